From an optimization exercise on the open Yosys and OpenROAD flow, aimed at small area; shortcuts taken in it are not production practice. Where RTL was checked, it was by simulation tests only, not by an equivalence proof against the original. The runs stand in the order in which they began. Some may have run side by side, so a run need not build on the results above it, and the first need not be the original design. Not every run is shown, and edits may drop behaviour that the tests do not exercise. The RTL of runs 5 and 7 was laid out without a check of its function. Power and IR drop assume default switching activity. The clock port is modelled as an ideal driver; clocking choices that lean on that would not hold on a real chip.

`flow/run.sh`:
```
#!/bin/bash
# synth_recipe.tcl (not shown) runs the flow's synth.tcl, then flattens the netlist and writes it again
# the make line also repeats each setting of config.mk as NAME=value (left out here)
make -C /OpenROAD-flow-scripts/flow DESIGN_CONFIG=/design/flow/config.mk WORK_HOME=/design/flow/orfs CLKGATE_MAP_FILE= SYNTH_SCRIPT=/design/flow/synth_recipe.tcl finish
```
`flow/config.mk`:
```
export PLATFORM = sky130hd
export DESIGN_NAME = CIC_Interpolator
export DESIGN_NICKNAME = CIC_Interpolator
export VERILOG_FILES = /design/flow/design.v
export SDC_FILE = /design/flow/constraint.sdc
export NUM_CORES = 4
export LEC_CHECK = 0
export CAP_MARGIN = 20
export CORE_MARGIN = 2
export CORE_UTILIZATION = 40
export SLEW_MARGIN = 20
```
`flow/constraint.sdc`:
```
create_clock -name core_clock -period 4.0 [get_ports {clk}]
set_input_delay 0.8000 -clock core_clock [delete_from_list [all_inputs] [get_ports {clk}]]
set_output_delay 0.8000 -clock core_clock [all_outputs]
set_load 0.01 [all_outputs]
```
`flow/design.v`:
```
`timescale 1ns / 1ps
module SRAM(
    clk,
	 rst,
	 i_write_EN,
    i_data,
    o_data
    );
 parameter ADDR_WIDTH = 12,
			  DATA_WIDTH = 8,
			  DEPTH      = 4096;
 input wire clk, rst, i_write_EN;
 input wire [DATA_WIDTH - 1:0] i_data;
 output reg  [DATA_WIDTH - 1:0] o_data;
 integer Index;
 reg signed [DATA_WIDTH-1:0] memory_array [0:DEPTH-2];
    always @ (posedge clk)
    begin
        if(rst) begin
            o_data   <= 0;
            for(Index = 0; Index < DEPTH - 1; Index = Index + 1) begin
                memory_array[Index] <= 0;
            end
        end else if(i_write_EN) begin
            o_data <= memory_array[DEPTH-2];									 
            for(Index = 1; Index < DEPTH - 1; Index = Index + 1) begin
                memory_array[Index] <= memory_array[Index - 1];
            end
            memory_array[0] <= i_data;
        end
    end
endmodule
`timescale 1ns/1ns
module Comb         (input wire 	   				clk,
							input wire 	   				ce,
							input wire 	   				rst,
							input wire signed [31:0] 	d_in,
							output reg signed [31:0] 	d_out);
parameter M = 2;
reg  [31:0] mem_write;
wire [31:0] mem_read;
SRAM #(.ADDR_WIDTH(8), .DATA_WIDTH(32), .DEPTH(M)) memory(clk, rst, ce, mem_write, mem_read);
	always @(posedge clk)
	begin
		if (rst)
		begin
			d_out     <= 32'd0;
			mem_write <= 32'd0;
		end else if (ce)
		begin
			mem_write <= d_in;
			d_out		<= d_in - mem_read;
		end
	end
endmodule
`timescale 1ns/1ns
module upsampler  (input wire 	   			clk,
						 input wire 	   			rst,
						 input wire signed [31:0] 	d_in,
						 output reg signed [31:0] 	d_out);
	parameter R = 2;
reg [7:0] zero_counter;
	always @(posedge clk)
	begin
		if (rst)
		begin
			d_out <= 32'd0;
			zero_counter <= 8'd0;
		end else
		begin
			if(zero_counter < R) begin
				d_out <= 32'd0;
				zero_counter <= zero_counter + 1'b1;
			end
			else begin
				d_out <= d_in;
				zero_counter <= 8'd0;
			end
		end
	end
endmodule
`timescale 1ns/1ns
module Intergrator		(input wire 	   			clk,
								 input wire 	   			rst,
								 input wire signed [31:0] 	d_in,
								 output reg signed [31:0] 	d_out);
	always @(posedge clk)
	begin
		if (rst)
		begin
			d_out <= 32'd0;
		end else
		begin
			d_out		<= d_out + d_in;
		end
	end
endmodule
`timescale 1ns / 1ps
module CIC_Interpolator 			(input wire 	   			clk,
								 			 input wire 	   			rst,
											 input wire signed [31:0] 	d_in,
											 output reg signed [31:0] 	d_out);
parameter M = 2,
			 R = 2;
reg sclk;								 
reg [7:0] clk_scaler_counter;
wire [31:0] comb_out1, comb_out2, comb_out3, comb_out;
wire [31:0] upsampler_out;
wire [31:0] integ_out1, integ_out2, integ_out3, integ_out;
always @(posedge clk)
begin
	if (rst) begin
		sclk               <= 1'b0;
		clk_scaler_counter <= 8'd0;
	end
	else begin
		clk_scaler_counter <= clk_scaler_counter + 1'b1;
		if(clk_scaler_counter >= R) begin
			sclk <= 1'b1;
			clk_scaler_counter <= 8'd0;
		end
		else begin
			sclk <= 1'b0;
		end
	end
end
Comb  #(.M(M)) comb1(clk,sclk,rst, d_in, 		comb_out1);
Comb  #(.M(M)) comb2(clk,sclk,rst, comb_out1, comb_out2);
Comb  #(.M(M)) comb3(clk,sclk,rst, comb_out2, comb_out3);
Comb  #(.M(M)) comb4(clk,sclk,rst, comb_out3, comb_out);
upsampler  #(.R(R)) Upsample(clk, rst, comb_out, upsampler_out);
Intergrator	integrator1	(clk,rst,upsampler_out,integ_out1);
Intergrator	integrator2	(clk,rst,integ_out1,integ_out2);
Intergrator	integrator3	(clk,rst,integ_out2,integ_out3);
Intergrator	integrator4	(clk,rst,integ_out3,integ_out);
always @(*) begin
	d_out = integ_out;
end
endmodule
```
==> results of run 1 <==
==> path summary, 6_finish.rpt <==
check | end
max | integrator2.d_out[28]
min | Upsample.zero_counter[0]
max reg2reg | integrator2.d_out[28]
min reg2reg | Upsample.zero_counter[0]
==> routing by layer <==
| metal | vias to the layer above | share of wire, % | wire length [um] |
|---|---|---|---|
| li1 | 13900 | - | - |
| met1 | 12400 | 48 | 37500 |
| met2 | 354 | 47 | 36200 |
| met3 | 116 | 3.0 | 2350 |
| met4 | 0 | 2.1 | 1640 |
| met5 | - | 0 | 0 |
==> area by class of cell <==
type,count,area (um2)
timing repair buffer,85,881
sequential,689,13800
inverter,179,672
fill,8710,48300
tap,1165,1460
multi-input combinational,2942,20300
clock inverter,32,587
clock buffer,107,2160
==> where the power goes <==
| part | internal [W] | switching (W) | total (W) |
|---|---|---|---|
| combinational | 0.00310 | 0.00399 | 0.00709 |
| sequential | 0.00774 | 0.000723 | 0.00847 |
| clock | 0.00471 | 0.00294 | 0.00765 |
| total | 0.0156 | 0.00765 | 0.0232 |
==> critical path: cells and delay by family, from the launching register on <==
kind / cells / cell delay, ns
flops: 1 / 0.32
compound gates: 7 / 1.92
fa+ha+maj: 2 / 0.64
xor+xnor: 1 / 0.13
simple gates: 1 / 0.05
==> kinds of logic (layout without fill, tap and decap cells) <==
logic type	Yosys count	in the layout
and+or+nand+nor	1204	1204
adders and majority gates	259	259
xor gates and xnor gates	216	216
muxes	430	430
buffers and inverters	379	403
other	1	10
DFF	689	689
AOI/OAI and AO/OA	823	823
==> synth_stat cells, types with 8 or more instances <==
cell / number
sky130_fd_sc_hd__nor2_1: 655
sky130_fd_sc_hd__nor3b_1: 9
sky130_fd_sc_hd__or3_1: 10
sky130_fd_sc_hd__a211oi_1: 29
sky130_fd_sc_hd__buf_1: 45
sky130_fd_sc_hd__inv_1: 179
sky130_fd_sc_hd__xnor2_1: 124
sky130_fd_sc_hd__o21ai_0: 163
sky130_fd_sc_hd__nor3_1: 43
sky130_fd_sc_hd__a21oi_1: 225
sky130_fd_sc_hd__xor2_1: 92
sky130_fd_sc_hd__dfxtp_1: 689
sky130_fd_sc_hd__fa_1: 8
sky130_fd_sc_hd__nand3_1: 59
sky130_fd_sc_hd__o31ai_1: 16
sky130_fd_sc_hd__o21a_1: 29
sky130_fd_sc_hd__clkbuf_1: 147
sky130_fd_sc_hd__ha_1: 251
sky130_fd_sc_hd__a31oi_1: 33
sky130_fd_sc_hd__o21bai_1: 28
sky130_fd_sc_hd__and3_1: 24
sky130_fd_sc_hd__o211ai_1: 17
sky130_fd_sc_hd__nand2b_1: 19
sky130_fd_sc_hd__mux2i_1: 427
sky130_fd_sc_hd__a221oi_1: 11
sky130_fd_sc_hd__nand4_1: 47
sky130_fd_sc_hd__o2111ai_1: 8
sky130_fd_sc_hd__o21ai_1: 17
sky130_fd_sc_hd__nand2_1: 214
sky130_fd_sc_hd__nor2b_1: 46
sky130_fd_sc_hd__a21o_1: 140
sky130_fd_sc_hd__and2_1: 45
==> layout by cell type (no fill, tap or decap), types with 17 or more instances in the layout <==
cell type                           n
sky130_fd_sc_hd__and3_1            24
sky130_fd_sc_hd__a21o_1           140
sky130_fd_sc_hd__nand2b_1          18
sky130_fd_sc_hd__mux2i_1          427
sky130_fd_sc_hd__nand3_1           59
sky130_fd_sc_hd__a21oi_1          225
sky130_fd_sc_hd__xnor2_1          124
sky130_fd_sc_hd__ha_1             251
sky130_fd_sc_hd__nor2b_1           45
sky130_fd_sc_hd__o21ai_0          163
sky130_fd_sc_hd__clkbuf_16         76
sky130_fd_sc_hd__nand2_1          214
sky130_fd_sc_hd__clkbuf_1          17
sky130_fd_sc_hd__o21a_1            29
sky130_fd_sc_hd__inv_1            179
sky130_fd_sc_hd__a211oi_1          29
sky130_fd_sc_hd__o21bai_1          28
sky130_fd_sc_hd__dfxtp_1          688
sky130_fd_sc_hd__and2_1            45
sky130_fd_sc_hd__o211ai_1          17
sky130_fd_sc_hd__clkdlybuf4s50_1   64
sky130_fd_sc_hd__o21ai_1           17
sky130_fd_sc_hd__xor2_1            92
sky130_fd_sc_hd__nand4_1           47
sky130_fd_sc_hd__nor2_1           654
sky130_fd_sc_hd__a31oi_1           33
sky130_fd_sc_hd__nor3_1            43
==> per-stage QoR <==
stage	total power, W	util [%]
5_1_grt	0.0246	45.2
3_5_place_dp	0.0157	42.1
4_1_cts	0.0234	45.2
3_3_place_gp	0.0157	42.1
6_report	0.0232	45.2
2_1_floorplan	0.0139	-
==> results.py, run 1 <==
metrics = {
    "outcome": {
        "outcome": "complete, no violations",
    },
    "route": {
        "drtIter0Drc": 1406,
        "num_vias": 26800,
        "postRouteAntennaNets": 0,
        "routed_via_density": 5.15,
        "drt_wl_total_um": 77600,
        "dr.pass1.iters": 5,
        "detail_route.wl_per_cell_um": 14.9,
        "drc_violation_count_after_routing": 0,
    },
    "logic_synthesis": {
        "biggest_area_consumer_among_synthesized_cells": "sky130_fd_sc_hd__dfxtp_1",
        "synth_cell_type_count": 92,
        "number_of_synthesized_register_bits": 689,
        "ys.warnings.count": 6,
        "netlist_top_cells_area": "sky130_fd_sc_hd__dfxtp_1, sky130_fd_sc_hd__mux2i_1, sky130_fd_sc_hd__ha_1, sky130_fd_sc_hd__nor2_1, sky130_fd_sc_hd__a21oi_1",
        "synth_xor_xnor_area_share_pct": 5.34,
        "mux_share_of_post_synthesis_cell_area_pct": 12.2,
        "synth_edf_count": 0,
        "synth_area_um2": 35400,
        "postSynth.topFlopCell": "sky130_fd_sc_hd__dfxtp_1",
        "yosys.area.top_type_share_pct": 38.9,
        "synth.avg_cell_area_um2": 8.86,
        "synth_sequential_area_ratio_pct": 38.9,
        "synth_top_family_by_area": "compound AO/OA/AOI/OAI gates",
        "fraction_of_the_mapped_netlist_area_in_adder_cells_pct": 9.31,
        "post_synth_and_or_nand_nor_area_fraction_pct": 14.9,
        "post_synth_inst_count": 4001,
        "synthArstFlopShare_pct": 0,
        "area_fraction_in_compound_gates_after_synthesis_pct": 15.3,
    },
    "sta": {
        "layout_worst_path_cycle_share_pct": 79.3,
        "setup_tns_ns": 0,
        "timing.final.max_slew_violations": 0,
        "fin_worst_skew_ns": 0.0309,
        "rsz_0062_raised_after_global_routing": "false",
        "timing.final.ws_setup_ns": 0.826,
        "holdWs_ns": 0.423,
        "max_clock_freq_mhz": 315,
        "tightest_slew_ns": 1.04,
        "layout_min_cycle_time_ns": 3.17,
        "max-slew-margin-rel_pct": 30.3,
        "final_hold_viols": 0,
        "final_setup_vio_count": 0,
    },
    "critical_path": {
        "slowest_stage": "sky130_fd_sc_hd__a2111oi_1",
        "reg2regPathDepth": 11,
        "max_stage_delay_ns": 0.53,
        "critical_path_class": "reg2reg",
        "critical_path_required_ns": 4.51,
        "end_kind": "register",
        "rr_startpoint": "integrator1.d_out[0]",
        "crit_path_max_fanout": 4,
        "cp_cell_sequence": "ha_1, fa_1, a21oi_1, o21ai_1, a2111oi_1, o41ai_1, a31oi_1, o211a_1, o21ai_2, xnor2_1, nor2_1",
        "arrival_ns": 3.68,
        "worst_r2r_setup_slack_ns": 0.83,
        "startpoint": "integrator1.d_out[0]",
        "crit_path_start_kind": "register",
    },
    "final_layout": {
        "post_layout_nonfiller_instances": 5199,
        "final_layout_size_suffix_gt1_share_pct": 4.66,
        "area_growth_syn_to_layout_pct": 12.3,
        "design.final.nets": 4266,
        "antennaDiodeCount": 0,
        "post-route-cell-area_um2": 39800,
    },
    "place": {
        "io_buffer_count": 65,
        "globalplace.congestion": 0.873,
        "dp_cells": 5060,
        "placement.setup.worst_slack_ns": 0.339,
        "detailed_place.area_um2": 37100,
        "place.detailed.hpwl_um": 56100,
    },
    "clocking": {
        "clock_pin_transition_on_the_worst_setup_and_hold_timing_paths_ns": 0.06,
        "cts_post_setup_buffers_inserted": 0,
        "cts_root_buffer": "sky130_fd_sc_hd__clkbuf_16",
        "worst_skew_pair.late_latency_ns": 0.64,
        "cts-htree-levels": 3,
        "cts_max_path_buffers": 3,
        "clock_sinks": 689,
        "cts_resized": 0,
        "cts_buffers": 76,
        "cts_tree": "done",
        "cts_hold_repair.buffers": 0,
    },
    "global_routing": {
        "globalRouteMet2Util_pct": 28.7,
        "gr-usage-all-layers_pct": 17.0,
        "grt_antenna_before_repair": 0,
        "gr-max-usage-layer": "met2",
        "largest_net_degree_at_the_start_of_global_routing": 156,
        "vias_in_the_first_global_route": 25400,
        "overall_overflow_remaining_after_global_route": 0,
        "grt.met3_usage_pct": 2.48,
        "globalRouteMet1Util_pct": 22.7,
        "grt_pass1_wl_um": 129000,
    },
    "floorplanning": {
        "top_level_ports": 66,
        "initial_core_util_pct": 40.2,
        "die_x_um": 302,
        "fp.dieArea_um2": 91000,
        "fp.coreArea_um2": 88100,
        "die_h_um": 302,
        "floorplan.rows": 109,
    },
    "power_and_ir_drop": {
        "cellLeakagePower_nw": 17.4,
        "cellPowerDensity_nw_per_um2": 583,
        "ir_drop_mv": 0.376,
    },
    "worst_hold_path": {
        "timing.hold.worst_path_depth": 1,
        "min_path_type": "reg2reg",
        "min_from": "Upsample.zero_counter[0]",
    },
    "job": {
        "cap_violations": 0,
    },
}
==> run 2, diff against run 1 <==
==> flow/design.v (replaced) <==
`timescale 1ns / 1ps
module SRAM #(parameter DATA_WIDTH = 32)
            (input  wire                    clk,
             input  wire                    i_flush,
             input  wire                    i_write_EN,
             input  wire [DATA_WIDTH-1:0]   i_data,
             output wire [DATA_WIDTH-1:0]   o_tap1,      
             output wire [DATA_WIDTH-1:0]   o_tap4);     
 reg [DATA_WIDTH-1:0] r0, r1, r2, r3;
    always @(posedge clk)
    begin
        r0 <= i_flush ? {DATA_WIDTH{1'b0}} : (i_write_EN ? i_data : r3);
        r1 <= r0;
        r2 <= r1;
        r3 <= r2;
    end
 assign o_tap1 = r2;
 assign o_tap4 = r3;
endmodule
`timescale 1ns/1ns
module Comb         (input  wire                clk,
                     input  wire                ce,
                     input  wire                flush,
                     input  wire        [31:0]  d_in,
                     output wire        [31:0]  d_out);
wire [31:0] tap1, tap4;
SRAM #(.DATA_WIDTH(32)) memory(.clk(clk), .i_flush(flush), .i_write_EN(ce),
                               .i_data(d_in), .o_tap1(tap1), .o_tap4(tap4));
assign d_out = tap1 - tap4;
endmodule
`timescale 1ns/1ns
module upsampler  (input  wire clk,
                   input  wire rst,
                   output wire sample,
                   output wire flush);
reg [1:0] phase;
reg       first;
	always @(posedge clk)
	begin
		if (rst)
		begin
			phase <= 2'd0;
			first <= 1'b1;
		end else
		begin
			phase <= (phase == 2'd2) ? 2'd0 : phase + 2'd1;
			if (phase == 2'd2)
				first <= 1'b0;
		end
	end
assign sample = (phase == 2'd0) & ~first;
assign flush  = rst | first;
endmodule
`timescale 1ns/1ns
module Intergrator		(input  wire 	   		clk,
						 input  wire 	   		rst,
						 input  wire [31:0] 	d_in,
						 output reg  [31:0] 	d_out);
	always @(posedge clk)
	begin
		if (rst)
			d_out <= 32'd0;
		else
			d_out <= d_out + d_in;
	end
endmodule
`timescale 1ns / 1ps
module CIC_Interpolator 			(input wire 	   			clk,
								 			 input wire 	   			rst,
											 input wire signed [31:0] 	d_in,
											 output wire signed [31:0] 	d_out);
wire sample, flush;
wire [31:0] comb_out1, comb_out2, comb_out3, comb_out;
reg  [31:0] integ_out1;
wire [31:0] integ_out2, integ_out3, integ_out;
upsampler  ctrl(.clk(clk), .rst(rst), .sample(sample), .flush(flush));
Comb comb1(clk, sample, flush, d_in,      comb_out1);
Comb comb2(clk, sample, flush, comb_out1, comb_out2);
Comb comb3(clk, sample, flush, comb_out2, comb_out3);
Comb comb4(clk, sample, flush, comb_out3, comb_out);
always @(posedge clk)
begin
	if (rst)
		integ_out1 <= 32'd0;
	else if (sample)
		integ_out1 <= integ_out1 + comb_out;
end
Intergrator	integrator2	(clk,rst,integ_out1,integ_out2);
Intergrator	integrator3	(clk,rst,integ_out2,integ_out3);
Intergrator	integrator4	(clk,rst,integ_out3,integ_out);
assign d_out = integ_out;
endmodule
==> run 2 against run 1 <==
Effect of this change:
- die area down 22%
- final cell count is 26% lower
- sequential power decreased by 16%
- fmax fell by 13%
- synthesized cell count decreased by 29%
- register-to-register slack got worse by 0.48 ns
- largest cell class unchanged
- highest routed layer unchanged
==> results.py, run 2 <==
metrics = {
    "clocking": {
        "cts_hold_repair.buffers": 0,
        "clock_pin_transition_on_the_worst_setup_and_hold_timing_paths_ns": 0.06,
        "cts_post_setup_buffers_inserted": 0,
        "worst_skew_pair.late_latency_ns": 0.61,
        "clock_sinks": 643,
        "cts_buffers": 69,
        "cts_max_path_buffers": 3,
        "cts_root_buffer": "sky130_fd_sc_hd__clkbuf_16",
        "cts_resized": 0,
        "cts_tree": "done",
        "cts-htree-levels": 3,
    },
    "power_and_ir_drop": {
        "cellLeakagePower_nw": 13.9,
        "clockPowerShare_pct": 32.1,
        "power.internal_w": 0.0137,
        "p_sw_share_pct": 31.9,
        "fin_total_pwr_w": 0.0201,
        "power.net_switching_w": 0.00641,
        "power.combinational.fraction_pct": 32.3,
        "share_seq_of_total_power_pct": 35.6,
        "cellPowerDensity_nw_per_um2": 640,
        "ir_drop_mv": 0.374,
    },
    "logic_synthesis": {
        "synth_edf_count": 0,
        "biggest_area_consumer_among_synthesized_cells": "sky130_fd_sc_hd__dfxtp_1",
        "synthArstFlopShare_pct": 0,
        "synth_top_family_by_area": "compound AO/OA/AOI/OAI gates",
        "postSynth.topFlopCell": "sky130_fd_sc_hd__dfxtp_1",
        "synth_xor_xnor_area_share_pct": 6.28,
        "synth_cell_type_count": 76,
        "area_fraction_in_compound_gates_after_synthesis_pct": 16.5,
        "post_synth_and_or_nand_nor_area_fraction_pct": 10.5,
        "post_synth_inst_count": 2827,
        "yosys.area.top_type_share_pct": 46.9,
        "ys.warnings.count": 4,
        "synth_sequential_area_ratio_pct": 46.9,
        "netlist_top_cells_area": "sky130_fd_sc_hd__dfxtp_1, sky130_fd_sc_hd__ha_1, sky130_fd_sc_hd__a21oi_1, sky130_fd_sc_hd__xnor2_1, sky130_fd_sc_hd__nor2_1",
        "yosys.cell_count.top_type": "sky130_fd_sc_hd__dfxtp_1",
        "synth.avg_cell_area_um2": 9.72,
        "fraction_of_the_mapped_netlist_area_in_adder_cells_pct": 12.7,
        "number_of_synthesized_register_bits": 643,
        "mux_share_of_post_synthesis_cell_area_pct": 2.62,
        "ys_top_cells_by_count": "sky130_fd_sc_hd__dfxtp_1, sky130_fd_sc_hd__nor2_1, sky130_fd_sc_hd__inv_1",
        "synth_area_um2": 27500,
    },
    "critical_path": {
        "crit_path_max_fanout": 5,
        "critical_path_class": "reg2reg",
        "startpoint": "integ_out1[6]",
        "reg_to_reg_endpoint": "integ_out1[31]",
        "slowest_stage": "sky130_fd_sc_hd__fa_1",
        "end_kind": "register",
        "crit_path_start_kind": "register",
        "rr_startpoint": "integ_out1[6]",
        "arrival_ns": 4.20,
        "cp_cell_sequence": "inv_1, fa_1, inv_1, ha_1, a21oi_1, o211ai_1, a21bo_2, a41oi_2, o31ai_4, a21oi_2, o21ai_1, xnor2_1, or3_1, a21oi_1",
        "worst_r2r_setup_slack_ns": 0.34,
        "critical_path_required_ns": 4.54,
        "reg2regPathDepth": 14,
        "max_stage_delay_ns": 0.53,
    },
    "place": {
        "globalplace.congestion": 0.867,
        "place.detailed.hpwl_um": 37000,
        "dp_cells": 3709,
        "io_buffer_count": 65,
    },
    "sta": {
        "fin_worst_skew_ns": 0.0241,
        "max-slew-margin-rel_pct": 41.4,
        "tightest_slew_ns": 0.857,
        "timing.final.max_slew_violations": 0,
        "rsz_0062_raised_after_global_routing": "false",
        "final_setup_vio_count": 0,
        "layout_worst_path_cycle_share_pct": 91.5,
        "setup_tns_ns": 0,
        "layout_min_cycle_time_ns": 3.66,
        "final_hold_viols": 0,
        "max_clock_freq_mhz": 273,
    },
    "floorplanning": {
        "floorplan.rows": 96,
        "fp.coreArea_um2": 68300,
        "initial_core_util_pct": 40.2,
        "top_level_ports": 66,
        "die_h_um": 266,
        "fp.dieArea_um2": 70800,
        "die_x_um": 266,
    },
    "worst_hold_path": {
        "min_path_type": "reg2reg",
        "timing.hold.worst_path_depth": 0,
        "worst_hold_path.endpoint": "comb1.memory.r1[0]",
        "min_from": "comb1.memory.r0[0]",
    },
    "route": {
        "routed_via_density": 4.90,
        "postRouteAntennaNets": 0,
        "num_vias": 18800,
        "drt_wl_total_um": 51500,
        "dr.pass1.iters": 4,
        "drc_violation_count_after_routing": 0,
        "drtIter0Drc": 758,
        "detail_route.wl_per_cell_um": 13.5,
    },
    "final_layout": {
        "final_layout_size_suffix_gt1_share_pct": 5.26,
        "area_growth_syn_to_layout_pct": 14.2,
        "commonest_cells_after_routing_fill_and_taps_aside": "sky130_fd_sc_hd__dfxtp_1, sky130_fd_sc_hd__nor2_1, sky130_fd_sc_hd__inv_1, sky130_fd_sc_hd__a21oi_1, sky130_fd_sc_hd__ha_1",
        "antennaDiodeCount": 0,
        "post_layout_nonfiller_instances": 3829,
        "design.final.nets": 3189,
        "count_of_fill_cells_added_during_filler_insertion": 6343,
        "layout.cells.most_common": "sky130_fd_sc_hd__dfxtp_1",
    },
    "global_routing": {
        "vias_in_the_first_global_route": 18400,
        "grt_pass1_wl_um": 86700,
        "gr-usage-all-layers_pct": 14.7,
        "largest_net_degree_at_the_start_of_global_routing": 88,
        "overall_overflow_remaining_after_global_route": 0,
        "grt_antenna_before_repair": 0,
    },
    "outcome": {
        "outcome": "complete, no violations",
    },
    "job": {
        "cap_violations": 0,
    },
}
run 2: changes by cell type in the layout (fill, tap and decap cells not counted), moves of 26 or more:
cell                      before  now
sky130_fd_sc_hd__nand2_1     214  153
sky130_fd_sc_hd__nor2_1      654  282
sky130_fd_sc_hd__and2_1       45    8
sky130_fd_sc_hd__ha_1        251  219
sky130_fd_sc_hd__inv_1       179  248
sky130_fd_sc_hd__fa_1          8   37
sky130_fd_sc_hd__nand3_1      59   31
sky130_fd_sc_hd__mux2i_1     427   72
sky130_fd_sc_hd__dfxtp_1     688  643
sky130_fd_sc_hd__o21ai_0     163  101
sky130_fd_sc_hd__nand4_1      47   21
run 2: how the worst max path moves through the flow:
| stage | end | slack, ns | cells after the start |
|---|---|---|---|
| floorplan | integ_out1[31] | 0.66 | 15 |
| global placement | integ_out1[31] | 0.29 | 14 |
| detailed placement | integ_out1[31] | 0.28 | 14 |
| CTS | integ_out1[31] | 0.26 | 14 |
| global route | integ_out1[31] | 0.02 | 14 |
| finish | integ_out1[31] | 0.34 | 14 |
run 2: worst max-delay path, delay by kind of cell, from the launching register on:
kind                     cells  cell delay (ns)
AO/OA/AOI/OAI                8             1.83
adder cells (fa/ha/maj)      2             0.87
flip-flops                   1             0.36
AND/OR/NAND/NOR              1             0.31
XOR/XNOR                     1             0.13
buffers and inverters        2             0.11
run 2: power by group through the flow:
stage	clock, W	combinational [W]	sequential [W]
after global placement	0	0.00632	0.00728
after global routing	0.00689	0.00723	0.00721
after CTS	0.00665	0.00646	0.00715
after floorplan	0	0.00511	0.00720
after detailed placement	0	0.00643	0.00729
final	0.00645	0.00648	0.00714
run 2: routing by layer:
layer	global-route usage (%)	share of wire, %	up-vias
li1	-	-	9874
met1	18.5	48	8437
met2	25.1	46	312
met3	2.57	3.0	128
met4	5.62	3.3	0
met5	0	0	-
run 2: final cells by class:
| class | instances | area [um2] | share of cell area, % |
|---|---|---|---|
| multi-input combinational | 1858 | 13400 | 42.7 |
| sequential | 643 | 12900 | 41.0 |
| clock buffer | 94 | 1960 | 6.25 |
| tap | 882 | 1100 | 3.52 |
| inverter | 249 | 935 | 2.98 |
| timing repair buffer | 77 | 738 | 2.35 |
| clock inverter | 26 | 369 | 1.18 |
run 2: metrics by stage:
step	area, um2	utilization (%)	hold slack, ns	setup slack, ns
3_3_place_gp	29000	42.5	0.309	0.294
4_1_cts	31400	45.9	0.319	0.260
5_1_grt	31400	45.9	0.322	0.0186
3_5_place_dp	29000	42.5	0.312	0.284
2_1_floorplan	27500	-	0.310	0.665
6_report	31400	45.9	0.319	0.342
run 2: kinds of logic (layout without fill, tap and decap cells):
group | count (synthesis) | count (layout)
mux | 72 | 72
fa+ha+maj | 257 | 257
compound gates | 687 | 687
xor+xnor | 197 | 197
buf+inv | 326 | 446
flops | 643 | 643
simple gates | 645 | 645
==> run 3, diff against run 2 <==
--- a/flow/config.mk
+++ b/flow/config.mk
@@ -8,4 +8,5 @@
 export CAP_MARGIN = 20
 export CORE_MARGIN = 2
 export CORE_UTILIZATION = 40
+export CTS_BUF_LIST = sky130_fd_sc_hd__clkbuf_4
 export SLEW_MARGIN = 20
==> run 3 against run 2 <==
Effect of this change:
- core utilization down 0.57 points
- clock-buffer cell count increased by 134
- largest power group unchanged
- fmax is 0.23% higher
- sequential share of layout area grew 0.52 points
- highest routed layer unchanged
- total power shrank 6.4%
- wire length rose by 1.2%
- first-iteration DRC count fell by 14%
- clock skew rose by 0.047 ns
- setup slack gained 0.0084 ns
- via count increased by 2.8%
==> results.py, run 3 <==
metrics = {
    "route": {
        "postRouteAntennaNets": 0,
        "drtIter0Drc": 650,
        "detail_route.wl_per_cell_um": 13.1,
        "routed_via_density": 4.84,
        "dr.pass1.iters": 7,
        "drt_wl_total_um": 52100,
        "drc_violation_count_after_routing": 0,
        "num_vias": 19300,
    },
    "clocking": {
        "cts_buffers": 165,
        "clock_sinks": 643,
        "cts_hold_repair.buffers": 0,
        "cts-htree-levels": 4,
        "clock_pin_transition_on_the_worst_setup_and_hold_timing_paths_ns": 0.07,
        "cts_post_setup_buffers_inserted": 0,
        "cts_tree": "done",
        "worst_skew_pair.late_latency_ns": 0.99,
        "cts_max_path_buffers": 3,
        "cts_root_buffer": "sky130_fd_sc_hd__clkbuf_4",
    },
    "critical_path": {
        "critical_path_required_ns": 4.86,
        "reg_to_reg_endpoint": "integ_out1[31]",
        "crit_path_start_kind": "register",
        "critical_path_class": "reg2reg",
        "end_kind": "register",
        "rr_startpoint": "integ_out1[11]",
        "worst_r2r_setup_slack_ns": 0.35,
        "crit_path_max_fanout": 7,
        "arrival_ns": 4.51,
        "reg2regPathDepth": 14,
    },
    "logic_synthesis": {
        "synthArstFlopShare_pct": 0,
        "number_of_synthesized_register_bits": 643,
        "yosys.cell_count.top_type": "sky130_fd_sc_hd__dfxtp_1",
        "postSynth.topFlopCell": "sky130_fd_sc_hd__dfxtp_1",
        "netlist_top_cells_area": "sky130_fd_sc_hd__dfxtp_1, sky130_fd_sc_hd__ha_1, sky130_fd_sc_hd__a21oi_1, sky130_fd_sc_hd__xnor2_1, sky130_fd_sc_hd__nor2_1",
        "biggest_area_consumer_among_synthesized_cells": "sky130_fd_sc_hd__dfxtp_1",
        "synth.avg_cell_area_um2": 9.72,
        "synth_sequential_area_ratio_pct": 46.9,
        "ys_top_cells_by_count": "sky130_fd_sc_hd__dfxtp_1, sky130_fd_sc_hd__nor2_1, sky130_fd_sc_hd__inv_1",
        "yosys.area.top_type_share_pct": 46.9,
        "synth_edf_count": 0,
        "synth_cell_type_count": 76,
        "post_synth_inst_count": 2827,
        "synth_area_um2": 27500,
        "ys.warnings.count": 4,
    },
    "global_routing": {
        "grt_antenna_before_repair": 2,
        "largest_net_degree_at_the_start_of_global_routing": 88,
        "gr-usage-all-layers_pct": 15.1,
        "overall_overflow_remaining_after_global_route": 0,
        "grt_pass1_wl_um": 88000,
        "vias_in_the_first_global_route": 19200,
    },
    "place": {
        "dp_cells": 3709,
        "place.detailed.hpwl_um": 37000,
        "globalplace.congestion": 0.867,
        "io_buffer_count": 65,
        "placement.setup.worst_slack_ns": 0.284,
    },
    "sta": {
        "final_hold_viols": 0,
        "max_clock_freq_mhz": 274,
        "rsz_0062_raised_after_global_routing": "false",
        "timing.final.ws_setup_ns": 0.350,
        "max-slew-margin-rel_pct": 37.8,
        "fin_worst_skew_ns": 0.0709,
        "tightest_slew_ns": 0.933,
        "setup_tns_ns": 0,
        "layout_min_cycle_time_ns": 3.65,
        "final_setup_vio_count": 0,
        "layout_worst_path_cycle_share_pct": 91.2,
        "timing.final.max_slew_violations": 0,
    },
    "final_layout": {
        "seq_area_um2": 12900,
        "final_layout_size_suffix_gt1_share_pct": 9.32,
        "post_layout_nonfiller_instances": 3985,
        "area_growth_syn_to_layout_pct": 12.8,
        "commonest_cells_after_routing_fill_and_taps_aside": "sky130_fd_sc_hd__dfxtp_1, sky130_fd_sc_hd__nor2_1, sky130_fd_sc_hd__inv_1, sky130_fd_sc_hd__clkbuf_4, sky130_fd_sc_hd__a21oi_1",
        "multi_input_comb_area_um2": 13400,
        "design.final.nets": 3285,
        "layout.cells.most_common": "sky130_fd_sc_hd__dfxtp_1",
        "post-route-util_pct": 45.3,
        "count_of_fill_cells_added_during_filler_insertion": 6494,
    },
    "floorplanning": {
        "fp.coreArea_um2": 68300,
        "fp.dieArea_um2": 70800,
        "floorplan.rows": 96,
        "top_level_ports": 66,
        "die_h_um": 266,
        "die_x_um": 266,
        "initial_core_util_pct": 40.2,
    },
    "outcome": {
        "outcome": "complete, no violations",
    },
    "worst_hold_path": {
        "timing.hold.worst_path_depth": 0,
        "worst_hold_path.endpoint": "comb3.memory.r1[10]",
        "min_path_type": "reg2reg",
        "min_from": "comb3.memory.r0[10]",
    },
    "power_and_ir_drop": {
        "cellLeakagePower_nw": 13.9,
        "fin_total_pwr_w": 0.0188,
        "ir_drop_mv": 0.299,
        "cellPowerDensity_nw_per_um2": 606,
    },
    "job": {
        "cap_violations": 0,
    },
}
[run 3: area by class of cell]
cell class | instances | area share [%]
Multi-Input combinational cell | 1858 | 43.2
Tap cell | 882 | 3.56
Inverter | 249 | 3.02
Sequential cell | 643 | 41.6
Timing Repair Buffer | 77 | 2.38
Antenna cell | 3 | 0.0242
Clock buffer | 228 | 5.53
Clock inverter | 45 | 0.711
[run 3: how the worst max path moves through the flow]
stage	slack (ns)	startpoint	end
after CTS	0.24	integ_out1[1]	integ_out1[31]
final	0.35	integ_out1[11]	integ_out1[31]
after floorplan	0.66	integ_out1[11]	integ_out1[31]
after global placement	0.29	integ_out1[1]	integ_out1[31]
after detailed placement	0.28	integ_out1[1]	integ_out1[31]
after global routing	0.003	integ_out1[9]	integ_out1[31]
[run 3: logic make-up after synthesis]
group | share of synthesized area, %
compound gates | 16.5
xor+xnor | 6.28
fa+ha+maj | 12.7
buf+inv | 4.48
flops | 46.9
mux | 2.62
simple gates | 10.5
[run 3: per-stage QoR]
step	hold slack [ns]	cell area [um2]
floorplan	0.310	27500
global placement	0.309	29000
detailed placement	0.312	29000
CTS	0.280	31000
global route	0.286	31000
finish	0.284	31000
[run 3: critical path, cell delays in order, from the launching register on]
cell and delay, ns:
sky130_fd_sc_hd__dfxtp_1 0.36, sky130_fd_sc_hd__inv_1 0.08, sky130_fd_sc_hd__fa_1 0.53, sky130_fd_sc_hd__inv_1 0.04, sky130_fd_sc_hd__ha_1 0.37, sky130_fd_sc_hd__and3_1 0.22
sky130_fd_sc_hd__a221oi_1 0.27, sky130_fd_sc_hd__a21bo_2 0.29, sky130_fd_sc_hd__a41oi_2 0.33, sky130_fd_sc_hd__o31ai_4 0.12, sky130_fd_sc_hd__a21oi_2 0.22, sky130_fd_sc_hd__o21ai_1 0.11
sky130_fd_sc_hd__xnor2_1 0.13, sky130_fd_sc_hd__or3_1 0.31, sky130_fd_sc_hd__a21oi_1 0.14
[run 3: power by group]
part,total [W],switching (W),internal [W],leakage (nW)
Sequential,0.00714,0.000287,0.00686,5.19
Combinational,0.00647,0.00352,0.00295,7.54
Clock,0.00516,0.00253,0.00263,1.15
[run 3: timing repair]
| item | 4_1_cts | 5_1_grt |
|---|---|---|
| gates resized for setup | 0 | 2 |
| setup endpoints to repair | 0 | 1 |
| endpoints found under the hold margin | 0 | 0 |
[run 3: metal layers]
layer  vias up  wire [um]  global-route usage (%)  part of all wire (%)
li1      10100          -                       -                     -
met1      8673      24600                    18.0                    47
met2       350      24100                    25.2                    46
met3       110       1990                    3.90                   3.8
met4         0       1440                    7.32                   2.8
met5         -          0                       0                     0
==> run 4, diff against run 3 <==
--- a/flow/config.mk
+++ b/flow/config.mk
@@ -8,5 +8,5 @@
 export CAP_MARGIN = 20
 export CORE_MARGIN = 2
 export CORE_UTILIZATION = 40
-export CTS_BUF_LIST = sky130_fd_sc_hd__clkbuf_4
+export CTS_BUF_LIST = sky130_fd_sc_hd__clkbuf_8
 export SLEW_MARGIN = 20
==> run 4 against run 3 <==
Effect of this change:
- area after synthesis stayed put
- non-clock buffer count stayed put
- design area is 0.57% higher
- critical path depth stayed put
- sequential share of layout area is 0.24 points lower
- critical path type unchanged
- highest routed layer unchanged
==> results.py, run 4 <==
metrics = {
    "outcome": {
        "outcome": "complete, no violations",
    },
    "clocking": {
        "cts_tree": "done",
        "worst_skew_pair.late_latency_ns": 0.71,
        "cts_post_setup_buffers_inserted": 0,
        "cts_buffers": 101,
        "cts-htree-levels": 3,
        "clock_sinks": 643,
        "cts_max_path_buffers": 3,
        "cts_root_buffer": "sky130_fd_sc_hd__clkbuf_8",
        "clock_pin_transition_on_the_worst_setup_and_hold_timing_paths_ns": 0.06,
    },
    "final_layout": {
        "final_layout_size_suffix_gt1_share_pct": 6.59,
        "post_layout_nonfiller_instances": 3888,
        "post-route-util_pct": 45.6,
        "area_growth_syn_to_layout_pct": 13.4,
        "post-route-cell-area_um2": 31200,
        "commonest_cells_after_routing_fill_and_taps_aside": "sky130_fd_sc_hd__dfxtp_1, sky130_fd_sc_hd__nor2_1, sky130_fd_sc_hd__inv_1, sky130_fd_sc_hd__a21oi_1, sky130_fd_sc_hd__ha_1",
        "layout.cells.most_common": "sky130_fd_sc_hd__dfxtp_1",
        "antennaDiodeCount": 0,
        "design.final.nets": 3221,
    },
    "logic_synthesis": {
        "synth_edf_count": 0,
        "synth_cell_type_count": 76,
        "postSynth.topFlopCell": "sky130_fd_sc_hd__dfxtp_1",
        "ys.warnings.count": 4,
        "post_synth_inst_count": 2827,
        "number_of_synthesized_register_bits": 643,
        "synthArstFlopShare_pct": 0,
        "ys_top_cells_by_count": "sky130_fd_sc_hd__dfxtp_1, sky130_fd_sc_hd__nor2_1, sky130_fd_sc_hd__inv_1",
        "synth_sequential_area_ratio_pct": 46.9,
        "synth.avg_cell_area_um2": 9.72,
        "yosys.area.top_type_share_pct": 46.9,
        "biggest_area_consumer_among_synthesized_cells": "sky130_fd_sc_hd__dfxtp_1",
        "synth_area_um2": 27500,
        "netlist_top_cells_area": "sky130_fd_sc_hd__dfxtp_1, sky130_fd_sc_hd__ha_1, sky130_fd_sc_hd__a21oi_1, sky130_fd_sc_hd__xnor2_1, sky130_fd_sc_hd__nor2_1",
        "yosys.cell_count.top_type": "sky130_fd_sc_hd__dfxtp_1",
    },
    "sta": {
        "layout_worst_path_cycle_share_pct": 90.4,
        "rsz_0062_raised_after_global_routing": "false",
        "layout_min_cycle_time_ns": 3.62,
        "final_setup_vio_count": 0,
        "max_clock_freq_mhz": 277,
        "setup_tns_ns": 0,
        "holdWs_ns": 0.312,
        "max-slew-margin-rel_pct": 38.3,
        "tightest_slew_ns": 0.925,
        "final_hold_viols": 0,
        "fin_worst_skew_ns": 0.0334,
        "timing.final.max_slew_violations": 0,
    },
    "place": {
        "io_buffer_count": 65,
        "globalplace.congestion": 0.867,
        "dp_cells": 3709,
        "place.detailed.hpwl_um": 37000,
        "detailed_place.area_um2": 29000,
    },
    "worst_hold_path": {
        "min_path_type": "reg2reg",
    },
    "power_and_ir_drop": {
        "cellLeakagePower_nw": 13.9,
        "cellPowerDensity_nw_per_um2": 618,
        "ir_drop_mv": 0.403,
    },
    "critical_path": {
        "cp_cell_sequence": "inv_1, fa_1, inv_1, ha_1, a21oi_1, o211ai_1, a21bo_2, a41oi_2, o31ai_4, a21oi_2, o21ai_1, xnor2_1, or3_1, a21oi_1",
        "slowest_stage": "sky130_fd_sc_hd__fa_1",
        "end_kind": "register",
        "critical_path_class": "reg2reg",
        "critical_path_required_ns": 4.63,
        "crit_path_max_fanout": 5,
        "crit_path_start_kind": "register",
        "max_stage_delay_ns": 0.53,
        "arrival_ns": 4.25,
    },
    "floorplanning": {
        "die_h_um": 266,
        "floorplan.rows": 96,
        "top_level_ports": 66,
        "die_x_um": 266,
        "fp.coreArea_um2": 68300,
        "fp.dieArea_um2": 70800,
        "initial_core_util_pct": 40.2,
    },
    "global_routing": {
        "overall_overflow_remaining_after_global_route": 0,
        "grt_antenna_before_repair": 0,
        "grt_pass1_wl_um": 87400,
        "vias_in_the_first_global_route": 18700,
        "gr-usage-all-layers_pct": 14.8,
        "largest_net_degree_at_the_start_of_global_routing": 88,
    },
    "job": {
        "cap_violations": 0,
    },
    "route": {
        "drt_wl_total_um": 51900,
        "num_vias": 18900,
        "dr.pass1.iters": 5,
        "drtIter0Drc": 743,
        "detail_route.wl_per_cell_um": 13.3,
        "routed_via_density": 4.86,
        "postRouteAntennaNets": 0,
        "drc_violation_count_after_routing": 0,
    },
}
-- run 4: changes by cell type in the layout (fill, tap and decap cells not counted), moves of 2 or more --
cell	before	now
sky130_fd_sc_hd__inv_6	6	0
sky130_fd_sc_hd__clkinv_1	30	0
sky130_fd_sc_hd__diode_2	3	0
sky130_fd_sc_hd__bufinv_16	0	2
sky130_fd_sc_hd__inv_12	0	3
sky130_fd_sc_hd__clkbuf_8	0	130
sky130_fd_sc_hd__clkbuf_4	228	0
sky130_fd_sc_hd__clkinv_2	3	14
sky130_fd_sc_hd__clkinv_4	2	0
sky130_fd_sc_hd__inv_1	248	275
sky130_fd_sc_hd__clkinvlp_4	2	0
sky130_fd_sc_hd__inv_2	3	1
-- run 4: logic make-up (layout without fill, tap and decap cells) --
| group | Yosys count | in the layout | synth area share, % |
|---|---|---|---|
| AO/OA/AOI/OAI | 687 | 687 | 16.5 |
| AND/OR/NAND/NOR | 645 | 645 | 10.5 |
| flip-flops | 643 | 643 | 46.9 |
| buffers and inverters | 326 | 505 | 4.48 |
| adder cells (fa/ha/maj) | 257 | 257 | 12.7 |
| XOR/XNOR | 197 | 197 | 6.28 |
| multiplexers | 72 | 72 | 2.62 |
-- run 4: final cells by class --
cell class                      count  area [um2]
Inverter                          249         935
Fill cell                        6415       37200
Clock buffer                      130        1790
Tap cell                          882        1100
Timing Repair Buffer               77         738
Sequential cell                   643       12900
Multi-Input combinational cell   1858       13400
Clock inverter                     49         328
-- run 4: power breakdown --
group / switching (W) / leakage (nW) / internal, W
combinational: 0.00353 / 7.54 / 0.00295
clock: 0.00256 / 1.21 / 0.00307
sequential: 0.000286 / 5.19 / 0.00686
-- run 4: repair_timing --
item                       in CTS  in global routing
setup endpoints to repair       0                  1
resized for setup               0                  2
hold buffers                    0                  0
-- run 4: critical path: cells and delay by family, from the launching register on --
kind                     cells  cell delay [ns]
AO/OA/AOI/OAI                8             1.78
adder cells (fa/ha/maj)      2             0.87
flip-flops                   1             0.36
AND/OR/NAND/NOR              1             0.31
XOR/XNOR                     1             0.13
buffers and inverters        2             0.11
-- run 4: final timing paths --
check             cells past startpoint                 from             endpoint  slack, ns
setup reg to reg                     14        integ_out1[6]       integ_out1[31]       0.38
hold reg to reg                       0  comb4.memory.r0[29]  comb4.memory.r1[29]       0.31
hold / removal                        0  comb4.memory.r0[29]  comb4.memory.r1[29]       0.31
setup / recovery                     14        integ_out1[6]       integ_out1[31]       0.38
-- run 4: metal layers --
layer | global-route usage, % | up-vias | share of wire [%]
li1 | - | 9944 | -
met1 | 18.5 | 8514 | 48
met2 | 25.2 | 301 | 46
met3 | 2.99 | 128 | 3.2
met4 | 5.85 | 0 | 3.1
met5 | 0 | - | 0
-- run 4: through the flow --
step                setup slack [ns]  power [W]
floorplan                      0.665     0.0123
global placement               0.294     0.0136
detailed placement             0.284     0.0137
CTS                            0.255     0.0195
global route                 0.00442     0.0206
finish                         0.385     0.0193
==> run 5, diff against run 4 <==
--- a/flow/design.v
+++ b/flow/design.v
@@ -26,7 +26,7 @@
 wire [31:0] tap1, tap4;
 SRAM #(.DATA_WIDTH(32)) memory(.clk(clk), .i_flush(flush), .i_write_EN(ce),
                                .i_data(d_in), .o_tap1(tap1), .o_tap4(tap4));
-assign d_out = tap1 - tap4;
+Adder32 sub(.a(tap1), .b(~tap4), .cin(1'b1), .s(d_out));
 endmodule
 `timescale 1ns/1ns
 module upsampler  (input  wire clk,
@@ -56,13 +56,38 @@
 						 input  wire 	   		rst,
 						 input  wire [31:0] 	d_in,
 						 output reg  [31:0] 	d_out);
+wire [31:0] sum;
+Adder32 add(.a(d_out), .b(d_in), .cin(1'b0), .s(sum));
 	always @(posedge clk)
 	begin
 		if (rst)
 			d_out <= 32'd0;
 		else
-			d_out <= d_out + d_in;
+			d_out <= sum;
 	end
+endmodule
+module Adder32 (input  wire [31:0] a,
+                input  wire [31:0] b,
+                input  wire        cin,
+                output wire [31:0] s);
+wire [31:0] p = a ^ b;
+wire [31:0] g = a & b;
+reg  [31:0] G, P, Gn, Pn;
+integer i, d;
+always @(*) begin
+	G = g; P = p;
+	G[0] = g[0] | (p[0] & cin);
+	for (d = 1; d < 32; d = d * 2) begin
+		Gn = G; Pn = P;
+		for (i = 0; i < 32; i = i + 1)
+			if ((i / d) % 2 == 1) begin
+				Gn[i] = G[i] | (P[i] & G[(i / d) * d - 1]);
+				Pn[i] = P[i] & P[(i / d) * d - 1];
+			end
+		G = Gn; P = Pn;
+	end
+end
+assign s = p ^ {G[30:0], cin};
 endmodule
 `timescale 1ns / 1ps
 module CIC_Interpolator 			(input wire 	   			clk,
@@ -70,20 +95,26 @@
 											 input wire signed [31:0] 	d_in,
 											 output wire signed [31:0] 	d_out);
 wire sample, flush;
-wire [31:0] comb_out1, comb_out2, comb_out3, comb_out;
+wire [31:0] comb_out1, comb_out2, comb_out3;
 reg  [31:0] integ_out1;
 wire [31:0] integ_out2, integ_out3, integ_out;
 upsampler  ctrl(.clk(clk), .rst(rst), .sample(sample), .flush(flush));
 Comb comb1(clk, sample, flush, d_in,      comb_out1);
 Comb comb2(clk, sample, flush, comb_out1, comb_out2);
 Comb comb3(clk, sample, flush, comb_out2, comb_out3);
-Comb comb4(clk, sample, flush, comb_out3, comb_out);
+wire [31:0] tap1, tap4;
+SRAM #(.DATA_WIDTH(32)) comb4_mem(.clk(clk), .i_flush(flush), .i_write_EN(sample),
+                                  .i_data(comb_out3), .o_tap1(tap1), .o_tap4(tap4));
+wire [31:0] integ_next1, cs_s, cs_c;
+assign cs_s = integ_out1 ^ tap1 ^ ~tap4;
+assign cs_c = (integ_out1 & tap1) | (integ_out1 & ~tap4) | (tap1 & ~tap4);
+Adder32 add1(.a(cs_s), .b({cs_c[30:0], 1'b1}), .cin(1'b0), .s(integ_next1));
 always @(posedge clk)
 begin
 	if (rst)
 		integ_out1 <= 32'd0;
 	else if (sample)
-		integ_out1 <= integ_out1 + comb_out;
+		integ_out1 <= integ_next1;
 end
 Intergrator	integrator2	(clk,rst,integ_out1,integ_out2);
 Intergrator	integrator3	(clk,rst,integ_out2,integ_out3);
--- a/flow/config.mk
+++ b/flow/config.mk
@@ -7,6 +7,6 @@
 export LEC_CHECK = 0
 export CAP_MARGIN = 20
 export CORE_MARGIN = 2
-export CORE_UTILIZATION = 40
-export CTS_BUF_LIST = sky130_fd_sc_hd__clkbuf_8
+export CORE_UTILIZATION = 60
+export CTS_BUF_LIST = sky130_fd_sc_hd__clkbuf_2 sky130_fd_sc_hd__clkbuf_4 sky130_fd_sc_hd__clkbuf_8
 export SLEW_MARGIN = 20
==> run 5 against run 4 <==
Effect of this change:
- still clean
- global-route usage increased by 4.8 points
- core utilization increased by 23 points
- area after synthesis decreased by 8.1%
- setup slack got worse by 0.16 ns
- critical endpoint unchanged
- largest cell class is now registers
==> results.py, run 5 <==
metrics = {
    "route": {
        "postRouteAntennaNets": 0,
        "drt_wl_total_um": 41500,
        "drc_violation_count_after_routing": 0,
        "routed_via_density": 5.05,
        "dr.pass1.iters": 5,
        "detail_route.wl_per_cell_um": 13.2,
        "drtIter0Drc": 656,
        "num_vias": 15900,
    },
    "final_layout": {
        "final_layout_size_suffix_gt1_share_pct": 9.02,
        "post-route-cell-area_um2": 28700,
        "area_growth_syn_to_layout_pct": 13.5,
        "design.final.nets": 2839,
        "post-route-util_pct": 68.6,
        "commonest_cells_after_routing_fill_and_taps_aside": "sky130_fd_sc_hd__dfxtp_1, sky130_fd_sc_hd__inv_1, sky130_fd_sc_hd__nor2_1, sky130_fd_sc_hd__ha_1, sky130_fd_sc_hd__a21oi_1",
        "antennaDiodeCount": 0,
        "post_layout_nonfiller_instances": 3145,
        "layout.cells.most_common": "sky130_fd_sc_hd__dfxtp_1",
    },
    "critical_path": {
        "critical_path_class": "reg2reg",
        "critical_path_required_ns": 4.54,
        "crit_path_max_fanout": 4,
        "end_kind": "register",
        "crit_path_start_kind": "register",
        "worst_r2r_setup_slack_ns": 0.22,
        "arrival_ns": 4.32,
    },
    "sta": {
        "rsz_0062_raised_after_global_routing": "false",
        "layout_min_cycle_time_ns": 3.78,
        "setup_tns_ns": 0,
        "final_setup_vio_count": 0,
        "tightest_slew_ns": 0.993,
        "layout_worst_path_cycle_share_pct": 94.4,
        "final_hold_viols": 0,
        "max_clock_freq_mhz": 265,
        "holdWs_ns": 0.313,
        "fin_worst_skew_ns": 0.0150,
        "max-slew-margin-rel_pct": 33.8,
        "timing.final.max_slew_violations": 0,
    },
    "logic_synthesis": {
        "netlist_top_cells_area": "sky130_fd_sc_hd__dfxtp_1, sky130_fd_sc_hd__ha_1, sky130_fd_sc_hd__fa_1, sky130_fd_sc_hd__inv_1, sky130_fd_sc_hd__nor2_1",
        "synthArstFlopShare_pct": 0,
        "synth.avg_cell_area_um2": 10.5,
        "ys.warnings.count": 5,
        "synth_area_um2": 25200,
        "synth_cell_type_count": 72,
        "post_synth_inst_count": 2398,
        "biggest_area_consumer_among_synthesized_cells": "sky130_fd_sc_hd__dfxtp_1",
        "synth_sequential_area_ratio_pct": 51.0,
        "ys_top_cells_by_count": "sky130_fd_sc_hd__dfxtp_1, sky130_fd_sc_hd__inv_1, sky130_fd_sc_hd__nor2_1",
        "yosys.cell_count.top_type": "sky130_fd_sc_hd__dfxtp_1",
        "synth_edf_count": 0,
        "number_of_synthesized_register_bits": 643,
        "yosys.area.top_type_share_pct": 51.0,
        "postSynth.topFlopCell": "sky130_fd_sc_hd__dfxtp_1",
    },
    "floorplanning": {
        "die_x_um": 209,
        "top_level_ports": 66,
        "die_h_um": 209,
        "fp.dieArea_um2": 43700,
        "floorplan.rows": 75,
        "fp.coreArea_um2": 41800,
        "initial_core_util_pct": 60.4,
    },
    "global_routing": {
        "globalRouteMet2Util_pct": 32.7,
        "grt.met3_usage_pct": 3.73,
        "grt_pass1_wl_um": 71300,
        "vias_in_the_first_global_route": 15700,
        "overall_overflow_remaining_after_global_route": 0,
        "grt_antenna_before_repair": 0,
        "gr-max-usage-layer": "met2",
        "largest_net_degree_at_the_start_of_global_routing": 97,
        "gr-usage-all-layers_pct": 19.6,
        "globalRouteMet1Util_pct": 25.1,
    },
    "clocking": {
        "cts_tree": "done",
        "cts_post_setup_buffers_inserted": 0,
        "worst_skew_pair.late_latency_ns": 0.66,
        "clock_sinks": 643,
        "clock_pin_transition_on_the_worst_setup_and_hold_timing_paths_ns": 0.07,
        "cts-htree-levels": 3,
        "cts_resized": 0,
        "cts_max_path_buffers": 3,
        "cts_hold_repair.buffers": 0,
        "cts_buffers": 101,
        "cts_root_buffer": "sky130_fd_sc_hd__clkbuf_8",
    },
    "outcome": {
        "outcome": "complete, no violations",
    },
    "place": {
        "dp_cells": 2964,
        "place.detailed.hpwl_um": 29100,
        "io_buffer_count": 65,
        "globalplace.congestion": 0.830,
        "detailed_place.area_um2": 26500,
    },
    "worst_hold_path": {
        "min_path_type": "reg2reg",
    },
    "job": {
        "cap_violations": 0,
    },
    "power_and_ir_drop": {
        "ir_drop_mv": 0.336,
        "cellPowerDensity_nw_per_um2": 637,
        "cellLeakagePower_nw": 12.5,
    },
}
-- run 5: changes by cell type after synthesis, sizes merged, moves of 10 or more --
cell,change
xnor2,-45
a21o,-65
nand2b,-12
a31oi,-12
nand2,-50
a22o,-22
inv,+13
fa,+29
a21oi,-76
o21ai,-37
clkbuf,-23
nor2,-47
o21a,-10
nand4,-11
-- run 5: kinds of logic (layout without fill, tap and decap cells) --
family | count (synthesis) | after routing | synth area share, %
flip-flops | 643 | 643 | 51.0
AO/OA/AOI/OAI | 425 | 425 | 11.1
adder cells (fa/ha/maj) | 277 | 277 | 15.7
XOR/XNOR | 160 | 160 | 5.55
multiplexers | 78 | 78 | 3.10
buffers and inverters | 314 | 522 | 4.67
AND/OR/NAND/NOR | 501 | 501 | 8.91
-- run 5: area by class of cell --
type | instances | area (um2)
tap | 539 | 674
clock inverter | 20 | 115
inverter | 263 | 987
multi-input combinational | 1441 | 11200
sequential | 643 | 12900
clock buffer | 161 | 2050
timing repair buffer | 78 | 746
fill | 3249 | 13100
-- run 5: worst paths after layout --
check | startpoint | end | depth (start not counted)
max | integ_out1[1] | integ_out1[31] | 14
min | comb3.memory.r1[8] | comb3.memory.r2[8] | 0
max reg2reg | integ_out1[1] | integ_out1[31] | 14
min reg2reg | comb3.memory.r1[8] | comb3.memory.r2[8] | 0
-- run 5: power by group --
part | total, W | leakage, nW | switching, W | internal, W
registers | 0.00717 | 5.19 | 0.000289 | 0.00689
clock network | 0.00565 | 1.16 | 0.00242 | 0.00324
logic | 0.00542 | 6.15 | 0.00288 | 0.00254
-- run 5: critical path, cell delays in order (launching register included) --
cell                       delay (ns)
sky130_fd_sc_hd__dfxtp_1         0.39
sky130_fd_sc_hd__inv_1           0.08
sky130_fd_sc_hd__fa_1            0.54
sky130_fd_sc_hd__inv_1           0.06
sky130_fd_sc_hd__fa_1            0.46
sky130_fd_sc_hd__a211oi_1        0.25
sky130_fd_sc_hd__o21bai_1        0.15
sky130_fd_sc_hd__o21a_1          0.26
sky130_fd_sc_hd__o211ai_1        0.31
sky130_fd_sc_hd__a21oi_1         0.19
sky130_fd_sc_hd__o21ai_0         0.21
sky130_fd_sc_hd__o21ai_0         0.19
sky130_fd_sc_hd__mux2i_1         0.24
sky130_fd_sc_hd__a211oi_1        0.10
sky130_fd_sc_hd__a31o_2          0.22
-- run 5: routing by layer --
| metal | routed length, um | vias to the layer above |
|---|---|---|
| met3 | 1390 | 90 |
| met4 | 1080 | 0 |
| met2 | 19100 | 228 |
| met5 | 0 | - |
| met1 | 19900 | 7270 |
| li1 | - | 8287 |
-- run 5: per-stage QoR --
stage	worst slack (ns)	total power [W]
global placement	0.347	0.0125
detailed placement	0.230	0.0127
floorplan	0.771	0.0116
finish	0.225	0.0183
CTS	0.210	0.0185
global route	0.0298	0.0195
==> run 6, diff against run 5 <==
==> flow/design.v (replaced) <==
`timescale 1ns / 1ps
module SRAM #(parameter DATA_WIDTH = 11,
              parameter TAP1 = 1,
              parameter TAP4 = 4)
            (input  wire                    clk,
             input  wire [DATA_WIDTH-1:0]   i_data,
             output wire [DATA_WIDTH-1:0]   o_tap1,
             output wire [DATA_WIDTH-1:0]   o_tap4);
 reg  [3*TAP4*DATA_WIDTH-1:0] memory_array;
 wire [(3*TAP4+1)*DATA_WIDTH-1:0] line = {memory_array, i_data};
    always @ (posedge clk)
        memory_array <= line[3*TAP4*DATA_WIDTH-1:0];
 assign o_tap1 = line[3*TAP1*DATA_WIDTH +: DATA_WIDTH];
 assign o_tap4 = line[3*TAP4*DATA_WIDTH +: DATA_WIDTH];
endmodule
`timescale 1ns/1ns
module Comb #(parameter D = 1)
                    (input  wire                clk,
                     input  wire                first,    
                     input  wire                va,
                     input  wire                vb,
                     input  wire        [10:0]  d_in,
                     output wire        [10:0]  d_out);
wire [10:0] tap1, tap4;
reg         carry;
wire        cin, cout;
SRAM #(.DATA_WIDTH(11), .TAP1(D), .TAP4(D + 3)) memory(.clk(clk), .i_data(d_in), .o_tap1(tap1), .o_tap4(tap4));
assign cin = first | carry;
Adder #(.W(11)) sub(.a(tap1 & {11{va}}), .b(~(tap4 & {11{vb}})), .cin(cin),
                    .s(d_out), .cout(cout));
always @(posedge clk)
	carry <= cout;
endmodule
`timescale 1ns/1ns
module upsampler  (input  wire        clk,
                   input  wire        rst,
                   input  wire [31:0] d_in,
                   output wire [10:0] d_out,      
                   output wire        first,      
                   output wire        load,       
                   output wire        v0,         
                   output wire        v3);        
reg [1:0]  phase;
reg [2:0]  nsmp;
reg [10:0] dig1;
reg [9:0]  dig2;
	always @(posedge clk)
	begin
		if (rst)
		begin
			phase <= 2'd0;
			nsmp  <= 3'd0;
		end else
		begin
			phase <= (phase == 2'd2) ? 2'd0 : phase + 2'd1;
			if (phase == 2'd2 && nsmp != 3'd4)
				nsmp <= nsmp + 3'd1;
		end
	end
	always @(posedge clk)
	begin
		dig1 <= (phase == 2'd0) ? d_in[21:11] : {1'b0, dig2};
		dig2 <= d_in[31:22];
	end
assign d_out = (phase == 2'd0) ? d_in[10:0] : dig1;
assign first = (phase == 2'd0);
assign load  = (phase == 2'd0);
assign v0    = (nsmp != 3'd0);
assign v3    = (nsmp == 3'd4);
endmodule
`timescale 1ns/1ns
module Intergrator		(input  wire 	   		clk,
						 input  wire 	   		rst,
						 input  wire [31:0] 	d_in,
						 output reg  [31:0] 	d_out);
wire [31:0] sum;
Adder #(.W(32)) add(.a(d_out), .b(d_in), .cin(1'b0), .s(sum), .cout());
	always @(posedge clk)
	begin
		if (rst)
			d_out <= 32'd0;
		else
			d_out <= sum;
	end
endmodule
module Adder #(parameter W = 32)
              (input  wire [W-1:0] a,
               input  wire [W-1:0] b,
               input  wire         cin,
               output wire [W-1:0] s,
               output wire         cout);
wire [W-1:0] p = a ^ b;
wire [W-1:0] g = a & b;
reg  [W-1:0] G, P, Gn, Pn;
integer i, d;
always @(*) begin
	G = g; P = p;
	G[0] = g[0] | (p[0] & cin);
	for (d = 1; d < W; d = d * 2) begin
		Gn = G; Pn = P;
		for (i = 0; i < W; i = i + 1)
			if ((i / d) % 2 == 1) begin
				Gn[i] = G[i] | (P[i] & G[(i / d) * d - 1]);
				Pn[i] = P[i] & P[(i / d) * d - 1];
			end
		G = Gn; P = Pn;
	end
end
assign s    = p ^ {G[W-2:0], cin};
assign cout = G[W-1];
endmodule
`timescale 1ns / 1ps
module CIC_Interpolator 			(input wire 	   			clk,
								 			 input wire 	   			rst,
											 input wire signed [31:0] 	d_in,
											 output wire signed [31:0] 	d_out);
wire        first, load, v0, v3;
wire [10:0] dig_in, comb_out1, comb_out2, comb_out3;
reg  [31:0] integ_out1;
wire [31:0] integ_out2, integ_out3, integ_out;
upsampler  ctrl(.clk(clk), .rst(rst), .d_in(d_in), .d_out(dig_in), .first(first),
                .load(load), .v0(v0), .v3(v3));
Comb #(.D(0)) comb1(clk, first, v0, v3, dig_in,    comb_out1);
Comb #(.D(1)) comb2(clk, first, v0, v3, comb_out1, comb_out2);
Comb #(.D(1)) comb3(clk, first, v0, v3, comb_out2, comb_out3);
wire [10:0] tap1, tap4;
SRAM #(.DATA_WIDTH(11), .TAP1(1), .TAP4(4)) comb4_mem(.clk(clk), .i_data(comb_out3), .o_tap1(tap1), .o_tap4(tap4));
reg  [10:0] acc_d0, acc_d1, acc_d2;
reg         cs_carry, add_carry;
wire [10:0] x = acc_d2 & {11{v0}};
wire [10:0] y = tap1 & {11{v0}};
wire [10:0] z = ~(tap4 & {11{v3}});
wire [10:0] cs_s = x ^ y ^ z;
wire [10:0] cs_c = (x & y) | (x & z) | (y & z);
wire [10:0] acc_next;
wire        add_cout;
Adder #(.W(11)) acc_add(.a(cs_s), .b({cs_c[9:0], first | cs_carry}),
                        .cin(~first & add_carry), .s(acc_next), .cout(add_cout));
always @(posedge clk)
begin
	acc_d0    <= acc_next;
	acc_d1    <= acc_d0;
	acc_d2    <= acc_d1;
	cs_carry  <= cs_c[10];
	add_carry <= add_cout;
end
always @(posedge clk)
begin
	if (rst)
		integ_out1 <= 32'd0;
	else if (load & v0)
		integ_out1 <= {acc_d0[9:0], acc_d1, acc_d2};
end
Intergrator	integrator2	(clk,rst,integ_out1,integ_out2);
Intergrator	integrator3	(clk,rst,integ_out2,integ_out3);
Intergrator	integrator4	(clk,rst,integ_out3,integ_out);
assign d_out = integ_out;
endmodule
--- a/flow/config.mk
+++ b/flow/config.mk
@@ -7,6 +7,5 @@
 export LEC_CHECK = 0
 export CAP_MARGIN = 20
 export CORE_MARGIN = 2
-export CORE_UTILIZATION = 60
-export CTS_BUF_LIST = sky130_fd_sc_hd__clkbuf_2 sky130_fd_sc_hd__clkbuf_4 sky130_fd_sc_hd__clkbuf_8
+export CORE_UTILIZATION = 40
 export SLEW_MARGIN = 20
==> run 6 against run 5 <==
Effect of this change:
- wire length is 21% lower
- sequential power is 36% higher
- design area is 13% lower
- die area is 25% higher
- hold slack worse by 0.0030 ns
- global-route usage is 7.0 points lower
- register-to-register slack better by 0.04 ns
- final cell count is 19% lower
- critical path type unchanged
==> results.py, run 6 <==
metrics = {
    "power_and_ir_drop": {
        "fin_total_pwr_w": 0.0184,
        "p_sw_share_pct": 23.7,
        "power.net_switching_w": 0.00436,
        "share_seq_of_total_power_pct": 52.9,
        "ir_drop_mv": 0.372,
        "clockPowerShare_pct": 35.5,
        "cellLeakagePower_nw": 10.8,
        "cellPowerDensity_nw_per_um2": 736,
        "power.combinational.fraction_pct": 11.6,
        "power.internal_w": 0.0141,
    },
    "worst_hold_path": {
        "worst_hold_path.endpoint": "comb2.memory.memory_array[108]",
        "timing.hold.worst_path_depth": 0,
        "min_from": "comb2.memory.memory_array[97]",
        "min_path_type": "reg2reg",
    },
    "logic_synthesis": {
        "synth_sequential_area_ratio_pct": 65.1,
        "ys.warnings.count": 9,
        "synthArstFlopShare_pct": 0,
        "synth_area_um2": 21100,
        "ys_top_cells_by_count": "sky130_fd_sc_hd__dfxtp_1, sky130_fd_sc_hd__nand2_1, sky130_fd_sc_hd__ha_1",
        "post_synth_inst_count": 1711,
        "synth_cell_type_count": 63,
        "number_of_synthesized_register_bits": 687,
        "postSynth.topFlopCell": "sky130_fd_sc_hd__dfxtp_1",
        "synth.avg_cell_area_um2": 12.4,
        "yosys.area.top_type_share_pct": 65.1,
        "yosys.cell_count.top_type": "sky130_fd_sc_hd__dfxtp_1",
        "synth_edf_count": 0,
        "biggest_area_consumer_among_synthesized_cells": "sky130_fd_sc_hd__dfxtp_1",
        "netlist_top_cells_area": "sky130_fd_sc_hd__dfxtp_1, sky130_fd_sc_hd__ha_1, sky130_fd_sc_hd__fa_1, sky130_fd_sc_hd__nand2_1, sky130_fd_sc_hd__xnor2_1",
    },
    "clocking": {
        "clock_sinks": 687,
        "cts_max_path_buffers": 3,
        "clock_pin_transition_on_the_worst_setup_and_hold_timing_paths_ns": 0.06,
        "cts-htree-levels": 3,
        "cts_buffers": 68,
        "cts_post_setup_buffers_inserted": 0,
        "cts_tree": "done",
        "cts_root_buffer": "sky130_fd_sc_hd__clkbuf_16",
        "worst_skew_pair.late_latency_ns": 0.60,
    },
    "critical_path": {
        "crit_path_max_fanout": 6,
        "reg2regPathDepth": 14,
        "critical_path_class": "reg2reg",
        "arrival_ns": 4.27,
        "reg_to_reg_endpoint": "acc_d0[8]",
        "rr_startpoint": "ctrl.nsmp[0]",
        "end_kind": "register",
        "crit_path_start_kind": "register",
        "critical_path_required_ns": 4.53,
        "worst_r2r_setup_slack_ns": 0.26,
    },
    "final_layout": {
        "post_layout_nonfiller_instances": 2562,
        "biggestRegsByFlops": "comb2.memory.memory_array: 132 flops, comb3.memory.memory_array: 132 flops, comb4_mem.memory_array: 132 flops",
        "layout.cells.most_common": "sky130_fd_sc_hd__dfxtp_1",
        "commonest_cells_after_routing_fill_and_taps_aside": "sky130_fd_sc_hd__dfxtp_1, sky130_fd_sc_hd__nand2_1, sky130_fd_sc_hd__ha_1, sky130_fd_sc_hd__nor2_1, sky130_fd_sc_hd__a21oi_1",
        "count_of_fill_cells_added_during_filler_insertion": 4654,
        "antennaDiodeCount": 0,
        "area_growth_syn_to_layout_pct": 18.4,
        "seq_area_um2": 13800,
        "final_layout_size_suffix_gt1_share_pct": 9.45,
        "design.final.nets": 2032,
        "multi_input_comb_area_um2": 7040,
    },
    "sta": {
        "layout_worst_path_cycle_share_pct": 93.5,
        "tightest_slew_ns": 1.04,
        "holdWs_ns": 0.310,
        "max-slew-margin-rel_pct": 30.7,
        "final_hold_viols": 0,
        "max_clock_freq_mhz": 268,
        "timing.final.ws_setup_ns": 0.262,
        "timing.final.max_slew_violations": 0,
        "fin_worst_skew_ns": 0.0192,
        "final_setup_vio_count": 0,
        "setup_tns_ns": 0,
        "layout_min_cycle_time_ns": 3.74,
        "rsz_0062_raised_after_global_routing": "false",
    },
    "place": {
        "io_buffer_count": 65,
        "placement.setup.worst_slack_ns": -0.0791,
        "globalplace.congestion": 0.813,
        "place.detailed.hpwl_um": 22400,
        "dp_cells": 2440,
    },
    "floorplanning": {
        "floorplan.rows": 84,
        "fp.coreArea_um2": 52400,
        "die_h_um": 234,
        "fp.dieArea_um2": 54700,
        "die_x_um": 234,
        "initial_core_util_pct": 40.3,
        "top_level_ports": 66,
    },
    "route": {
        "drc_violation_count_after_routing": 0,
        "routed_via_density": 4.52,
        "num_vias": 11600,
        "detail_route.wl_per_cell_um": 12.7,
        "postRouteAntennaNets": 0,
        "dr.pass1.iters": 4,
        "drt_wl_total_um": 32700,
        "drtIter0Drc": 453,
    },
    "outcome": {
        "outcome": "complete, no violations",
    },
    "job": {
        "cap_violations": 0,
    },
    "global_routing": {
        "gr-usage-all-layers_pct": 12.6,
        "largest_net_degree_at_the_start_of_global_routing": 78,
        "overall_overflow_remaining_after_global_route": 0,
        "vias_in_the_first_global_route": 11900,
        "grt_antenna_before_repair": 0,
        "grt_pass1_wl_um": 56000,
    },
}
## run 6: cells by family (layout without fill, tap and decap cells)
family	after synthesis	in the layout	share of synthesized area (%)
fa+ha+maj	176	176	12.1
simple gates	428	428	9.79
flops	687	687	65.1
buf+inv	98	261	1.74
xor+xnor	79	79	3.27
compound gates	215	215	6.61
mux	28	28	1.48
## run 6: worst max-delay path by stage
stage	end	cells past startpoint	slack [ns]	from
6_report	acc_d0[8]	14	0.26	ctrl.nsmp[0]
4_1_cts	acc_d0[8]	14	0.12	ctrl.nsmp[0]
3_3_place_gp	comb2.memory.memory_array[8]	12	-0.03	d_in[0]
5_1_grt	acc_d0[8]	14	0.06	ctrl.nsmp[1]
2_1_floorplan	acc_d0[8]	16	0.09	ctrl.nsmp[0]
3_5_place_dp	comb2.memory.memory_array[8]	12	-0.08	d_in[0]
## run 6: final cells by class
type,instances,share of cell area (%)
clock buffers,101,8.26
repair buffers,77,3.00
well taps,688,3.44
inverters,62,0.930
flip-flops and latches,687,55.0
clock inverters,21,1.29
multi-input cells,926,28.1
## run 6: per-stage QoR
| step | util [%] | area (um2) |
|---|---|---|
| 4_1_cts | 47.7 | 25000 |
| 5_1_grt | 47.7 | 25000 |
| 3_5_place_dp | 43.1 | 22600 |
| 6_report | 47.7 | 25000 |
| 3_3_place_gp | 43.1 | 22600 |
| 2_1_floorplan | - | 21100 |
## run 6: power by group through the flow
stage | registers, W | clock network, W | logic (W)
after floorplan | 0.00961 | 0 | 0.00162
final | 0.00975 | 0.00654 | 0.00214
after detailed placement | 0.00993 | 0 | 0.00215
after CTS | 0.00982 | 0.00673 | 0.00216
after global routing | 0.0100 | 0.00702 | 0.00244
after global placement | 0.00990 | 0 | 0.00207
## run 6: layer usage
metal	GRT usage (%)	vias to the layer above	wire, um
li1	-	5897	-
met1	14.7	5441	14600
met3	3.21	63	1240
met5	0	-	0
met4	4.59	0	817
met2	22.4	173	16000
## run 6: timing repair
| action | CTS | global route |
|---|---|---|
| hold buffers | 0 | 0 |
| setup endpoints to repair | 0 | 6 |
| resized for setup | 0 | 4 |
## run 6: worst max-delay path, cell delays in order (launching register included)
cell and delay (ns):
sky130_fd_sc_hd__dfxtp_1 0.31, sky130_fd_sc_hd__inv_1 0.09, sky130_fd_sc_hd__ha_1 0.25, sky130_fd_sc_hd__nand2b_2 0.11, sky130_fd_sc_hd__and2_1 0.19, sky130_fd_sc_hd__fa_1 0.51
sky130_fd_sc_hd__fa_1 0.45, sky130_fd_sc_hd__fa_1 0.39, sky130_fd_sc_hd__a21o_1 0.17, sky130_fd_sc_hd__a21oi_1 0.23, sky130_fd_sc_hd__o21bai_1 0.13, sky130_fd_sc_hd__a21oi_2 0.21
sky130_fd_sc_hd__o21a_1 0.18, sky130_fd_sc_hd__fa_1 0.41, sky130_fd_sc_hd__inv_1 0.05
==> run 7, diff against run 6 <==
==> flow/design.v: back to that of run 5 <==
--- a/flow/config.mk
+++ b/flow/config.mk
@@ -8,4 +8,7 @@
 export CAP_MARGIN = 20
 export CORE_MARGIN = 2
 export CORE_UTILIZATION = 40
+export CTS_BUF_LIST = sky130_fd_sc_hd__clkbuf_16
+export CTS_CLUSTER_DIAMETER = 100
+export CTS_CLUSTER_SIZE = 30
 export SLEW_MARGIN = 20
==> run 7 against run 6 <==
Effect of this change:
- total power is 15% lower
- setup slack better by 0.0052 ns
- hold slack improved by 0.020 ns
- synthesized cell count up 40%
- largest cell class unchanged
==> results.py, run 7 <==
metrics = {
    "logic_synthesis": {
        "number_of_synthesized_register_bits": 643,
        "netlist_top_cells_area": "sky130_fd_sc_hd__dfxtp_1, sky130_fd_sc_hd__ha_1, sky130_fd_sc_hd__fa_1, sky130_fd_sc_hd__inv_1, sky130_fd_sc_hd__nor2_1",
        "yosys.cell_count.top_type": "sky130_fd_sc_hd__dfxtp_1",
        "biggest_area_consumer_among_synthesized_cells": "sky130_fd_sc_hd__dfxtp_1",
        "postSynth.topFlopCell": "sky130_fd_sc_hd__dfxtp_1",
        "synth_area_um2": 25200,
        "synth_edf_count": 0,
        "yosys.area.top_type_share_pct": 51.0,
        "ys_top_cells_by_count": "sky130_fd_sc_hd__dfxtp_1, sky130_fd_sc_hd__inv_1, sky130_fd_sc_hd__nor2_1",
        "synthArstFlopShare_pct": 0,
        "post_synth_inst_count": 2398,
        "synth_cell_type_count": 72,
        "synth_sequential_area_ratio_pct": 51.0,
        "ys.warnings.count": 5,
        "synth.avg_cell_area_um2": 10.5,
    },
    "critical_path": {
        "critical_path_required_ns": 4.51,
        "arrival_ns": 4.24,
        "end_kind": "register",
        "critical_path_class": "reg2reg",
        "crit_path_max_fanout": 4,
        "crit_path_start_kind": "register",
    },
    "final_layout": {
        "area_growth_syn_to_layout_pct": 9.14,
        "seq_area_um2": 12900,
        "multi_input_comb_area_um2": 11200,
        "commonest_cells_after_routing_fill_and_taps_aside": "sky130_fd_sc_hd__dfxtp_1, sky130_fd_sc_hd__inv_1, sky130_fd_sc_hd__nor2_1, sky130_fd_sc_hd__ha_1, sky130_fd_sc_hd__a21oi_1",
        "post_layout_nonfiller_instances": 3300,
        "antennaDiodeCount": 0,
        "design.final.nets": 2761,
        "count_of_fill_cells_added_during_filler_insertion": 5926,
        "final_layout_size_suffix_gt1_share_pct": 3.30,
        "post-route-cell-area_um2": 27500,
        "layout.cells.most_common": "sky130_fd_sc_hd__dfxtp_1",
    },
    "sta": {
        "fin_worst_skew_ns": 0.0131,
        "max-slew-margin-rel_pct": 35.6,
        "max_clock_freq_mhz": 268,
        "layout_min_cycle_time_ns": 3.73,
        "final_setup_vio_count": 0,
        "rsz_0062_raised_after_global_routing": "false",
        "timing.final.ws_setup_ns": 0.267,
        "layout_worst_path_cycle_share_pct": 93.3,
        "timing.final.max_slew_violations": 0,
        "setup_tns_ns": 0,
        "tightest_slew_ns": 0.966,
        "final_hold_viols": 0,
    },
    "power_and_ir_drop": {
        "fin_total_pwr_w": 0.0156,
        "ir_drop_mv": 0.367,
        "cellLeakagePower_nw": 11.7,
        "cellPowerDensity_nw_per_um2": 567,
    },
    "global_routing": {
        "gr-usage-all-layers_pct": 13.1,
        "grt_pass1_wl_um": 71000,
        "overall_overflow_remaining_after_global_route": 0,
        "vias_in_the_first_global_route": 14800,
        "grt_antenna_before_repair": 0,
        "largest_net_degree_at_the_start_of_global_routing": 93,
    },
    "route": {
        "drt_wl_total_um": 41900,
        "routed_via_density": 4.58,
        "postRouteAntennaNets": 0,
        "drtIter0Drc": 706,
        "drc_violation_count_after_routing": 0,
        "num_vias": 15100,
        "detail_route.wl_per_cell_um": 12.7,
        "dr.pass1.iters": 4,
    },
    "job": {
        "cap_violations": 0,
    },
    "floorplanning": {
        "floorplan.rows": 92,
        "top_level_ports": 66,
        "fp.dieArea_um2": 65100,
        "fp.coreArea_um2": 62700,
        "die_x_um": 255,
        "die_h_um": 255,
        "initial_core_util_pct": 40.2,
    },
    "clocking": {
        "cts_post_setup_buffers_inserted": 0,
        "cts_hold_repair.buffers": 0,
        "cts_max_path_buffers": 3,
        "cts_resized": 0,
        "cts-htree-levels": 1,
        "clock_sinks": 643,
        "cts_buffers": 25,
        "worst_skew_pair.late_latency_ns": 0.60,
        "cts_tree": "done",
        "cts_root_buffer": "sky130_fd_sc_hd__clkbuf_16",
        "clock_pin_transition_on_the_worst_setup_and_hold_timing_paths_ns": 0.11,
    },
    "place": {
        "io_buffer_count": 65,
        "placement.setup.worst_slack_ns": 0.207,
        "globalplace.congestion": 0.822,
        "place.detailed.hpwl_um": 30700,
        "detailed_place.area_um2": 26900,
        "dp_cells": 3269,
    },
    "outcome": {
        "outcome": "complete, no violations",
    },
    "worst_hold_path": {
        "min_path_type": "reg2reg",
    },
}
[run 7: changes by cell type in the layout (fill, tap and decap cells not counted), moves of 44 or more]
cell	change
sky130_fd_sc_hd__inv_1	+201
sky130_fd_sc_hd__nor2_1	+141
sky130_fd_sc_hd__ha_1	+80
sky130_fd_sc_hd__mux2i_1	+75
sky130_fd_sc_hd__a21oi_1	+68
sky130_fd_sc_hd__xor2_1	+57
sky130_fd_sc_hd__nand2_1	-50
sky130_fd_sc_hd__and2_1	-47
sky130_fd_sc_hd__clkbuf_16	-45
sky130_fd_sc_hd__dfxtp_1	-44
[run 7: layout make-up]
| cell class | count | area share [%] |
|---|---|---|
| Clock inverter | 6 | 0.177 |
| Tap cell | 846 | 3.84 |
| Clock buffer | 25 | 2.27 |
| Multi-Input combinational cell | 1441 | 40.7 |
| Inverter | 263 | 3.58 |
| Sequential cell | 643 | 46.7 |
| Timing Repair Buffer | 76 | 2.70 |
[run 7: path summary, 6_finish.rpt]
kind / start / to / slack (ns) / cells after the start
min reg2reg: comb4_mem.r0[24] / comb4_mem.r1[24] / 0.33 / 0
max: integ_out1[1] / integ_out1[31] / 0.27 / 14
max reg2reg: integ_out1[1] / integ_out1[31] / 0.27 / 14
min: comb4_mem.r0[24] / comb4_mem.r1[24] / 0.33 / 0
[run 7: kinds of logic (layout without fill, tap and decap cells)]
kind of cell / Yosys count / after routing / synth area share [%]
compound gates: 425 / 425 / 11.1
xor+xnor: 160 / 160 / 5.55
buf+inv: 314 / 370 / 4.67
fa+ha+maj: 277 / 277 / 15.7
mux: 78 / 78 / 3.10
simple gates: 501 / 501 / 8.91
flops: 643 / 643 / 51.0
[run 7: worst max-delay path: stages, from the launching register on]
cell,delay (ns)
sky130_fd_sc_hd__dfxtp_1,0.40
sky130_fd_sc_hd__inv_1,0.09
sky130_fd_sc_hd__fa_1,0.54
sky130_fd_sc_hd__inv_1,0.06
sky130_fd_sc_hd__fa_1,0.46
sky130_fd_sc_hd__a211oi_1,0.26
sky130_fd_sc_hd__o21bai_1,0.16
sky130_fd_sc_hd__o21a_1,0.25
sky130_fd_sc_hd__o211ai_1,0.28
sky130_fd_sc_hd__a21oi_1,0.18
sky130_fd_sc_hd__o21ai_0,0.19
sky130_fd_sc_hd__o21ai_0,0.18
sky130_fd_sc_hd__mux2i_1,0.25
sky130_fd_sc_hd__a211oi_1,0.11
sky130_fd_sc_hd__a31o_2,0.23
[run 7: routing by layer]
layer / GRT usage (%) / wire length, um / up-vias
li1: - / - / 8075
met1: 18.1 / 21500 / 6831
met2: 22.0 / 18500 / 145
met3: 1.51 / 978 / 54
met4: 3.19 / 944 / 0
met5: 0 / 0 / -
[run 7: through the flow]
stage          hold slack [ns]  util (%)
6_report                 0.330      43.9
5_1_grt                  0.332      43.9
4_1_cts                  0.329      43.9
3_5_place_dp             0.312      42.8
3_3_place_gp             0.310      42.8
2_1_floorplan            0.310         -
[run 7: report_power, final]
part	total [W]	internal, W	switching (W)
clock network	0.00304	0.00115	0.00188
registers	0.00718	0.00687	0.000303
logic	0.00542	0.00254	0.00287
==> run 8, diff against run 7 <==
==> flow/design.v: back to that of run 6 <==
==> run 8 against run 7 <==
Effect of this change:
- still clean on timing, DRC and antenna
- setup slack improved by 0.00058 ns
- non-clock buffer count grew 1
- die area is 16% lower
- sequential share of layout area grew 12 points
==> results.py, run 8 <==
metrics = {
    "power_and_ir_drop": {
        "cellPowerDensity_nw_per_um2": 647,
        "cellLeakagePower_nw": 9.97,
        "fin_total_pwr_w": 0.0151,
        "ir_drop_mv": 0.361,
    },
    "logic_synthesis": {
        "yosys.cell_count.top_type": "sky130_fd_sc_hd__dfxtp_1",
        "synth_edf_count": 0,
        "postSynth.topFlopCell": "sky130_fd_sc_hd__dfxtp_1",
        "yosys.area.top_type_share_pct": 65.1,
        "post_synth_inst_count": 1711,
        "ys_top_cells_by_count": "sky130_fd_sc_hd__dfxtp_1, sky130_fd_sc_hd__nand2_1, sky130_fd_sc_hd__ha_1",
        "synth_sequential_area_ratio_pct": 65.1,
        "synth_area_um2": 21100,
        "synthArstFlopShare_pct": 0,
        "netlist_top_cells_area": "sky130_fd_sc_hd__dfxtp_1, sky130_fd_sc_hd__ha_1, sky130_fd_sc_hd__fa_1, sky130_fd_sc_hd__nand2_1, sky130_fd_sc_hd__xnor2_1",
        "synth_cell_type_count": 63,
        "synth.avg_cell_area_um2": 12.4,
        "biggest_area_consumer_among_synthesized_cells": "sky130_fd_sc_hd__dfxtp_1",
        "number_of_synthesized_register_bits": 687,
        "ys.warnings.count": 9,
    },
    "clocking": {
        "clock_sinks": 687,
        "clock_pin_transition_on_the_worst_setup_and_hold_timing_paths_ns": 0.12,
        "cts_resized": 0,
        "cts-htree-levels": 1,
        "worst_skew_pair.late_latency_ns": 0.61,
        "cts_max_path_buffers": 3,
        "cts_buffers": 27,
        "cts_tree": "done",
        "cts_root_buffer": "sky130_fd_sc_hd__clkbuf_16",
        "cts_hold_repair.buffers": 0,
        "cts_post_setup_buffers_inserted": 0,
    },
    "final_layout": {
        "biggestRegsByFlops": "comb2.memory.memory_array: 132 flops, comb3.memory.memory_array: 132 flops, comb4_mem.memory_array: 132 flops",
        "antennaDiodeCount": 0,
        "post-route-util_pct": 44.6,
        "area_growth_syn_to_layout_pct": 10.7,
        "post_layout_nonfiller_instances": 2473,
        "design.final.nets": 1991,
        "layout.cells.most_common": "sky130_fd_sc_hd__dfxtp_1",
        "commonest_cells_after_routing_fill_and_taps_aside": "sky130_fd_sc_hd__dfxtp_1, sky130_fd_sc_hd__nand2_1, sky130_fd_sc_hd__ha_1, sky130_fd_sc_hd__nor2_1, sky130_fd_sc_hd__a21oi_1",
        "final_layout_size_suffix_gt1_share_pct": 5.43,
    },
    "route": {
        "routed_via_density": 4.52,
        "drc_violation_count_after_routing": 0,
        "drtIter0Drc": 509,
        "postRouteAntennaNets": 0,
        "dr.pass1.iters": 5,
        "drt_wl_total_um": 31200,
        "detail_route.wl_per_cell_um": 12.6,
        "num_vias": 11200,
    },
    "global_routing": {
        "vias_in_the_first_global_route": 11300,
        "grt_antenna_before_repair": 0,
        "gr-usage-all-layers_pct": 11.9,
        "grt_pass1_wl_um": 53800,
        "overall_overflow_remaining_after_global_route": 0,
        "largest_net_degree_at_the_start_of_global_routing": 78,
    },
    "sta": {
        "holdWs_ns": 0.324,
        "tightest_slew_ns": 1.03,
        "layout_min_cycle_time_ns": 3.73,
        "final_hold_viols": 0,
        "max_clock_freq_mhz": 268,
        "final_setup_vio_count": 0,
        "timing.final.max_slew_violations": 0,
        "timing.final.ws_setup_ns": 0.268,
        "fin_worst_skew_ns": 0.0232,
        "max-slew-margin-rel_pct": 31.1,
        "layout_worst_path_cycle_share_pct": 93.3,
        "rsz_0062_raised_after_global_routing": "false",
    },
    "critical_path": {
        "critical_path_required_ns": 4.55,
        "reg_to_reg_endpoint": "acc_d0[8]",
        "critical_path_class": "reg2reg",
        "arrival_ns": 4.29,
        "worst_r2r_setup_slack_ns": 0.27,
        "crit_path_max_fanout": 6,
        "crit_path_start_kind": "register",
        "rr_startpoint": "ctrl.nsmp[0]",
        "reg2regPathDepth": 14,
        "end_kind": "register",
    },
    "floorplanning": {
        "top_level_ports": 66,
        "floorplan.rows": 84,
        "die_h_um": 234,
        "die_x_um": 234,
        "fp.dieArea_um2": 54700,
        "fp.coreArea_um2": 52400,
        "initial_core_util_pct": 40.3,
    },
    "place": {
        "placement.setup.worst_slack_ns": -0.0791,
        "place.detailed.hpwl_um": 22400,
        "dp_cells": 2440,
        "globalplace.congestion": 0.813,
        "io_buffer_count": 65,
    },
    "worst_hold_path": {
        "min_path_type": "reg2reg",
        "worst_hold_path.endpoint": "comb4_mem.memory_array[62]",
        "timing.hold.worst_path_depth": 0,
        "min_from": "comb4_mem.memory_array[51]",
    },
    "job": {
        "cap_violations": 0,
    },
    "outcome": {
        "outcome": "complete, no violations",
    },
}
## run 8: changes by cell type after synthesis, sizes merged, moves of 48 or more
cell | previous run | this run
inv | 262 | 62
a21oi | 146 | 83
mux2i | 77 | 2
ha | 211 | 130
nand2 | 104 | 154
xor2 | 80 | 23
nor2 | 236 | 94
and2 | 5 | 53
## run 8: kinds of logic after synthesis
| logic type | after synthesis | synth area share [%] |
|---|---|---|
| buffers and inverters | 98 | 1.74 |
| adders and majority gates | 176 | 12.1 |
| muxes | 28 | 1.48 |
| DFF | 687 | 65.1 |
| AOI/OAI and AO/OA | 215 | 6.61 |
| and+or+nand+nor | 428 | 9.79 |
| xor gates and xnor gates | 79 | 3.27 |
## run 8: worst max-delay path by stage
stage / startpoint / slack [ns] / end / cells after the start
2_1_floorplan: ctrl.nsmp[0] / 0.09 / acc_d0[8] / 16
4_1_cts: ctrl.nsmp[0] / 0.14 / acc_d0[8] / 14
6_report: ctrl.nsmp[0] / 0.27 / acc_d0[8] / 14
3_3_place_gp: d_in[0] / -0.03 / comb2.memory.memory_array[8] / 12
3_5_place_dp: d_in[0] / -0.08 / comb2.memory.memory_array[8] / 12
5_1_grt: ctrl.nsmp[1] / 0.01 / acc_d0[8] / 14
## run 8: metrics by stage
stage | setup TNS, ns | cell area (um2)
finish | 0 | 23400
global route | 0 | 23400
CTS | 0 | 23400
detailed placement | -0.117 | 22600
global placement | -0.0344 | 22600
floorplan | 0 | 21100
## run 8: final cells by class
class                           count  area [um2]
Clock buffer                       27         676
Clock inverter                      6        86.3
Fill cell                        4813       29100
Inverter                           62         233
Multi-Input combinational cell    926        7040
Sequential cell                   687       13800
Tap cell                          688         861
Timing Repair Buffer               77         751
## run 8: power by group
group / total, W / internal [W] / switching (W)
logic: 0.00213 / 0.00107 / 0.00107
clock network: 0.00328 / 0.00131 / 0.00196
registers: 0.00972 / 0.00903 / 0.000694
## run 8: worst max-delay path, cell delays in order, from the launching register on
cell and delay (ns):
sky130_fd_sc_hd__dfxtp_1 0.33, sky130_fd_sc_hd__inv_1 0.09, sky130_fd_sc_hd__ha_1 0.24, sky130_fd_sc_hd__and2_1 0.25
sky130_fd_sc_hd__nand2_1 0.09, sky130_fd_sc_hd__fa_1 0.47, sky130_fd_sc_hd__fa_1 0.45, sky130_fd_sc_hd__fa_1 0.39
sky130_fd_sc_hd__a21o_1 0.17, sky130_fd_sc_hd__a21oi_1 0.23, sky130_fd_sc_hd__o21bai_1 0.13, sky130_fd_sc_hd__a21oi_2 0.21
sky130_fd_sc_hd__o21a_1 0.18, sky130_fd_sc_hd__fa_1 0.41, sky130_fd_sc_hd__inv_1 0.05
## run 8: layer usage
layer / vias to the layer above / GRT usage [%] / share of wire (%)
li1: 5768 / - / -
met1: 5241 / 14.5 / 46
met2: 122 / 21.6 / 49
met3: 47 / 1.95 / 3.2
met4: 0 / 2.99 / 2.4
met5: - / 0 / 0
==> run 9, diff against run 8 <==
--- a/flow/config.mk
+++ b/flow/config.mk
@@ -9,6 +9,6 @@
 export CORE_MARGIN = 2
 export CORE_UTILIZATION = 40
 export CTS_BUF_LIST = sky130_fd_sc_hd__clkbuf_16
-export CTS_CLUSTER_DIAMETER = 100
-export CTS_CLUSTER_SIZE = 30
+export CTS_CLUSTER_DIAMETER = 80
+export CTS_CLUSTER_SIZE = 20
 export SLEW_MARGIN = 20
==> run 9 against run 8 <==
Effect of this change:
- still clean
- setup slack worse by 0.0035 ns
- sequential cell count unchanged
- non-clock buffer count unchanged
- first-iteration DRC count down 5.1%
- combinational power about the same
- design area up 1.8%
- core utilization up 0.82 points
- clock-buffer cell count up 15
- total power up 5.7%
- sequential share of layout area down 1.1 points
- critical endpoint unchanged
- largest cell class unchanged
- largest power group unchanged
==> results.py, run 9 <==
metrics = {
    "critical_path": {
        "worst_r2r_setup_slack_ns": 0.26,
        "crit_path_max_fanout": 6,
        "startpoint": "ctrl.nsmp[0]",
        "end_kind": "register",
        "crit_path_start_kind": "register",
        "rr_startpoint": "ctrl.nsmp[0]",
        "reg_to_reg_endpoint": "acc_d0[8]",
        "reg2regPathDepth": 14,
        "critical_path_class": "reg2reg",
        "critical_path_required_ns": 4.53,
        "arrival_ns": 4.26,
    },
    "floorplanning": {
        "fp.dieArea_um2": 54700,
        "top_level_ports": 66,
        "die_x_um": 234,
        "floorplan.rows": 84,
        "initial_core_util_pct": 40.3,
        "die_h_um": 234,
        "fp.coreArea_um2": 52400,
    },
    "worst_hold_path": {
        "timing.hold.worst_path_depth": 0,
        "min_path_type": "reg2reg",
        "worst_hold_path.endpoint": "comb4_mem.memory_array[86]",
        "min_from": "comb4_mem.memory_array[75]",
    },
    "clocking": {
        "clock_pin_transition_on_the_worst_setup_and_hold_timing_paths_ns": 0.08,
        "cts_buffers": 42,
        "worst_skew_pair.late_latency_ns": 0.61,
        "cts_hold_repair.buffers": 0,
        "cts_tree": "done",
        "cts_max_path_buffers": 3,
        "cts-htree-levels": 2,
        "cts_root_buffer": "sky130_fd_sc_hd__clkbuf_16",
        "clock_sinks": 687,
    },
    "final_layout": {
        "post_layout_nonfiller_instances": 2493,
        "commonest_cells_after_routing_fill_and_taps_aside": "sky130_fd_sc_hd__dfxtp_1, sky130_fd_sc_hd__nand2_1, sky130_fd_sc_hd__ha_1, sky130_fd_sc_hd__nor2_1, sky130_fd_sc_hd__a21oi_1",
        "antennaDiodeCount": 0,
        "area_growth_syn_to_layout_pct": 12.7,
        "design.final.nets": 2006,
        "final_layout_size_suffix_gt1_share_pct": 6.54,
        "biggestRegsByFlops": "comb2.memory.memory_array: 132 flops, comb3.memory.memory_array: 132 flops, comb4_mem.memory_array: 132 flops",
        "layout.cells.most_common": "sky130_fd_sc_hd__dfxtp_1",
    },
    "route": {
        "dr.pass1.iters": 4,
        "drtIter0Drc": 483,
        "drc_violation_count_after_routing": 0,
        "num_vias": 11300,
        "routed_via_density": 4.54,
        "postRouteAntennaNets": 0,
        "detail_route.wl_per_cell_um": 12.8,
        "drt_wl_total_um": 31900,
    },
    "sta": {
        "layout_min_cycle_time_ns": 3.74,
        "final_setup_vio_count": 0,
        "layout_worst_path_cycle_share_pct": 93.4,
        "fin_worst_skew_ns": 0.0336,
        "timing.final.max_slew_violations": 0,
        "final_hold_viols": 0,
        "max_clock_freq_mhz": 268,
        "tightest_slew_ns": 1.04,
        "max-slew-margin-rel_pct": 30.8,
        "rsz_0062_raised_after_global_routing": "false",
    },
    "power_and_ir_drop": {
        "cellLeakagePower_nw": 10.2,
        "cellPowerDensity_nw_per_um2": 671,
        "fin_total_pwr_w": 0.0160,
        "ir_drop_mv": 0.359,
    },
    "global_routing": {
        "largest_net_degree_at_the_start_of_global_routing": 78,
        "gr-usage-all-layers_pct": 12.3,
        "grt_pass1_wl_um": 54800,
        "grt_antenna_before_repair": 0,
        "overall_overflow_remaining_after_global_route": 0,
        "vias_in_the_first_global_route": 11600,
    },
    "logic_synthesis": {
        "netlist_top_cells_area": "sky130_fd_sc_hd__dfxtp_1, sky130_fd_sc_hd__ha_1, sky130_fd_sc_hd__fa_1, sky130_fd_sc_hd__nand2_1, sky130_fd_sc_hd__xnor2_1",
        "synth_edf_count": 0,
        "post_synth_inst_count": 1711,
        "number_of_synthesized_register_bits": 687,
        "synth_area_um2": 21100,
        "synth_cell_type_count": 63,
        "yosys.cell_count.top_type": "sky130_fd_sc_hd__dfxtp_1",
        "biggest_area_consumer_among_synthesized_cells": "sky130_fd_sc_hd__dfxtp_1",
        "yosys.area.top_type_share_pct": 65.1,
        "ys_top_cells_by_count": "sky130_fd_sc_hd__dfxtp_1, sky130_fd_sc_hd__nand2_1, sky130_fd_sc_hd__ha_1",
        "synthArstFlopShare_pct": 0,
        "synth_sequential_area_ratio_pct": 65.1,
        "ys.warnings.count": 9,
        "postSynth.topFlopCell": "sky130_fd_sc_hd__dfxtp_1",
        "synth.avg_cell_area_um2": 12.4,
    },
    "job": {
        "cap_violations": 0,
    },
    "place": {
        "place.detailed.hpwl_um": 22400,
        "io_buffer_count": 65,
        "globalplace.congestion": 0.813,
        "dp_cells": 2440,
    },
    "outcome": {
        "outcome": "complete, no violations",
    },
}
-- run 9: area by class of cell --
cell class,count,area (um2)
clock buffers,42,1050
inverters,62,233
fillers,4764,28600
flip-flops and latches,687,13800
well taps,688,861
clock inverters,11,140
multi-input cells,926,7040
repair buffers,77,751
-- run 9: worst max path at each step --
stage                                         to  slack (ns)
floorplan                              acc_d0[8]        0.09
global placement    comb2.memory.memory_array[8]       -0.03
detailed placement  comb2.memory.memory_array[8]       -0.08
CTS                                    acc_d0[8]        0.14
global route                           acc_d0[8]        0.04
finish                                 acc_d0[8]        0.26
-- run 9: timing repair --
action | in CTS | in global routing
endpoints found under the hold margin | 0 | 0
gates resized for setup | 0 | 4
setup buffers | 0 | 0
endpoints found under the setup margin | 0 | 6
-- run 9: cells by family (layout without fill, tap and decap cells) --
group	Yosys count	in the layout	share of synthesized area, %
flops	687	687	65.1
simple gates	428	428	9.79
compound gates	215	215	6.61
fa+ha+maj	176	176	12.1
buf+inv	98	192	1.74
xor+xnor	79	79	3.27
mux	28	28	1.48
-- run 9: where the power goes --
part	switching (W)	internal, W	leakage, nW
combinational	0.00107	0.00107	3.91
sequential	0.000695	0.00904	5.69
clock	0.00219	0.00194	0.581
-- run 9: critical path, stage by stage, from the launching register on --
cell                       delay (ns)
sky130_fd_sc_hd__dfxtp_1         0.32
sky130_fd_sc_hd__inv_1           0.09
sky130_fd_sc_hd__ha_1            0.24
sky130_fd_sc_hd__nand2b_2        0.11
sky130_fd_sc_hd__and2_1          0.19
sky130_fd_sc_hd__fa_1            0.51
sky130_fd_sc_hd__fa_1            0.45
sky130_fd_sc_hd__fa_1            0.39
sky130_fd_sc_hd__a21o_1          0.17
sky130_fd_sc_hd__a21oi_1         0.23
sky130_fd_sc_hd__o21bai_1        0.13
sky130_fd_sc_hd__a21oi_2         0.21
sky130_fd_sc_hd__o21a_1          0.18
sky130_fd_sc_hd__fa_1            0.41
sky130_fd_sc_hd__inv_1           0.05
-- run 9: per-stage QoR --
step | setup WS, ns | util [%] | TNS [ns] | hold WS, ns | instance area (um2)
after global placement | -0.0344 | 43.1 | -0.0344 | 0.310 | 22600
final | 0.264 | 45.4 | 0 | 0.307 | 23800
after global routing | 0.0375 | 45.4 | 0 | 0.307 | 23800
after CTS | 0.141 | 45.4 | 0 | 0.306 | 23800
after detailed placement | -0.0791 | 43.1 | -0.117 | 0.312 | 22600
after floorplan | 0.0873 | - | 0 | 0.310 | 21100
-- run 9: per-layer routing --
layer	wire length [um]	vias up	track usage (%)	part of all wire (%)
li1	-	5802	-	-
met4	837	0	4.61	2.6
met1	14200	5320	14.5	45
met2	15700	133	22.1	49
met3	1100	53	2.37	3.4
met5	0	-	0	0
==> run 10, diff against run 9 <==
--- a/flow/design.v
+++ b/flow/design.v
@@ -5,13 +5,17 @@
             (input  wire                    clk,
              input  wire [DATA_WIDTH-1:0]   i_data,
              output wire [DATA_WIDTH-1:0]   o_tap1,
-             output wire [DATA_WIDTH-1:0]   o_tap4);
+             output wire [DATA_WIDTH-1:0]   o_tap4,
+             output wire [DATA_WIDTH-1:0]   o_tap2,      
+             output wire [DATA_WIDTH-1:0]   o_tap3);     
  reg  [3*TAP4*DATA_WIDTH-1:0] memory_array;
  wire [(3*TAP4+1)*DATA_WIDTH-1:0] line = {memory_array, i_data};
     always @ (posedge clk)
         memory_array <= line[3*TAP4*DATA_WIDTH-1:0];
  assign o_tap1 = line[3*TAP1*DATA_WIDTH +: DATA_WIDTH];
  assign o_tap4 = line[3*TAP4*DATA_WIDTH +: DATA_WIDTH];
+ assign o_tap2 = line[3*(TAP1+1)*DATA_WIDTH +: DATA_WIDTH];
+ assign o_tap3 = line[3*(TAP1+2)*DATA_WIDTH +: DATA_WIDTH];
 endmodule
 `timescale 1ns/1ns
 module Comb #(parameter D = 1)
@@ -24,7 +28,8 @@
 wire [10:0] tap1, tap4;
 reg         carry;
 wire        cin, cout;
-SRAM #(.DATA_WIDTH(11), .TAP1(D), .TAP4(D + 3)) memory(.clk(clk), .i_data(d_in), .o_tap1(tap1), .o_tap4(tap4));
+SRAM #(.DATA_WIDTH(11), .TAP1(D), .TAP4(D + 3)) memory(.clk(clk), .i_data(d_in), .o_tap1(tap1), .o_tap4(tap4),
+                               .o_tap2(), .o_tap3());
 assign cin = first | carry;
 Adder #(.W(11)) sub(.a(tap1 & {11{va}}), .b(~(tap4 & {11{vb}})), .cin(cin),
                     .s(d_out), .cout(cout));
@@ -39,6 +44,8 @@
                    output wire        first,      
                    output wire        load,       
                    output wire        v0,         
+                   output wire        v1,         
+                   output wire        v2,         
                    output wire        v3);        
 reg [1:0]  phase;
 reg [2:0]  nsmp;
@@ -66,6 +73,8 @@
 assign first = (phase == 2'd0);
 assign load  = (phase == 2'd0);
 assign v0    = (nsmp != 3'd0);
+assign v1    = (nsmp >= 3'd2);
+assign v2    = (nsmp >= 3'd3);
 assign v3    = (nsmp == 3'd4);
 endmodule
 `timescale 1ns/1ns
@@ -114,27 +123,28 @@
 								 			 input wire 	   			rst,
 											 input wire signed [31:0] 	d_in,
 											 output wire signed [31:0] 	d_out);
-wire        first, load, v0, v3;
+wire        first, load, v0, v1, v2, v3;
 wire [10:0] dig_in, comb_out1, comb_out2, comb_out3;
 reg  [31:0] integ_out1;
 wire [31:0] integ_out2, integ_out3, integ_out;
 upsampler  ctrl(.clk(clk), .rst(rst), .d_in(d_in), .d_out(dig_in), .first(first),
-                .load(load), .v0(v0), .v3(v3));
+                .load(load), .v0(v0), .v1(v1), .v2(v2), .v3(v3));
 Comb #(.D(0)) comb1(clk, first, v0, v3, dig_in,    comb_out1);
 Comb #(.D(1)) comb2(clk, first, v0, v3, comb_out1, comb_out2);
 Comb #(.D(1)) comb3(clk, first, v0, v3, comb_out2, comb_out3);
-wire [10:0] tap1, tap4;
-SRAM #(.DATA_WIDTH(11), .TAP1(1), .TAP4(4)) comb4_mem(.clk(clk), .i_data(comb_out3), .o_tap1(tap1), .o_tap4(tap4));
+wire [10:0] tap1, tap2, tap3;
+SRAM #(.DATA_WIDTH(11), .TAP1(1), .TAP4(3)) comb4_mem(.clk(clk), .i_data(comb_out3),
+        .o_tap1(tap1), .o_tap2(tap2), .o_tap3(tap3), .o_tap4());
 reg  [10:0] acc_d0, acc_d1, acc_d2;
 reg         cs_carry, add_carry;
-wire [10:0] x = acc_d2 & {11{v0}};
-wire [10:0] y = tap1 & {11{v0}};
-wire [10:0] z = ~(tap4 & {11{v3}});
+wire [10:0] x = tap1 & {11{v0}};
+wire [10:0] y = tap2 & {11{v1}};
+wire [10:0] z = tap3 & {11{v2}};
 wire [10:0] cs_s = x ^ y ^ z;
 wire [10:0] cs_c = (x & y) | (x & z) | (y & z);
 wire [10:0] acc_next;
 wire        add_cout;
-Adder #(.W(11)) acc_add(.a(cs_s), .b({cs_c[9:0], first | cs_carry}),
+Adder #(.W(11)) acc_add(.a(cs_s), .b({cs_c[9:0], ~first & cs_carry}),
                         .cin(~first & add_carry), .s(acc_next), .cout(add_cout));
 always @(posedge clk)
 begin
--- a/flow/config.mk
+++ b/flow/config.mk
@@ -9,6 +9,6 @@
 export CORE_MARGIN = 2
 export CORE_UTILIZATION = 40
 export CTS_BUF_LIST = sky130_fd_sc_hd__clkbuf_16
-export CTS_CLUSTER_DIAMETER = 80
-export CTS_CLUSTER_SIZE = 20
+export CTS_CLUSTER_DIAMETER = 100
+export CTS_CLUSTER_SIZE = 30
 export SLEW_MARGIN = 20
==> run 10 against run 9 <==
Effect of this change:
- still clean on timing, DRC and antenna
- sequential power fell by about 10%
- fmax fell by 0.33%
- sequential cell count fell by 33
- via count rose by 0.31%
- clock power fell by 23%
- setup slack got worse by 0.012 ns
- synthesized cell count rose by 1.3%
- global-route usage fell by 0.31 points
- first-iteration DRC count rose by 3.5%
- hold slack improved by 0.0062 ns
- clock-buffer cell count fell by 16
- critical path type unchanged
- critical endpoint is now acc_d0[9]
- largest power group unchanged
- highest routed layer unchanged
==> results.py, run 10 <==
metrics = {
    "sta": {
        "final_setup_vio_count": 0,
        "final_hold_viols": 0,
        "layout_worst_path_cycle_share_pct": 93.7,
        "fin_worst_skew_ns": 0.0187,
        "timing.final.ws_setup_ns": 0.252,
        "rsz_0062_raised_after_global_routing": "false",
        "max-slew-margin-rel_pct": 50.2,
        "max_clock_freq_mhz": 267,
        "layout_min_cycle_time_ns": 3.75,
        "tightest_slew_ns": 0.740,
        "timing.final.max_slew_violations": 0,
    },
    "final_layout": {
        "post_layout_nonfiller_instances": 2492,
        "post-route-cell-area_um2": 23000,
        "seq_area_um2": 13100,
        "area_growth_syn_to_layout_pct": 11.1,
        "design.final.nets": 2020,
        "multi_input_comb_area_um2": 7180,
        "layout.cells.most_common": "sky130_fd_sc_hd__dfxtp_1",
        "count_of_fill_cells_added_during_filler_insertion": 4720,
        "biggestRegsByFlops": "comb2.memory.memory_array: 132 flops, comb3.memory.memory_array: 132 flops",
        "final_layout_size_suffix_gt1_share_pct": 5.63,
        "commonest_cells_after_routing_fill_and_taps_aside": "sky130_fd_sc_hd__dfxtp_1, sky130_fd_sc_hd__nand2_1, sky130_fd_sc_hd__ha_1, sky130_fd_sc_hd__a21oi_1, sky130_fd_sc_hd__nor2_1",
        "antennaDiodeCount": 0,
    },
    "floorplanning": {
        "die_h_um": 231,
        "initial_core_util_pct": 40.4,
        "fp.coreArea_um2": 51200,
        "die_x_um": 231,
        "floorplan.rows": 83,
        "top_level_ports": 66,
        "fp.dieArea_um2": 53600,
    },
    "logic_synthesis": {
        "synth_cell_type_count": 56,
        "postSynth.topFlopCell": "sky130_fd_sc_hd__dfxtp_1",
        "ys_top_cells_by_count": "sky130_fd_sc_hd__dfxtp_1, sky130_fd_sc_hd__nand2_1, sky130_fd_sc_hd__ha_1",
        "synthArstFlopShare_pct": 0,
        "post_synth_inst_count": 1734,
        "synth.avg_cell_area_um2": 11.9,
        "netlist_top_cells_area": "sky130_fd_sc_hd__dfxtp_1, sky130_fd_sc_hd__ha_1, sky130_fd_sc_hd__fa_1, sky130_fd_sc_hd__nand2_1, sky130_fd_sc_hd__a21oi_1",
        "synth_edf_count": 0,
        "synth_area_um2": 20700,
        "yosys.cell_count.top_type": "sky130_fd_sc_hd__dfxtp_1",
        "yosys.area.top_type_share_pct": 63.3,
        "biggest_area_consumer_among_synthesized_cells": "sky130_fd_sc_hd__dfxtp_1",
        "synth_sequential_area_ratio_pct": 63.3,
        "number_of_synthesized_register_bits": 654,
        "ys.warnings.count": 10,
    },
    "global_routing": {
        "overall_overflow_remaining_after_global_route": 0,
        "grt_pass1_wl_um": 53500,
        "globalRouteMet2Util_pct": 22.2,
        "grt.met3_usage_pct": 1.88,
        "globalRouteMet1Util_pct": 14.4,
        "largest_net_degree_at_the_start_of_global_routing": 119,
        "gr-usage-all-layers_pct": 12.0,
        "gr-max-usage-layer": "met2",
        "vias_in_the_first_global_route": 11400,
        "grt_antenna_before_repair": 0,
    },
    "clocking": {
        "cts_max_path_buffers": 3,
        "cts_root_buffer": "sky130_fd_sc_hd__clkbuf_16",
        "cts_buffers": 26,
        "clock_sinks": 654,
        "cts_tree": "done",
        "cts-htree-levels": 1,
        "cts_hold_repair.buffers": 0,
        "worst_skew_pair.late_latency_ns": 0.61,
        "clock_pin_transition_on_the_worst_setup_and_hold_timing_paths_ns": 0.10,
    },
    "critical_path": {
        "worst_r2r_setup_slack_ns": 0.25,
        "crit_path_max_fanout": 5,
        "worst_path_dominant_cell_family": "adder cells",
        "slowest_stage": "sky130_fd_sc_hd__fa_1",
        "cp_common_cell": "sky130_fd_sc_hd__fa_1",
        "end_kind": "register",
        "critical_path.n_buffers_inverters": 2,
        "crit_path_start_kind": "register",
        "critical_path_required_ns": 4.48,
        "arrival_ns": 4.23,
        "cp_cell_sequence": "ha_1, ha_1, nor2_1, o21ai_1, nand2_1, fa_1, fa_1, inv_1, fa_1, a21o_1, a21oi_2, o21bai_1, a21oi_2, o21bai_1, a21oi_2, inv_1, fa_1, xor2_1",
        "critical_path_class": "reg2reg",
        "max_stage_delay_ns": 0.51,
    },
    "route": {
        "routed_via_density": 4.55,
        "postRouteAntennaNets": 0,
        "drtIter0Drc": 500,
        "drt_wl_total_um": 31100,
        "drc_violation_count_after_routing": 0,
        "num_vias": 11300,
        "detail_route.wl_per_cell_um": 12.5,
        "dr.pass1.iters": 4,
    },
    "outcome": {
        "outcome": "complete, no violations",
    },
    "power_and_ir_drop": {
        "ir_drop_mv": 0.354,
        "cellLeakagePower_nw": 9.81,
        "cellPowerDensity_nw_per_um2": 558,
    },
    "job": {
        "cap_violations": 0,
    },
    "place": {
        "io_buffer_count": 65,
        "dp_cells": 2459,
        "placement.setup.worst_slack_ns": -0.279,
        "globalplace.congestion": 0.805,
        "detailed_place.area_um2": 22200,
        "place.detailed.hpwl_um": 22200,
    },
    "worst_hold_path": {
        "min_path_type": "reg2reg",
    },
}
## run 10: changes by cell type in the layout (fill, tap and decap cells not counted), moves of 16 or more
cell,delta
sky130_fd_sc_hd__inv_1,+21
sky130_fd_sc_hd__nor3_1,+21
sky130_fd_sc_hd__dfxtp_1,-33
sky130_fd_sc_hd__xnor2_1,-19
sky130_fd_sc_hd__clkbuf_16,-16
sky130_fd_sc_hd__a21oi_1,+16
## run 10: metal layers
metal  up-vias  wire, um
li1       5888         -
met1      5290     14000
met2       125     15600
met3        40       881
met4         0       637
met5         -         0
## run 10: power breakdown
group / internal (W) / total (W) / switching (W)
Combinational: 0.000461 / 0.000929 / 0.000468
Sequential: 0.00829 / 0.00874 / 0.000448
Clock: 0.00127 / 0.00316 / 0.00189
## run 10: final timing paths
path,start,depth (start not counted),end
worst min-delay path,comb1.memory.memory_array[48],0,comb1.memory.memory_array[59]
worst max register to register,ctrl.nsmp[1],18,acc_d0[9]
worst min register to register,comb1.memory.memory_array[48],0,comb1.memory.memory_array[59]
worst max-delay path,ctrl.nsmp[1],18,acc_d0[9]
## run 10: layout make-up
| class | count | area share (%) |
|---|---|---|
| sequential | 654 | 57.0 |
| multi-input combinational | 963 | 31.2 |
| tap | 680 | 3.70 |
| timing repair buffer | 81 | 3.48 |
| clock buffer | 26 | 2.83 |
| inverter | 82 | 1.34 |
| clock inverter | 6 | 0.463 |
## run 10: kinds of logic (layout without fill, tap and decap cells)
family | Yosys count | after routing | share of synthesized area [%]
flops | 654 | 654 | 63.3
simple gates | 443 | 443 | 10.3
compound gates | 253 | 253 | 7.77
fa+ha+maj | 178 | 178 | 12.4
buf+inv | 117 | 195 | 2.12
xor+xnor | 57 | 57 | 2.41
mux | 32 | 32 | 1.74
## run 10: timing repair
action,CTS,global route
gates resized for setup,0,8
endpoints found under the setup margin,0,7
buffers inserted,0,0
## run 10: stage by stage
step,util (%),setup TNS (ns),total power (W),hold slack (ns)
floorplan,-,0,0.00938,0.310
global placement,43.4,-0.537,0.00979,0.310
detailed placement,43.4,-0.798,0.00986,0.312
CTS,44.8,0,0.0130,0.315
global route,44.9,0,0.0136,0.311
finish,44.9,0,0.0128,0.313
==> run 11, diff against run 10 <==
--- a/flow/design.v
+++ b/flow/design.v
@@ -43,6 +43,9 @@
                    output wire [10:0] d_out,      
                    output wire        first,      
                    output wire        load,       
+                   output wire        ph0,        
+                   output wire        ph1,
+                   output wire        ph2,
                    output wire        v0,         
                    output wire        v1,         
                    output wire        v2,         
@@ -72,6 +75,9 @@
 assign d_out = (phase == 2'd0) ? d_in[10:0] : dig1;
 assign first = (phase == 2'd0);
 assign load  = (phase == 2'd0);
+assign ph0   = (phase == 2'd0);
+assign ph1   = (phase == 2'd1);
+assign ph2   = (phase == 2'd2);
 assign v0    = (nsmp != 3'd0);
 assign v1    = (nsmp >= 3'd2);
 assign v2    = (nsmp >= 3'd3);
@@ -82,15 +88,39 @@
 						 input  wire 	   		rst,
 						 input  wire [31:0] 	d_in,
 						 output reg  [31:0] 	d_out);
+reg  [3:1]  carry;
+wire [3:0]  cout;
 wire [31:0] sum;
-Adder #(.W(32)) add(.a(d_out), .b(d_in), .cin(1'b0), .s(sum), .cout());
+RippleAdder8 add0(.a(d_out[7:0]),   .b(d_in[7:0]),   .cin(1'b0),     .s(sum[7:0]),   .cout(cout[0]));
+RippleAdder8 add1(.a(d_out[15:8]),  .b(d_in[15:8]),  .cin(carry[1]), .s(sum[15:8]),  .cout(cout[1]));
+RippleAdder8 add2(.a(d_out[23:16]), .b(d_in[23:16]), .cin(carry[2]), .s(sum[23:16]), .cout(cout[2]));
+RippleAdder8 add3(.a(d_out[31:24]), .b(d_in[31:24]), .cin(carry[3]), .s(sum[31:24]), .cout(cout[3]));
 	always @(posedge clk)
 	begin
 		if (rst)
+		begin
 			d_out <= 32'd0;
-		else
+			carry <= 3'd0;
+		end else
+		begin
 			d_out <= sum;
-	end
+			carry <= cout[2:0];
+		end
+	end
+endmodule
+module RippleAdder8 (input  wire [7:0] a,
+                     input  wire [7:0] b,
+                     input  wire       cin,
+                     output wire [7:0] s,
+                     output wire       cout);
+wire [8:0] c;
+assign c[0] = cin;
+genvar i;
+generate for (i = 0; i < 8; i = i + 1) begin : bit_
+	assign s[i]   = a[i] ^ b[i] ^ c[i];
+	assign c[i+1] = (a[i] & b[i]) | (c[i] & (a[i] ^ b[i]));
+end endgenerate
+assign cout = c[8];
 endmodule
 module Adder #(parameter W = 32)
               (input  wire [W-1:0] a,
@@ -123,19 +153,19 @@
 								 			 input wire 	   			rst,
 											 input wire signed [31:0] 	d_in,
 											 output wire signed [31:0] 	d_out);
-wire        first, load, v0, v1, v2, v3;
+wire        first, load, ph0, ph1, ph2, v0, v1, v2, v3;
 wire [10:0] dig_in, comb_out1, comb_out2, comb_out3;
 reg  [31:0] integ_out1;
 wire [31:0] integ_out2, integ_out3, integ_out;
 upsampler  ctrl(.clk(clk), .rst(rst), .d_in(d_in), .d_out(dig_in), .first(first),
-                .load(load), .v0(v0), .v1(v1), .v2(v2), .v3(v3));
+                .load(load), .ph0(ph0), .ph1(ph1), .ph2(ph2), .v0(v0), .v1(v1), .v2(v2), .v3(v3));
 Comb #(.D(0)) comb1(clk, first, v0, v3, dig_in,    comb_out1);
 Comb #(.D(1)) comb2(clk, first, v0, v3, comb_out1, comb_out2);
 Comb #(.D(1)) comb3(clk, first, v0, v3, comb_out2, comb_out3);
 wire [10:0] tap1, tap2, tap3;
 SRAM #(.DATA_WIDTH(11), .TAP1(1), .TAP4(3)) comb4_mem(.clk(clk), .i_data(comb_out3),
         .o_tap1(tap1), .o_tap2(tap2), .o_tap3(tap3), .o_tap4());
-reg  [10:0] acc_d0, acc_d1, acc_d2;
+reg  [10:0] acc_d0;
 reg         cs_carry, add_carry;
 wire [10:0] x = tap1 & {11{v0}};
 wire [10:0] y = tap2 & {11{v1}};
@@ -149,8 +179,6 @@
 always @(posedge clk)
 begin
 	acc_d0    <= acc_next;
-	acc_d1    <= acc_d0;
-	acc_d2    <= acc_d1;
 	cs_carry  <= cs_c[10];
 	add_carry <= add_cout;
 end
@@ -158,11 +186,35 @@
 begin
 	if (rst)
 		integ_out1 <= 32'd0;
-	else if (load & v0)
-		integ_out1 <= {acc_d0[9:0], acc_d1, acc_d2};
+	else
+	begin
+		if (ph0)
+			integ_out1[7:0]   <= acc_next[7:0];
+		if (ph1)
+			integ_out1[15:8]  <= {acc_next[4:0], acc_d0[10:8]};
+		if (ph2)
+			integ_out1[23:16] <= {acc_next[1:0], acc_d0[10:5]};
+		if (ph0 & v0)
+			integ_out1[31:24] <= acc_d0[9:2];
+	end
 end
 Intergrator	integrator2	(clk,rst,integ_out1,integ_out2);
 Intergrator	integrator3	(clk,rst,integ_out2,integ_out3);
 Intergrator	integrator4	(clk,rst,integ_out3,integ_out);
-assign d_out = integ_out;
-endmodule
+reg [7:0]  out0_d1, out0_d2, out0_d3, out1_d1, out1_d2, out2_d1;
+always @(posedge clk)
+begin
+	if (rst)
+	begin
+		out0_d1 <= 8'd0; out0_d2 <= 8'd0; out0_d3 <= 8'd0;
+		out1_d1 <= 8'd0; out1_d2 <= 8'd0;
+		out2_d1 <= 8'd0;
+	end else
+	begin
+		out0_d1 <= integ_out[7:0];   out0_d2 <= out0_d1; out0_d3 <= out0_d2;
+		out1_d1 <= integ_out[15:8];  out1_d2 <= out1_d1;
+		out2_d1 <= integ_out[23:16];
+	end
+end
+assign d_out = {integ_out[31:24], out2_d1, out1_d2, out0_d3};
+endmodule
==> run 11 against run 10 <==
Effect of this change:
- still clean
- sequential share of layout area rose by 4.6 points
- core utilization is 0.36 points lower
- non-clock buffer count is 4 lower
- global-route usage fell by 1.6 points
- hold slack better by 0.010 ns
- setup slack improved by 0.11 ns
- sequential power rose by 4.3%
- critical path type unchanged
- critical endpoint unchanged
- highest routed layer unchanged
==> results.py, run 11 <==
metrics = {
    "outcome": {
        "outcome": "complete, no violations",
    },
    "logic_synthesis": {
        "netlist_top_cells_area": "sky130_fd_sc_hd__dfxtp_1, sky130_fd_sc_hd__fa_1, sky130_fd_sc_hd__nor2b_1, sky130_fd_sc_hd__ha_1, sky130_fd_sc_hd__inv_1",
        "post_synth_inst_count": 1486,
        "synth.avg_cell_area_um2": 13.7,
        "synth_edf_count": 0,
        "ys_top_cells_by_count": "sky130_fd_sc_hd__dfxtp_1, sky130_fd_sc_hd__fa_1, sky130_fd_sc_hd__nor2b_1",
        "synth_cell_type_count": 42,
        "synth_sequential_area_ratio_pct": 67.7,
        "synthArstFlopShare_pct": 0,
        "biggest_area_consumer_among_synthesized_cells": "sky130_fd_sc_hd__dfxtp_1",
        "ys.warnings.count": 9,
        "yosys.cell_count.top_type": "sky130_fd_sc_hd__dfxtp_1",
        "yosys.area.top_type_share_pct": 67.7,
        "postSynth.topFlopCell": "sky130_fd_sc_hd__dfxtp_1",
        "number_of_synthesized_register_bits": 687,
        "synth_area_um2": 20300,
    },
    "final_layout": {
        "biggestRegsByFlops": "comb2.memory.memory_array: 132 flops, comb3.memory.memory_array: 132 flops",
        "antennaDiodeCount": 0,
        "layout.cells.most_common": "sky130_fd_sc_hd__dfxtp_1",
        "count_of_fill_cells_added_during_filler_insertion": 4479,
        "final_layout_size_suffix_gt1_share_pct": 4.66,
        "design.final.nets": 1744,
        "area_growth_syn_to_layout_pct": 10.0,
        "commonest_cells_after_routing_fill_and_taps_aside": "sky130_fd_sc_hd__dfxtp_1, sky130_fd_sc_hd__fa_1, sky130_fd_sc_hd__nor2b_1, sky130_fd_sc_hd__inv_1, sky130_fd_sc_hd__nor2_1",
        "post_layout_nonfiller_instances": 2216,
    },
    "place": {
        "place.detailed.hpwl_um": 17800,
        "placement.setup.worst_slack_ns": 0.273,
        "dp_cells": 2187,
        "globalplace.congestion": 0.781,
        "io_buffer_count": 65,
    },
    "global_routing": {
        "gr-usage-all-layers_pct": 10.4,
        "grt_antenna_before_repair": 0,
        "largest_net_degree_at_the_start_of_global_routing": 87,
        "grt_pass1_wl_um": 45000,
        "vias_in_the_first_global_route": 9312,
        "overall_overflow_remaining_after_global_route": 0,
    },
    "route": {
        "drc_violation_count_after_routing": 0,
        "dr.pass1.iters": 4,
        "num_vias": 9223,
        "drtIter0Drc": 339,
        "drt_wl_total_um": 25800,
        "detail_route.wl_per_cell_um": 11.6,
        "postRouteAntennaNets": 0,
        "routed_via_density": 4.16,
    },
    "critical_path": {
        "end_kind": "register",
        "startpoint": "ctrl.nsmp[0]",
        "crit_path_start_kind": "register",
        "crit_path_max_fanout": 11,
        "arrival_ns": 4.13,
        "rr_startpoint": "ctrl.nsmp[0]",
        "reg2regPathDepth": 11,
        "critical_path_required_ns": 4.49,
        "reg_to_reg_endpoint": "acc_d0[9]",
        "worst_r2r_setup_slack_ns": 0.36,
        "critical_path_class": "reg2reg",
    },
    "clocking": {
        "cts_post_setup_buffers_inserted": 0,
        "cts_resized": 0,
        "clock_sinks": 687,
        "cts_tree": "done",
        "cts_root_buffer": "sky130_fd_sc_hd__clkbuf_16",
        "clock_pin_transition_on_the_worst_setup_and_hold_timing_paths_ns": 0.11,
        "cts_buffers": 26,
        "cts_hold_repair.buffers": 0,
        "worst_skew_pair.late_latency_ns": 0.59,
        "cts-htree-levels": 1,
        "cts_max_path_buffers": 3,
    },
    "power_and_ir_drop": {
        "ir_drop_mv": 0.524,
        "cellLeakagePower_nw": 9.37,
        "cellPowerDensity_nw_per_um2": 596,
        "fin_total_pwr_w": 0.0133,
    },
    "sta": {
        "final_hold_viols": 0,
        "timing.final.max_slew_violations": 0,
        "layout_min_cycle_time_ns": 3.64,
        "max-slew-margin-rel_pct": 58.5,
        "max_clock_freq_mhz": 275,
        "final_setup_vio_count": 0,
        "tightest_slew_ns": 0.623,
        "setup_tns_ns": 0,
        "holdWs_ns": 0.323,
        "rsz_0062_raised_after_global_routing": "false",
        "timing.final.ws_setup_ns": 0.361,
        "layout_worst_path_cycle_share_pct": 91.0,
        "fin_worst_skew_ns": 0.0127,
    },
    "worst_hold_path": {
        "worst_hold_path.endpoint": "comb3.memory.memory_array[24]",
        "min_from": "comb3.memory.memory_array[13]",
        "min_path_type": "reg2reg",
        "timing.hold.worst_path_depth": 0,
    },
    "floorplanning": {
        "die_x_um": 229,
        "fp.dieArea_um2": 52600,
        "initial_core_util_pct": 40.5,
        "die_h_um": 229,
        "top_level_ports": 66,
        "floorplan.rows": 82,
        "fp.coreArea_um2": 50200,
    },
    "job": {
        "cap_violations": 0,
    },
}
## run 11: layout make-up
| cell class | instances | area [um2] | area share [%] |
|---|---|---|---|
| sequential | 687 | 13800 | 61.5 |
| multi-input combinational | 647 | 5930 | 26.6 |
| tap | 672 | 841 | 3.76 |
| timing repair buffer | 77 | 754 | 3.38 |
| clock buffer | 26 | 651 | 2.91 |
| inverter | 104 | 390 | 1.75 |
| clock inverter | 3 | 23.8 | 0.106 |
## run 11: how the worst max path moves through the flow
stage                                        end  slack, ns  cells after the start
finish                                 acc_d0[9]       0.36                     11
global route                           acc_d0[9]       0.17                     11
CTS                                    acc_d0[9]       0.33                     11
detailed placement  comb2.memory.memory_array[8]       0.27                     11
global placement    comb2.memory.memory_array[8]       0.35                     11
floorplan                              acc_d0[9]       0.54                     15
## run 11: worst max-delay path: stages (launching register included)
cell	delay (ns)
sky130_fd_sc_hd__dfxtp_1	0.35
sky130_fd_sc_hd__inv_1	0.09
sky130_fd_sc_hd__ha_1	0.20
sky130_fd_sc_hd__or3_1	0.50
sky130_fd_sc_hd__and2_1	0.26
sky130_fd_sc_hd__fa_1	0.49
sky130_fd_sc_hd__fa_1	0.49
sky130_fd_sc_hd__a211oi_2	0.26
sky130_fd_sc_hd__o211ai_1	0.16
sky130_fd_sc_hd__and2_1	0.20
sky130_fd_sc_hd__fa_1	0.38
sky130_fd_sc_hd__xor2_1	0.17
## run 11: metrics by stage
stage	instance area (um2)	util, %
floorplan	20300	-
global placement	21700	43.2
detailed placement	21700	43.2
CTS	22300	44.5
global route	22300	44.5
finish	22300	44.5
## run 11: kinds of logic after synthesis
logic type | share of synthesized area (%)
mux | 1.95
buf+inv | 3.09
fa+ha+maj | 14.8
xor+xnor | 1.21
compound gates | 2.37
flops | 67.7
simple gates | 8.91
## run 11: report_power, final
part	internal, W	leakage, nW	total, W	switching, W
registers	0.00864	5.67	0.00912	0.000479
logic	0.000556	3.37	0.00115	0.000591
clock network	0.00118	0.334	0.00307	0.00188
total	0.0104	9.37	0.0133	0.00295
## run 11: per-layer routing
metal / wire (um) / vias up / track usage (%)
met4: 671 / 0 / 3.02
met5: 0 / - / 0
li1: - / 4662 / -
met3: 812 / 44 / 1.79
met1: 11900 / 4417 / 13.2
met2: 12400 / 100 / 18.0
==> run 12, diff against run 11 <==
--- a/flow/design.v
+++ b/flow/design.v
@@ -50,38 +50,38 @@
                    output wire        v1,         
                    output wire        v2,         
                    output wire        v3);        
-reg [1:0]  phase;
-reg [2:0]  nsmp;
+reg [2:0]  phase;       
+reg [3:0]  nsmp;        
 reg [10:0] dig1;
 reg [9:0]  dig2;
 	always @(posedge clk)
 	begin
 		if (rst)
 		begin
-			phase <= 2'd0;
-			nsmp  <= 3'd0;
+			phase <= 3'b001;
+			nsmp  <= 4'b0000;
 		end else
 		begin
-			phase <= (phase == 2'd2) ? 2'd0 : phase + 2'd1;
-			if (phase == 2'd2 && nsmp != 3'd4)
-				nsmp <= nsmp + 3'd1;
+			phase <= {phase[1:0], phase[2]};
+			if (phase[2])
+				nsmp <= {nsmp[2:0], 1'b1};
 		end
 	end
 	always @(posedge clk)
 	begin
-		dig1 <= (phase == 2'd0) ? d_in[21:11] : {1'b0, dig2};
+		dig1 <= phase[0] ? d_in[21:11] : {1'b0, dig2};
 		dig2 <= d_in[31:22];
 	end
-assign d_out = (phase == 2'd0) ? d_in[10:0] : dig1;
-assign first = (phase == 2'd0);
-assign load  = (phase == 2'd0);
-assign ph0   = (phase == 2'd0);
-assign ph1   = (phase == 2'd1);
-assign ph2   = (phase == 2'd2);
-assign v0    = (nsmp != 3'd0);
-assign v1    = (nsmp >= 3'd2);
-assign v2    = (nsmp >= 3'd3);
-assign v3    = (nsmp == 3'd4);
+assign d_out = phase[0] ? d_in[10:0] : dig1;
+assign first = phase[0];
+assign load  = phase[0];
+assign ph0   = phase[0];
+assign ph1   = phase[1];
+assign ph2   = phase[2];
+assign v0    = nsmp[0];
+assign v1    = nsmp[1];
+assign v2    = nsmp[2];
+assign v3    = nsmp[3];
 endmodule
 `timescale 1ns/1ns
 module Intergrator		(input  wire 	   		clk,
@@ -122,12 +122,39 @@
 end endgenerate
 assign cout = c[8];
 endmodule
-module Adder #(parameter W = 32)
+module Adder #(parameter W = 11,
+               parameter LO = 6)
               (input  wire [W-1:0] a,
                input  wire [W-1:0] b,
                input  wire         cin,
                output wire [W-1:0] s,
                output wire         cout);
+wire [W:0]   c;         
+wire [W-1:0] s0;        
+wire         clo;       
+wire [W-1:LO] ones;     
+assign c[0] = cin;
+genvar i;
+generate for (i = 0; i < W; i = i + 1) begin : bit_
+	wire ci = (i == LO) ? 1'b0 : c[i];
+	assign s0[i]  = a[i] ^ b[i] ^ ci;
+	assign c[i+1] = (a[i] & b[i]) | (ci & (a[i] ^ b[i]));
+end endgenerate
+assign clo = c[LO];
+assign ones[LO] = 1'b1;
+generate for (i = LO + 1; i < W; i = i + 1) begin : ones_
+	assign ones[i] = ones[i-1] & s0[i-1];
+end endgenerate
+assign s[LO-1:0] = s0[LO-1:0];
+assign s[W-1:LO] = s0[W-1:LO] ^ ({(W-LO){clo}} & ones);
+assign cout      = c[W] | (clo & ones[W-1] & s0[W-1]);
+endmodule
+module AdderSk #(parameter W = 32)
+                (input  wire [W-1:0] a,
+                 input  wire [W-1:0] b,
+                 input  wire         cin,
+                 output wire [W-1:0] s,
+                 output wire         cout);
 wire [W-1:0] p = a ^ b;
 wire [W-1:0] g = a & b;
 reg  [W-1:0] G, P, Gn, Pn;
@@ -174,7 +201,7 @@
 wire [10:0] cs_c = (x & y) | (x & z) | (y & z);
 wire [10:0] acc_next;
 wire        add_cout;
-Adder #(.W(11)) acc_add(.a(cs_s), .b({cs_c[9:0], ~first & cs_carry}),
+AdderSk #(.W(11)) acc_add(.a(cs_s), .b({cs_c[9:0], ~first & cs_carry}),
                         .cin(~first & add_carry), .s(acc_next), .cout(add_cout));
 always @(posedge clk)
 begin
@@ -204,17 +231,9 @@
 reg [7:0]  out0_d1, out0_d2, out0_d3, out1_d1, out1_d2, out2_d1;
 always @(posedge clk)
 begin
-	if (rst)
-	begin
-		out0_d1 <= 8'd0; out0_d2 <= 8'd0; out0_d3 <= 8'd0;
-		out1_d1 <= 8'd0; out1_d2 <= 8'd0;
-		out2_d1 <= 8'd0;
-	end else
-	begin
-		out0_d1 <= integ_out[7:0];   out0_d2 <= out0_d1; out0_d3 <= out0_d2;
-		out1_d1 <= integ_out[15:8];  out1_d2 <= out1_d1;
-		out2_d1 <= integ_out[23:16];
-	end
-end
-assign d_out = {integ_out[31:24], out2_d1, out1_d2, out0_d3};
-endmodule
+	out0_d1 <= integ_out[7:0];   out0_d2 <= out0_d1; out0_d3 <= out0_d2;
+	out1_d1 <= integ_out[15:8];  out1_d2 <= out1_d1;
+	out2_d1 <= integ_out[23:16];
+end
+assign d_out = {integ_out[31:24], {out2_d1, out1_d2, out0_d3} & {24{v0}}};
+endmodule
==> run 12 against run 11 <==
Effect of this change:
- combinational power fell by 58%
- clock power barely moved
- sequential power fell by 5.6%
- sequential cell count rose by 2
- via count fell by 8.2%
- still clean
- sequential share of layout area rose by 1.7 points
- hold slack improved by 0.0029 ns
- core utilization rose by 0.090 points
- global-route usage barely moved
- critical path depth fell by 2
- final cell count fell by 5.3%
- wire length fell by 2.9%
==> results.py, run 12 <==
metrics = {
    "sta": {
        "max_clock_freq_mhz": 262,
        "rsz_0062_raised_after_global_routing": "false",
        "setup_tns_ns": 0,
        "holdWs_ns": 0.326,
        "max-slew-margin-rel_pct": 45.9,
        "fin_worst_skew_ns": 0.0228,
        "final_hold_viols": 0,
        "timing.final.ws_setup_ns": 0.178,
        "tightest_slew_ns": 0.810,
        "layout_min_cycle_time_ns": 3.82,
        "layout_worst_path_cycle_share_pct": 95.5,
        "final_setup_vio_count": 0,
        "timing.final.max_slew_violations": 0,
    },
    "job": {
        "cap_violations": 0,
    },
    "logic_synthesis": {
        "ys_top_cells_by_count": "sky130_fd_sc_hd__dfxtp_1, sky130_fd_sc_hd__fa_1, sky130_fd_sc_hd__inv_1",
        "synth_sequential_area_ratio_pct": 69.9,
        "ys.warnings.count": 9,
        "yosys.area.top_type_share_pct": 69.9,
        "netlist_top_cells_area": "sky130_fd_sc_hd__dfxtp_1, sky130_fd_sc_hd__fa_1, sky130_fd_sc_hd__and2_1, sky130_fd_sc_hd__nor2b_1, sky130_fd_sc_hd__inv_1",
        "number_of_synthesized_register_bits": 689,
        "synthArstFlopShare_pct": 0,
        "synth.avg_cell_area_um2": 14.4,
        "synth_cell_type_count": 39,
        "yosys.cell_count.top_type": "sky130_fd_sc_hd__dfxtp_1",
        "postSynth.topFlopCell": "sky130_fd_sc_hd__dfxtp_1",
        "synth_edf_count": 0,
        "biggest_area_consumer_among_synthesized_cells": "sky130_fd_sc_hd__dfxtp_1",
        "post_synth_inst_count": 1373,
        "synth_area_um2": 19700,
    },
    "worst_hold_path": {
        "worst_hold_path.endpoint": "comb3.memory.memory_array[76]",
        "timing.hold.worst_path_depth": 0,
        "min_path_type": "reg2reg",
        "min_from": "comb3.memory.memory_array[65]",
    },
    "clocking": {
        "cts_post_setup_buffers_inserted": 0,
        "cts_root_buffer": "sky130_fd_sc_hd__clkbuf_16",
        "clock_sinks": 689,
        "worst_skew_pair.late_latency_ns": 0.60,
        "cts_max_path_buffers": 3,
        "cts_buffers": 26,
        "cts_hold_repair.buffers": 0,
        "cts-htree-levels": 1,
        "clock_pin_transition_on_the_worst_setup_and_hold_timing_paths_ns": 0.10,
        "cts_tree": "done",
        "cts_resized": 0,
    },
    "final_layout": {
        "count_of_fill_cells_added_during_filler_insertion": 4467,
        "design.final.nets": 1626,
        "biggestRegsByFlops": "comb2.memory.memory_array: 132 flops, comb3.memory.memory_array: 132 flops",
        "commonest_cells_after_routing_fill_and_taps_aside": "sky130_fd_sc_hd__dfxtp_1, sky130_fd_sc_hd__fa_1, sky130_fd_sc_hd__inv_1, sky130_fd_sc_hd__and2_1, sky130_fd_sc_hd__nor2b_1",
        "area_growth_syn_to_layout_pct": 10.5,
        "final_layout_size_suffix_gt1_share_pct": 5.16,
        "antennaDiodeCount": 0,
        "layout.cells.most_common": "sky130_fd_sc_hd__dfxtp_1",
        "post_layout_nonfiller_instances": 2099,
        "seq_area_um2": 13800,
        "multi_input_comb_area_um2": 5400,
        "post-route-util_pct": 44.6,
    },
    "critical_path": {
        "arrival_ns": 4.32,
        "crit_path_start_kind": "register",
        "reg_to_reg_endpoint": "comb4_mem.memory_array[10]",
        "worst_r2r_setup_slack_ns": 0.18,
        "critical_path_class": "reg2reg",
        "reg2regPathDepth": 9,
        "end_kind": "register",
        "critical_path_required_ns": 4.50,
        "crit_path_max_fanout": 4,
        "rr_startpoint": "ctrl.nsmp[3]",
        "startpoint": "ctrl.nsmp[3]",
    },
    "global_routing": {
        "gr-usage-all-layers_pct": 10.4,
        "vias_in_the_first_global_route": 8817,
        "overall_overflow_remaining_after_global_route": 0,
        "largest_net_degree_at_the_start_of_global_routing": 120,
        "grt_antenna_before_repair": 0,
        "grt_pass1_wl_um": 43200,
    },
    "power_and_ir_drop": {
        "ir_drop_mv": 0.364,
        "cellPowerDensity_nw_per_um2": 558,
        "cellLeakagePower_nw": 9.09,
    },
    "place": {
        "io_buffer_count": 65,
        "globalplace.congestion": 0.703,
        "place.detailed.hpwl_um": 17000,
        "dp_cells": 2071,
        "placement.setup.worst_slack_ns": -0.449,
    },
    "route": {
        "routed_via_density": 4.03,
        "drtIter0Drc": 296,
        "drt_wl_total_um": 25000,
        "topRoutingLayerUsed": "met4",
        "drc_violation_count_after_routing": 0,
        "postRouteAntennaNets": 0,
        "detail_route.wl_per_cell_um": 11.9,
        "route.layer.met1.wl_um": 11500,
        "dr.pass1.iters": 4,
        "met2_wirelength_um": 12000,
        "num_vias": 8465,
        "dr_wl_met3_um": 805,
    },
    "floorplanning": {
        "fp.dieArea_um2": 51100,
        "top_level_ports": 66,
        "die_h_um": 226,
        "initial_core_util_pct": 40.4,
        "floorplan.rows": 81,
        "die_x_um": 226,
        "fp.coreArea_um2": 48800,
    },
    "outcome": {
        "outcome": "complete, no violations",
    },
}
## run 12: cell count changes after synthesis, sizes merged, moves of 11 or more
| cell | delta |
|---|---|
| nand2 | -16 |
| fa | +15 |
| clkbuf | +11 |
| buf | -14 |
| a21oi | -12 |
| and2 | +31 |
| ha | -25 |
| nor2b | -44 |
| inv | -16 |
## run 12: power by group
part	total (W)	switching [W]	internal, W
logic	0.000478	0.000233	0.000245
registers	0.00861	0.000387	0.00823
clock network	0.00308	0.00189	0.00119
total	0.0122	0.00251	0.00966
## run 12: worst max path at each step
stage | to
finish | comb4_mem.memory_array[10]
floorplan | comb4_mem.memory_array[10]
detailed placement | comb2.memory.memory_array[10]
global route | comb2.memory.memory_array[10]
global placement | comb2.memory.memory_array[10]
CTS | comb4_mem.memory_array[10]
## run 12: through the flow
step / instance area (um2) / power [W]
CTS: 21800 / 0.0124
detailed placement: 21100 / 0.00929
finish: 21800 / 0.0122
floorplan: 19700 / 0.00896
global placement: 21100 / 0.00923
global route: 21800 / 0.0128
## run 12: logic make-up (layout without fill, tap and decap cells)
kind of cell               after synthesis  count (layout)  share of synthesized area [%]
muxes                                   41              41                           2.21
adders and majority gates              157             157                           15.1
and+or+nand+nor                        305             305                           8.10
DFF                                    689             689                           69.9
AOI/OAI and AO/OA                       29              29                           1.05
xor gates and xnor gates                19              19                          0.843
buffers and inverters                  133             195                           2.78
## run 12: per-layer routing
layer | vias to the layer above | track usage (%)
met2 | 89 | 18.3
met3 | 39 | 1.78
li1 | 4261 | -
met4 | 0 | 2.84
met5 | - | 0
met1 | 4076 | 13.2
## run 12: final cells by class
| type | instances | area share [%] |
|---|---|---|
| clock buffers | 26 | 2.98 |
| flip-flops and latches | 689 | 63.3 |
| repair buffers | 79 | 3.51 |
| well taps | 664 | 3.81 |
| clock inverters | 2 | 0.155 |
| multi-input cells | 551 | 24.7 |
| inverters | 88 | 1.52 |
## run 12: critical path, cell delays in order (launching register included)
cell,delay (ns)
sky130_fd_sc_hd__dfxtp_1,0.35
sky130_fd_sc_hd__and2_1,0.16
sky130_fd_sc_hd__fa_1,0.42
sky130_fd_sc_hd__fa_1,0.41
sky130_fd_sc_hd__fa_1,0.45
sky130_fd_sc_hd__fa_1,0.41
sky130_fd_sc_hd__fa_1,0.39
sky130_fd_sc_hd__fa_1,0.40
sky130_fd_sc_hd__nor4_1,0.43
sky130_fd_sc_hd__ha_1,0.31
==> run 13, diff against run 12 <==
==> flow/flow/run.sh (new file) <==
#!/bin/bash
# Standard layout, with the port buffers made of the smallest plain buffer.
set -o pipefail
ls -la > ls.log 2>&1
cat standard.sh > standard_sh.log 2>&1
export BUFFER_PORTS_ARGS="-buffer_cell sky130_fd_sc_hd__buf_1"
bash standard.sh > standard.log 2>&1
==> flow/standard.sh (new file) <==
#!/bin/bash
# synth_recipe.tcl (not shown) runs the flow's synth.tcl, then flattens the netlist and writes it again
# the make line also repeats each setting of config.mk as NAME=value (left out here)
make -C /OpenROAD-flow-scripts/flow DESIGN_CONFIG=/design/flow/config.mk WORK_HOME=/design/flow/orfs CLKGATE_MAP_FILE= SYNTH_SCRIPT=/design/flow/synth_recipe.tcl "${@:-finish}"
removed: flow/run.sh
==> run 13 against run 12 <==
Effect of this change:
- global-route usage fell by 0.29 points
- clock skew fell by 0.0050 ns
- clock-buffer cell count did not move
- clock power barely moved
- area after synthesis did not move
- core utilization fell by 0.85 points
- fmax rose by 3.0%
- largest cell class unchanged
- largest power group unchanged
- sequential cell count did not move
==> results.py, run 13 <==
metrics = {
    "power_and_ir_drop": {
        "fin_total_pwr_w": 0.0121,
        "power.combinational.fraction_pct": 3.7,
        "clockPowerShare_pct": 25.3,
        "cellPowerDensity_nw_per_um2": 566,
        "power.net_switching_w": 0.00248,
        "power.internal_w": 0.00963,
        "p_sw_share_pct": 20.5,
        "share_seq_of_total_power_pct": 71.0,
        "cellLeakagePower_nw": 8.92,
        "ir_drop_mv": 0.330,
    },
    "logic_synthesis": {
        "netlist_top_cells_area": "sky130_fd_sc_hd__dfxtp_1, sky130_fd_sc_hd__fa_1, sky130_fd_sc_hd__and2_1, sky130_fd_sc_hd__nor2b_1, sky130_fd_sc_hd__inv_1",
        "ys_top_cells_by_count": "sky130_fd_sc_hd__dfxtp_1, sky130_fd_sc_hd__fa_1, sky130_fd_sc_hd__inv_1",
        "synth_sequential_area_ratio_pct": 69.9,
        "yosys.area.top_type_share_pct": 69.9,
        "post_synth_inst_count": 1373,
        "synth.avg_cell_area_um2": 14.4,
        "synth_edf_count": 0,
        "postSynth.topFlopCell": "sky130_fd_sc_hd__dfxtp_1",
        "yosys.cell_count.top_type": "sky130_fd_sc_hd__dfxtp_1",
        "biggest_area_consumer_among_synthesized_cells": "sky130_fd_sc_hd__dfxtp_1",
        "ys.warnings.count": 9,
        "synth_area_um2": 19700,
        "number_of_synthesized_register_bits": 689,
        "synth_cell_type_count": 39,
        "synthArstFlopShare_pct": 0,
    },
    "route": {
        "routed_via_density": 4.03,
        "drt_wl_total_um": 24200,
        "detail_route.wl_per_cell_um": 11.5,
        "drtIter0Drc": 281,
        "drc_violation_count_after_routing": 0,
        "num_vias": 8461,
        "postRouteAntennaNets": 0,
        "dr.pass1.iters": 4,
    },
    "worst_hold_path": {
        "min_path_type": "in2reg",
    },
    "final_layout": {
        "commonest_cells_after_routing_fill_and_taps_aside": "sky130_fd_sc_hd__dfxtp_1, sky130_fd_sc_hd__fa_1, sky130_fd_sc_hd__inv_1, sky130_fd_sc_hd__and2_1, sky130_fd_sc_hd__nor2b_1",
        "antennaDiodeCount": 0,
        "biggestRegsByFlops": "comb2.memory.memory_array: 132 flops, comb3.memory.memory_array: 132 flops",
        "area_growth_syn_to_layout_pct": 8.36,
        "layout.cells.most_common": "sky130_fd_sc_hd__dfxtp_1",
        "post-route-cell-area_um2": 21400,
        "count_of_fill_cells_added_during_filler_insertion": 4493,
        "design.final.nets": 1624,
        "final_layout_size_suffix_gt1_share_pct": 5.02,
    },
    "critical_path": {
        "crit_path_start_kind": "register",
        "critical_path_required_ns": 4.49,
        "arrival_ns": 4.20,
        "crit_path_max_fanout": 4,
        "end_kind": "register",
        "critical_path_class": "reg2reg",
    },
    "clocking": {
        "cts_hold_repair.buffers": 0,
        "cts_tree": "done",
        "clock_sinks": 689,
        "clock_pin_transition_on_the_worst_setup_and_hold_timing_paths_ns": 0.10,
        "cts_post_setup_buffers_inserted": 0,
        "cts_max_path_buffers": 3,
        "cts_resized": 0,
        "cts_root_buffer": "sky130_fd_sc_hd__clkbuf_16",
        "worst_skew_pair.late_latency_ns": 0.59,
        "cts-htree-levels": 1,
        "cts_buffers": 26,
    },
    "floorplanning": {
        "die_x_um": 226,
        "initial_core_util_pct": 40.4,
        "top_level_ports": 66,
        "floorplan.rows": 81,
        "die_h_um": 226,
        "fp.dieArea_um2": 51100,
        "fp.coreArea_um2": 48800,
    },
    "sta": {
        "timing.final.max_slew_violations": 0,
        "layout_worst_path_cycle_share_pct": 92.7,
        "final_hold_viols": 0,
        "layout_min_cycle_time_ns": 3.71,
        "max-slew-margin-rel_pct": 49.6,
        "final_setup_vio_count": 0,
        "max_clock_freq_mhz": 270,
        "tightest_slew_ns": 0.755,
        "fin_worst_skew_ns": 0.0178,
        "rsz_0062_raised_after_global_routing": "false",
    },
    "place": {
        "detailed_place.area_um2": 20700,
        "place.detailed.hpwl_um": 16400,
        "io_buffer_count": 65,
        "globalplace.congestion": 0.709,
    },
    "global_routing": {
        "grt_pass1_wl_um": 42200,
        "vias_in_the_first_global_route": 8652,
        "largest_net_degree_at_the_start_of_global_routing": 112,
        "grt_antenna_before_repair": 0,
        "overall_overflow_remaining_after_global_route": 0,
        "gr-usage-all-layers_pct": 10.1,
    },
    "outcome": {
        "outcome": "complete, no violations",
    },
    "job": {
        "cap_violations": 0,
    },
}
[run 13: kinds of logic (layout without fill, tap and decap cells)]
| group | after synthesis | in the layout | share of synthesized area (%) |
|---|---|---|---|
| xor+xnor | 19 | 19 | 0.843 |
| mux | 41 | 41 | 2.21 |
| compound gates | 29 | 29 | 1.05 |
| fa+ha+maj | 157 | 157 | 15.1 |
| buf+inv | 133 | 193 | 2.78 |
| simple gates | 305 | 305 | 8.10 |
| flops | 689 | 689 | 69.9 |
[run 13: worst max-delay path, stage by stage (launching register included)]
cell                      delay, ns
sky130_fd_sc_hd__dfxtp_1       0.35
sky130_fd_sc_hd__and2_1        0.16
sky130_fd_sc_hd__fa_1          0.40
sky130_fd_sc_hd__fa_1          0.40
sky130_fd_sc_hd__fa_1          0.40
sky130_fd_sc_hd__fa_1          0.43
sky130_fd_sc_hd__fa_1          0.41
sky130_fd_sc_hd__fa_1          0.40
sky130_fd_sc_hd__nor4_1        0.36
sky130_fd_sc_hd__ha_1          0.30
[run 13: stage by stage]
step	TNS (ns)	std cells	hold WS, ns	worst slack, ns	utilization (%)
2_1_floorplan	0	1373	0.310	0.0469	-
3_3_place_gp	-0.0582	2069	0.310	-0.0582	42.4
3_5_place_dp	-0.0717	2069	0.312	-0.0648	42.4
4_1_cts	0	2097	0.255	0.219	43.8
5_1_grt	0	2097	0.247	0.0846	43.8
6_report	0	2097	0.289	0.290	43.8
[run 13: power groups by stage]
stage | logic [W] | registers (W) | clock network [W]
4_1_cts | 0.000471 | 0.00864 | 0.00321
3_3_place_gp | 0.000450 | 0.00874 | 0
6_report | 0.000453 | 0.00860 | 0.00306
3_5_place_dp | 0.000469 | 0.00879 | 0
2_1_floorplan | 0.000354 | 0.00860 | 0
5_1_grt | 0.000543 | 0.00875 | 0.00345
[run 13: metal layers]
layer / up-vias / global-route usage, % / wire length [um]
li1: 4260 / - / -
met1: 4079 / 13.0 / 11200
met2: 82 / 17.7 / 11700
met3: 40 / 1.81 / 752
met4: 0 / 2.14 / 499
met5: - / 0 / 0
[run 13: path summary, 6_finish.rpt]
kind                         startpoint                          to  slack [ns]  cells past startpoint
max                        ctrl.nsmp[3]  comb4_mem.memory_array[10]        0.29                      9
min                            d_in[31]                ctrl.dig2[9]        0.29                      1
max reg2reg                ctrl.nsmp[3]  comb4_mem.memory_array[10]        0.29                      9
min reg2reg  comb4_mem.memory_array[77]  comb4_mem.memory_array[88]        0.33                      0
[run 13: final cells by class]
class | instances | area, um2 | share of cell area, %
clock buffer | 26 | 651 | 3.04
clock inverter | 2 | 33.8 | 0.158
inverter | 88 | 330 | 1.54
multi-input combinational | 551 | 5400 | 25.2
sequential | 689 | 13800 | 64.5
tap | 664 | 831 | 3.88
timing repair buffer | 77 | 350 | 1.64
==> run 14, diff against run 13 <==
==> flow/flow/run.sh (replaced) <==
#!/bin/bash
# The standard layout (standard synthesis unchanged), except that the
# buffer placed on every input and output port is the plain buf_1 cell
# rather than the delay buffer the resizer would pick. The full output of
# the ORFS run goes to standard.log here; ORFS's own per-step logs are kept
# under orfs/logs.
set -o pipefail
export BUFFER_PORTS_ARGS="-buffer_cell sky130_fd_sc_hd__buf_1"
bash standard.sh > standard.log 2>&1
--- a/flow/config.mk
+++ b/flow/config.mk
@@ -9,6 +9,6 @@
 export CORE_MARGIN = 2
 export CORE_UTILIZATION = 40
 export CTS_BUF_LIST = sky130_fd_sc_hd__clkbuf_16
-export CTS_CLUSTER_DIAMETER = 100
-export CTS_CLUSTER_SIZE = 30
+export CTS_CLUSTER_DIAMETER = 80
+export CTS_CLUSTER_SIZE = 36
 export SLEW_MARGIN = 20
==> run 14 against run 13 <==
Effect of this change:
- global-route usage is essentially flat
- clock skew is 0.0031 ns higher
- sequential power barely moved
- sequential cell count did not move
- non-clock buffer count unchanged
- register-to-register slack is essentially flat
- clock-buffer cell count shrank 1
- fmax down 0.14%
==> results.py, run 14 <==
metrics = {
    "outcome": {
        "outcome": "complete, no violations",
    },
    "sta": {
        "layout_min_cycle_time_ns": 3.72,
        "final_setup_vio_count": 0,
        "max-slew-margin-rel_pct": 48.8,
        "setup_tns_ns": 0,
        "holdWs_ns": 0.291,
        "max_clock_freq_mhz": 269,
        "tightest_slew_ns": 0.767,
        "rsz_0062_raised_after_global_routing": "false",
        "fin_worst_skew_ns": 0.0209,
        "layout_worst_path_cycle_share_pct": 92.9,
        "timing.final.max_slew_violations": 0,
        "final_hold_viols": 0,
    },
    "floorplanning": {
        "initial_core_util_pct": 40.4,
        "floorplan.rows": 81,
        "die_x_um": 226,
        "fp.dieArea_um2": 51100,
        "fp.coreArea_um2": 48800,
        "die_h_um": 226,
        "top_level_ports": 66,
    },
    "clocking": {
        "cts_post_setup_buffers_inserted": 0,
        "clock_pin_transition_on_the_worst_setup_and_hold_timing_paths_ns": 0.12,
        "cts-htree-levels": 1,
        "cts_buffers": 25,
        "clock_sinks": 689,
        "cts_max_path_buffers": 3,
        "cts_root_buffer": "sky130_fd_sc_hd__clkbuf_16",
        "cts_tree": "done",
        "worst_skew_pair.late_latency_ns": 0.59,
        "cts_hold_repair.buffers": 0,
        "cts_resized": 0,
    },
    "critical_path": {
        "worst_r2r_setup_slack_ns": 0.28,
        "critical_path_class": "reg2reg",
        "reg2regPathDepth": 9,
        "crit_path_max_fanout": 4,
        "end_kind": "register",
        "rr_startpoint": "ctrl.nsmp[3]",
        "reg_to_reg_endpoint": "comb4_mem.memory_array[10]",
        "arrival_ns": 4.21,
        "crit_path_start_kind": "register",
        "endpoint": "comb4_mem.memory_array[10]",
        "critical_path_required_ns": 4.49,
        "startpoint": "ctrl.nsmp[3]",
    },
    "logic_synthesis": {
        "yosys.area.top_type_share_pct": 69.9,
        "ys.warnings.count": 9,
        "postSynth.topFlopCell": "sky130_fd_sc_hd__dfxtp_1",
        "synth_top_family_by_area": "adder cells",
        "synthArstFlopShare_pct": 0,
        "ys_top_cells_by_count": "sky130_fd_sc_hd__dfxtp_1, sky130_fd_sc_hd__fa_1, sky130_fd_sc_hd__inv_1",
        "synth_sequential_area_ratio_pct": 69.9,
        "synth_edf_count": 0,
        "netlist_top_cells_area": "sky130_fd_sc_hd__dfxtp_1, sky130_fd_sc_hd__fa_1, sky130_fd_sc_hd__and2_1, sky130_fd_sc_hd__nor2b_1, sky130_fd_sc_hd__inv_1",
        "number_of_synthesized_register_bits": 689,
        "biggest_area_consumer_among_synthesized_cells": "sky130_fd_sc_hd__dfxtp_1",
        "synth_xor_xnor_area_share_pct": 0.843,
        "synth_area_um2": 19700,
        "synth.avg_cell_area_um2": 14.4,
        "mux_share_of_post_synthesis_cell_area_pct": 2.21,
        "post_synth_inst_count": 1373,
        "yosys.cell_count.top_type": "sky130_fd_sc_hd__dfxtp_1",
        "synth_cell_type_count": 39,
        "post_synth_and_or_nand_nor_area_fraction_pct": 8.10,
        "fraction_of_the_mapped_netlist_area_in_adder_cells_pct": 15.1,
        "area_fraction_in_compound_gates_after_synthesis_pct": 1.05,
    },
    "place": {
        "detailed_place.area_um2": 20700,
        "globalplace.congestion": 0.709,
        "place.detailed.hpwl_um": 16400,
        "dp_cells": 2069,
        "io_buffer_count": 65,
    },
    "final_layout": {
        "area_growth_syn_to_layout_pct": 8.98,
        "count_of_fill_cells_added_during_filler_insertion": 4483,
        "post_layout_nonfiller_instances": 2104,
        "biggestRegsByFlops": "comb2.memory.memory_array: 132 flops, comb3.memory.memory_array: 132 flops",
        "final_layout_size_suffix_gt1_share_pct": 5.49,
        "design.final.nets": 1623,
        "layout.cells.most_common": "sky130_fd_sc_hd__dfxtp_1",
        "antennaDiodeCount": 0,
        "post-route-cell-area_um2": 21500,
        "commonest_cells_after_routing_fill_and_taps_aside": "sky130_fd_sc_hd__dfxtp_1, sky130_fd_sc_hd__fa_1, sky130_fd_sc_hd__inv_1, sky130_fd_sc_hd__and2_1, sky130_fd_sc_hd__nor2b_1",
    },
    "power_and_ir_drop": {
        "ir_drop_mv": 0.354,
        "cellLeakagePower_nw": 8.98,
        "cellPowerDensity_nw_per_um2": 577,
    },
    "global_routing": {
        "gr-usage-all-layers_pct": 10.1,
        "largest_net_degree_at_the_start_of_global_routing": 112,
        "grt_pass1_wl_um": 42100,
        "vias_in_the_first_global_route": 8605,
        "grt_antenna_before_repair": 0,
        "overall_overflow_remaining_after_global_route": 0,
    },
    "route": {
        "postRouteAntennaNets": 0,
        "routed_via_density": 4.01,
        "dr.pass1.iters": 4,
        "detail_route.wl_per_cell_um": 11.6,
        "drtIter0Drc": 303,
        "drt_wl_total_um": 24400,
        "drc_violation_count_after_routing": 0,
        "num_vias": 8442,
    },
    "job": {
        "cap_violations": 0,
    },
    "worst_hold_path": {
        "min_path_type": "in2reg",
    },
}
-- run 14: changes by cell type in the layout (fill, tap and decap cells not counted) --
cell                        delta
sky130_fd_sc_hd__clkinv_4      +1
sky130_fd_sc_hd__inv_16        +3
sky130_fd_sc_hd__inv_6         +1
sky130_fd_sc_hd__clkbuf_16     -1
sky130_fd_sc_hd__bufinv_16     +2
sky130_fd_sc_hd__inv_8         +1
-- run 14: per-stage QoR --
stage,setup slack (ns),power [W],utilization [%]
floorplan,0.0469,0.00896,-
detailed placement,-0.0648,0.00925,42.4
finish,0.285,0.0124,44.0
global placement,-0.0582,0.00919,42.4
CTS,0.225,0.0126,44.0
global route,0.0880,0.0130,44.0
-- run 14: how the worst min path moves through the flow --
stage          slack, ns                       endpoint                           from  cells past startpoint
5_1_grt             0.25                   ctrl.dig2[7]                       d_in[29]                      1
6_report            0.29                   ctrl.dig2[9]                       d_in[31]                      1
2_1_floorplan       0.31  comb1.memory.memory_array[11]   comb1.memory.memory_array[0]                      0
4_1_cts             0.25                   ctrl.dig2[4]                       d_in[26]                      1
3_5_place_dp        0.31  comb1.memory.memory_array[62]  comb1.memory.memory_array[51]                      0
3_3_place_gp        0.31  comb3.memory.memory_array[21]  comb3.memory.memory_array[10]                      0
-- run 14: routing by layer --
| metal | up-vias | GRT usage [%] | wire length, um |
|---|---|---|---|
| met5 | - | 0 | 0 |
| met4 | 0 | 2.31 | 527 |
| met3 | 32 | 1.82 | 780 |
| met2 | 79 | 17.4 | 11700 |
| met1 | 4065 | 13.2 | 11500 |
| li1 | 4266 | - | - |
-- run 14: logic make-up after synthesis --
logic type,count (synthesis)
fa+ha+maj,157
mux,41
flops,689
compound gates,29
xor+xnor,19
buf+inv,133
simple gates,305
-- run 14: cell type report --
cell class	instances	area [um2]	area share (%)
clock buffer	25	626	2.91
multi-input combinational	551	5400	25.1
clock inverter	10	183	0.849
sequential	689	13800	64.1
inverter	88	330	1.54
timing repair buffer	77	350	1.63
tap	664	831	3.86
-- run 14: worst max-delay path, stage by stage, from the launching register on --
cell                      delay, ns
sky130_fd_sc_hd__dfxtp_1       0.36
sky130_fd_sc_hd__and2_1        0.16
sky130_fd_sc_hd__fa_1          0.40
sky130_fd_sc_hd__fa_1          0.40
sky130_fd_sc_hd__fa_1          0.40
sky130_fd_sc_hd__fa_1          0.43
sky130_fd_sc_hd__fa_1          0.40
sky130_fd_sc_hd__fa_1          0.40
sky130_fd_sc_hd__nor4_1        0.36
sky130_fd_sc_hd__ha_1          0.31
-- run 14: where the power goes --
| part | internal, W | switching (W) | leakage [nW] | total, W |
|---|---|---|---|---|
| clock network | 0.00134 | 0.00202 | 0.397 | 0.00337 |
| registers | 0.00822 | 0.000374 | 5.70 | 0.00860 |
| logic | 0.000220 | 0.000234 | 2.88 | 0.000454 |
==> run 15, diff against run 14 <==
--- a/flow/config.mk
+++ b/flow/config.mk
@@ -9,6 +9,6 @@
 export CORE_MARGIN = 2
 export CORE_UTILIZATION = 40
 export CTS_BUF_LIST = sky130_fd_sc_hd__clkbuf_16
-export CTS_CLUSTER_DIAMETER = 80
-export CTS_CLUSTER_SIZE = 36
+export CTS_CLUSTER_DIAMETER = 100
+export CTS_CLUSTER_SIZE = 30
 export SLEW_MARGIN = 20
==> run 15 against run 14 <==
Effect of this change:
- still clean
- core utilization down 0.25 points
- area after synthesis unchanged
- die area unchanged
- via count up 0.23%
- design area down 0.58%
- sequential share of layout area up 0.37 points
- register-to-register slack about the same
- wire length down 0.96%
- hold slack worse by 0.0024 ns
- sequential cell count unchanged
- largest cell class unchanged
==> results.py, run 15 <==
metrics = {
    "route": {
        "num_vias": 8461,
        "drtIter0Drc": 281,
        "postRouteAntennaNets": 0,
        "drc_violation_count_after_routing": 0,
        "drt_wl_total_um": 24200,
        "dr.pass1.iters": 4,
        "routed_via_density": 4.03,
        "detail_route.wl_per_cell_um": 11.5,
    },
    "final_layout": {
        "layout.cells.most_common": "sky130_fd_sc_hd__dfxtp_1",
        "area_growth_syn_to_layout_pct": 8.36,
        "seq_area_um2": 13800,
        "final_layout_size_suffix_gt1_share_pct": 5.02,
        "multi_input_comb_area_um2": 5400,
        "count_of_fill_cells_added_during_filler_insertion": 4493,
        "commonest_cells_after_routing_fill_and_taps_aside": "sky130_fd_sc_hd__dfxtp_1, sky130_fd_sc_hd__fa_1, sky130_fd_sc_hd__inv_1, sky130_fd_sc_hd__and2_1, sky130_fd_sc_hd__nor2b_1",
        "design.final.nets": 1624,
        "biggestRegsByFlops": "comb2.memory.memory_array: 132 flops, comb3.memory.memory_array: 132 flops",
        "antennaDiodeCount": 0,
    },
    "place": {
        "place.detailed.hpwl_um": 16400,
        "placement.setup.worst_slack_ns": -0.0648,
        "globalplace.congestion": 0.709,
        "io_buffer_count": 65,
    },
    "critical_path": {
        "critical_path_required_ns": 4.49,
        "rr_startpoint": "ctrl.nsmp[3]",
        "arrival_ns": 4.20,
        "max_stage_delay_ns": 0.43,
        "crit_path_max_fanout": 4,
        "cp_common_cell": "sky130_fd_sc_hd__fa_1",
        "critical_path.n_buffers_inverters": 0,
        "crit_path_start_kind": "register",
        "end_kind": "register",
        "startpoint": "ctrl.nsmp[3]",
        "slowest_stage": "sky130_fd_sc_hd__fa_1",
        "cp_cell_sequence": "and2_1, fa_1, fa_1, fa_1, fa_1, fa_1, fa_1, nor4_1, ha_1",
        "critical_path_class": "reg2reg",
        "worst_path_dominant_cell_family": "adder cells",
    },
    "global_routing": {
        "vias_in_the_first_global_route": 8652,
        "gr-usage-all-layers_pct": 10.1,
        "largest_net_degree_at_the_start_of_global_routing": 112,
        "grt_antenna_before_repair": 0,
        "grt_pass1_wl_um": 42200,
        "overall_overflow_remaining_after_global_route": 0,
    },
    "power_and_ir_drop": {
        "clockPowerShare_pct": 25.3,
        "ir_drop_mv": 0.330,
        "cellPowerDensity_nw_per_um2": 566,
        "p_sw_share_pct": 20.5,
        "share_seq_of_total_power_pct": 71.0,
        "fin_total_pwr_w": 0.0121,
        "cellLeakagePower_nw": 8.92,
        "power.combinational.fraction_pct": 3.7,
        "power.net_switching_w": 0.00248,
        "power.internal_w": 0.00963,
    },
    "clocking": {
        "clock_sinks": 689,
        "clock_pin_transition_on_the_worst_setup_and_hold_timing_paths_ns": 0.10,
        "cts_hold_repair.buffers": 0,
        "cts_root_buffer": "sky130_fd_sc_hd__clkbuf_16",
        "cts_buffers": 26,
        "cts_post_setup_buffers_inserted": 0,
        "worst_skew_pair.late_latency_ns": 0.59,
        "cts_tree": "done",
        "cts_max_path_buffers": 3,
        "cts-htree-levels": 1,
        "cts_resized": 0,
    },
    "sta": {
        "layout_min_cycle_time_ns": 3.71,
        "max_clock_freq_mhz": 270,
        "tightest_slew_ns": 0.755,
        "rsz_0062_raised_after_global_routing": "false",
        "timing.final.max_slew_violations": 0,
        "final_setup_vio_count": 0,
        "holdWs_ns": 0.289,
        "fin_worst_skew_ns": 0.0178,
        "timing.final.ws_setup_ns": 0.290,
        "max-slew-margin-rel_pct": 49.6,
        "layout_worst_path_cycle_share_pct": 92.7,
        "final_hold_viols": 0,
    },
    "floorplanning": {
        "die_h_um": 226,
        "fp.dieArea_um2": 51100,
        "floorplan.rows": 81,
        "fp.coreArea_um2": 48800,
        "top_level_ports": 66,
        "initial_core_util_pct": 40.4,
        "die_x_um": 226,
    },
    "logic_synthesis": {
        "netlist_top_cells_area": "sky130_fd_sc_hd__dfxtp_1, sky130_fd_sc_hd__fa_1, sky130_fd_sc_hd__and2_1, sky130_fd_sc_hd__nor2b_1, sky130_fd_sc_hd__inv_1",
        "synth.avg_cell_area_um2": 14.4,
        "postSynth.topFlopCell": "sky130_fd_sc_hd__dfxtp_1",
        "synth_sequential_area_ratio_pct": 69.9,
        "post_synth_inst_count": 1373,
        "yosys.area.top_type_share_pct": 69.9,
        "ys_top_cells_by_count": "sky130_fd_sc_hd__dfxtp_1, sky130_fd_sc_hd__fa_1, sky130_fd_sc_hd__inv_1",
        "biggest_area_consumer_among_synthesized_cells": "sky130_fd_sc_hd__dfxtp_1",
        "synth_edf_count": 0,
        "ys.warnings.count": 9,
        "synth_area_um2": 19700,
        "yosys.cell_count.top_type": "sky130_fd_sc_hd__dfxtp_1",
        "synth_cell_type_count": 39,
        "synthArstFlopShare_pct": 0,
        "number_of_synthesized_register_bits": 689,
    },
    "worst_hold_path": {
        "min_from": "d_in[31]",
        "min_path_type": "in2reg",
    },
    "outcome": {
        "outcome": "complete, no violations",
    },
    "job": {
        "cap_violations": 0,
    },
}
## run 15: cell counts after synthesis
No cell type changed its count.
## run 15: power groups by stage
stage / Combinational, W / Clock [W] / Sequential [W]
global placement: 0.000450 / 0 / 0.00874
finish: 0.000453 / 0.00306 / 0.00860
detailed placement: 0.000469 / 0 / 0.00879
global route: 0.000543 / 0.00345 / 0.00875
floorplan: 0.000354 / 0 / 0.00860
CTS: 0.000471 / 0.00321 / 0.00864
## run 15: routing by layer
layer	wire length (um)	vias to the layer above	global-route usage, %
met1	11200	4079	13.0
met4	499	0	2.14
met3	752	40	1.81
li1	-	4260	-
met2	11700	82	17.7
met5	0	-	0
## run 15: final cells by class
cell class	instances	share of cell area, %
timing repair buffer	77	1.64
multi-input combinational	551	25.2
sequential	689	64.5
tap	664	3.88
clock buffer	26	3.04
clock inverter	2	0.158
inverter	88	1.54
## run 15: worst register-to-register path, cell delays in order (launching register included)
cell,delay [ns]
sky130_fd_sc_hd__dfxtp_1,0.35
sky130_fd_sc_hd__and2_1,0.16
sky130_fd_sc_hd__fa_1,0.40
sky130_fd_sc_hd__fa_1,0.40
sky130_fd_sc_hd__fa_1,0.40
sky130_fd_sc_hd__fa_1,0.43
sky130_fd_sc_hd__fa_1,0.41
sky130_fd_sc_hd__fa_1,0.40
sky130_fd_sc_hd__nor4_1,0.36
sky130_fd_sc_hd__ha_1,0.30
## run 15: final timing paths
kind	to	cells past startpoint	slack, ns
min reg2reg	comb4_mem.memory_array[88]	0	0.33
min	ctrl.dig2[9]	1	0.29
max	comb4_mem.memory_array[10]	9	0.29
max reg2reg	comb4_mem.memory_array[10]	9	0.29
## run 15: kinds of logic (layout without fill, tap and decap cells)
family / after synthesis / after routing / share of synthesized area (%)
simple gates: 305 / 305 / 8.10
flops: 689 / 689 / 69.9
buf+inv: 133 / 193 / 2.78
compound gates: 29 / 29 / 1.05
mux: 41 / 41 / 2.21
xor+xnor: 19 / 19 / 0.843
fa+ha+maj: 157 / 157 / 15.1
## run 15: through the flow
step	instances	utilization, %	setup TNS, ns	cell area (um2)
detailed placement	2069	42.4	-0.0717	20700
global route	2097	43.8	0	21400
CTS	2097	43.8	0	21400
finish	2097	43.8	0	21400
floorplan	1373	-	0	19700
global placement	2069	42.4	-0.0582	20700
==> run 16, diff against run 15 <==
--- a/flow/config.mk
+++ b/flow/config.mk
@@ -7,7 +7,7 @@
 export LEC_CHECK = 0
 export CAP_MARGIN = 20
 export CORE_MARGIN = 2
-export CORE_UTILIZATION = 40
+export CORE_UTILIZATION = 65
 export CTS_BUF_LIST = sky130_fd_sc_hd__clkbuf_16
 export CTS_CLUSTER_DIAMETER = 100
 export CTS_CLUSTER_SIZE = 30
==> run 16 against run 15 <==
Effect of this change:
- register-to-register slack worse by 0.12 ns
- total power is 0.31% higher
- critical path depth is 1 higher
- sequential cell count stayed put
- clock skew is 0.0014 ns lower
- global-route usage is 6.9 points higher
- clock power hardly changed
- clock-buffer cell count is 1 higher
- die area is 38% lower
- fmax is 3.1% lower
- setup slack worse by 0.12 ns
- critical endpoint is now comb3.memory.memory_array[10]
- largest cell class unchanged
==> results.py, run 16 <==
metrics = {
    "floorplanning": {
        "fp.dieArea_um2": 31800,
        "floorplan.rows": 63,
        "top_level_ports": 66,
        "die_x_um": 178,
        "die_h_um": 178,
        "fp.coreArea_um2": 29800,
        "initial_core_util_pct": 66.2,
    },
    "clocking": {
        "cts_post_setup_buffers_inserted": 0,
        "cts-htree-levels": 1,
        "cts_max_path_buffers": 3,
        "clock_sinks": 689,
        "clock_pin_transition_on_the_worst_setup_and_hold_timing_paths_ns": 0.11,
        "worst_skew_pair.late_latency_ns": 0.57,
        "cts_hold_repair.buffers": 0,
        "cts_resized": 0,
        "cts_root_buffer": "sky130_fd_sc_hd__clkbuf_16",
        "cts_buffers": 26,
        "cts_tree": "done",
    },
    "global_routing": {
        "grt.met3_usage_pct": 2.66,
        "overall_overflow_remaining_after_global_route": 0,
        "largest_net_degree_at_the_start_of_global_routing": 68,
        "globalRouteMet1Util_pct": 24.8,
        "vias_in_the_first_global_route": 8558,
        "grt_antenna_before_repair": 0,
        "gr-usage-all-layers_pct": 17.0,
        "gr-max-usage-layer": "met2",
        "grt_pass1_wl_um": 42800,
        "globalRouteMet2Util_pct": 27.3,
    },
    "sta": {
        "max-slew-margin-rel_pct": 47.8,
        "layout_min_cycle_time_ns": 3.83,
        "timing.final.ws_setup_ns": 0.173,
        "layout_worst_path_cycle_share_pct": 95.7,
        "setup_tns_ns": 0,
        "final_setup_vio_count": 0,
        "max_clock_freq_mhz": 261,
        "final_hold_viols": 0,
        "rsz_0062_raised_after_global_routing": "false",
        "tightest_slew_ns": 0.783,
        "fin_worst_skew_ns": 0.0164,
        "timing.final.max_slew_violations": 0,
    },
    "critical_path": {
        "crit_path_start_kind": "register",
        "slowest_stage": "sky130_fd_sc_hd__dfxtp_2",
        "crit_path_max_fanout": 10,
        "arrival_ns": 4.29,
        "max_stage_delay_ns": 0.50,
        "critical_path_required_ns": 4.46,
        "cp_cell_sequence": "buf_4, nor2_1, fa_1, fa_1, fa_1, fa_1, fa_1, fa_1, nor4_1, ha_1",
        "end_kind": "register",
        "critical_path_class": "reg2reg",
        "cp_common_cell": "sky130_fd_sc_hd__fa_1",
    },
    "final_layout": {
        "antennaDiodeCount": 0,
        "commonest_cells_after_routing_fill_and_taps_aside": "sky130_fd_sc_hd__dfxtp_1, sky130_fd_sc_hd__fa_1, sky130_fd_sc_hd__inv_1, sky130_fd_sc_hd__and2_1, sky130_fd_sc_hd__nor2b_1",
        "area_growth_syn_to_layout_pct": 6.72,
        "layout.cells.most_common": "sky130_fd_sc_hd__dfxtp_1",
        "biggestRegsByFlops": "comb2.memory.memory_array: 132 flops, comb3.memory.memory_array: 132 flops",
        "final_layout_size_suffix_gt1_share_pct": 5.35,
        "seq_area_um2": 13800,
        "count_of_fill_cells_added_during_filler_insertion": 2093,
        "design.final.nets": 1629,
        "multi_input_comb_area_um2": 5400,
    },
    "place": {
        "io_buffer_count": 65,
        "place.detailed.hpwl_um": 17500,
        "placement.setup.worst_slack_ns": 0.0135,
        "globalplace.congestion": 0.735,
    },
    "logic_synthesis": {
        "biggest_area_consumer_among_synthesized_cells": "sky130_fd_sc_hd__dfxtp_1",
        "postSynth.topFlopCell": "sky130_fd_sc_hd__dfxtp_1",
        "synthArstFlopShare_pct": 0,
        "ys.warnings.count": 9,
        "synth_area_um2": 19700,
        "synth_edf_count": 0,
        "synth_cell_type_count": 39,
        "ys_top_cells_by_count": "sky130_fd_sc_hd__dfxtp_1, sky130_fd_sc_hd__fa_1, sky130_fd_sc_hd__inv_1",
        "mux_share_of_post_synthesis_cell_area_pct": 2.21,
        "synth_top_family_by_area": "adder cells",
        "fraction_of_the_mapped_netlist_area_in_adder_cells_pct": 15.1,
        "area_fraction_in_compound_gates_after_synthesis_pct": 1.05,
        "synth.avg_cell_area_um2": 14.4,
        "netlist_top_cells_area": "sky130_fd_sc_hd__dfxtp_1, sky130_fd_sc_hd__fa_1, sky130_fd_sc_hd__and2_1, sky130_fd_sc_hd__nor2b_1, sky130_fd_sc_hd__inv_1",
        "number_of_synthesized_register_bits": 689,
        "yosys.cell_count.top_type": "sky130_fd_sc_hd__dfxtp_1",
        "yosys.area.top_type_share_pct": 69.9,
        "synth_xor_xnor_area_share_pct": 0.843,
        "post_synth_and_or_nand_nor_area_fraction_pct": 8.10,
        "post_synth_inst_count": 1373,
        "synth_sequential_area_ratio_pct": 69.9,
    },
    "route": {
        "dr.pass1.iters": 4,
        "drtIter0Drc": 319,
        "postRouteAntennaNets": 0,
        "detail_route.wl_per_cell_um": 13.9,
        "drt_wl_total_um": 25400,
        "routed_via_density": 4.67,
        "drc_violation_count_after_routing": 0,
        "num_vias": 8528,
    },
    "job": {
        "cap_violations": 0,
    },
    "power_and_ir_drop": {
        "cellLeakagePower_nw": 8.94,
        "ir_drop_mv": 0.471,
        "cellPowerDensity_nw_per_um2": 577,
    },
    "outcome": {
        "outcome": "complete, no violations",
    },
    "worst_hold_path": {
        "min_path_type": "in2reg",
    },
}
-- run 16: where the power goes --
group / leakage [nW] / internal (W) / total [W] / switching (W)
clock: 0.338 / 0.00121 / 0.00306 / 0.00184
sequential: 5.70 / 0.00823 / 0.00863 / 0.000403
combinational: 2.90 / 0.000224 / 0.000462 / 0.000237
total: 8.94 / 0.00967 / 0.0122 / 0.00248
-- run 16: worst max-delay path, delay by kind of cell, from the launching register on --
family / cells / cell delay (ns)
buffers and inverters: 1 / 0.17
flip-flops: 1 / 0.50
AND/OR/NAND/NOR: 2 / 0.33
adder cells (fa/ha/maj): 7 / 2.70
-- run 16: final timing paths --
check | from | slack (ns) | depth (start not counted) | end
worst max-delay path | ctrl.phase[0] | 0.17 | 10 | comb3.memory.memory_array[10]
worst min-delay path | d_in[22] | 0.31 | 1 | ctrl.dig2[0]
worst max register to register | ctrl.phase[0] | 0.17 | 10 | comb3.memory.memory_array[10]
worst min register to register | comb4_mem.memory_array[86] | 0.33 | 0 | comb4_mem.memory_array[97]
-- run 16: cell families after synthesis --
| kind of cell | count (synthesis) |
|---|---|
| XOR/XNOR | 19 |
| buffers and inverters | 133 |
| multiplexers | 41 |
| flip-flops | 689 |
| AND/OR/NAND/NOR | 305 |
| adder cells (fa/ha/maj) | 157 |
| AO/OA/AOI/OAI | 29 |
-- run 16: cell type report --
cell class | count | area share (%)
clock inverter | 1 | 0.0178
timing repair buffer | 82 | 1.78
multi-input combinational | 551 | 25.6
inverter | 88 | 1.57
tap | 390 | 2.32
sequential | 689 | 65.5
clock buffer | 27 | 3.21
-- run 16: metrics by stage --
stage	hold WS [ns]	util (%)	area, um2	cells	power [W]
2_1_floorplan	0.310	-	19700	1373	0.00896
3_3_place_gp	0.310	68.4	20400	1800	0.00920
3_5_place_dp	0.312	68.4	20400	1800	0.00928
4_1_cts	0.284	70.7	21100	1828	0.0123
5_1_grt	0.282	70.7	21100	1828	0.0127
6_report	0.314	70.7	21100	1828	0.0122
-- run 16: routing by layer --
| layer | wire [um] | vias up |
|---|---|---|
| li1 | - | 4269 |
| met1 | 12700 | 4128 |
| met2 | 11300 | 99 |
| met3 | 887 | 32 |
| met4 | 491 | 0 |
| met5 | 0 | - |
==> run 17, diff against run 16 <==
--- a/flow/config.mk
+++ b/flow/config.mk
@@ -7,8 +7,8 @@
 export LEC_CHECK = 0
 export CAP_MARGIN = 20
 export CORE_MARGIN = 2
-export CORE_UTILIZATION = 65
-export CTS_BUF_LIST = sky130_fd_sc_hd__clkbuf_16
+export CORE_UTILIZATION = 40
+export CTS_BUF_LIST = sky130_fd_sc_hd__clkbuf_16 sky130_fd_sc_hd__clkbuf_8
 export CTS_CLUSTER_DIAMETER = 100
 export CTS_CLUSTER_SIZE = 30
 export SLEW_MARGIN = 20
==> run 17 against run 16 <==
Effect of this change:
- clock power is essentially flat
- final cell count grew 15%
- design area grew 1.5%
- largest power group unchanged
==> results.py, run 17 <==
metrics = {
    "place": {
        "globalplace.congestion": 0.709,
        "io_buffer_count": 65,
        "place.detailed.hpwl_um": 16400,
    },
    "critical_path": {
        "arrival_ns": 4.20,
        "max_stage_delay_ns": 0.43,
        "rr_startpoint": "ctrl.nsmp[3]",
        "slowest_stage": "sky130_fd_sc_hd__fa_1",
        "critical_path_required_ns": 4.49,
        "reg2regPathDepth": 9,
        "crit_path_max_fanout": 4,
        "cp_common_cell": "sky130_fd_sc_hd__fa_1",
        "end_kind": "register",
        "worst_r2r_setup_slack_ns": 0.29,
        "crit_path_start_kind": "register",
        "cp_cell_sequence": "and2_1, fa_1, fa_1, fa_1, fa_1, fa_1, fa_1, nor4_1, ha_1",
        "critical_path_class": "reg2reg",
        "reg_to_reg_endpoint": "comb4_mem.memory_array[10]",
    },
    "global_routing": {
        "largest_net_degree_at_the_start_of_global_routing": 112,
        "globalRouteMet1Util_pct": 13.0,
        "overall_overflow_remaining_after_global_route": 0,
        "grt_pass1_wl_um": 42200,
        "gr-max-usage-layer": "met2",
        "gr-usage-all-layers_pct": 10.1,
        "globalRouteMet2Util_pct": 17.7,
        "grt.met3_usage_pct": 1.81,
        "grt_antenna_before_repair": 0,
        "vias_in_the_first_global_route": 8652,
    },
    "clocking": {
        "cts_max_path_buffers": 3,
        "cts_hold_repair.buffers": 0,
        "cts_buffers": 26,
        "cts_root_buffer": "sky130_fd_sc_hd__clkbuf_16",
        "clock_sinks": 689,
        "worst_skew_pair.late_latency_ns": 0.59,
        "cts_tree": "done",
        "cts_resized": 0,
        "clock_pin_transition_on_the_worst_setup_and_hold_timing_paths_ns": 0.10,
        "cts_post_setup_buffers_inserted": 0,
        "cts-htree-levels": 1,
    },
    "final_layout": {
        "area_growth_syn_to_layout_pct": 8.36,
        "biggestRegsByFlops": "comb2.memory.memory_array: 132 flops, comb3.memory.memory_array: 132 flops",
        "antennaDiodeCount": 0,
        "layout.cells.most_common": "sky130_fd_sc_hd__dfxtp_1",
        "commonest_cells_after_routing_fill_and_taps_aside": "sky130_fd_sc_hd__dfxtp_1, sky130_fd_sc_hd__fa_1, sky130_fd_sc_hd__inv_1, sky130_fd_sc_hd__and2_1, sky130_fd_sc_hd__nor2b_1",
        "final_layout_size_suffix_gt1_share_pct": 5.02,
        "design.final.nets": 1624,
        "count_of_fill_cells_added_during_filler_insertion": 4493,
    },
    "power_and_ir_drop": {
        "ir_drop_mv": 0.330,
        "cellLeakagePower_nw": 8.92,
        "power.net_switching_w": 0.00248,
        "power.internal_w": 0.00963,
        "p_sw_share_pct": 20.5,
        "cellPowerDensity_nw_per_um2": 566,
        "power.combinational.fraction_pct": 3.7,
        "share_seq_of_total_power_pct": 71.0,
        "fin_total_pwr_w": 0.0121,
        "clockPowerShare_pct": 25.3,
    },
    "logic_synthesis": {
        "synthArstFlopShare_pct": 0,
        "synth.avg_cell_area_um2": 14.4,
        "yosys.area.top_type_share_pct": 69.9,
        "synth_area_um2": 19700,
        "ys.warnings.count": 9,
        "post_synth_inst_count": 1373,
        "postSynth.topFlopCell": "sky130_fd_sc_hd__dfxtp_1",
        "ys_top_cells_by_count": "sky130_fd_sc_hd__dfxtp_1, sky130_fd_sc_hd__fa_1, sky130_fd_sc_hd__inv_1",
        "number_of_synthesized_register_bits": 689,
        "synth_edf_count": 0,
        "synth_sequential_area_ratio_pct": 69.9,
        "yosys.cell_count.top_type": "sky130_fd_sc_hd__dfxtp_1",
        "netlist_top_cells_area": "sky130_fd_sc_hd__dfxtp_1, sky130_fd_sc_hd__fa_1, sky130_fd_sc_hd__and2_1, sky130_fd_sc_hd__nor2b_1, sky130_fd_sc_hd__inv_1",
        "synth_cell_type_count": 39,
        "biggest_area_consumer_among_synthesized_cells": "sky130_fd_sc_hd__dfxtp_1",
    },
    "route": {
        "drtIter0Drc": 281,
        "detail_route.wl_per_cell_um": 11.5,
        "drc_violation_count_after_routing": 0,
        "postRouteAntennaNets": 0,
        "num_vias": 8461,
        "dr.pass1.iters": 4,
        "drt_wl_total_um": 24200,
        "routed_via_density": 4.03,
    },
    "worst_hold_path": {
        "worst_hold_path.endpoint": "ctrl.dig2[9]",
        "min_from": "d_in[31]",
        "timing.hold.worst_path_depth": 1,
        "min_path_type": "in2reg",
    },
    "floorplanning": {
        "die_h_um": 226,
        "top_level_ports": 66,
        "fp.coreArea_um2": 48800,
        "initial_core_util_pct": 40.4,
        "floorplan.rows": 81,
        "fp.dieArea_um2": 51100,
        "die_x_um": 226,
    },
    "sta": {
        "max-slew-margin-rel_pct": 49.6,
        "tightest_slew_ns": 0.755,
        "final_setup_vio_count": 0,
        "fin_worst_skew_ns": 0.0178,
        "final_hold_viols": 0,
        "setup_tns_ns": 0,
        "rsz_0062_raised_after_global_routing": "false",
        "timing.final.max_slew_violations": 0,
        "max_clock_freq_mhz": 270,
        "layout_min_cycle_time_ns": 3.71,
        "layout_worst_path_cycle_share_pct": 92.7,
    },
    "job": {
        "cap_violations": 0,
    },
    "outcome": {
        "outcome": "complete, no violations",
    },
}
[run 17: power groups by stage]
stage	combinational (W)	sequential (W)	clock, W
2_1_floorplan	0.000354	0.00860	0
3_3_place_gp	0.000450	0.00874	0
3_5_place_dp	0.000469	0.00879	0
4_1_cts	0.000471	0.00864	0.00321
5_1_grt	0.000543	0.00875	0.00345
6_report	0.000453	0.00860	0.00306
[run 17: final cells by class]
class | instances | area [um2] | share of cell area, %
Clock inverter | 2 | 33.8 | 0.158
Multi-Input combinational cell | 551 | 5400 | 25.2
Tap cell | 664 | 831 | 3.88
Timing Repair Buffer | 77 | 350 | 1.64
Inverter | 88 | 330 | 1.54
Clock buffer | 26 | 651 | 3.04
Sequential cell | 689 | 13800 | 64.5
[run 17: per-layer routing]
layer | vias to the layer above | routed length (um)
li1 | 4260 | -
met1 | 4079 | 11200
met2 | 82 | 11700
met3 | 40 | 752
met4 | 0 | 499
met5 | - | 0
[run 17: cell families (layout without fill, tap and decap cells)]
family | Yosys count | in the layout | share of synthesized area (%)
flip-flops | 689 | 689 | 69.9
AND/OR/NAND/NOR | 305 | 305 | 8.10
adder cells (fa/ha/maj) | 157 | 157 | 15.1
buffers and inverters | 133 | 193 | 2.78
multiplexers | 41 | 41 | 2.21
AO/OA/AOI/OAI | 29 | 29 | 1.05
XOR/XNOR | 19 | 19 | 0.843
[run 17: worst max path at each step]
stage	to	depth (start not counted)	from
floorplan	comb4_mem.memory_array[10]	11	ctrl.phase[0]
global placement	comb2.memory.memory_array[10]	14	d_in[0]
detailed placement	comb2.memory.memory_array[10]	14	d_in[0]
CTS	comb4_mem.memory_array[10]	9	ctrl.nsmp[3]
global route	comb4_mem.memory_array[10]	9	ctrl.nsmp[3]
finish	comb4_mem.memory_array[10]	9	ctrl.nsmp[3]
[run 17: critical path, delay by kind of cell (launching register included)]
| kind | cells | cell delay [ns] |
|---|---|---|
| simple gates | 2 | 0.52 |
| flops | 1 | 0.35 |
| fa+ha+maj | 7 | 2.74 |
[run 17: metrics by stage]
stage	hold slack, ns	utilization (%)	setup WS [ns]	std cells	instance area [um2]
floorplan	0.310	-	0.0469	1373	19700
CTS	0.255	43.8	0.219	2097	21400
global route	0.247	43.8	0.0846	2097	21400
finish	0.289	43.8	0.290	2097	21400
detailed placement	0.312	42.4	-0.0648	2069	20700
global placement	0.310	42.4	-0.0582	2069	20700
==> run 18, diff against run 17 <==
--- a/flow/config.mk
+++ b/flow/config.mk
@@ -8,7 +8,7 @@
 export CAP_MARGIN = 20
 export CORE_MARGIN = 2
 export CORE_UTILIZATION = 40
-export CTS_BUF_LIST = sky130_fd_sc_hd__clkbuf_16 sky130_fd_sc_hd__clkbuf_8
-export CTS_CLUSTER_DIAMETER = 100
-export CTS_CLUSTER_SIZE = 30
+export CTS_BUF_LIST = sky130_fd_sc_hd__clkbuf_16
+export CTS_CLUSTER_DIAMETER = 150
+export CTS_CLUSTER_SIZE = 32
 export SLEW_MARGIN = 20
==> run 18 against run 17 <==
Effect of this change:
- core utilization hardly changed
- register-to-register slack about the same
- die area is the same
- first-iteration DRC count up 7.8%
- non-clock buffer count did not move
- clock skew shrank 0.0023 ns
- critical path type unchanged
- largest power group unchanged
==> results.py, run 18 <==
metrics = {
    "final_layout": {
        "layout.cells.most_common": "sky130_fd_sc_hd__dfxtp_1",
        "area_growth_syn_to_layout_pct": 8.24,
        "commonest_cells_after_routing_fill_and_taps_aside": "sky130_fd_sc_hd__dfxtp_1, sky130_fd_sc_hd__fa_1, sky130_fd_sc_hd__inv_1, sky130_fd_sc_hd__and2_1, sky130_fd_sc_hd__nor2b_1",
        "final_layout_size_suffix_gt1_share_pct": 5.03,
        "antennaDiodeCount": 0,
        "biggestRegsByFlops": "comb2.memory.memory_array: 132 flops, comb3.memory.memory_array: 132 flops",
        "design.final.nets": 1623,
        "post_layout_nonfiller_instances": 2096,
    },
    "power_and_ir_drop": {
        "cellLeakagePower_nw": 8.90,
        "cellPowerDensity_nw_per_um2": 567,
        "power.internal_w": 0.00960,
        "ir_drop_mv": 0.380,
        "clockPowerShare_pct": 25.3,
        "p_sw_share_pct": 20.8,
        "share_seq_of_total_power_pct": 70.9,
        "power.combinational.fraction_pct": 3.7,
        "power.net_switching_w": 0.00252,
    },
    "place": {
        "place.detailed.hpwl_um": 16400,
        "placement.setup.worst_slack_ns": -0.0648,
        "io_buffer_count": 65,
        "dp_cells": 2069,
        "globalplace.congestion": 0.709,
    },
    "route": {
        "dr.pass1.iters": 4,
        "routed_via_density": 4.02,
        "drtIter0Drc": 303,
        "drt_wl_total_um": 24500,
        "postRouteAntennaNets": 0,
        "num_vias": 8435,
        "drc_violation_count_after_routing": 0,
        "detail_route.wl_per_cell_um": 11.7,
    },
    "critical_path": {
        "crit_path_start_kind": "register",
        "cp_common_cell": "sky130_fd_sc_hd__fa_1",
        "arrival_ns": 4.20,
        "critical_path_class": "reg2reg",
        "end_kind": "register",
        "critical_path.n_buffers_inverters": 0,
        "critical_path_required_ns": 4.48,
        "max_stage_delay_ns": 0.43,
        "cp_cell_sequence": "and2_1, fa_1, fa_1, fa_1, fa_1, fa_1, fa_1, nor4_1, ha_1",
        "slowest_stage": "sky130_fd_sc_hd__fa_1",
        "worst_path_dominant_cell_family": "adder cells",
        "crit_path_max_fanout": 4,
    },
    "floorplanning": {
        "die_x_um": 226,
        "fp.dieArea_um2": 51100,
        "floorplan.rows": 81,
        "fp.coreArea_um2": 48800,
        "initial_core_util_pct": 40.4,
        "die_h_um": 226,
        "top_level_ports": 66,
    },
    "logic_synthesis": {
        "synth_xor_xnor_area_share_pct": 0.843,
        "synth_sequential_area_ratio_pct": 69.9,
        "netlist_top_cells_area": "sky130_fd_sc_hd__dfxtp_1, sky130_fd_sc_hd__fa_1, sky130_fd_sc_hd__and2_1, sky130_fd_sc_hd__nor2b_1, sky130_fd_sc_hd__inv_1",
        "area_fraction_in_compound_gates_after_synthesis_pct": 1.05,
        "number_of_synthesized_register_bits": 689,
        "post_synth_and_or_nand_nor_area_fraction_pct": 8.10,
        "postSynth.topFlopCell": "sky130_fd_sc_hd__dfxtp_1",
        "synth_top_family_by_area": "adder cells",
        "post_synth_inst_count": 1373,
        "biggest_area_consumer_among_synthesized_cells": "sky130_fd_sc_hd__dfxtp_1",
        "yosys.area.top_type_share_pct": 69.9,
        "ys_top_cells_by_count": "sky130_fd_sc_hd__dfxtp_1, sky130_fd_sc_hd__fa_1, sky130_fd_sc_hd__inv_1",
        "ys.warnings.count": 9,
        "mux_share_of_post_synthesis_cell_area_pct": 2.21,
        "synth_cell_type_count": 39,
        "synth_area_um2": 19700,
        "synthArstFlopShare_pct": 0,
        "yosys.cell_count.top_type": "sky130_fd_sc_hd__dfxtp_1",
        "synth.avg_cell_area_um2": 14.4,
        "synth_edf_count": 0,
        "fraction_of_the_mapped_netlist_area_in_adder_cells_pct": 15.1,
    },
    "outcome": {
        "outcome": "complete, no violations",
    },
    "sta": {
        "final_hold_viols": 0,
        "timing.final.max_slew_violations": 0,
        "timing.final.ws_setup_ns": 0.287,
        "tightest_slew_ns": 0.761,
        "fin_worst_skew_ns": 0.0154,
        "layout_worst_path_cycle_share_pct": 92.8,
        "max-slew-margin-rel_pct": 49.2,
        "layout_min_cycle_time_ns": 3.71,
        "max_clock_freq_mhz": 269,
        "rsz_0062_raised_after_global_routing": "false",
        "setup_tns_ns": 0,
        "final_setup_vio_count": 0,
        "holdWs_ns": 0.291,
    },
    "global_routing": {
        "gr-usage-all-layers_pct": 10.1,
        "overall_overflow_remaining_after_global_route": 0,
        "largest_net_degree_at_the_start_of_global_routing": 112,
        "grt_pass1_wl_um": 42200,
        "vias_in_the_first_global_route": 8629,
        "grt_antenna_before_repair": 0,
    },
    "worst_hold_path": {
        "min_path_type": "in2reg",
    },
    "job": {
        "cap_violations": 0,
    },
    "clocking": {
        "cts_max_path_buffers": 3,
        "cts_hold_repair.buffers": 0,
        "worst_skew_pair.late_latency_ns": 0.60,
        "cts_buffers": 25,
        "cts_resized": 0,
        "clock_pin_transition_on_the_worst_setup_and_hold_timing_paths_ns": 0.11,
        "cts-htree-levels": 1,
        "clock_sinks": 689,
        "cts_post_setup_buffers_inserted": 0,
        "cts_tree": "done",
        "cts_root_buffer": "sky130_fd_sc_hd__clkbuf_16",
    },
}
[run 18: changes by cell type in the layout (fill, tap and decap cells not counted)]
cell | previous run | this run
sky130_fd_sc_hd__clkbuf_16 | 26 | 25
sky130_fd_sc_hd__clkinv_16 | 1 | 0
sky130_fd_sc_hd__inv_1 | 89 | 88
sky130_fd_sc_hd__inv_12 | 0 | 1
sky130_fd_sc_hd__inv_16 | 0 | 1
[run 18: final cells by class]
type / instances / area (um2)
Fill cell: 4499 / 27500
Sequential cell: 689 / 13800
Multi-Input combinational cell: 551 / 5400
Tap cell: 664 / 831
Clock buffer: 25 / 626
Timing Repair Buffer: 77 / 350
Inverter: 88 / 330
Clock inverter: 2 / 36.3
[run 18: worst paths after layout]
check / start / endpoint / slack (ns) / depth (start not counted)
setup / recovery: ctrl.nsmp[3] / comb4_mem.memory_array[10] / 0.29 / 9
hold / removal: d_in[22] / ctrl.dig2[0] / 0.29 / 1
setup reg to reg: ctrl.nsmp[3] / comb4_mem.memory_array[10] / 0.29 / 9
hold reg to reg: out0_d1[3] / out0_d2[3] / 0.32 / 0
[run 18: kinds of logic after synthesis]
| group | after synthesis |
|---|---|
| DFF | 689 |
| xor gates and xnor gates | 19 |
| adders and majority gates | 157 |
| buffers and inverters | 133 |
| and+or+nand+nor | 305 |
| AOI/OAI and AO/OA | 29 |
| muxes | 41 |
[run 18: stage by stage]
step	power, W	utilization [%]	area (um2)
after floorplan	0.00896	-	19700
after CTS	0.0123	43.7	21400
after global routing	0.0127	43.7	21400
after global placement	0.00919	42.4	20700
final	0.0121	43.7	21400
after detailed placement	0.00925	42.4	20700
[run 18: power groups by stage]
stage               sequential, W  combinational (W)  clock, W
floorplan                 0.00860           0.000354         0
global placement          0.00874           0.000450         0
detailed placement        0.00879           0.000469         0
CTS                       0.00864           0.000471   0.00319
global route              0.00875           0.000542   0.00343
finish                    0.00860           0.000454   0.00307
[run 18: metal layers]
metal	share of wire [%]	GRT usage, %	routed length [um]	vias to the layer above
li1	-	-	-	4260
met1	47	13.2	11600	4071
met5	0	0	0	-
met2	48	17.6	11700	73
met3	3.2	1.85	782	31
met4	1.9	2.14	461	0

## re-timing with driven ports
Ports are ideal in the flow. The routed layouts listed here were re-timed in OpenROAD. Step 1, drivers: a clkbuf_16 drives clk and a buf_2 each remaining input, both assumed. Step 2 moves the port delays by t, midway between the first and last clock arrival at a register: inputs arrive t later, outputs are due t later. That takes back most of the time a late clock gives input paths. Three values: ideal ports, drivers, drivers and shift; two values: the first two.
run | shift t [ns] | setup WS [ns] | worst data-port slew with drivers (ns)
run 1 | 0.688 | 0.826 / 0.826 / 0.269 | 0.09
run 2 | 0.653 | 0.342 / 0.342 / 0.342 | 0.08
run 3 | 1.004 | 0.350 / 0.350 / 0.350 | 0.08
run 4 | 0.744 | 0.385 / 0.385 / 0.385 | 0.08
run 5 | 0.704 | 0.225 / 0.225 / 0.225 | 0.05
run 6 | 0.639 | 0.262 / 0.262 / -0.063 | 0.04
run 7 | 0.651 | 0.267 / 0.267 / 0.267 | 0.04
run 8 | 0.647 | 0.268 / 0.268 / -0.033 | 0.04
run 9 | 0.642 | 0.264 / 0.264 / -0.036 | 0.04
run 10 | 0.644 | 0.252 / 0.252 / -0.240 | 0.04
run 11 | 0.636 | 0.361 / 0.361 / 0.239 | 0.04
run 12 | 0.638 | 0.178 / 0.178 / -0.410 | 0.04
run 13 | 0.633 | 0.290 / 0.290 / -0.046 | 0.05
run 14 | 0.629 | 0.285 / 0.285 / -0.025 | 0.05
run 15 | 0.633 | 0.290 / 0.290 / -0.046 | 0.05
run 16 | 0.619 | 0.173 / 0.173 / 0.000 | 0.05
run 17 | 0.633 | 0.290 / 0.290 / -0.046 | 0.05
run 18 | 0.634 | 0.287 / 0.287 / -0.045 | 0.05
Met with ideal ports but missed after step 2: setup timing in 10 of these runs. The setup slack of run 12, which loses most, moves by 0.000 ns with the drivers and by -0.588 ns with both steps.
